From an optimization exercise on the open Yosys and OpenROAD flow, aimed at small area, a short achievable clock period and few clock cycles per item; shortcuts taken in it are not production practice.
At most, simulation tests tie the RTL to the original design; equivalence was not proved.
Order is by start time. A run may have started before the one above it ended, and the first run may already hold edits.
Some runs may be left out. An edit can pass the tests and still lose a function that they never use.
Only the layout flow was run in runs 10, 14, 17, 19 and 21 to 24; the RTL was not checked for function there.
In runs 9 to 24 the design's own scripts or RTL, not TritonCTS, make the clock network.
The clock input has no modelled driver; a real chip could not lean on it and would need a root buffer or a full tree.
Power figures rest on the tool's default switching activity, not on a simulated workload.

File: design/flow/run.sh
#!/bin/bash
# synth_recipe.tcl (not shown) runs the flow's synth.tcl, then flattens the netlist and writes it again
# the make line also repeats each setting of config.mk as NAME=value (left out here)
make -C /OpenROAD-flow-scripts/flow DESIGN_CONFIG=/design/flow/config.mk WORK_HOME=/design/flow/orfs CLKGATE_MAP_FILE= SYNTH_SCRIPT=/design/flow/synth_recipe.tcl finish
File: design/flow/config.mk
export PLATFORM = sky130hd
export DESIGN_NAME = qspi_memory_interface
export DESIGN_NICKNAME = qspi_memory_interface
export VERILOG_FILES = /design/flow/design.v
export SDC_FILE = /design/flow/constraint.sdc
export NUM_CORES = 4
export LEC_CHECK = 0
export CAP_MARGIN = 20
export CORE_MARGIN = 2
export CORE_UTILIZATION = 40
export SLEW_MARGIN = 20
File: design/flow/constraint.sdc
create_clock -name core_clock -period 10.0 [get_ports {clk}]
set_input_delay 2.0000 -clock core_clock [delete_from_list [all_inputs] [get_ports {clk}]]
set_output_delay 2.0000 -clock core_clock [all_outputs]
set_load 0.01 [all_outputs]
File: design/flow/design.v
module qspi_memory_interface (
    input  wire        clk,
    input  wire        spi_rst_n,
    input  wire        st,
    input  wire        ld,
    input  wire        spi_target,     
    input  wire [15:0] addr,
    input  wire [15:0] data_in,
    output reg  [15:0] data_out,
    output wire        spi_clk,
    output wire        spi_flash_cs,   
    output wire        spi_ram_cs,     
    input  wire [3:0]  spi_data_in,
    output wire [3:0]  spi_data_out,
    output wire [3:0]  spi_data_oe,
    output reg         busy
);
    wire init_done;
    reg        init_spi_clk;
    reg        init_flash_cs;
    reg        init_ram_cs;
    reg [3:0]  init_data_out;
    reg [3:0]  init_data_oe;
    reg        core_spi_clk;
    reg        core_flash_cs;
    reg        core_ram_cs;
    reg [3:0]  core_data_out;
    reg [3:0]  core_data_oe;
    assign spi_clk      = init_done ? core_spi_clk   : init_spi_clk;
    assign spi_flash_cs = init_done ? core_flash_cs  : init_flash_cs;
    assign spi_ram_cs   = init_done ? core_ram_cs    : init_ram_cs;
    assign spi_data_out = init_done ? core_data_out  : init_data_out;
    assign spi_data_oe  = init_done ? core_data_oe   : init_data_oe;
    localparam W_IDLE       = 2'd0;
    localparam W_START      = 2'd1;
    localparam W_WAIT_BUSY  = 2'd2;
    localparam W_WAIT_IDLE  = 2'd3;
    reg [1:0]  wstate;
    reg        op_is_read;
    reg [15:0] core_addr_cpu;
    reg [15:0] core_write_word;
    reg        core_start_read;
    reg        core_start_write;
    reg        core_target_ram;
    wire [15:0] core_read_word;
    wire        core_busy;
    always @(posedge clk or negedge spi_rst_n) begin
        if (!spi_rst_n) begin
            wstate           <= W_IDLE;
            busy             <= 1'b0;
            op_is_read       <= 1'b0;
            core_addr_cpu    <= 16'h0000;
            core_write_word  <= 16'h0000;
            core_start_read  <= 1'b0;
            core_start_write <= 1'b0;
            core_target_ram  <= 1'b0;
            data_out         <= 16'h0000;
        end else begin
            core_start_read  <= 1'b0;
            core_start_write <= 1'b0;
            case (wstate)
                W_IDLE: begin
                    busy <= !init_done;
                    if (!init_done) begin
                        wstate <= W_IDLE;
                    end else if (ld) begin
                        busy            <= 1'b1;
                        op_is_read      <= 1'b1;
                        core_target_ram <= spi_target;
                        core_addr_cpu   <= addr;
                        wstate          <= W_START;
                    end else if (st) begin
                        if (spi_target) begin
                            busy             <= 1'b1;
                            op_is_read       <= 1'b0;
                            core_target_ram  <= 1'b1;
                            core_addr_cpu    <= addr;
                            core_write_word  <= data_in;
                            wstate           <= W_START;
                        end else begin
                            busy   <= 1'b0;
                            wstate <= W_IDLE;
                        end
                    end
                end
                W_START: begin
                    busy <= 1'b1;
                    if (op_is_read)
                        core_start_read <= 1'b1;
                    else
                        core_start_write <= 1'b1;
                    wstate <= W_WAIT_BUSY;
                end
                W_WAIT_BUSY: begin
                    busy <= 1'b1;
                    if (core_busy)
                        wstate <= W_WAIT_IDLE;
                end
                W_WAIT_IDLE: begin
                    if (!core_busy) begin
                        if (op_is_read)
                            data_out <= core_read_word;
                        busy       <= 1'b0;
                        op_is_read <= 1'b0;
                        wstate     <= W_IDLE;
                    end else begin
                        busy <= 1'b1;
                    end
                end
            endcase
        end
    end
    localparam I_IDLE       = 3'd0;
    localparam I_WAIT_PWR   = 3'd1;
    localparam I_LOAD       = 3'd2;
    localparam I_SHIFT_LOW  = 3'd3;
    localparam I_SHIFT_HIGH = 3'd4;
    localparam I_CS_HIGH    = 3'd5;
    localparam I_GAP        = 3'd6;
    localparam I_DONE       = 3'd7;
    localparam INIT_STEP_FLASH_RST_EN = 4'd0;
    localparam INIT_STEP_FLASH_RST    = 4'd1;
    localparam INIT_STEP_FLASH_WREN   = 4'd2;
    localparam INIT_STEP_FLASH_SR2    = 4'd3;
    localparam INIT_STEP_FLASH_EB     = 4'd4;
    localparam INIT_STEP_FLASH_CONT   = 4'd5;
    localparam INIT_STEP_END          = 4'd6;
    localparam integer INIT_CLK_HZ      = 50000000;
    localparam integer INIT_WAIT_BITS   = 22;
    localparam [INIT_WAIT_BITS-1:0] INIT_POWER_WAIT_CYCLES      = (INIT_CLK_HZ / 1000) * 10;
    localparam [INIT_WAIT_BITS-1:0] INIT_RESET_WAIT_CYCLES      = (INIT_CLK_HZ / 1000) * 2;
    localparam [INIT_WAIT_BITS-1:0] INIT_FLASH_SR2_WAIT_CYCLES  = (INIT_CLK_HZ / 1000) * 40;
    localparam [INIT_WAIT_BITS-1:0] INIT_FLASH_CONT_WAIT_CYCLES = (INIT_CLK_HZ / 1000) * 1;
    localparam [INIT_WAIT_BITS-1:0] INIT_CMD_GAP_CYCLES         = (INIT_CLK_HZ / 1000000) * 5 + 4;
    function [INIT_WAIT_BITS-1:0] init_gap_cycles;
        input [3:0] stp;
        begin
            case (stp)
                INIT_STEP_FLASH_RST:  init_gap_cycles = INIT_RESET_WAIT_CYCLES;
                INIT_STEP_FLASH_SR2:  init_gap_cycles = INIT_FLASH_SR2_WAIT_CYCLES;
                INIT_STEP_FLASH_CONT: init_gap_cycles = INIT_FLASH_CONT_WAIT_CYCLES;
                default:              init_gap_cycles = INIT_CMD_GAP_CYCLES;
            endcase
        end
    endfunction
    function [2:0] init_bytes_left;
        input [3:0] stp;
        begin
            case (stp)
                INIT_STEP_FLASH_SR2:  init_bytes_left = 3'd2;
                INIT_STEP_FLASH_CONT: init_bytes_left = 3'd6;
                INIT_STEP_END:        init_bytes_left = 3'd0;
                default:              init_bytes_left = 3'd1;
            endcase
        end
    endfunction
    function [7:0] init_byte;
        input [3:0] stp;
        input [2:0] idx;
        begin
            case (stp)
                INIT_STEP_FLASH_RST_EN: init_byte = 8'h66;
                INIT_STEP_FLASH_RST:    init_byte = 8'h99;
                INIT_STEP_FLASH_WREN:   init_byte = 8'h06;
                INIT_STEP_FLASH_SR2:    init_byte = (idx == 3'd0) ? 8'h31 : 8'h02;
                INIT_STEP_FLASH_EB:     init_byte = 8'hEB;
                INIT_STEP_FLASH_CONT: begin
                    case (idx)
                        3'd0: init_byte = 8'h00;  
                        3'd1: init_byte = 8'h00;  
                        3'd2: init_byte = 8'h00;  
                        3'd3: init_byte = 8'hA0;  
                        default: init_byte = 8'h00;  
                    endcase
                end
                default: init_byte = 8'h00;
            endcase
        end
    endfunction
    reg [2:0]  init_state;
    reg [3:0]  init_step;
    reg [7:0]  init_shift;
    reg [2:0]  init_bit_cnt;
    reg [INIT_WAIT_BITS-1:0] init_wait_cnt;
    reg [2:0]  init_byte_idx;
    reg        init_done_r;
    wire       init_use_quad_w   = (init_step == INIT_STEP_FLASH_CONT);
    wire [2:0] init_bytes_left_w = init_bytes_left(init_step);
    assign init_done = init_done_r;
    always @(posedge clk or negedge spi_rst_n) begin
        if (!spi_rst_n) begin
            init_state    <= I_IDLE;
            init_step     <= INIT_STEP_FLASH_RST_EN;
            init_done_r   <= 1'b0;
            init_spi_clk  <= 1'b0;
            init_flash_cs <= 1'b1;
            init_ram_cs   <= 1'b1;
            init_data_out <= 4'b0000;
            init_data_oe  <= 4'b0000;
            init_shift    <= 8'h00;
            init_bit_cnt  <= 3'd0;
            init_wait_cnt <= {INIT_WAIT_BITS{1'b0}};
            init_byte_idx <= 3'd0;
        end else begin
            case (init_state)
                I_IDLE: begin
                    init_done_r   <= 1'b0;
                    init_spi_clk  <= 1'b0;
                    init_flash_cs <= 1'b1;
                    init_ram_cs   <= 1'b1;
                    init_data_oe  <= 4'b0000;
                    init_wait_cnt <= INIT_POWER_WAIT_CYCLES;
                    init_state    <= I_WAIT_PWR;
                end
                I_WAIT_PWR: begin
                    if (init_wait_cnt != {INIT_WAIT_BITS{1'b0}})
                        init_wait_cnt <= init_wait_cnt - {{(INIT_WAIT_BITS-1){1'b0}}, 1'b1};
                    else
                        init_state <= I_LOAD;
                end
                I_LOAD: begin
                    if (init_step >= INIT_STEP_END) begin
                        init_state <= I_DONE;
                    end else begin
                        init_spi_clk  <= 1'b0;
                        init_flash_cs <= 1'b0;
                        init_ram_cs   <= 1'b1;
                        init_byte_idx <= 3'd0;
                        init_shift    <= init_byte(init_step, 3'd0);
                        init_bit_cnt  <= init_use_quad_w ? 3'd1 : 3'd7;
                        init_state    <= I_SHIFT_LOW;
                    end
                end
                I_SHIFT_LOW: begin
                    init_spi_clk <= 1'b0;
                    if (init_use_quad_w) begin
                        init_data_oe  <= 4'b1111;
                        init_data_out <= init_shift[7:4];
                    end else begin
                        init_data_oe  <= 4'b0001;
                        init_data_out <= {3'b000, init_shift[7]};
                    end
                    init_state <= I_SHIFT_HIGH;
                end
                I_SHIFT_HIGH: begin
                    init_spi_clk <= 1'b1;
                    if (init_bit_cnt == 3'd0) begin
                        if (init_byte_idx + 3'd1 >= init_bytes_left_w) begin
                            init_state <= I_CS_HIGH;
                        end else begin
                            init_byte_idx <= init_byte_idx + 3'd1;
                            init_shift    <= init_byte(init_step, init_byte_idx + 3'd1);
                            init_bit_cnt  <= init_use_quad_w ? 3'd1 : 3'd7;
                            init_state    <= I_SHIFT_LOW;
                        end
                    end else begin
                        if (init_use_quad_w)
                            init_shift <= {init_shift[3:0], 4'h0};
                        else
                            init_shift <= {init_shift[6:0], 1'b0};
                        init_bit_cnt <= init_bit_cnt - 3'd1;
                        init_state   <= I_SHIFT_LOW;
                    end
                end
                I_CS_HIGH: begin
                    init_spi_clk <= 1'b0;
                    init_data_oe <= 4'b0000;
                    if (init_step == INIT_STEP_FLASH_EB) begin
                        init_flash_cs <= 1'b0;
                        init_ram_cs   <= 1'b1;
                        init_step     <= INIT_STEP_FLASH_CONT;
                        init_state    <= I_LOAD;
                    end else begin
                        init_flash_cs <= 1'b1;
                        init_ram_cs   <= 1'b1;
                        init_wait_cnt <= init_gap_cycles(init_step);
                        init_state    <= I_GAP;
                    end
                end
                I_GAP: begin
                    if (init_wait_cnt != {INIT_WAIT_BITS{1'b0}})
                        init_wait_cnt <= init_wait_cnt - {{(INIT_WAIT_BITS-1){1'b0}}, 1'b1};
                    else begin
                        init_step  <= init_step + 4'd1;
                        init_state <= I_LOAD;
                    end
                end
                I_DONE: begin
                    init_done_r   <= 1'b1;
                    init_spi_clk  <= 1'b0;
                    init_flash_cs <= 1'b1;
                    init_ram_cs   <= 1'b1;
                    init_data_oe  <= 4'b0000;
                end
            endcase
        end
    end
    localparam C_IDLE        = 4'd0;
    localparam C_FLASH_ADDR  = 4'd1;
    localparam C_FLASH_MODE  = 4'd2;
    localparam C_FLASH_DUMMY = 4'd3;
    localparam C_FLASH_DATA  = 4'd4;
    localparam C_RAM_CMD     = 4'd5;
    localparam C_RAM_ADDR    = 4'd6;
    localparam C_RAM_DATA    = 4'd7;
    localparam C_FINISH      = 4'd8;
    reg [3:0]  core_state;
    reg        core_is_writing;
    reg [15:0] core_read_shift;
    reg [4:0]  core_count;
    reg [15:0] core_read_word_r;
    assign core_busy      = (core_state != C_IDLE);
    assign core_read_word = core_read_word_r;
    wire [23:0] flash_byte_addr = {7'b0000000, core_addr_cpu, 1'b0};
    wire [23:0] ram_byte_addr   = {1'b0, 6'b000000, core_addr_cpu, 1'b0};
    wire ram_cmd_mosi = (core_count == 5'd1) ||
                        ((core_count == 5'd0) && !core_is_writing);  
    always @(posedge clk or negedge spi_rst_n) begin
        if (!spi_rst_n) begin
            core_state       <= C_IDLE;
            core_spi_clk     <= 1'b0;
            core_flash_cs    <= 1'b1;
            core_ram_cs      <= 1'b1;
            core_data_oe     <= 4'b0000;
            core_is_writing  <= 1'b0;
            core_read_shift  <= 16'h0000;
            core_count       <= 5'd0;
            core_read_word_r <= 16'h0000;
        end else if (!init_done) begin
            core_state     <= C_IDLE;
            core_spi_clk   <= 1'b0;
            core_flash_cs  <= 1'b1;
            core_ram_cs    <= 1'b1;
            core_data_oe   <= 4'b0000;
        end else begin
            if (core_state == C_IDLE) begin
                core_spi_clk  <= 1'b0;
                core_data_oe  <= 4'b0000;
                core_flash_cs <= 1'b1;
                core_ram_cs   <= 1'b1;
                if (core_start_read || core_start_write) begin
                    core_is_writing <= core_start_write;
                    core_read_shift <= 16'h0000;
                    if (core_target_ram) begin
                        core_flash_cs <= 1'b1;
                        core_ram_cs   <= 1'b0;
                        core_data_oe  <= 4'b0001;  
                        core_count    <= 5'd7;     
                        core_state    <= C_RAM_CMD;
                    end else begin
                        core_flash_cs <= 1'b0;
                        core_ram_cs   <= 1'b1;
                        core_data_oe  <= 4'b1111;
                        core_count    <= 5'd5;  
                        core_state    <= C_FLASH_ADDR;
                    end
                end
            end else if (core_state == C_FINISH) begin
                core_spi_clk    <= 1'b0;
                core_data_oe    <= 4'b0000;
                core_flash_cs   <= 1'b1;
                core_ram_cs     <= 1'b1;
                core_is_writing <= 1'b0;
                core_state      <= C_IDLE;
            end else begin
                core_spi_clk <= !core_spi_clk;
                if (core_spi_clk) begin
                    case (core_state)
                        C_FLASH_ADDR: begin
                            if (core_count == 5'd0) begin
                                core_count <= 5'd1;  
                                core_state <= C_FLASH_MODE;
                            end else begin
                                core_count <= core_count - 5'd1;
                            end
                        end
                        C_FLASH_MODE: begin
                            if (core_count == 5'd0) begin
                                core_data_oe <= 4'b0000;
                                core_count   <= 5'd3;  
                                core_state   <= C_FLASH_DUMMY;
                            end else begin
                                core_count <= core_count - 5'd1;
                            end
                        end
                        C_FLASH_DUMMY: begin
                            if (core_count == 5'd0) begin
                                core_count <= 5'd3;  
                                core_state <= C_FLASH_DATA;
                            end else begin
                                core_count <= core_count - 5'd1;
                            end
                        end
                        C_FLASH_DATA: begin
                            core_read_shift <= {core_read_shift[11:0], spi_data_in};
                            if (core_count == 5'd0) begin
                                core_read_word_r <= {core_read_shift[11:0], spi_data_in};
                                core_state       <= C_FINISH;
                            end else begin
                                core_count <= core_count - 5'd1;
                            end
                        end
                        C_RAM_CMD: begin
                            if (core_count == 5'd0) begin
                                core_count <= 5'd23;  
                                core_state <= C_RAM_ADDR;
                            end else begin
                                core_count <= core_count - 5'd1;
                            end
                        end
                        C_RAM_ADDR: begin
                            if (core_count == 5'd0) begin
                                core_count <= 5'd15;  
                                core_state <= C_RAM_DATA;
                                if (core_is_writing)
                                    core_data_oe <= 4'b0001;  
                                else
                                    core_data_oe <= 4'b0000;  
                            end else begin
                                core_count <= core_count - 5'd1;
                            end
                        end
                        C_RAM_DATA: begin
                            if (core_is_writing) begin
                                if (core_count == 5'd0) begin
                                    core_state <= C_FINISH;
                                end else begin
                                    core_count <= core_count - 5'd1;
                                end
                            end else begin
                                core_read_shift <= {core_read_shift[14:0], spi_data_in[1]};
                                if (core_count == 5'd0) begin
                                    core_read_word_r <= {core_read_shift[14:0], spi_data_in[1]};
                                    core_state       <= C_FINISH;
                                end else begin
                                    core_count <= core_count - 5'd1;
                                end
                            end
                        end
                        default: begin
                            core_state <= C_FINISH;
                        end
                    endcase
                end
            end
        end
    end
    always @(*) begin
        core_data_out = 4'b1111;
        case (core_state)
            C_FLASH_ADDR: begin
                case (core_count)
                    5'd5: core_data_out = flash_byte_addr[23:20];
                    5'd4: core_data_out = flash_byte_addr[19:16];
                    5'd3: core_data_out = flash_byte_addr[15:12];
                    5'd2: core_data_out = flash_byte_addr[11:8];
                    5'd1: core_data_out = flash_byte_addr[7:4];
                    default: core_data_out = flash_byte_addr[3:0];
                endcase
            end
            C_FLASH_MODE: begin
                core_data_out = (core_count == 5'd1) ? 4'hA : 4'h0;
            end
            C_FLASH_DUMMY: begin
                core_data_out = 4'b1111;
            end
            C_FLASH_DATA: begin
                core_data_out = 4'b1111;
            end
            C_RAM_CMD: begin
                core_data_out = {3'b111, ram_cmd_mosi};
            end
            C_RAM_ADDR: begin
                core_data_out = {3'b111, ram_byte_addr[core_count]};
            end
            C_RAM_DATA: begin
                if (core_is_writing)
                    core_data_out = {3'b111, core_write_word[core_count]};
                else
                    core_data_out = 4'b1111;
            end
            default: begin
                core_data_out = 4'b1111;
            end
        endcase
    end
endmodule
==> results of run 1 <==
where the power goes:
| part | total (W) | internal (W) | switching (W) |
|---|---|---|---|
| Combinational | 0.0000386 | 0.0000209 | 0.0000178 |
| Sequential | 0.000630 | 0.000625 | 0.00000552 |
| Clock | 0.000646 | 0.000338 | 0.000307 |
cells in the mapped netlist, types with 4 or more instances:
cell      instances
buf_1             5
mux2_2           75
a32o_1            7
mux4_2            8
a22oi_1           4
or3_1             5
or2_2             6
mux2i_1          25
and2_1            7
o32ai_1           5
inv_1            26
xnor2_1           7
o21ai_0          78
nor2b_1          11
ha_1             25
o22a_1            6
nor3_1           28
nand4_1           5
a31oi_1          18
nand2b_1         13
o211ai_1          4
nor4_1            5
and3_1            5
nand2_1          83
a22o_1            6
nor2_1           76
a21oi_1          49
o22ai_1           6
dfrtp_1         150
a211oi_1          5
clkbuf_1         46
or4_1             5
o31ai_1           6
nand3_1          13
routing by layer:
metal / track usage [%] / share of wire [%]
met5: 0 / 0
met4: 4.11 / 1.1
met3: 3.82 / 4.3
met2: 29.1 / 47
met1: 25.7 / 48
layout make-up:
| cell class | instances | area [um^2] | area share (%) |
|---|---|---|---|
| clock buffers | 17 | 425 | 4.21 |
| flip-flops and latches | 153 | 3830 | 37.9 |
| repair buffers | 78 | 764 | 7.56 |
| multi-input cells | 650 | 4480 | 44.3 |
| inverters | 26 | 97.6 | 0.966 |
| clock inverters | 15 | 166 | 1.65 |
| well taps | 275 | 344 | 3.40 |
cells in the final DEF, fill, tap and decap left out, types with 5 or more instances in the layout:
cell	count
nor2_1	76
o22a_1	6
a22o_1	6
o21ai_0	77
ha_1	25
or3_1	5
inv_8	8
inv_1	26
nand4_1	5
mux2_2	75
clkdlybuf4s50_1	67
nand2_1	83
a31oi_1	18
a21oi_1	49
or4_1	5
and3_1	5
a211oi_1	5
clkbuf_16	17
a32o_1	7
o32ai_1	5
nor2b_1	11
o31ai_1	6
o22ai_1	6
mux4_2	8
nand3_1	13
and2_1	7
nand2b_1	13
nor3_1	26
dfrtp_1	150
buf_4	8
or2_2	6
xnor2_1	7
mux2i_1	25
nor4_1	5
logic make-up (layout without fill, tap and decap cells):
kind of cell,after synthesis,after routing,synth area share [%]
adder cells (fa/ha/maj),25,25,3.64
AO/OA/AOI/OAI,232,232,17.1
flip-flops,153,153,44.6
AND/OR/NAND/NOR,277,277,15.5
multiplexers,108,108,14.8
XOR/XNOR,8,8,0.815
buffers and inverters,80,136,3.59
state kept, by name, indices dropped and copies added (netlist names), 2 cells and up:
name,count
core_count,5
wstate,2
core_write_word,16
init_step,4
init_bit_cnt,3
core_read_word_r,16
core_state,4
core_addr_cpu,16
init_state,3
init_data_out,4
core_data_oe,2
init_wait_cnt,22
init_shift,8
init_byte_idx,3
data_out,16
core_read_shift,15
init_data_oe,2
worst max-delay path by stage:
stage                       to  cells after the start  slack (ns)
2_1_floorplan  spi_data_out[0]                      5        5.99
3_3_place_gp   spi_data_out[0]                      6        5.16
3_5_place_dp   spi_data_out[0]                      8        5.16
5_1_grt        spi_data_out[0]                      8        4.38
6_report       spi_data_out[0]                      8        4.60
4_1_cts        spi_data_out[0]                      6        4.69
critical path, stage by stage (launching register included):
cell and delay [ns]:
dfrtp_1 0.53, inv_1 0.24, ha_1 0.19, nor4b_1 0.75, a22oi_1 0.16, a21oi_1 0.20
o22ai_1 0.10, o311ai_0 0.17, clkdlybuf4s50_1 0.63
stage by stage:
stage | setup slack (ns) | instance area, um^2 | utilization, %
floorplan | 5.99 | 8600 | -
detailed placement | 5.16 | 9500 | 45.0
global route | 4.38 | 10100 | 47.9
CTS | 4.69 | 10100 | 47.9
global placement | 5.16 | 9500 | 45.0
finish | 4.60 | 10100 | 47.9
==> qor.yml, run 1 <==
io_buffers: 68
vias: 6746
cts_buffers: 17
yosys_warnings: 1
path_class: "register to output pin"
netlist_top_cells_area: "dfrtp_1 44%, mux2_2 9.8%, o21ai_0 4.5%"
grt_pass1_wl_um: 33500
synth_cell_type_count: 68
hold_depth: 2
fin_crit_ns: 5.40
synth_nets: 949
r2r-start: "init_step[0]"
clk_pin_slew_ns: 0.07
startpoint: "core_count[0]"
worst-endpoint-required_ns: 8.00
cts_hold_buf: 0
synth-seq-cells: 153
whs_ns: 0.477
ff2ff_setup_slack_ns: 6.54
ff2ff_path_depth: 11
drive_gt1_share_pct: 16.0
rows: 53
critical_path.max_fanout: 10
yosysTopAreaCell: "dfrtp_1"
stdcell_count: 1214
synthCells: 883
die_h_um: 151
die_area_um2: 22700
power_leakage_nw: 4.34
finalHoldViolCount: 0
power.total_w: 0.00131
hp-start: "core_read_word_r[4]"
wl_per_cell_um: 16.3
die_w_um: 151
tns_ns: 0
async_reset_ff_share_pct: 100
vdd_drop_max_mv: 0.0851
r2r_end: "init_shift[6]"
first_pass_iters: 5
clockBufferDepth: 2
coreArea_um2: 21100
num-fill-cells: 1956
num_antenna_cells: 0
grt_setup_unrepaired: "false"
cts_sinks: 153
viasPerCell: 5.56
post-route-drc-count: 0
clockRootBuffer: "clkbuf_16"
timing.final.crit_share_pct: 54.0
area_growth_pct: 17.5
cts.repair.resized: 0
worstMarginPinSlew_ns: 1.00
drv_slew: 0
relSlewSlack_pct: 33.1
synth_area_um2: 8600
nets: 992
antenna_found_initial: 0
dp_hpwl_um: 13700
drt-total-wl_um: 19800
final_antenna_net_count: 0
power.density_nw_per_um2: 130
dr.first_iter.drc_count: 593
endpoint_kind: "output pin"
grt_max_degree: 78
ios: 69
finalClockSkew_ns: 0.0125
seq_area_frac_synth_pct: 44.6
start_util_pct: 40.8
worstHoldPathType: "register to register"
worstSkewPairLatency_ns: 0.43
avgSynthCellArea_um2: 9.74
yosys.area.top_type_share_pct: 43.6
grtUsageTotal_pct: 18.3
cts_tree: "done"
arrival_ns: 3.40
place_congestion: 0.872
grt_overflow: 0
status: "timing/DRC/antenna clean"
fmax_mhz: 185
cap_viol_max_count: 0
holdPathEnd: "core_read_word_r[4]"
h-tree-depth: 4
finalSetupViolCount: 0
post_cts_buffers: 0
synth_edf_count: 0
cp-start-kind: "register"
dp_cells: 1181
grt_pass1_vias: 6552
ys.flop_type: "dfrtp_1"
Testbench counts, summed over its fixed seeds: cycles 88,960, ops 1,280.
==> inputs of run 2 (changes only) <==
==> design/flow/design.v (replaced) <==
module qspi_memory_interface (
    input  wire        clk,
    input  wire        spi_rst_n,
    input  wire        st,
    input  wire        ld,
    input  wire        spi_target,     
    input  wire [15:0] addr,
    input  wire [15:0] data_in,
    output reg  [15:0] data_out,
    output wire        spi_clk,
    output reg         spi_flash_cs,   
    output reg         spi_ram_cs,     
    input  wire [3:0]  spi_data_in,
    output wire [3:0]  spi_data_out,
    output wire [3:0]  spi_data_oe,
    output reg         busy
);
    localparam integer LFSR_N = 28;
    localparam integer LFSR_M = 25;
    localparam integer PAT_K  = 15;
    localparam [PAT_K-1:0] PAT = 15'd31999;
    reg  [6:0]  cnt;
    reg         init_done;
    reg  [3:0]  istep;
    reg         wr;
    reg  [31:0] sr;
    reg  [3:0]  dq;
    reg         oeq;
    reg         oe0;
    assign spi_clk      = cnt[0];
    assign spi_data_out = dq;
    assign spi_data_oe  = {oeq, oeq, oeq, oe0};
    wire [5:0] b   = cnt[6:1];
    wire       ev  = !cnt[0];
    wire       fl  = !spi_flash_cs;
    wire       rm  = !spi_ram_cs;
    reg        i_wait;
    reg        i_cmd_bit;
    reg [6:0]  i_last;
    always @(*) begin
        i_wait    = 1'b0;
        i_cmd_bit = 1'b0;
        i_last    = 7'd15;
        case (istep)
            4'd1: i_cmd_bit = (b == 6'd1) || (b == 6'd2) || (b == 6'd5) || (b == 6'd6);    
            4'd2: i_cmd_bit = (b == 6'd0) || (b == 6'd3) || (b == 6'd4) || (b == 6'd7);    
            4'd4: i_cmd_bit = (b == 6'd5) || (b == 6'd6);                                  
            4'd5: begin                                                                    
                i_cmd_bit = (b == 6'd2) || (b == 6'd3) || (b == 6'd7) || (b == 6'd14);
                i_last    = 7'd31;
            end
            4'd10: begin                                                                   
                i_cmd_bit = (b == 6'd0) || (b == 6'd1) || (b == 6'd2) || (b == 6'd4) ||
                            (b == 6'd6) || (b == 6'd7);
                i_last    = 7'd39;
            end
            default: i_wait = 1'b1;
        endcase
    end
    wire i_eb   = (istep == 4'd10);
    wire hit    = (sr[PAT_K-1:0] == PAT);
    wire lfsr_fb = !(sr[LFSR_N-1] ^ sr[LFSR_M-1]);
    wire go_f   = ld & !spi_target;
    wire go_r   = spi_target & (ld | st);
    wire f_end  = (cnt == 7'd30);
    wire r_end  = (b == 6'd47) & (cnt[0] | !wr);
    reg [3:0] f_nib;
    always @(*) begin
        case (b)
            6'd1:    f_nib = {3'b000, sr[31]};
            6'd2:    f_nib = {sr[31], sr[29], sr[27], sr[25]};
            6'd3:    f_nib = {sr[25], sr[23], sr[21], sr[19]};
            6'd4:    f_nib = {sr[19], sr[17], sr[15], sr[13]};
            6'd5:    f_nib = {sr[13], sr[11], sr[9], 1'b0};
            6'd6:    f_nib = 4'b1010;
            default: f_nib = 4'b0000;
        endcase
    end
    wire r_bit = (b == 6'd6) | ((b == 6'd7) & !wr) |
                 ((b >= 6'd15) & (b <= 6'd30) & sr[27]) |
                 ((b >= 6'd32) & sr[28]);
    always @(posedge clk or negedge spi_rst_n) begin
        if (!spi_rst_n) begin
            busy         <= 1'b0;
            spi_flash_cs <= 1'b1;
            spi_ram_cs   <= 1'b1;
            cnt          <= 7'd0;
            init_done    <= 1'b0;
            istep        <= 4'd0;
            oeq          <= 1'b0;
            oe0          <= 1'b0;
            data_out     <= 16'h0000;
        end else if (!init_done) begin
            busy <= 1'b1;
            oeq  <= 1'b0;
            oe0  <= 1'b0;
            if (busy && !i_wait) begin
                if (spi_flash_cs) begin
                    spi_flash_cs <= 1'b0;
                end else begin
                    cnt <= cnt + 7'd1;
                    oe0 <= 1'b1;
                    oeq <= i_eb & (b >= 6'd8);
                    if (cnt == i_last) begin
                        cnt          <= 7'd0;
                        spi_flash_cs <= 1'b1;
                        oe0          <= 1'b0;
                        oeq          <= 1'b0;
                        istep        <= istep + 4'd1;
                        if (i_eb) begin
                            init_done <= 1'b1;
                            busy      <= 1'b0;
                        end
                    end
                end
            end else if (busy && hit) begin
                istep <= istep + 4'd1;
            end
        end else if (!busy) begin
            busy         <= go_f | go_r;
            spi_flash_cs <= !go_f;
            spi_ram_cs   <= !go_r;
            oeq          <= 1'b0;
            oe0          <= 1'b0;
        end else begin
            cnt <= cnt + 7'd1;
            if (fl) begin
                oeq <= (cnt < 7'd15);
                oe0 <= (cnt < 7'd15);
                if (ev && cnt >= 7'd24)
                    data_out <= {data_out[11:0], spi_data_in};
                if (f_end) begin
                    busy         <= 1'b0;
                    spi_flash_cs <= 1'b1;
                    cnt          <= 7'd0;
                    oeq          <= 1'b0;
                    oe0          <= 1'b0;
                end
            end else begin
                oeq <= 1'b0;
                oe0 <= 1'b1;
                if (!wr && ev && cnt >= 7'd64)
                    data_out <= {data_out[14:0], spi_data_in[1]};
                if (r_end) begin
                    busy       <= 1'b0;
                    spi_ram_cs <= 1'b1;
                    cnt        <= 7'd0;
                    oe0        <= 1'b0;
                end
            end
        end
    end
    wire [31:0] ring_in;
    genvar gi;
    generate
        for (gi = 0; gi < 16; gi = gi + 1) begin : g_map
            assign ring_in[(2*gi + 31) % 32] = addr[gi];
            assign ring_in[(2*gi + 30) % 32] = data_in[gi];
        end
    endgenerate
    wire sr_load = init_done & !busy;
    wire sr_rot  = busy & (init_done | (i_wait & !hit));
    wire sr_in0  = init_done ? sr[31] : lfsr_fb;
    always @(posedge clk) begin
        sr <= ({32{sr_load}} & ring_in) | ({32{sr_rot}} & {sr[30:0], sr_in0});
        if (sr_load)
            wr <= !ld;
    end
    always @(posedge clk) begin
        if (!init_done)
            dq <= {i_eb & (b == 6'd14), 1'b0, i_eb & (b == 6'd14), i_cmd_bit};
        else if (fl)
            dq <= f_nib;
        else
            dq <= {3'b000, r_bit};
    end
endmodule
==> qor.yml, run 2 <==
area_growth_pct: 24.3
num-fill-cells: 844
synth_nets: 406
grt_overflow: 0
finalHoldViolCount: 0
status: "timing/DRC/antenna clean"
largest_reg_flops: 32
synth_most_common_cell: "dfxtp_1"
start_util_pct: 40.6
mostFrequentLayoutCell: "clkdlybuf4s50_1"
synthTopCellsByCount: "36 x dfxtp_1, 34 x a22o_1, 31 x dfrtp_1, 27 x o21ai_0, 25 x nand2_1"
path_class: "register to output pin"
clk_pin_slew_ns: 0.08
arrival_ns: 2.01
dr.first_iter.drc_count: 149
crit_buf_inv: 1
antenna_found_initial: 0
io_buffers: 68
cp_top_family: "flip-flops"
worst-endpoint-required_ns: 8.00
ys.flop_type: "dfxtp_1"
synth_cell_type_count: 70
seq_area_frac_synth_pct: 42.9
async_reset_ff_share_pct: 47.1
finalSetupViolCount: 0
grt_setup_unrepaired: "false"
relSlewSlack_pct: 50.7
h-tree-depth: 3
fmax_mhz: 249
netlist_top_cells_area: "dfrtp_1 21%, dfxtp_1 20%, a22o_1 8.1%"
cts_tree: "done"
first_pass_iters: 4
fin_crit_ns: 4.01
regMostFlops: "sr"
die_area_um2: 9990
largest_registers: "sr (32), data_out (16), cnt (7)"
timing.final.crit_share_pct: 40.1
synthCells: 359
mostFrequentLayoutCells: "68 x clkdlybuf4s50_1, 36 x dfxtp_1, 34 x a22o_1"
critical_path.max_fanout: 26
yosys.area.top_type_share_pct: 21.1
design_area_um2: 4580
clockBufferDepth: 2
num_antenna_cells: 0
cts_buffers: 9
clockRootBuffer: "clkbuf_8"
yosysTopAreaCell: "dfrtp_1"
avgSynthCellArea_um2: 10.3
coreArea_um2: 9060
worstHoldPathType: "register to register"
endpoint_kind: "output pin"
yosys_warnings: 1
wl_per_cell_um: 16.2
rows: 35
synth-seq-cells: 70
synth_area_um2: 3680
grt_max_degree: 34
worstSkewPairLatency_ns: 0.36
cts.repair.resized: 0
grt_pass1_vias: 2790
finalClockSkew_ns: 0.0140
place_area_um2: 4330
synth_edf_count: 1
final_antenna_net_count: 0
cp-start-kind: "register"
grt_pass1_wl_um: 13800
ios: 69
cap_viol_max_count: 0
vias: 2889
cp_slowest_cell: "dfstp_2"
nets: 459
drv_slew: 0
drt-total-wl_um: 8550
drive_gt1_share_pct: 11.3
post_cts_buffers: 0
post-route-drc-count: 0
die_w_um: 99.9
worstMarginPinSlew_ns: 0.739
die_h_um: 99.9
tns_ns: 0
cpPeakStageDelay_ns: 1.00
cts_hold_buf: 0
cts_sinks: 70
cp_cell_sequence: "clkdlybuf4s50_1"
dp_hpwl_um: 6040
grtUsageTotal_pct: 17.6
place_congestion: 0.870
viasPerCell: 5.47
==> run 2: changes by cell type after synthesis, sizes merged, moves of 12 or more <==
cell    delta
dfrtp    -119
a21oi     -38
mux2      -72
inv       -12
clkbuf    -37
dfxtp     +36
nor3      -17
buf       +13
a22o      +28
ha        -19
o21ai     -51
nor2      -66
a31oi     -12
nand2     -58
==> run 2: through the flow <==
stage	cells	utilization [%]	hold slack (ns)	setup WS, ns
after floorplan	359	-	0.420	7.44
after global placement	510	47.7	0.427	6.37
after detailed placement	510	47.7	0.432	6.37
after CTS	526	50.2	0.447	5.97
after global routing	528	50.5	0.464	5.94
final	528	50.5	0.451	5.99
==> run 2: cells by family after synthesis <==
family | synth area share (%)
compound gates | 21.6
mux | 6.80
flops | 42.9
buf+inv | 6.80
simple gates | 17.7
fa+ha+maj | 2.04
xor+xnor | 2.18
==> run 2: worst paths after layout <==
kind | depth (start not counted) | start | endpoint | slack [ns]
max | 1 | spi_flash_cs | spi_flash_cs | 5.99
min | 1 | sr[20] | sr[21] | 0.45
max reg2reg | 6 | cnt[1] | istep[1] | 7.76
min reg2reg | 1 | sr[20] | sr[21] | 0.45
max in group asynchronous | 2 | spi_rst_n | spi_ram_cs | 7.61
min in group asynchronous | 2 | spi_rst_n | data_out[12] | 2.04
==> run 2: worst reg2reg max path: stages, from the launching register on <==
cell      delay [ns]
dfrtp_1         0.76
ha_1            0.33
nand3b_1        0.17
nor2_1          0.22
a31oi_4         0.14
nor3_4          0.19
mux2_4          0.32
==> run 2: layout make-up <==
cell class                 count  area [um^2]  share of cell area (%)
sequential                    70         1580                    34.5
multi-input combinational    245         1860                    40.7
tap                          111          139                    3.03
clock inverter                 6         92.6                    2.02
clock buffer                  10          128                    2.79
inverter                      14         52.6                    1.15
timing repair buffer          72          726                    15.9
==> run 2: layer usage <==
metal / GRT usage [%] / routed length [um]
met4: 6.74 / 163
met1: 23.9 / 4080
met5: 0 / 0
met3: 4.11 / 364
met2: 27.6 / 3940
Testbench counts for the RTL of run 2, summed over its fixed seeds: cycles 82,887, ops 1,280.
Power of run 2 is not shown: the default activity estimate is doubtful for this run.
==> inputs of run 3 (changes only) <==
--- a/design/flow/design.v
+++ b/design/flow/design.v
@@ -22,5 +22,4 @@
     reg  [6:0]  cnt;
     reg         init_done;
-    reg  [3:0]  istep;
     reg         wr;
     reg  [31:0] sr;
@@ -35,28 +34,19 @@
     wire       fl  = !spi_flash_cs;
     wire       rm  = !spi_ram_cs;
-    reg        i_wait;
-    reg        i_cmd_bit;
-    reg [6:0]  i_last;
-    always @(*) begin
-        i_wait    = 1'b0;
-        i_cmd_bit = 1'b0;
-        i_last    = 7'd15;
-        case (istep)
-            4'd1: i_cmd_bit = (b == 6'd1) || (b == 6'd2) || (b == 6'd5) || (b == 6'd6);    
-            4'd2: i_cmd_bit = (b == 6'd0) || (b == 6'd3) || (b == 6'd4) || (b == 6'd7);    
-            4'd4: i_cmd_bit = (b == 6'd5) || (b == 6'd6);                                  
-            4'd5: begin                                                                    
-                i_cmd_bit = (b == 6'd2) || (b == 6'd3) || (b == 6'd7) || (b == 6'd14);
-                i_last    = 7'd31;
-            end
-            4'd10: begin                                                                   
-                i_cmd_bit = (b == 6'd0) || (b == 6'd1) || (b == 6'd2) || (b == 6'd4) ||
-                            (b == 6'd6) || (b == 6'd7);
-                i_last    = 7'd39;
-            end
-            default: i_wait = 1'b1;
-        endcase
-    end
-    wire i_eb   = (istep == 4'd10);
+    wire [15:0] t = data_out;
+    wire s66  = t[0] & !t[1];
+    wire s99  = t[1] & !t[2];
+    wire s06  = t[3] & !t[4];
+    wire s31  = t[4] & !t[5];
+    wire i_eb = t[9];
+    wire i_wait = !t[0] | (t[2] & !t[3]) | (t[5] & !t[9]);
+    wire i_cmd_bit =
+        (s66 & ((b == 6'd1) || (b == 6'd2) || (b == 6'd5) || (b == 6'd6))) |
+        (s99 & ((b == 6'd0) || (b == 6'd3) || (b == 6'd4) || (b == 6'd7))) |
+        (s06 & ((b == 6'd5) || (b == 6'd6))) |
+        (s31 & ((b == 6'd2) || (b == 6'd3) || (b == 6'd7) || (b == 6'd14))) |
+        (i_eb & ((b == 6'd0) || (b == 6'd1) || (b == 6'd2) || (b == 6'd4) ||
+                 (b == 6'd6) || (b == 6'd7)));
+    wire [6:0] i_last = i_eb ? 7'd39 : (s31 ? 7'd31 : 7'd15);
     wire hit    = (sr[PAT_K-1:0] == PAT);
     wire lfsr_fb = !(sr[LFSR_N-1] ^ sr[LFSR_M-1]);
@@ -80,4 +70,18 @@
                  ((b >= 6'd15) & (b <= 6'd30) & sr[27]) |
                  ((b >= 6'd32) & sr[28]);
+    wire i_step  = busy & ((i_wait & hit) | (!i_wait & fl & (cnt == i_last)));
+    wire i_end   = i_step & i_eb;
+    wire d_sh4   = init_done & busy & fl & ev & (cnt >= 7'd24);
+    wire d_sh1   = init_done ? (busy & rm & !wr & ev & (cnt >= 7'd64)) : (i_step & !i_eb);
+    wire d_hold  = !(d_sh4 | d_sh1 | i_end);
+    wire d_in1   = spi_data_in[1] | !init_done;
+    always @(posedge clk or negedge spi_rst_n) begin
+        if (!spi_rst_n)
+            data_out <= 16'h0000;
+        else
+            data_out <= ({16{d_hold}} & data_out) |
+                        ({16{d_sh4}}  & {data_out[11:0], spi_data_in}) |
+                        ({16{d_sh1}}  & {data_out[14:0], d_in1});
+    end
     always @(posedge clk or negedge spi_rst_n) begin
         if (!spi_rst_n) begin
@@ -87,8 +91,6 @@
             cnt          <= 7'd0;
             init_done    <= 1'b0;
-            istep        <= 4'd0;
             oeq          <= 1'b0;
             oe0          <= 1'b0;
-            data_out     <= 16'h0000;
         end else if (!init_done) begin
             busy <= 1'b1;
@@ -107,5 +109,4 @@
                         oe0          <= 1'b0;
                         oeq          <= 1'b0;
-                        istep        <= istep + 4'd1;
                         if (i_eb) begin
                             init_done <= 1'b1;
@@ -114,6 +115,4 @@
                     end
                 end
-            end else if (busy && hit) begin
-                istep <= istep + 4'd1;
             end
         end else if (!busy) begin
@@ -128,6 +127,4 @@
                 oeq <= (cnt < 7'd15);
                 oe0 <= (cnt < 7'd15);
-                if (ev && cnt >= 7'd24)
-                    data_out <= {data_out[11:0], spi_data_in};
                 if (f_end) begin
                     busy         <= 1'b0;
@@ -140,6 +137,4 @@
                 oeq <= 1'b0;
                 oe0 <= 1'b1;
-                if (!wr && ev && cnt >= 7'd64)
-                    data_out <= {data_out[14:0], spi_data_in[1]};
                 if (r_end) begin
                     busy       <= 1'b0;
==> design/flow/flow/run.sh (new file) <==
#!/bin/bash
set -euo pipefail
bash standard.sh finish SETUP_SLACK_MARGIN=7 > make_finish.log 2>&1
==> design/flow/standard.sh (new file) <==
#!/bin/bash
# synth_recipe.tcl (not shown) runs the flow's synth.tcl, then flattens the netlist and writes it again
# the make line also repeats each setting of config.mk as NAME=value (left out here)
make -C /OpenROAD-flow-scripts/flow DESIGN_CONFIG=/design/flow/config.mk WORK_HOME=/design/flow/orfs CLKGATE_MAP_FILE= SYNTH_SCRIPT=/design/flow/synth_recipe.tcl "${@:-finish}"
removed: design/flow/run.sh
==> qor.yml, run 3 <==
crit_buf_inv: 1
synthCells: 333
cap_viol_max_count: 0
grt_overflow: 0
fmax_mhz: 333
synthAdderAreaFrac_pct: 0.778
grt_pass1_vias: 2743
cts_sinks: 66
largest_reg_flops: 32
yosys_warnings: 1
cpPeakStageDelay_ns: 0.56
seq_area_frac_synth_pct: 46.0
cts_hold_buf: 0
regMostFlops: "sr"
clockBufferDepth: 2
synth-seq-cells: 66
endpoint_kind: "output pin"
ff2ff_setup_slack_ns: 7.22
r2r-start: "cnt[3]"
dr.first_iter.drc_count: 223
synthTopCellsByCount: "36 x dfxtp_1, 34 x a22o_1, 27 x dfrtp_1, 27 x nand2_1, 20 x o21ai_0"
area_growth_pct: 30.4
largest_registers: "sr (32), data_out (16), cnt (7)"
grt_setup_unrepaired: "true"
synth_area_um2: 3220
grtUsageTotal_pct: 19.2
io_buffers: 68
worstHoldPathType: "register to register"
avgSynthCellArea_um2: 9.66
relSlewSlack_pct: 42.9
die_w_um: 93.7
cts_buffers: 9
clockRootBuffer: "clkbuf_8"
mostFrequentLayoutCell: "clkdlybuf4s50_1"
clk_pin_slew_ns: 0.07
drive_gt1_share_pct: 17.9
finalHoldViolCount: 0
drv_slew: 0
die_h_um: 93.7
synthSimpleGateAreaFrac_pct: 18.1
wl_per_cell_um: 16.1
dp_hpwl_um: 5440
cp-endpoint: "spi_ram_cs"
post-route-drc-count: 0
synthMuxAreaShare_pct: 0.933
timing.final.crit_share_pct: 30.1
yosysTopAreaCell: "dfxtp_1"
async_reset_ff_share_pct: 43.9
worst-path-stages: 1
grt_pass1_wl_um: 13300
arrival_ns: 1.01
ys.flop_type: "dfxtp_1"
start_util_pct: 41.4
worstMarginPinSlew_ns: 0.857
first_pass_iters: 4
ios: 69
r2r_end: "data_out[2]"
status: "timing/DRC/antenna clean"
ff2ff_path_depth: 6
cp_slowest_cell: "dfstp_2"
mostFrequentLayoutCells: "40 x clkdlybuf4s50_1, 36 x dfxtp_1, 34 x a22o_1"
synth_cell_type_count: 54
drt-total-wl_um: 8170
netlist_top_cells_area: "dfxtp_1 22%, dfrtp_1 21%, a22o_1 9.3%"
nets: 445
cts_tree: "done"
yosys.area.top_type_share_pct: 22.4
startpoint: "spi_ram_cs"
coreArea_um2: 7770
fin_crit_ns: 3.01
finalClockSkew_ns: 0.0109
rows: 32
final_antenna_net_count: 0
tns_ns: 0
synth_top_family_by_area: "compound AO/OA/AOI/OAI gates"
synth_most_common_cell: "dfxtp_1"
synth_nets: 376
synth_xor_area_share_pct: 1.36
worst-endpoint-required_ns: 8.00
cp_cell_sequence: "buf_6"
antenna_found_initial: 0
critical_path.max_fanout: 3
vias: 2833
die_area_um2: 8780
viasPerCell: 5.57
synth_compound_area_share_pct: 27.0
path_class: "register to output pin"
synth_edf_count: 1
place_congestion: 0.806
cp-start-kind: "register"
grt_max_degree: 35
cp_top_family: "flip-flops"
h-tree-depth: 3
worstSkewPairLatency_ns: 0.35
num_antenna_cells: 0
finalSetupViolCount: 0
## run 3: changes by cell type in the layout (fill, tap and decap cells not counted), moves of 12 or more
cell / change
clkdlybuf4s50_1: -28
buf_4: +19
mux2i_1: -16
a221o_1: +15
clkbuf_2: +14
and2_1: +12
dfrtp_1: -12
## run 3: routing by layer
metal  share of wire, %  up-vias  GRT usage (%)
li1                   -     1381              -
met1                 46     1347           25.8
met2                 47       91           30.9
met3                5.7       14           3.53
met4                1.5        0           6.76
met5                  0        -              0
## run 3: cell families after synthesis
| kind of cell | Yosys count |
|---|---|
| buffers and inverters | 40 |
| AO/OA/AOI/OAI | 112 |
| flip-flops | 66 |
| adder cells (fa/ha/maj) | 2 |
| XOR/XNOR | 5 |
| multiplexers | 3 |
| AND/OR/NAND/NOR | 105 |
## run 3: how the worst min path moves through the flow
stage               cells past startpoint  slack (ns)     end  startpoint
floorplan                               1        0.42  sr[17]      sr[16]
global placement                        1        0.43  sr[17]      sr[16]
detailed placement                      1        0.43  sr[19]      sr[18]
CTS                                     1        0.45  sr[17]      sr[16]
global route                            1        0.47  sr[21]      sr[20]
finish                                  1        0.45  sr[17]      sr[16]
## run 3: worst register-to-register path: stages (launching register included)
cell and delay [ns]:
dfrtp_1 0.81, nand2_1 0.20, a2111oi_4 0.80, nor2_1 0.14, nand2_1 0.11, o21ai_2 0.18, a221o_1 0.41
## run 3: layout make-up
class | count | area (um^2)
inverter | 9 | 33.8
clock inverter | 5 | 83.8
tap | 102 | 128
timing repair buffer | 89 | 754
sequential | 66 | 1490
fill | 739 | 3570
clock buffer | 11 | 151
multi-input combinational | 227 | 1550
## run 3: metrics by stage
| stage | hold slack [ns] | cell area [um^2] | setup WS, ns | cells | util (%) |
|---|---|---|---|---|---|
| after global placement | 0.427 | 3890 | 6.74 | 474 | 50.1 |
| after floorplan | 0.420 | 3220 | 7.45 | 333 | - |
| after CTS | 0.452 | 4260 | 6.95 | 508 | 54.8 |
| after detailed placement | 0.433 | 3890 | 6.73 | 474 | 50.1 |
| final | 0.448 | 4190 | 6.99 | 509 | 54.0 |
| after global routing | 0.472 | 4190 | 6.98 | 509 | 54.0 |
## run 3: timing repair
action                     4_1_cts  5_1_grt
resized for setup               67       17
setup endpoints to repair       28       32
buffers inserted                18        1
Testbench counts for the RTL of run 3, summed over its fixed seeds: cycles 82,887, ops 1,280.
Power of run 3 is not shown: the default activity estimate is doubtful for this run.
==> inputs of run 4 (changes only) <==
==> design/flow/flow/run.sh (replaced) <==
#!/bin/bash
set -euo pipefail
bash standard.sh finish SETUP_SLACK_MARGIN=7.5 > make_finish.log 2>&1
==> qor.yml, run 4 <==
status: "timing/DRC/antenna clean"
synthCells: 333
place_congestion: 0.813
grt_max_degree: 35
wl_per_cell_um: 15.8
fin_crit_ns: 3.00
grt_overflow: 0
endpoint_kind: "output pin"
cpPeakStageDelay_ns: 0.55
worstMarginPinSlew_ns: 0.858
yosysTopAreaCell: "dfxtp_1"
coreArea_um2: 7770
synth_cell_type_count: 54
synth-seq-cells: 66
h-tree-depth: 3
path_class: "register to output pin"
worstSkewPairLatency_ns: 0.35
critical_path.max_fanout: 2
vias: 2885
clockRootBuffer: "clkbuf_8"
dr.first_iter.drc_count: 147
start_util_pct: 41.4
largest_reg_flops: 32
grt_setup_unrepaired: "true"
antenna_found_initial: 1
cp-start-kind: "register"
avgSynthCellArea_um2: 9.66
regMostFlops: "sr"
synth_area_um2: 3220
largest_registers: "sr (32), data_out (16), cnt (7)"
synth_most_common_cell: "dfxtp_1"
grt_pass1_wl_um: 13300
fmax_mhz: 334
first_pass_iters: 4
mostFrequentLayoutCells: "34 x a22o_1, 34 x dfxtp_1, 33 x clkdlybuf4s50_1"
num-fill-cells: 711
drt-total-wl_um: 8210
finalClockSkew_ns: 0.00793
viasPerCell: 5.56
relSlewSlack_pct: 42.3
yosys.area.top_type_share_pct: 22.4
grt_pass1_vias: 2786
ys.flop_type: "dfxtp_1"
io_buffers: 68
grtUsageTotal_pct: 19.3
cts_sinks: 66
place_ws_ns: 6.73
async_reset_ff_share_pct: 43.9
finalSetupViolCount: 0
finalHoldViolCount: 0
whs_ns: 0.443
post-route-drc-count: 0
cp_top_family: "flip-flops"
layout_setup_ws_ns: 7.00
final_antenna_net_count: 0
cts_buffers: 9
cp_slowest_cell: "dfstp_2"
die_area_um2: 8780
netlist_top_cells_area: "dfxtp_1 22%, dfrtp_1 21%, a22o_1 9.3%"
cts_tree: "done"
die_w_um: 93.7
die_h_um: 93.7
synth_nets: 376
ff2ff_setup_slack_ns: 7.71
nets: 454
drv_slew: 0
area_growth_pct: 33.3
crit_buf_inv: 1
yosys_warnings: 1
synth_edf_count: 1
seq_area_frac_synth_pct: 46.0
synthTopCellsByCount: "36 x dfxtp_1, 34 x a22o_1, 27 x dfrtp_1, 27 x nand2_1, 20 x o21ai_0"
timing.final.crit_share_pct: 30.0
ios: 69
drive_gt1_share_pct: 23.3
clk_pin_slew_ns: 0.07
tns_ns: 0
dp_hpwl_um: 5380
rows: 32
worstHoldPathType: "register to register"
clockBufferDepth: 2
cap_viol_max_count: 0
cp_cell_sequence: "buf_6"
arrival_ns: 1.00
worst-endpoint-required_ns: 8.00
## run 4: final timing paths
check / cells past startpoint / end / startpoint
max reg2reg: 6 / data_out[7] / cnt[1]
min reg2reg: 1 / sr[31] / sr[30]
min in group asynchronous: 2 / data_out[14] / spi_rst_n
min: 1 / sr[31] / sr[30]
max: 1 / spi_ram_cs / spi_ram_cs
max in group asynchronous: 2 / spi_ram_cs / spi_rst_n
## run 4: cell type report
cell class / instances / area [um^2] / share of cell area [%]
multi-input cells: 227 / 1570 / 36.7
inverters: 9 / 33.8 / 0.788
repair buffers: 98 / 838 / 19.6
well taps: 102 / 128 / 2.98
diodes: 1 / 2.50 / 0.0584
flip-flops and latches: 66 / 1500 / 35.0
clock buffers: 11 / 153 / 3.56
clock inverters: 5 / 60.1 / 1.40
## run 4: timing repair
action                                  CTS  global route
buffers inserted                         22             5
endpoints found under the hold margin     0             0
pin swaps                                 3             2
hold buffers                              0             0
gates resized for setup                 142            10
endpoints found under the setup margin   46            43
## run 4: metrics by stage
| stage | utilization (%) | cells | instance area (um^2) |
|---|---|---|---|
| floorplan | - | 333 | 3230 |
| global placement | 50.1 | 474 | 3890 |
| detailed placement | 50.1 | 474 | 3890 |
| CTS | 54.1 | 512 | 4200 |
| global route | 55.2 | 519 | 4290 |
| finish | 55.2 | 519 | 4290 |
## run 4: kinds of logic after synthesis
logic type | count (synthesis) | synth area share [%]
muxes | 3 | 0.934
adders and majority gates | 2 | 0.778
buffers and inverters | 40 | 5.83
DFF | 66 | 46.0
AOI/OAI and AO/OA | 112 | 27.0
xor gates and xnor gates | 5 | 1.36
and+or+nand+nor | 105 | 18.1
## run 4: layer usage
layer	vias up	track usage, %	share of wire (%)
li1	1409	-	-
met1	1395	25.5	46
met2	71	30.3	48
met3	10	5.30	4.9
met4	0	7.25	1.3
met5	-	0	0
Power of run 4 is not shown: the default activity estimate is doubtful for this run.
==> inputs of run 5 (changes only) <==
==> design/flow/flow/run.sh (replaced) <==
#!/bin/bash
set -euo pipefail
bash standard.sh finish SETUP_SLACK_MARGIN=7 "BUFFER_PORTS_ARGS=-buffer_cell sky130_fd_sc_hd__buf_1" > make_finish.log 2>&1
--- a/design/flow/config.mk
+++ b/design/flow/config.mk
@@ -8,4 +8,4 @@
 export CAP_MARGIN = 20
 export CORE_MARGIN = 2
-export CORE_UTILIZATION = 40
+export CORE_UTILIZATION = 65
 export SLEW_MARGIN = 20
==> qor.yml, run 5 <==
regMostFlops: "sr"
cts_tree: "done"
grt_setup_unrepaired: "true"
drt-total-wl_um: 7780
finalSetupViolCount: 0
drive_gt1_share_pct: 10.2
synth_most_common_cell: "dfxtp_1"
dp_hpwl_um: 5130
cp_slowest_cell: "dfstp_2"
ff2ff_path_depth: 6
antenna_found_initial: 0
yosys.area.top_type_share_pct: 22.4
rows: 25
place_congestion: 0.896
cpPeakStageDelay_ns: 0.53
cp_top_family: "flip-flops"
synth_nets: 376
post-route-drc-count: 0
area_growth_pct: 13.7
cts_buffers: 9
netlist_top_cells_area: "dfxtp_1 22%, dfrtp_1 21%, a22o_1 9.3%"
cp_cell_sequence: "clkbuf_2"
coreArea_um2: 4750
worstHoldPathType: "register to register"
relSlewSlack_pct: 31.2
crit_buf_inv: 1
num_antenna_cells: 0
synth_cell_type_count: 54
r2r_end: "data_out[1]"
grt_pass1_vias: 2621
worstMarginPinSlew_ns: 1.03
multi_input_area_um2: 1550
async_reset_ff_share_pct: 43.9
drv_slew: 0
status: "timing/DRC/antenna clean"
startpoint: "spi_flash_cs"
yosys_warnings: 1
h-tree-depth: 3
worstSkewPairLatency_ns: 0.35
synth_area_um2: 3220
vias: 2874
fmax_mhz: 333
synthCells: 333
clockRootBuffer: "clkbuf_8"
cp-start-kind: "register"
dr.first_iter.drc_count: 339
nets: 431
wl_per_cell_um: 16.9
die_area_um2: 5530
clockBufferDepth: 2
final_antenna_net_count: 0
largest_registers: "sr (32), data_out (16), cnt (7)"
tns_ns: 0
worst-endpoint-required_ns: 8.00
fin_crit_ns: 3.00
ios: 69
place_ws_ns: 7.17
synthTopCellsByCount: "36 x dfxtp_1, 34 x a22o_1, 27 x dfrtp_1, 27 x nand2_1, 20 x o21ai_0"
ff2ff_setup_slack_ns: 7.14
die_w_um: 74.4
final_util_pct: 76.9
seq_area_frac_synth_pct: 46.0
grt_pass1_wl_um: 12400
timing.final.crit_share_pct: 30.0
critical_path.max_fanout: 2
first_pass_iters: 5
grt_overflow: 0
finalHoldViolCount: 0
viasPerCell: 6.25
start_util_pct: 67.7
holdPathEnd: "sr[17]"
io_buffers: 68
ys.flop_type: "dfxtp_1"
grt_max_degree: 35
path_class: "register to output pin"
synth-seq-cells: 66
clk_pin_slew_ns: 0.07
avgSynthCellArea_um2: 9.66
grtUsageTotal_pct: 29.5
seq_area_um2: 1490
dp_cells: 439
r2r-start: "cnt[1]"
synth_edf_count: 1
largest_reg_flops: 32
finalClockSkew_ns: 0.0115
cts_hold_buf: 0
die_h_um: 74.4
yosysTopAreaCell: "dfxtp_1"
num-fill-cells: 363
mostFrequentLayoutCells: "66 x buf_1, 36 x dfxtp_1, 34 x a22o_1"
arrival_ns: 1.00
endpoint_kind: "output pin"
cts_sinks: 66
stdcell_count: 460
cap_viol_max_count: 0
hp-start: "sr[16]"
hold_depth: 1
mostFrequentLayoutCell: "buf_1"
layout_setup_ws_ns: 7.00
-- run 5: cell counts after synthesis --
No cell type changed its count.
-- run 5: cell type report --
| cell class | count | area share, % |
|---|---|---|
| multi-input cells | 227 | 42.5 |
| repair buffers | 75 | 8.66 |
| well taps | 67 | 2.29 |
| clock buffers | 12 | 4.28 |
| inverters | 9 | 0.924 |
| flip-flops and latches | 66 | 40.7 |
| clock inverters | 4 | 0.684 |
-- run 5: worst max path at each step --
stage | end | slack, ns | depth (start not counted)
after floorplan | data_out[0] | 7.45 | 3
after detailed placement | spi_flash_cs | 7.17 | 1
after CTS | spi_flash_cs | 6.96 | 1
after global placement | spi_flash_cs | 7.17 | 1
after global routing | spi_flash_cs | 6.97 | 1
final | spi_flash_cs | 7.00 | 1
-- run 5: per-layer routing --
layer / wire length (um) / vias up / GRT usage [%] / share of wire (%)
li1: - / 1351 / - / -
met1: 3390 / 1377 / 40.4 / 44
met2: 3760 / 137 / 47.8 / 48
met3: 553 / 9 / 6.50 / 7.1
met4: 79 / 0 / 7.54 / 1.0
met5: 0 / - / 0 / 0
-- run 5: timing repair --
| item | CTS | global route |
|---|---|---|
| buffers inserted | 5 | 0 |
| endpoints found under the hold margin | 0 | 0 |
| endpoints found under the setup margin | 6 | 6 |
| gates resized for setup | 5 | 6 |
| cloned | 0 | 0 |
-- run 5: metrics by stage --
| stage | cell area, um^2 | hold slack, ns |
|---|---|---|
| finish | 3660 | 0.451 |
| CTS | 3640 | 0.450 |
| detailed placement | 3420 | 0.433 |
| floorplan | 3220 | 0.420 |
| global route | 3660 | 0.463 |
| global placement | 3420 | 0.423 |
-- run 5: cell families after synthesis --
family	Yosys count	synth area share, %
AOI/OAI and AO/OA	112	27.0
xor gates and xnor gates	5	1.36
adders and majority gates	2	0.778
buffers and inverters	40	5.83
DFF	66	46.0
muxes	3	0.934
and+or+nand+nor	105	18.1
Power of run 5 is not shown: the default activity estimate is doubtful for this run.
==> inputs of run 6 (changes only) <==
--- a/design/flow/config.mk
+++ b/design/flow/config.mk
@@ -8,4 +8,4 @@
 export CAP_MARGIN = 20
 export CORE_MARGIN = 2
-export CORE_UTILIZATION = 65
+export CORE_UTILIZATION = 40
 export SLEW_MARGIN = 20
==> qor.yml, run 6 <==
path_class: "register to output pin"
synthCells: 333
die_h_um: 93.7
cts_sinks: 66
fmax_mhz: 335
tns_ns: 0
synth_cell_type_count: 54
die_area_um2: 8780
largest_reg_flops: 32
ys.flop_type: "dfxtp_1"
ios: 69
synth_nets: 376
cts_hold_buf: 0
whs_ns: 0.442
first_pass_iters: 4
timing.final.crit_share_pct: 29.8
largest_registers: "sr (32), data_out (16), cnt (7)"
finalHoldViolCount: 0
async_reset_ff_share_pct: 43.9
critical_path.max_fanout: 3
cp_cell_sequence: "buf_6"
drv_slew: 0
synthTopCellsByCount: "36 x dfxtp_1, 34 x a22o_1, 27 x dfrtp_1, 27 x nand2_1, 20 x o21ai_0"
cp-start-kind: "register"
grt_pass1_vias: 2533
worstMarginPinSlew_ns: 0.872
grtUsageTotal_pct: 18.2
post-route-drc-count: 0
final_util_pct: 47.7
synth-seq-cells: 66
netlist_top_cells_area: "dfxtp_1 22%, dfrtp_1 21%, a22o_1 9.3%"
cpPeakStageDelay_ns: 0.55
mostFrequentLayoutCell: "buf_1"
worst-endpoint-required_ns: 8.00
grt_overflow: 0
h-tree-depth: 3
rows: 32
grt_max_degree: 35
yosys.area.top_type_share_pct: 22.4
io_buffers: 68
cp_top_family: "flip-flops"
worstHoldPathType: "register to register"
vias: 2774
synth_edf_count: 1
antenna_found_initial: 0
cap_viol_max_count: 0
clockBufferDepth: 2
endpoint_kind: "output pin"
crit_buf_inv: 1
regMostFlops: "sr"
start_util_pct: 41.4
place_congestion: 0.839
num_antenna_cells: 0
drt-total-wl_um: 7670
yosys_warnings: 1
yosysTopAreaCell: "dfxtp_1"
cp_slowest_cell: "dfstp_2"
die_w_um: 93.7
seq_area_um2: 1490
finalClockSkew_ns: 0.0122
seq_area_frac_synth_pct: 46.0
place_area_um2: 3460
design_area_um2: 3700
status: "timing/DRC/antenna clean"
dp_hpwl_um: 5230
finalSetupViolCount: 0
avgSynthCellArea_um2: 9.66
grt_setup_unrepaired: "true"
fin_crit_ns: 2.98
worstSkewPairLatency_ns: 0.34
mostFrequentLayoutCells: "66 x buf_1, 36 x dfxtp_1, 34 x a22o_1"
arrival_ns: 0.98
area_growth_pct: 15.2
final_antenna_net_count: 0
clockRootBuffer: "clkbuf_8"
grt_pass1_wl_um: 12600
synth_area_um2: 3220
multi_input_area_um2: 1550
drive_gt1_share_pct: 10.5
coreArea_um2: 7770
dr.first_iter.drc_count: 218
relSlewSlack_pct: 41.9
nets: 430
viasPerCell: 5.62
synth_most_common_cell: "dfxtp_1"
clk_pin_slew_ns: 0.07
cts_tree: "done"
cts_buffers: 9
num-fill-cells: 754
wl_per_cell_um: 15.5
-- run 6: cells by family (layout without fill, tap and decap cells) --
kind of cell    after synthesis  in the layout  share of synthesized area [%]
buf+inv                      40             99                           5.83
simple gates                105            105                           18.1
flops                        66             66                           46.0
fa+ha+maj                     2              2                          0.778
mux                           3              3                          0.934
compound gates              112            112                           27.0
xor+xnor                      5              5                           1.36
-- run 6: per-layer routing --
| layer | wire length [um] | global-route usage [%] |
|---|---|---|
| met5 | 0 | 0 |
| met4 | 90 | 5.07 |
| met3 | 441 | 4.82 |
| met2 | 3520 | 28.0 |
| met1 | 3610 | 25.4 |
-- run 6: through the flow --
step                cells  setup slack (ns)
floorplan             333              7.45
global placement      474              7.17
detailed placement    474              7.16
CTS                   494              7.00
global route          494              6.97
finish                494              7.02
-- run 6: path summary, 6_finish.rpt --
path | start | cells past startpoint | slack (ns) | to
worst max-delay path | spi_ram_cs | 1 | 7.02 | spi_ram_cs
worst min-delay path | sr[20] | 1 | 0.44 | sr[21]
worst max register to register | cnt[1] | 6 | 7.26 | data_out[6]
worst min register to register | sr[20] | 1 | 0.44 | sr[21]
max in group asynchronous | spi_rst_n | 2 | 8.02 | spi_flash_cs
min in group asynchronous | spi_rst_n | 2 | 1.65 | data_out[14]
-- run 6: repair_timing --
action	4_1_cts	5_1_grt
setup buffers	4	0
gates resized for setup	11	3
setup endpoints to repair	8	5
endpoints found under the hold margin	0	0
-- run 6: worst reg2reg max path: cells and delay by family (launching register included) --
| family | cells | cell delay [ns] |
|---|---|---|
| AOI/OAI and AO/OA | 3 | 0.94 |
| DFF | 1 | 0.91 |
| adders and majority gates | 1 | 0.39 |
| and+or+nand+nor | 2 | 0.39 |
-- run 6: layout make-up --
cell class / count / share of cell area, %
Timing Repair Buffer: 74 / 8.51
Clock inverter: 2 / 0.304
Clock buffer: 14 / 4.66
Multi-Input combinational cell: 227 / 41.9
Tap cell: 102 / 3.44
Sequential cell: 66 / 40.2
Inverter: 9 / 0.912
Power of run 6 is not shown: the default activity estimate is doubtful for this run.
==> inputs of run 7 (changes only) <==
--- a/design/flow/config.mk
+++ b/design/flow/config.mk
@@ -9,3 +9,5 @@
 export CORE_MARGIN = 2
 export CORE_UTILIZATION = 40
+export CTS_BUF_LIST = sky130_fd_sc_hd__clkbuf_4
+export CTS_CLUSTER_SIZE = 40
 export SLEW_MARGIN = 20
==> qor.yml, run 7 <==
status: "timing/DRC/antenna clean"
h-tree-depth: 3
cap_viol_max_count: 0
num-fill-cells: 769
worstSkewPairLatency_ns: 0.42
grt_max_degree: 35
hold_depth: 1
synthTopCellsByCount: "36 x dfxtp_1, 34 x a22o_1, 27 x dfrtp_1, 27 x nand2_1, 20 x o21ai_0"
post-route-drc-count: 0
synthCells: 333
synth_cell_type_count: 54
viasPerCell: 5.50
cts_buffers: 9
dr.first_iter.drc_count: 188
crit_buf_inv: 1
first_pass_iters: 5
relSlewSlack_pct: 41.1
cts_hold_buf: 0
largest_reg_flops: 32
worstMarginPinSlew_ns: 0.883
worstHoldPathType: "register to register"
die_w_um: 93.7
async_reset_ff_share_pct: 43.9
yosysTopAreaCell: "dfxtp_1"
drive_gt1_share_pct: 16.2
coreArea_um2: 7770
finalHoldViolCount: 0
seq_area_frac_synth_pct: 46.0
die_area_um2: 8780
worst-endpoint-required_ns: 8.00
fin_crit_ns: 3.06
die_h_um: 93.7
finalClockSkew_ns: 0.0238
clockRootBuffer: "clkbuf_4"
arrival_ns: 1.06
regMostFlops: "sr"
cts_tree: "done"
cp_cell_sequence: "buf_6"
cp_top_family: "flip-flops"
clockBufferDepth: 2
io_buffers: 68
ys.flop_type: "dfxtp_1"
place_congestion: 0.839
tns_ns: 0
wl_per_cell_um: 15.4
critical_path.max_fanout: 3
cp-start-kind: "register"
grt_pass1_vias: 2612
yosys.area.top_type_share_pct: 22.4
yosys_warnings: 1
rows: 32
ios: 69
dp_hpwl_um: 5230
grt_setup_unrepaired: "true"
drt-total-wl_um: 7870
timing.final.crit_share_pct: 30.6
clk_pin_slew_ns: 0.10
netlist_top_cells_area: "dfxtp_1 22%, dfrtp_1 21%, a22o_1 9.3%"
grt_overflow: 0
nets: 446
finalSetupViolCount: 0
cp_slowest_cell: "dfstp_2"
fmax_mhz: 327
ff2ff_path_depth: 6
ff2ff_setup_slack_ns: 7.22
avgSynthCellArea_um2: 9.66
worst-path-stages: 1
num_antenna_cells: 0
endpoint_kind: "output pin"
antenna_found_initial: 0
grt_pass1_wl_um: 12800
cts_sinks: 66
largest_registers: "sr (32), data_out (16), cnt (7)"
mostFrequentLayoutCells: "55 x buf_1, 36 x dfxtp_1, 34 x a22o_1"
area_growth_pct: 17.2
synth_area_um2: 3220
synth-seq-cells: 66
cpPeakStageDelay_ns: 0.56
final_antenna_net_count: 0
synth_nets: 376
vias: 2804
start_util_pct: 41.4
synth_most_common_cell: "dfxtp_1"
grtUsageTotal_pct: 18.6
drv_slew: 0
mostFrequentLayoutCell: "buf_1"
path_class: "register to output pin"
synth_edf_count: 1
==> run 7: cell types whose count changed in the layout (fill, tap and decap cells not counted) <==
cell,previous run,this run
buf_4,6,22
clkbuf_8,12,0
buf_1,66,55
clkbuf_4,0,11
clkbuf_2,0,9
clkinv_1,1,4
buf_6,2,4
clkbuf_1,2,0
dfrtp_1,18,19
dfrtp_2,9,8
==> run 7: repair_timing <==
item / in CTS / in global routing
setup buffers: 16 / 4
hold endpoints to repair: 0 / 0
gates resized for setup: 15 / 12
endpoints found under the setup margin: 17 / 14
==> run 7: routing by layer <==
layer	wire, um	GRT usage [%]
met2	3690	29.4
met4	73	4.35
met5	0	0
met3	440	5.70
met1	3660	25.2
==> run 7: kinds of logic (layout without fill, tap and decap cells) <==
group	after synthesis	after routing	synth area share (%)
AO/OA/AOI/OAI	112	112	27.0
AND/OR/NAND/NOR	105	105	18.1
buffers and inverters	40	115	5.83
multiplexers	3	3	0.934
flip-flops	66	66	46.0
XOR/XNOR	5	5	1.36
adder cells (fa/ha/maj)	2	2	0.778
==> run 7: through the flow <==
| stage | util, % | cells | setup slack (ns) | hold WS, ns | instance area (um^2) |
|---|---|---|---|---|---|
| 2_1_floorplan | - | 333 | 7.45 | 0.420 | 3220 |
| 3_3_place_gp | 44.6 | 474 | 7.17 | 0.426 | 3460 |
| 3_5_place_dp | 44.6 | 474 | 7.16 | 0.429 | 3460 |
| 4_1_cts | 47.9 | 506 | 6.91 | 0.451 | 3720 |
| 5_1_grt | 48.6 | 510 | 6.87 | 0.461 | 3770 |
| 6_report | 48.6 | 510 | 6.94 | 0.445 | 3770 |
==> run 7: path summary, 6_finish.rpt <==
kind,start,endpoint
max in group asynchronous,spi_rst_n,spi_ram_cs
min reg2reg,sr[20],sr[21]
max reg2reg,cnt[3],data_out[3]
min,sr[20],sr[21]
min in group asynchronous,spi_rst_n,data_out[14]
max,spi_ram_cs,spi_ram_cs
==> run 7: area by class of cell <==
type	instances	area [um^2]	area share, %
clock inverter	5	22.5	0.597
tap	102	128	3.38
inverter	9	33.8	0.896
sequential	66	1490	39.5
timing repair buffer	90	462	12.2
clock buffer	11	82.6	2.19
multi-input combinational	227	1550	41.2
Power of run 7 is not shown: the default activity estimate is doubtful for this run.
==> inputs of run 8 (changes only) <==
--- a/design/flow/config.mk
+++ b/design/flow/config.mk
@@ -9,5 +9,5 @@
 export CORE_MARGIN = 2
 export CORE_UTILIZATION = 40
-export CTS_BUF_LIST = sky130_fd_sc_hd__clkbuf_4
-export CTS_CLUSTER_SIZE = 40
+export CTS_CLUSTER_DIAMETER = 500
+export CTS_CLUSTER_SIZE = 100
 export SLEW_MARGIN = 20
==> qor.yml, run 8 <==
status: "timing/DRC/antenna clean"
path_class: "register to output pin"
io_buffers: 68
regMostFlops: "sr"
rows: 32
timing.final.crit_share_pct: 29.8
cpPeakStageDelay_ns: 0.55
finalClockSkew_ns: 0.0122
dp_hpwl_um: 5230
synth_area_um2: 3220
ff2ff_path_depth: 6
dr.first_iter.drc_count: 218
ios: 69
vias: 2774
clk_pin_slew_ns: 0.07
synth_nets: 376
synth_edf_count: 1
cp_top_family: "flip-flops"
viasPerCell: 5.62
arrival_ns: 0.98
worstSkewPairLatency_ns: 0.34
worstMarginPinSlew_ns: 0.872
synthCells: 333
hold_depth: 1
clockBufferDepth: 2
cap_viol_max_count: 0
drv_slew: 0
grt_max_degree: 35
cts_tree: "done"
grtUsageTotal_pct: 18.2
tns_ns: 0
cts_hold_buf: 0
crit_buf_inv: 1
first_pass_iters: 4
avgSynthCellArea_um2: 9.66
critical_path.max_fanout: 3
post-route-drc-count: 0
netlist_top_cells_area: "dfxtp_1 22%, dfrtp_1 21%, a22o_1 9.3%"
area_growth_pct: 15.2
synth_cell_type_count: 54
final_antenna_net_count: 0
yosys_warnings: 1
cp-start-kind: "register"
cp_slowest_cell: "dfstp_2"
die_area_um2: 8780
grt_pass1_wl_um: 12600
start_util_pct: 41.4
num-fill-cells: 754
die_w_um: 93.7
synth_most_common_cell: "dfxtp_1"
grt_setup_unrepaired: "true"
endpoint_kind: "output pin"
fmax_mhz: 335
clockRootBuffer: "clkbuf_8"
grt_overflow: 0
yosysTopAreaCell: "dfxtp_1"
die_h_um: 93.7
finalSetupViolCount: 0
num_antenna_cells: 0
ys.flop_type: "dfxtp_1"
coreArea_um2: 7770
worst-endpoint-required_ns: 8.00
largest_reg_flops: 32
drt-total-wl_um: 7670
largest_registers: "sr (32), data_out (16), cnt (7)"
mostFrequentLayoutCell: "buf_1"
yosys.area.top_type_share_pct: 22.4
synth-seq-cells: 66
finalHoldViolCount: 0
cp_cell_sequence: "buf_6"
place_congestion: 0.839
relSlewSlack_pct: 41.9
seq_area_frac_synth_pct: 46.0
cts_sinks: 66
cts_buffers: 9
async_reset_ff_share_pct: 43.9
synthTopCellsByCount: "36 x dfxtp_1, 34 x a22o_1, 27 x dfrtp_1, 27 x nand2_1, 20 x o21ai_0"
fin_crit_ns: 2.98
drive_gt1_share_pct: 10.5
worstHoldPathType: "register to register"
grt_pass1_vias: 2533
h-tree-depth: 3
nets: 430
wl_per_cell_um: 15.5
mostFrequentLayoutCells: "66 x buf_1, 36 x dfxtp_1, 34 x a22o_1"
worst-path-stages: 1
antenna_found_initial: 0
==> run 8: path summary, 6_finish.rpt <==
check | from | endpoint | slack [ns]
min in group asynchronous | spi_rst_n | data_out[14] | 1.65
worst min-delay path | sr[20] | sr[21] | 0.44
worst min register to register | sr[20] | sr[21] | 0.44
worst max-delay path | spi_ram_cs | spi_ram_cs | 7.02
max in group asynchronous | spi_rst_n | spi_flash_cs | 8.02
worst max register to register | cnt[1] | data_out[6] | 7.26
==> run 8: area by class of cell <==
| type | instances | area [um^2] | area share, % |
|---|---|---|---|
| Timing Repair Buffer | 74 | 315 | 8.51 |
| Clock buffer | 14 | 173 | 4.66 |
| Tap cell | 102 | 128 | 3.44 |
| Sequential cell | 66 | 1490 | 40.2 |
| Multi-Input combinational cell | 227 | 1550 | 41.9 |
| Inverter | 9 | 33.8 | 0.912 |
| Clock inverter | 2 | 11.3 | 0.304 |
==> run 8: timing repair <==
action | CTS | global route
cloned | 0 | 0
setup endpoints to repair | 8 | 5
buffers inserted | 4 | 0
endpoints found under the hold margin | 0 | 0
resized for setup | 11 | 3
==> run 8: routing by layer <==
metal	part of all wire (%)	global-route usage, %	vias up	wire [um]
met3	5.8	4.82	9	441
met5	0	0	-	0
met2	46	28.0	84	3520
met4	1.2	5.07	0	90
met1	47	25.4	1329	3610
li1	-	-	1352	-
==> run 8: stage by stage <==
step           instances  hold WS [ns]  cell area (um^2)  setup slack, ns  util [%]
2_1_floorplan        333         0.420              3220             7.45         -
3_3_place_gp         474         0.426              3460             7.17      44.6
3_5_place_dp         474         0.429              3460             7.16      44.6
4_1_cts              494         0.445              3700             7.00      47.6
5_1_grt              494         0.452              3700             6.97      47.7
6_report             494         0.442              3700             7.02      47.7
==> run 8: kinds of logic after synthesis <==
logic type,count (synthesis),synth area share [%]
DFF,66,46.0
adders and majority gates,2,0.778
and+or+nand+nor,105,18.1
AOI/OAI and AO/OA,112,27.0
buffers and inverters,40,5.83
xor gates and xnor gates,5,1.36
muxes,3,0.934
Power of run 8 is not shown: the default activity estimate is doubtful for this run.
==> inputs of run 9 (changes only) <==
--- a/design/flow/design.v
+++ b/design/flow/design.v
@@ -22,5 +22,4 @@
     reg  [6:0]  cnt;
     reg         init_done;
-    reg         wr;
     reg  [31:0] sr;
     reg  [3:0]  dq;
@@ -34,4 +33,5 @@
     wire       fl  = !spi_flash_cs;
     wire       rm  = !spi_ram_cs;
+    wire       wr  = oeq;
     wire [15:0] t = data_out;
     wire s66  = t[0] & !t[1];
@@ -89,5 +89,4 @@
             spi_flash_cs <= 1'b1;
             spi_ram_cs   <= 1'b1;
-            cnt          <= 7'd0;
             init_done    <= 1'b0;
             oeq          <= 1'b0;
@@ -101,9 +100,7 @@
                     spi_flash_cs <= 1'b0;
                 end else begin
-                    cnt <= cnt + 7'd1;
                     oe0 <= 1'b1;
                     oeq <= i_eb & (b >= 6'd8);
                     if (cnt == i_last) begin
-                        cnt          <= 7'd0;
                         spi_flash_cs <= 1'b1;
                         oe0          <= 1'b0;
@@ -120,8 +117,7 @@
             spi_flash_cs <= !go_f;
             spi_ram_cs   <= !go_r;
-            oeq          <= 1'b0;
+            oeq          <= go_r & !ld;
             oe0          <= 1'b0;
         end else begin
-            cnt <= cnt + 7'd1;
             if (fl) begin
                 oeq <= (cnt < 7'd15);
@@ -130,20 +126,29 @@
                     busy         <= 1'b0;
                     spi_flash_cs <= 1'b1;
-                    cnt          <= 7'd0;
                     oeq          <= 1'b0;
                     oe0          <= 1'b0;
                 end
             end else begin
-                oeq <= 1'b0;
                 oe0 <= 1'b1;
                 if (r_end) begin
                     busy       <= 1'b0;
                     spi_ram_cs <= 1'b1;
-                    cnt        <= 7'd0;
                     oe0        <= 1'b0;
+                    oeq        <= 1'b0;
                 end
             end
         end
     end
+    wire c_run = busy & (init_done ? !(fl ? f_end : r_end)
+                                   : (!i_wait & fl & (cnt != i_last)));
+    wire [6:0] cnt_nx = c_run ? cnt + 7'd1 : 7'd0;
+    always @(posedge clk or negedge spi_rst_n) begin
+        if (!spi_rst_n)
+            cnt[0] <= 1'b0;
+        else
+            cnt[0] <= cnt_nx[0];
+    end
+    always @(posedge clk)
+        cnt[6:1] <= cnt_nx[6:1];
     wire [31:0] ring_in;
     genvar gi;
@@ -157,9 +162,6 @@
     wire sr_rot  = busy & (init_done | (i_wait & !hit));
     wire sr_in0  = init_done ? sr[31] : lfsr_fb;
-    always @(posedge clk) begin
+    always @(posedge clk)
         sr <= ({32{sr_load}} & ring_in) | ({32{sr_rot}} & {sr[30:0], sr_in0});
-        if (sr_load)
-            wr <= !ld;
-    end
     always @(posedge clk) begin
         if (!init_done)
==> design/flow/flow/run.sh (replaced) <==
#!/bin/bash
set -euo pipefail
export POST_CTS_TCL="$PWD/flow/post_cts.tcl"
bash standard.sh finish SETUP_SLACK_MARGIN=7.5 "BUFFER_PORTS_ARGS=-buffer_cell sky130_fd_sc_hd__buf_1" > make_finish.log 2>&1
==> design/flow/flow/clocktree.tcl (new file) <==
# Replace the clock tree that CTS built with one level of clkbuf_16 buffers,
# each driving a group of flip-flops (split by x position).  The clock port
# then drives only these few buffers.
proc my_flat_clock_tree { ngroups } {
  set block [ord::get_db_block]
  set db [ord::get_db]
  set clknet [$block findNet clk]
  # all clock sinks reached through the existing tree
  set sinks {}
  set bufs {}
  set todo [list $clknet]
  while {[llength $todo]} {
    set net [lindex $todo 0]
    set todo [lrange $todo 1 end]
    foreach it [$net getITerms] {
      set inst [$it getInst]
      if {[[$it getMTerm] getName] eq "CLK"} {
        lappend sinks $it
      } elseif {[lsearch -exact $bufs $inst] < 0} {
        # a clock buffer, inverter or dummy load of the old tree
        lappend bufs $inst
        foreach ot [$inst getITerms] {
          if {[$ot isOutputSignal]} {
            set on [$ot getNet]
            if {$on ne "NULL" && $on ne ""} { lappend todo $on }
          }
        }
      }
    }
  }
  puts "flat clock tree: [llength $sinks] sinks, removing [llength $bufs] buffers"
  foreach it $sinks { $it disconnect }
  foreach inst $bufs {
    foreach it [$inst getITerms] {
      set n [$it getNet]
      $it disconnect
    }
  }
  foreach inst $bufs {
    set on ""
    odb::dbInst_destroy $inst
  }
  # remove now-empty clock nets except clk
  foreach net [$block getNets] {
    if {$net ne $clknet && [llength [$net getITerms]] == 0 && [llength [$net getBTerms]] == 0} {
      odb::dbNet_destroy $net
    }
  }
  # sort sinks by x and split into groups
  set keyed {}
  foreach it $sinks {
    set b [[$it getInst] getBBox]
    lappend keyed [list [$b xMin] [$b yMin] $it]
  }
  set keyed [lsort -integer -index 0 $keyed]
  set n [llength $keyed]
  set master [$db findMaster sky130_fd_sc_hd__clkbuf_16]
  for {set g 0} {$g < $ngroups} {incr g} {
    set lo [expr {$g * $n / $ngroups}]
    set hi [expr {($g + 1) * $n / $ngroups}]
    set inst [odb::dbInst_create $block $master "clkroot_$g"]
    set net [odb::dbNet_create $block "clknet_root_$g"]
    $net setSigType CLOCK
    set sx 0; set sy 0
    for {set i $lo} {$i < $hi} {incr i} {
      set e [lindex $keyed $i]
      [lindex $e 2] connect $net
      set sx [expr {$sx + [lindex $e 0]}]; set sy [expr {$sy + [lindex $e 1]}]
    }
    set k [expr {$hi - $lo}]
    [$inst findITerm A] connect $clknet
    [$inst findITerm X] connect $net
    $inst setLocation [expr {$sx / $k}] [expr {$sy / $k}]
    $inst setPlacementStatus PLACED
  }
}
==> design/flow/flow/post_cts.tcl (new file) <==
# POST_CTS hook: flatten the clock tree to one level of buffers, then
# legalise and repair timing again on the new tree.
source [file join [file dirname [info script]] clocktree.tcl]
my_flat_clock_tree 3
detailed_placement
estimate_parasitics -placement
repair_timing_helper
detailed_placement
check_placement -verbose
--- a/design/flow/config.mk
+++ b/design/flow/config.mk
@@ -9,5 +9,3 @@
 export CORE_MARGIN = 2
 export CORE_UTILIZATION = 40
-export CTS_CLUSTER_DIAMETER = 500
-export CTS_CLUSTER_SIZE = 100
 export SLEW_MARGIN = 20
==> qor.yml, run 9 <==
io_buffers: 68
synth_most_common_cell: "dfxtp_1"
grt_pass1_wl_um: 12300
clk_pin_slew_ns: 0.09
grt_max_degree: 33
die_h_um: 92.5
grt_pass1_vias: 2522
seq_area_um2: 1430
avgSynthCellArea_um2: 10.2
cp_cell_sequence: "buf_6"
cp-start-kind: "register"
multi_input_area_um2: 1550
start_util_pct: 41.0
layout_setup_ws_ns: 7.20
grt_overflow: 0
vias: 2603
fmax_mhz: 357
finalSetupViolCount: 0
cpPeakStageDelay_ns: 0.55
worstSkewPairLatency_ns: 0.15
grt_setup_unrepaired: "true"
die_w_um: 92.5
wl_per_cell_um: 15.4
synth_cell_type_count: 56
antenna_found_initial: 0
area_growth_pct: 20.2
drv_slew: 0
worstMarginPinSlew_ns: 0.623
path_class: "register to output pin"
place_congestion: 0.856
mostFrequentLayoutCells: "39 x dfxtp_1, 39 x buf_1, 34 x a22o_1"
place_ws_ns: 7.19
largest_reg_flops: 32
synth-seq-cells: 65
worst-endpoint-required_ns: 8.00
synth_area_um2: 3140
ios: 69
cp_top_family: "flip-flops"
drive_gt1_share_pct: 23.5
yosysTopAreaCell: "dfxtp_1"
finalHoldViolCount: 0
timing.final.crit_share_pct: 28.0
first_pass_iters: 6
largest_registers: "sr (32), data_out (16), cnt (7)"
cap_viol_max_count: 0
yosys.area.top_type_share_pct: 26.8
endpoint_kind: "output pin"
async_reset_ff_share_pct: 35.4
synthCells: 308
yosys_warnings: 1
dp_hpwl_um: 5130
fin_crit_ns: 2.80
dp_cells: 452
synth_edf_count: 0
dr.first_iter.drc_count: 134
grtUsageTotal_pct: 17.6
final_antenna_net_count: 0
ys.flop_type: "dfxtp_1"
num-fill-cells: 750
crit_buf_inv: 1
synth_nets: 351
synthTopCellsByCount: "42 x dfxtp_1, 34 x a22o_1, 21 x dfrtp_1"
worstHoldPathType: "register to register"
num_antenna_cells: 0
finalClockSkew_ns: 0.00912
relSlewSlack_pct: 58.4
post-route-drc-count: 0
regMostFlops: "sr"
nets: 423
netlist_top_cells_area: "dfxtp_1 27%, dfrtp_1 17%, a22o_1 9.5%"
viasPerCell: 5.42
status: "timing/DRC/antenna clean"
drt-total-wl_um: 7400
rows: 32
cp_slowest_cell: "dfstp_2"
die_area_um2: 8560
tns_ns: 0
seq_area_frac_synth_pct: 45.3
critical_path.max_fanout: 2
coreArea_um2: 7650
cts_sinks: 65
arrival_ns: 0.80
stdcell_count: 480
-- run 9: cell count changes after synthesis, sizes merged, moves of 3 or more --
cell	previous run	this run
xnor2	0	4
nand2	27	15
nand3b	0	3
nor3b	4	1
nor3	4	11
dfxtp	36	42
and3	5	1
a31oi	1	4
mux2i	3	6
dfrtp	27	21
nor2	13	8
a211oi	6	0
o21ai	23	11
clkbuf	16	11
-- run 9: per-layer routing --
layer  vias to the layer above  global-route usage [%]  wire length, um
met3                         3                    2.44              296
met1                      1242                    24.4             3470
met2                        65                    29.5             3580
met5                         -                       0                0
met4                         0                    3.48               51
li1                       1293                       -                -
-- run 9: cell type report --
class / count / share of cell area, %
multi-input combinational: 207 / 41.1
sequential: 65 / 38.0
timing repair buffer: 95 / 14.8
tap: 102 / 3.39
buffer: 3 / 1.99
inverter: 8 / 0.797
-- run 9: worst paths after layout --
check | startpoint | to | slack (ns) | cells after the start
hold reg to reg | sr[18] | sr[19] | 0.45 | 1
setup / recovery | spi_flash_cs | spi_flash_cs | 7.20 | 1
hold / removal | sr[18] | sr[19] | 0.45 | 1
min in group asynchronous | spi_rst_n | cnt[0] | 1.80 | 2
setup reg to reg | data_out[5] | data_out[9] | 7.73 | 6
max in group asynchronous | spi_rst_n | spi_flash_cs | 7.92 | 2
-- run 9: logic make-up (layout without fill, tap and decap cells) --
| logic type | Yosys count | in the layout | share of synthesized area, % |
|---|---|---|---|
| DFF | 65 | 65 | 45.3 |
| muxes | 6 | 6 | 1.92 |
| AOI/OAI and AO/OA | 100 | 100 | 26.6 |
| buffers and inverters | 36 | 106 | 5.79 |
| xor gates and xnor gates | 10 | 10 | 2.79 |
| and+or+nand+nor | 89 | 89 | 16.9 |
| adders and majority gates | 2 | 2 | 0.798 |
-- run 9: stage by stage --
stage | util, % | area [um^2] | hold slack, ns
global placement | 44.3 | 3390 | 0.432
global route | 49.3 | 3770 | 0.468
finish | 49.3 | 3770 | 0.453
detailed placement | 44.3 | 3390 | 0.435
floorplan | - | 3150 | 0.426
Testbench counts for the RTL of run 9, summed over its fixed seeds: cycles 82,887, ops 1,280.
Power of run 9 is not shown: the default activity estimate is doubtful for this run.
==> inputs of run 10 (changes only) <==
--- a/design/flow/design.v
+++ b/design/flow/design.v
@@ -9,6 +9,6 @@
     output reg  [15:0] data_out,
     output wire        spi_clk,
-    output reg         spi_flash_cs,   
-    output reg         spi_ram_cs,     
+    output wire        spi_flash_cs,   
+    output wire        spi_ram_cs,     
     input  wire [3:0]  spi_data_in,
     output wire [3:0]  spi_data_out,
@@ -31,6 +31,8 @@
     wire [5:0] b   = cnt[6:1];
     wire       ev  = !cnt[0];
-    wire       fl  = !spi_flash_cs;
-    wire       rm  = !spi_ram_cs;
+    reg        fl;
+    reg        rm;
+    assign spi_flash_cs = !fl;
+    assign spi_ram_cs   = !rm;
     wire       wr  = oeq;
     wire [15:0] t = data_out;
@@ -87,6 +89,6 @@
         if (!spi_rst_n) begin
             busy         <= 1'b0;
-            spi_flash_cs <= 1'b1;
-            spi_ram_cs   <= 1'b1;
+            fl <= 1'b0;
+            rm <= 1'b0;
             init_done    <= 1'b0;
             oeq          <= 1'b0;
@@ -97,11 +99,11 @@
             oe0  <= 1'b0;
             if (busy && !i_wait) begin
-                if (spi_flash_cs) begin
-                    spi_flash_cs <= 1'b0;
+                if (!fl) begin
+                    fl <= 1'b1;
                 end else begin
                     oe0 <= 1'b1;
                     oeq <= i_eb & (b >= 6'd8);
                     if (cnt == i_last) begin
-                        spi_flash_cs <= 1'b1;
+                        fl <= 1'b0;
                         oe0          <= 1'b0;
                         oeq          <= 1'b0;
@@ -115,6 +117,6 @@
         end else if (!busy) begin
             busy         <= go_f | go_r;
-            spi_flash_cs <= !go_f;
-            spi_ram_cs   <= !go_r;
+            fl <= go_f;
+            rm <= go_r;
             oeq          <= go_r & !ld;
             oe0          <= 1'b0;
@@ -125,5 +127,5 @@
                 if (f_end) begin
                     busy         <= 1'b0;
-                    spi_flash_cs <= 1'b1;
+                    fl <= 1'b0;
                     oeq          <= 1'b0;
                     oe0          <= 1'b0;
@@ -133,5 +135,5 @@
                 if (r_end) begin
                     busy       <= 1'b0;
-                    spi_ram_cs <= 1'b1;
+                    rm <= 1'b0;
                     oe0        <= 1'b0;
                     oeq        <= 1'b0;
==> design/flow/flow/run.sh (replaced) <==
#!/bin/bash
set -euo pipefail
export POST_CTS_TCL="$PWD/flow/post_cts.tcl"
bash standard.sh finish SETUP_SLACK_MARGIN=7 "BUFFER_PORTS_ARGS=-buffer_cell sky130_fd_sc_hd__buf_1" > make_finish.log 2>&1
==> qor.yml, run 10 <==
status: "timing/DRC/antenna clean"
synth_nets: 389
netlist_top_cells_area: "dfxtp_1 25%, dfrtp_1 17%, a22o_1 8.6%"
clk_pin_slew_ns: 0.09
synth_most_common_cell: "nand2_1"
fmax_mhz: 353
num-fill-cells: 825
grt_overflow: 0
critical_path.max_fanout: 13
largest_registers: "sr (32), data_out (16), cnt (7)"
synth_edf_count: 0
cp_top_family: "flip-flops"
largest_reg_flops: 32
cp_slowest_cell: "dfrtp_2"
grtUsageTotal_pct: 17.8
timing.final.crit_share_pct: 28.4
grt_setup_unrepaired: "false"
io_buffers: 68
fin_crit_ns: 2.84
dp_hpwl_um: 5620
r2r_end: "data_out[0]"
synth_area_um2: 3360
ff2ff_setup_slack_ns: 7.28
yosys.area.top_type_share_pct: 25.0
ff2ff_path_depth: 6
rows: 33
cpPeakStageDelay_ns: 0.50
drive_gt1_share_pct: 13.0
worstMarginPinSlew_ns: 1.09
area_growth_pct: 8.52
cap_viol_max_count: 0
grt_pass1_wl_um: 12700
relSlewSlack_pct: 27.1
synth_cell_type_count: 63
finalHoldViolCount: 0
synth-seq-cells: 65
r2r-start: "cnt[1]"
yosys_warnings: 1
finalSetupViolCount: 0
die_w_um: 95.7
seq_area_frac_synth_pct: 42.1
drv_slew: 0
die_area_um2: 9160
wl_per_cell_um: 16.0
holdPathEnd: "sr[23]"
start_util_pct: 41.2
antenna_found_initial: 0
cts_sinks: 65
die_h_um: 95.7
path_class: "register to output pin"
mostFrequentLayoutCell: "buf_1"
nets: 437
finalClockSkew_ns: 0.0110
grt_pass1_vias: 2611
first_pass_iters: 4
drt-total-wl_um: 7950
dr.first_iter.drc_count: 123
tns_ns: 0
post-route-drc-count: 0
worstSkewPairLatency_ns: 0.15
place_congestion: 0.856
vias: 2779
ys.flop_type: "dfxtp_1"
cp_cell_sequence: "buf_1"
viasPerCell: 5.59
final_antenna_net_count: 0
hold_depth: 1
grt_max_degree: 34
mostFrequentLayoutCells: "68 x buf_1, 46 x nand2_1, 42 x dfxtp_1"
regMostFlops: "sr"
synthTopCellsByCount: "46 x nand2_1, 42 x dfxtp_1, 33 x a22o_1, 23 x dfrtp_1, 20 x o21ai_0"
cp-start-kind: "register"
final_util_pct: 44.7
avgSynthCellArea_um2: 9.72
async_reset_ff_share_pct: 35.4
worst-endpoint-required_ns: 8.00
coreArea_um2: 8180
hp-start: "sr[22]"
endpoint_kind: "output pin"
synthCells: 346
arrival_ns: 0.84
crit_buf_inv: 1
ios: 69
num_antenna_cells: 0
worstHoldPathType: "register to register"
yosysTopAreaCell: "dfxtp_1"
==> run 10: changes by cell type after synthesis, moves of 5 or more <==
cell      before  now
nand2_1       15   46
a221o_1       15    0
and2_1        15    0
o21ai_0        7   20
o211ai_2       0    9
buf_6          1    9
mux2i_1        6    0
nor2_1         8   13
o211ai_1       1    6
==> run 10: worst max-delay path by stage <==
stage	startpoint	endpoint	slack, ns	cells past startpoint
after detailed placement	ld	oeq	7.22	5
after global placement	data_out[9]	data_out[9]	7.24	1
after floorplan	st	oeq	7.40	4
final	data_out[9]	data_out[9]	7.16	1
after global routing	data_out[9]	data_out[9]	7.12	1
==> run 10: routing by layer <==
metal  wire length, um  GRT usage, %  vias to the layer above
met2              3710          28.4                       72
met3               435          3.60                        6
li1                  -             -                     1351
met5                 0             0                        -
met1              3750          25.0                     1350
met4                65          3.69                        0
==> run 10: area by class of cell <==
cell class              count  area [um^2]  share of cell area, %
plain buffers               3         75.1                   2.06
inverters                   9         33.8                  0.925
multi-input cells         241         1690                   46.2
flip-flops and latches     65         1430                   39.0
well taps                 105          131                   3.60
repair buffers             74          300                   8.22
==> run 10: kinds of logic (layout without fill, tap and decap cells) <==
logic type	after synthesis	count (layout)	share of synthesized area [%]
compound gates	105	105	26.3
mux	3	3	1.00
simple gates	122	122	19.6
xor+xnor	9	9	2.34
buf+inv	40	86	7.88
fa+ha+maj	2	2	0.744
flops	65	65	42.1
==> run 10: stage by stage <==
step           area (um^2)  cells  hold WS [ns]  setup slack (ns)
3_5_place_dp          3530    489         0.435              7.22
2_1_floorplan         3360    346         0.426              7.40
6_report              3650    497         0.454              7.16
5_1_grt               3650    497         0.472              7.12
3_3_place_gp          3530    489         0.431              7.24
Power of run 10 is not shown: the default activity estimate is doubtful for this run.
==> inputs of run 11 (changes only) <==
--- a/design/flow/design.v
+++ b/design/flow/design.v
@@ -9,6 +9,6 @@
     output reg  [15:0] data_out,
     output wire        spi_clk,
-    output wire        spi_flash_cs,   
-    output wire        spi_ram_cs,     
+    output reg         spi_flash_cs,   
+    output reg         spi_ram_cs,     
     input  wire [3:0]  spi_data_in,
     output wire [3:0]  spi_data_out,
@@ -31,8 +31,6 @@
     wire [5:0] b   = cnt[6:1];
     wire       ev  = !cnt[0];
-    reg        fl;
-    reg        rm;
-    assign spi_flash_cs = !fl;
-    assign spi_ram_cs   = !rm;
+    wire       fl  = !spi_flash_cs;
+    wire       rm  = !spi_ram_cs;
     wire       wr  = oeq;
     wire [15:0] t = data_out;
@@ -89,6 +87,6 @@
         if (!spi_rst_n) begin
             busy         <= 1'b0;
-            fl <= 1'b0;
-            rm <= 1'b0;
+            spi_flash_cs <= 1'b1;
+            spi_ram_cs   <= 1'b1;
             init_done    <= 1'b0;
             oeq          <= 1'b0;
@@ -99,11 +97,11 @@
             oe0  <= 1'b0;
             if (busy && !i_wait) begin
-                if (!fl) begin
-                    fl <= 1'b1;
+                if (spi_flash_cs) begin
+                    spi_flash_cs <= 1'b0;
                 end else begin
                     oe0 <= 1'b1;
                     oeq <= i_eb & (b >= 6'd8);
                     if (cnt == i_last) begin
-                        fl <= 1'b0;
+                        spi_flash_cs <= 1'b1;
                         oe0          <= 1'b0;
                         oeq          <= 1'b0;
@@ -117,6 +115,6 @@
         end else if (!busy) begin
             busy         <= go_f | go_r;
-            fl <= go_f;
-            rm <= go_r;
+            spi_flash_cs <= !go_f;
+            spi_ram_cs   <= !go_r;
             oeq          <= go_r & !ld;
             oe0          <= 1'b0;
@@ -127,5 +125,5 @@
                 if (f_end) begin
                     busy         <= 1'b0;
-                    fl <= 1'b0;
+                    spi_flash_cs <= 1'b1;
                     oeq          <= 1'b0;
                     oe0          <= 1'b0;
@@ -135,5 +133,5 @@
                 if (r_end) begin
                     busy       <= 1'b0;
-                    rm <= 1'b0;
+                    spi_ram_cs <= 1'b1;
                     oe0        <= 1'b0;
                     oeq        <= 1'b0;
==> qor.yml, run 11 <==
seq_area_frac_synth_pct: 45.3
arrival_ns: 0.83
mostFrequentLayoutCell: "buf_1"
worstMarginPinSlew_ns: 0.924
drv_slew: 0
cp_cell_sequence: "buf_1"
crit_buf_inv: 1
ff2ff_path_depth: 6
synth_cell_type_count: 56
nets: 404
dp_hpwl_um: 5150
grtUsageTotal_pct: 17.2
io_buffers: 68
path_class: "register to output pin"
synthSimpleGateAreaFrac_pct: 16.9
final_antenna_net_count: 0
rows: 32
drt-total-wl_um: 7190
avgSynthCellArea_um2: 10.2
regMostFlops: "sr"
synth_top_family_by_area: "compound AO/OA/AOI/OAI gates"
wl_per_cell_um: 15.6
viasPerCell: 5.50
post-route-drc-count: 0
critical_path.max_fanout: 2
grt_pass1_vias: 2399
num_antenna_cells: 0
synth_compound_area_share_pct: 26.6
place_congestion: 0.811
worst-path-stages: 1
cp-start-kind: "register"
finalSetupViolCount: 0
synthTopCellsByCount: "42 x dfxtp_1, 34 x a22o_1, 21 x dfrtp_1"
die_area_um2: 8560
worstSkewPairLatency_ns: 0.15
tns_ns: 0
cp_top_family: "flip-flops"
relSlewSlack_pct: 38.3
grt_overflow: 0
yosys.area.top_type_share_pct: 26.8
dr.first_iter.drc_count: 103
worst-endpoint-required_ns: 8.00
start_util_pct: 41.0
die_w_um: 92.5
netlist_top_cells_area: "dfxtp_1 27%, dfrtp_1 17%, a22o_1 9.5%"
finalClockSkew_ns: 0.00697
largest_registers: "sr (32), data_out (16), cnt (7)"
finalHoldViolCount: 0
die_h_um: 92.5
ios: 69
drive_gt1_share_pct: 9.19
area_growth_pct: 12.0
synth_edf_count: 0
yosysTopAreaCell: "dfxtp_1"
synthAdderAreaFrac_pct: 0.798
grt_setup_unrepaired: "false"
synth_xor_area_share_pct: 2.79
hold_depth: 1
coreArea_um2: 7650
synth_most_common_cell: "dfxtp_1"
first_pass_iters: 4
vias: 2536
timing.final.crit_share_pct: 28.3
endpoint_kind: "output pin"
cpPeakStageDelay_ns: 0.53
antenna_found_initial: 0
grt_max_degree: 33
grt_pass1_wl_um: 12000
ys.flop_type: "dfxtp_1"
async_reset_ff_share_pct: 35.4
final_util_pct: 45.9
mostFrequentLayoutCells: "67 x buf_1, 42 x dfxtp_1, 34 x a22o_1"
cp_slowest_cell: "dfstp_2"
worstHoldPathType: "register to register"
cap_viol_max_count: 0
synthMuxAreaShare_pct: 1.92
fin_crit_ns: 2.83
synth-seq-cells: 65
clk_pin_slew_ns: 0.09
fmax_mhz: 353
num-fill-cells: 769
cts_sinks: 65
synth_nets: 351
synth_area_um2: 3140
status: "timing/DRC/antenna clean"
largest_reg_flops: 32
yosys_warnings: 1
synthCells: 308
[run 11: worst paths after layout]
check	start	end	slack, ns
hold reg to reg	sr[18]	sr[19]	0.45
setup reg to reg	cnt[1]	data_out[3]	7.39
setup / recovery	spi_flash_cs	spi_flash_cs	7.17
min in group asynchronous	spi_rst_n	cnt[0]	1.80
max in group asynchronous	spi_rst_n	spi_flash_cs	7.92
hold / removal	sr[18]	sr[19]	0.45
[run 11: final cells by class]
class	instances	area, um^2	area share [%]
flip-flops and latches	65	1420	40.5
plain buffers	3	75.1	2.14
inverters	8	30.0	0.855
well taps	102	128	3.64
multi-input cells	207	1540	43.8
repair buffers	76	317	9.02
[run 11: logic make-up after synthesis]
logic type      Yosys count
mux                       6
xor+xnor                 10
simple gates             89
fa+ha+maj                 2
flops                    65
buf+inv                  36
compound gates          100
[run 11: metrics by stage]
| stage | std cells | worst slack, ns | area, um^2 | hold WS [ns] |
|---|---|---|---|---|
| detailed placement | 453 | 7.20 | 3390 | 0.438 |
| global route | 461 | 7.13 | 3510 | 0.469 |
| global placement | 453 | 7.20 | 3390 | 0.432 |
| finish | 461 | 7.17 | 3510 | 0.450 |
| floorplan | 308 | 7.43 | 3140 | 0.426 |
[run 11: layer usage]
metal,vias up,routed length (um),global-route usage [%]
met5,-,0,0
li1,1257,-,-
met1,1221,3540,24.6
met3,6,253,2.44
met2,52,3350,28.0
met4,0,57,3.11
Testbench counts for the RTL of run 11, summed over its fixed seeds: cycles 82,887, ops 1,280.
Power of run 11 is not shown: the default activity estimate is doubtful for this run.
==> inputs of run 12 (changes only) <==
--- a/design/flow/config.mk
+++ b/design/flow/config.mk
@@ -8,4 +8,4 @@
 export CAP_MARGIN = 20
 export CORE_MARGIN = 2
-export CORE_UTILIZATION = 40
+export CORE_UTILIZATION = 65
 export SLEW_MARGIN = 20
==> qor.yml, run 12 <==
top_usage_layer: "met2"
finalSetupViolCount: 0
nets: 403
largest_reg_flops: 32
die_h_um: 73.5
coreArea_um2: 4690
worstHoldPathType: "register to register"
finalClockSkew_ns: 0.00837
fin_crit_ns: 2.83
start_util_pct: 66.8
hold_depth: 1
wl_per_cell_um: 16.2
mostFrequentLayoutCell: "buf_1"
whs_ns: 0.451
synth_most_common_cell: "dfxtp_1"
worstSkewPairLatency_ns: 0.15
synthCells: 308
grt_pass1_wl_um: 10800
regMostFlops: "sr"
rows: 25
drv_slew: 0
finalHoldViolCount: 0
antenna_found_initial: 0
clk_pin_slew_ns: 0.08
path_class: "register to output pin"
area_growth_pct: 10.0
largest_registers: "sr (32), data_out (16), cnt (7)"
die_w_um: 73.5
die_area_um2: 5400
dp_hpwl_um: 4680
ios: 69
yosys.area.top_type_share_pct: 26.8
synth-seq-cells: 65
grt_pass1_vias: 2279
post-route-drc-count: 0
grt_max_degree: 33
first_pass_iters: 4
ys.flop_type: "dfxtp_1"
io_buffers: 68
arrival_ns: 0.83
timing.final.crit_share_pct: 28.3
synth_cell_type_count: 56
drt-total-wl_um: 6660
met1_usage_pct: 34.1
endpoint_kind: "output pin"
r2r-start: "init_done"
crit_buf_inv: 1
viasPerCell: 6.23
avgSynthCellArea_um2: 10.2
status: "timing/DRC/antenna clean"
synth_area_um2: 3140
synth_edf_count: 0
place_congestion: 0.837
yosysTopAreaCell: "dfxtp_1"
cap_viol_max_count: 0
tns_ns: 0
worst-endpoint-required_ns: 8.00
worstMarginPinSlew_ns: 0.855
relSlewSlack_pct: 42.9
grt_util_met2_pct: 42.3
cp_cell_sequence: "buf_1"
num_antenna_cells: 0
ff2ff_setup_slack_ns: 7.33
seq_area_frac_synth_pct: 45.3
cp-start-kind: "register"
grt_overflow: 0
synthTopCellsByCount: "42 x dfxtp_1, 34 x a22o_1, 21 x dfrtp_1"
dr.first_iter.drc_count: 260
holdPathEnd: "sr[31]"
synth_nets: 351
critical_path.max_fanout: 2
final_antenna_net_count: 0
grtUsageTotal_pct: 25.4
cp_top_family: "flip-flops"
fmax_mhz: 353
cpPeakStageDelay_ns: 0.53
vias: 2566
hp-start: "sr[30]"
ff2ff_path_depth: 5
yosys_warnings: 1
r2r_end: "data_out[15]"
met3_usage_pct: 4.80
cp_slowest_cell: "dfstp_2"
async_reset_ff_share_pct: 35.4
drive_gt1_share_pct: 8.94
mostFrequentLayoutCells: "67 x buf_1, 42 x dfxtp_1, 34 x a22o_1"
cts_sinks: 65
grt_setup_unrepaired: "false"
netlist_top_cells_area: "dfxtp_1 27%, dfrtp_1 17%, a22o_1 9.5%"
run 12: logic make-up (layout without fill, tap and decap cells):
logic type	after synthesis	count (layout)	synth area share [%]
AOI/OAI and AO/OA	100	100	26.6
muxes	6	6	1.92
adders and majority gates	2	2	0.798
buffers and inverters	36	86	5.79
DFF	65	65	45.3
and+or+nand+nor	89	89	16.9
xor gates and xnor gates	10	10	2.79
run 12: routing by layer:
metal	up-vias	part of all wire (%)
met5	-	0
li1	1250	-
met3	8	5.2
met2	88	50
met4	0	1.4
met1	1220	44
run 12: how the worst max path moves through the flow:
stage,from,to,slack (ns),cells after the start
floorplan,oeq,spi_data_oe[1],7.43,1
global placement,spi_flash_cs,spi_flash_cs,7.21,1
detailed placement,spi_flash_cs,spi_flash_cs,7.19,1
global route,init_done,data_out[14],7.10,5
finish,spi_flash_cs,spi_flash_cs,7.17,1
run 12: final cells by class:
cell class | count | area [um^2]
Sequential cell | 65 | 1420
Tap cell | 54 | 67.6
Fill cell | 367 | 1240
Multi-Input combinational cell | 207 | 1540
Buffer | 3 | 75.1
Timing Repair Buffer | 75 | 315
Inverter | 8 | 30.0
run 12: through the flow:
step           setup slack, ns  area [um^2]  util (%)  instances
2_1_floorplan             7.43         3140         -        308
3_3_place_gp              7.21         3320      70.9        404
3_5_place_dp              7.19         3320      70.9        404
5_1_grt                   7.10         3450      73.5        412
6_report                  7.17         3450      73.5        412
Power of run 12 is not shown: the default activity estimate is doubtful for this run.
==> inputs of run 13 (changes only) <==
--- a/design/flow/flow/clocktree.tcl
+++ b/design/flow/flow/clocktree.tcl
@@ -1,6 +1,6 @@
-# Replace the clock tree that CTS built with one level of clkbuf_16 buffers,
+# Replace the clock tree that CTS built with one level of clock buffers,
 # each driving a group of flip-flops (split by x position).  The clock port
 # then drives only these few buffers.
-proc my_flat_clock_tree { ngroups } {
+proc my_flat_clock_tree { ngroups cell } {
   set block [ord::get_db_block]
   set db [ord::get_db]
@@ -55,5 +55,5 @@
   set keyed [lsort -integer -index 0 $keyed]
   set n [llength $keyed]
-  set master [$db findMaster sky130_fd_sc_hd__clkbuf_16]
+  set master [$db findMaster $cell]
   for {set g 0} {$g < $ngroups} {incr g} {
     set lo [expr {$g * $n / $ngroups}]
--- a/design/flow/flow/post_cts.tcl
+++ b/design/flow/flow/post_cts.tcl
@@ -2,5 +2,5 @@
 # legalise and repair timing again on the new tree.
 source [file join [file dirname [info script]] clocktree.tcl]
-my_flat_clock_tree 3
+my_flat_clock_tree 4 sky130_fd_sc_hd__clkbuf_8
 detailed_placement
 estimate_parasitics -placement
--- a/design/flow/config.mk
+++ b/design/flow/config.mk
@@ -8,4 +8,4 @@
 export CAP_MARGIN = 20
 export CORE_MARGIN = 2
-export CORE_UTILIZATION = 65
+export CORE_UTILIZATION = 40
 export SLEW_MARGIN = 20
==> qor.yml, run 13 <==
fmax_mhz: 352
design_area_um2: 3490
die_h_um: 92.5
worstHoldPathType: "register to register"
drive_gt1_share_pct: 9.44
viasPerCell: 5.54
synth_most_common_cell: "dfxtp_1"
netlist_top_cells_area: "dfxtp_1 27%, dfrtp_1 17%, a22o_1 9.5%"
crit_buf_inv: 1
regMostFlops: "sr"
mostFrequentLayoutCell: "buf_1"
clk_pin_slew_ns: 0.10
grt_setup_unrepaired: "false"
grt_max_degree: 33
grt_pass1_wl_um: 12200
multi_input_area_um2: 1540
start_util_pct: 41.0
worst-endpoint-required_ns: 8.00
tns_ns: 0
cp_top_family: "flip-flops"
worstMarginPinSlew_ns: 0.893
async_reset_ff_share_pct: 35.4
finalClockSkew_ns: 0.00772
die_area_um2: 8560
status: "timing/DRC/antenna clean"
worstSkewPairLatency_ns: 0.16
wl_per_cell_um: 15.7
layout_setup_ws_ns: 7.16
area_growth_pct: 11.3
drt-total-wl_um: 7250
synth_cell_type_count: 56
final_antenna_net_count: 0
post-route-drc-count: 0
place_ws_ns: 7.20
place_area_um2: 3390
yosys.area.top_type_share_pct: 26.8
yosys_warnings: 1
first_pass_iters: 4
synthCells: 308
seq_area_frac_synth_pct: 45.3
largest_reg_flops: 32
yosysTopAreaCell: "dfxtp_1"
drv_slew: 0
avgSynthCellArea_um2: 10.2
ios: 69
seq_area_um2: 1420
cts_sinks: 65
synth_area_um2: 3140
cp-start-kind: "register"
ys.flop_type: "dfxtp_1"
antenna_found_initial: 0
dp_hpwl_um: 5150
arrival_ns: 0.84
relSlewSlack_pct: 40.4
coreArea_um2: 7650
largest_registers: "sr (32), data_out (16), cnt (7)"
endpoint_kind: "output pin"
critical_path.max_fanout: 2
num-fill-cells: 766
finalSetupViolCount: 0
whs_ns: 0.458
nets: 405
cp_cell_sequence: "buf_1"
die_w_um: 92.5
vias: 2561
cpPeakStageDelay_ns: 0.54
cap_viol_max_count: 0
rows: 32
timing.final.crit_share_pct: 28.4
synth_edf_count: 0
place_congestion: 0.811
synth_nets: 351
dr.first_iter.drc_count: 136
grt_overflow: 0
synthTopCellsByCount: "42 x dfxtp_1, 34 x a22o_1, 21 x dfrtp_1"
finalHoldViolCount: 0
grtUsageTotal_pct: 17.5
io_buffers: 68
grt_pass1_vias: 2424
fin_crit_ns: 2.84
mostFrequentLayoutCells: "67 x buf_1, 42 x dfxtp_1, 34 x a22o_1"
num_antenna_cells: 0
path_class: "register to output pin"
synth-seq-cells: 65
cp_slowest_cell: "dfstp_2"
run 13: cells by family after synthesis:
| logic type | Yosys count | synth area share [%] |
|---|---|---|
| mux | 6 | 1.92 |
| compound gates | 100 | 26.6 |
| simple gates | 89 | 16.9 |
| xor+xnor | 10 | 2.79 |
| fa+ha+maj | 2 | 0.798 |
| buf+inv | 36 | 5.79 |
| flops | 65 | 45.3 |
run 13: area by class of cell:
cell class | instances | area share, %
buffer | 4 | 1.58
timing repair buffer | 76 | 9.07
tap | 102 | 3.66
multi-input combinational | 207 | 44.1
inverter | 8 | 0.860
sequential | 65 | 40.8
run 13: per-stage QoR:
stage,utilization (%),instances
2_1_floorplan,-,308
3_5_place_dp,44.4,453
5_1_grt,45.6,462
6_report,45.6,462
3_3_place_gp,44.4,453
run 13: routing by layer:
| metal | share of wire [%] | track usage, % | routed length, um |
|---|---|---|---|
| met1 | 47 | 24.8 | 3410 |
| met2 | 47 | 28.6 | 3390 |
| met3 | 5.1 | 2.69 | 372 |
| met4 | 1.0 | 3.48 | 74 |
| met5 | 0 | 0 | 0 |
run 13: path summary, 6_finish.rpt:
path | start | end | cells past startpoint | slack, ns
worst max-delay path | spi_flash_cs | spi_flash_cs | 1 | 7.16
worst min-delay path | sr[20] | sr[21] | 1 | 0.46
worst max register to register | cnt[1] | data_out[3] | 6 | 7.41
worst min register to register | sr[20] | sr[21] | 1 | 0.46
max in group asynchronous | spi_rst_n | spi_flash_cs | 2 | 7.93
min in group asynchronous | spi_rst_n | oe0 | 2 | 1.79
Power of run 13 is not shown: the default activity estimate is doubtful for this run.
==> inputs of run 14 (changes only) <==
--- a/design/flow/design.v
+++ b/design/flow/design.v
@@ -59,8 +59,5 @@
         case (b)
             6'd1:    f_nib = {3'b000, sr[31]};
-            6'd2:    f_nib = {sr[31], sr[29], sr[27], sr[25]};
-            6'd3:    f_nib = {sr[25], sr[23], sr[21], sr[19]};
-            6'd4:    f_nib = {sr[19], sr[17], sr[15], sr[13]};
-            6'd5:    f_nib = {sr[13], sr[11], sr[9], 1'b0};
+            6'd2, 6'd3, 6'd4, 6'd5: f_nib = data_out[15:12];
             6'd6:    f_nib = 4'b1010;
             default: f_nib = 4'b0000;
@@ -72,7 +69,15 @@
     wire i_step  = busy & ((i_wait & hit) | (!i_wait & fl & (cnt == i_last)));
     wire i_end   = i_step & i_eb;
-    wire d_sh4   = init_done & busy & fl & ev & (cnt >= 7'd24);
+    wire d_ld    = init_done & busy & fl & (cnt == 7'd0);
+    wire d_sh4   = init_done & busy & fl & ev & (cnt >= 7'd24 || (cnt >= 7'd4 && cnt <= 7'd8));
+    wire [15:0] a_ring;
+    genvar ai;
+    generate
+        for (ai = 0; ai < 16; ai = ai + 1) begin : g_aring
+            assign a_ring[ai] = sr[(2*ai + 31) % 32];
+        end
+    endgenerate
     wire d_sh1   = init_done ? (busy & rm & !wr & ev & (cnt >= 7'd64)) : (i_step & !i_eb);
-    wire d_hold  = !(d_sh4 | d_sh1 | i_end);
+    wire d_hold  = !(d_sh4 | d_sh1 | d_ld | i_end);
     wire d_in1   = spi_data_in[1] | !init_done;
     always @(posedge clk or negedge spi_rst_n) begin
@@ -82,5 +87,6 @@
             data_out <= ({16{d_hold}} & data_out) |
                         ({16{d_sh4}}  & {data_out[11:0], spi_data_in}) |
-                        ({16{d_sh1}}  & {data_out[14:0], d_in1});
+                        ({16{d_sh1}}  & {data_out[14:0], d_in1}) |
+                        ({16{d_ld}}   & {a_ring[14:0], 1'b0});
     end
     always @(posedge clk or negedge spi_rst_n) begin
--- a/design/flow/flow/clocktree.tcl
+++ b/design/flow/flow/clocktree.tcl
@@ -1,6 +1,6 @@
-# Replace the clock tree that CTS built with one level of clock buffers,
+# Replace the clock tree that CTS built with one level of clkbuf_16 buffers,
 # each driving a group of flip-flops (split by x position).  The clock port
 # then drives only these few buffers.
-proc my_flat_clock_tree { ngroups cell } {
+proc my_flat_clock_tree { ngroups } {
   set block [ord::get_db_block]
   set db [ord::get_db]
@@ -55,5 +55,5 @@
   set keyed [lsort -integer -index 0 $keyed]
   set n [llength $keyed]
-  set master [$db findMaster $cell]
+  set master [$db findMaster sky130_fd_sc_hd__clkbuf_16]
   for {set g 0} {$g < $ngroups} {incr g} {
     set lo [expr {$g * $n / $ngroups}]
==> design/flow/flow/post_cts.tcl (replaced) <==
# POST_CTS hook: flatten the clock tree to one level of buffers, then
# legalise and repair timing again on the new tree.
source [file join [file dirname [info script]] clocktree.tcl]
my_flat_clock_tree 3
detailed_placement
estimate_parasitics -placement
repair_timing_helper
detailed_placement
check_placement -verbose
==> qor.yml, run 14 <==
start_util_pct: 40.9
drv_slew: 0
largest_reg_flops: 32
hold_depth: 1
synthTopCellsByCount: "47 x a22o_1, 42 x dfxtp_1, 21 x dfrtp_1, 19 x nor2_1, 17 x nand2_1"
layout_setup_ws_ns: 7.15
num_antenna_cells: 0
cp-start-kind: "register"
avgSynthCellArea_um2: 10.1
cpPeakStageDelay_ns: 0.55
cts_sinks: 65
final_antenna_net_count: 0
coreArea_um2: 7690
fin_crit_ns: 2.85
synth_nets: 356
grt_setup_unrepaired: "false"
first_pass_iters: 4
nets: 408
tns_ns: 0
endpoint_kind: "output pin"
synth_cell_type_count: 57
grt_pass1_vias: 2513
mostFrequentLayoutCells: "67 x buf_1, 47 x a22o_1, 42 x dfxtp_1"
grt_pass1_wl_um: 12800
vdd_drop_max_mv: 0.135
fmax_mhz: 351
die_area_um2: 8580
holdPathEnd: "sr[31]"
largest_registers: "sr (32), data_out (16), cnt (7)"
wl_per_cell_um: 16.6
worst-endpoint-required_ns: 8.00
dr.first_iter.drc_count: 155
worstHoldPathType: "register to register"
ff2ff_path_depth: 6
dp_hpwl_um: 5560
synth_most_common_cell: "a22o_1"
worstMarginPinSlew_ns: 1.07
worstSkewPairLatency_ns: 0.15
critical_path.max_fanout: 2
status: "timing/DRC/antenna clean"
cp_top_family: "flip-flops"
r2r-start: "cnt[2]"
netlist_top_cells_area: "dfxtp_1 27%, dfrtp_1 17%, a22o_1 13%"
synth_edf_count: 0
cp_slowest_cell: "dfstp_2"
cp_cell_sequence: "buf_1"
post-route-drc-count: 0
vias: 2588
whs_ns: 0.451
power.density_nw_per_um2: 118
synth-seq-cells: 65
place_ws_ns: 7.19
arrival_ns: 0.85
num-fill-cells: 741
ios: 69
synth_area_um2: 3140
grtUsageTotal_pct: 18.3
finalSetupViolCount: 0
viasPerCell: 5.58
final_util_pct: 45.6
finalClockSkew_ns: 0.0112
power_leakage_nw: 1.35
drive_gt1_share_pct: 8.29
ys.flop_type: "dfxtp_1"
finalHoldViolCount: 0
regMostFlops: "sr"
mostFrequentLayoutCell: "buf_1"
yosys_warnings: 1
antenna_found_initial: 0
path_class: "register to output pin"
relSlewSlack_pct: 28.2
hp-start: "sr[30]"
place_congestion: 0.899
r2r_end: "data_out[0]"
async_reset_ff_share_pct: 35.4
synthCells: 312
die_h_um: 92.6
seq_area_frac_synth_pct: 45.2
cap_viol_max_count: 0
grt_max_degree: 34
die_w_um: 92.6
io_buffers: 68
drt-total-wl_um: 7720
timing.final.crit_share_pct: 28.5
clk_pin_slew_ns: 0.09
yosysTopAreaCell: "dfxtp_1"
area_growth_pct: 11.6
crit_buf_inv: 1
grt_overflow: 0
ff2ff_setup_slack_ns: 7.28
yosys.area.top_type_share_pct: 26.8
rows: 32
run 14: cell count changes in the layout (fill, tap and decap cells not counted), sizes merged, moves of 4 or more:
cell   change
and2      -14
a22o      +13
nor2      +11
nor3       -6
mux2i      -5
nor2b      +5
a31oi      -4
run 14: logic make-up after synthesis:
| family | Yosys count | synth area share [%] |
|---|---|---|
| AO/OA/AOI/OAI | 112 | 29.2 |
| XOR/XNOR | 10 | 2.79 |
| adder cells (fa/ha/maj) | 3 | 1.19 |
| buffers and inverters | 37 | 6.45 |
| flip-flops | 65 | 45.2 |
| multiplexers | 1 | 0.319 |
| AND/OR/NAND/NOR | 84 | 14.9 |
run 14: how the worst max path moves through the flow:
stage	from	endpoint	slack, ns	depth (start not counted)
after floorplan	data_out[9]	data_out[9]	7.41	1
after global placement	spi_flash_cs	spi_flash_cs	7.19	1
after detailed placement	spi_flash_cs	spi_flash_cs	7.19	1
after global routing	cnt[2]	data_out[0]	7.07	6
final	spi_flash_cs	spi_flash_cs	7.15	1
run 14: layout make-up:
type | count | area, um^2 | area share, %
inverter | 10 | 37.5 | 1.07
tap | 102 | 128 | 3.64
sequential | 65 | 1430 | 40.7
timing repair buffer | 74 | 308 | 8.78
multi-input combinational | 210 | 1530 | 43.6
buffer | 3 | 75.1 | 2.14
run 14: routing by layer:
layer  track usage (%)  up-vias  wire length, um
met5                 0        -                0
met1              27.6     1243             3870
met2              28.3       66             3480
met4              3.31        0               28
li1                  -     1277                -
met3              2.52        2              338
run 14: metrics by stage:
| step | total power, W | cells | instance area (um^2) |
|---|---|---|---|
| final | 0.000414 | 464 | 3510 |
| after global routing | 0.000429 | 464 | 3510 |
| after detailed placement | 0.000300 | 457 | 3380 |
| after global placement | 0.000299 | 457 | 3380 |
| after floorplan | 0.000287 | 312 | 3140 |
run 14: power by group:
| part | internal, W | leakage, nW | switching (W) |
|---|---|---|---|
| sequential | 0.000263 | 0.633 | 0.00000536 |
| clock | 0.0000548 | 0.0370 | 0.0000651 |
| combinational | 0.0000114 | 0.676 | 0.0000142 |
| total | 0.000329 | 1.35 | 0.0000846 |
run 14: worst reg2reg max path, delay by kind of cell (launching register included):
| kind | cells | cell delay, ns |
|---|---|---|
| AOI/OAI and AO/OA | 3 | 0.33 |
| DFF | 1 | 0.76 |
| and+or+nand+nor | 3 | 1.58 |
==> inputs of run 15 (changes only) <==
--- a/design/flow/design.v
+++ b/design/flow/design.v
@@ -59,5 +59,8 @@
         case (b)
             6'd1:    f_nib = {3'b000, sr[31]};
-            6'd2, 6'd3, 6'd4, 6'd5: f_nib = data_out[15:12];
+            6'd2:    f_nib = {sr[31], sr[29], sr[27], sr[25]};
+            6'd3:    f_nib = {sr[25], sr[23], sr[21], sr[19]};
+            6'd4:    f_nib = {sr[19], sr[17], sr[15], sr[13]};
+            6'd5:    f_nib = {sr[13], sr[11], sr[9], 1'b0};
             6'd6:    f_nib = 4'b1010;
             default: f_nib = 4'b0000;
@@ -69,15 +72,7 @@
     wire i_step  = busy & ((i_wait & hit) | (!i_wait & fl & (cnt == i_last)));
     wire i_end   = i_step & i_eb;
-    wire d_ld    = init_done & busy & fl & (cnt == 7'd0);
-    wire d_sh4   = init_done & busy & fl & ev & (cnt >= 7'd24 || (cnt >= 7'd4 && cnt <= 7'd8));
-    wire [15:0] a_ring;
-    genvar ai;
-    generate
-        for (ai = 0; ai < 16; ai = ai + 1) begin : g_aring
-            assign a_ring[ai] = sr[(2*ai + 31) % 32];
-        end
-    endgenerate
+    wire d_sh4   = init_done & busy & fl & ev & (cnt >= 7'd24);
     wire d_sh1   = init_done ? (busy & rm & !wr & ev & (cnt >= 7'd64)) : (i_step & !i_eb);
-    wire d_hold  = !(d_sh4 | d_sh1 | d_ld | i_end);
+    wire d_hold  = !(d_sh4 | d_sh1 | i_end);
     wire d_in1   = spi_data_in[1] | !init_done;
     always @(posedge clk or negedge spi_rst_n) begin
@@ -87,6 +82,5 @@
             data_out <= ({16{d_hold}} & data_out) |
                         ({16{d_sh4}}  & {data_out[11:0], spi_data_in}) |
-                        ({16{d_sh1}}  & {data_out[14:0], d_in1}) |
-                        ({16{d_ld}}   & {a_ring[14:0], 1'b0});
+                        ({16{d_sh1}}  & {data_out[14:0], d_in1});
     end
     always @(posedge clk or negedge spi_rst_n) begin
==> design/flow/flow/run.sh (replaced) <==
#!/bin/bash
set -euo pipefail
export POST_CTS_TCL="$PWD/flow/post_cts.tcl"
KNOBS=(SETUP_SLACK_MARGIN=7 "BUFFER_PORTS_ARGS=-buffer_cell sky130_fd_sc_hd__buf_1")
bash standard.sh synth "${KNOBS[@]}" > make_synth.log 2>&1

R="$PWD/orfs/results/$FLOW_PLATFORM/qspi_memory_interface/base"
PLAT="$FLOW_HOME/platforms/$FLOW_PLATFORM"
LIB="$PLAT/lib/sky130_fd_sc_hd__tt_025C_1v80.lib"
DU=$(sed -n '/DONT_USE_CELLS/,/^$/p' "$PLAT/config.mk" | grep -o 'sky130_fd_sc_hd__[a-z0-9_]*' | sed 's/^/-dont_use /' | tr '\n' ' ')
YOSYS=yosys
if [[ -x "$FLOW_HOME/../tools/install/yosys/bin/yosys" ]]; then YOSYS="$FLOW_HOME/../tools/install/yosys/bin/yosys"; fi
cp "$R/1_2_yosys.v" netlist_in.v
sed -e "s|LIBERTY|$LIB|g" -e "s|DONT_USE|$DU|" flow/remap.ys > remap.ys
"$YOSYS" -s remap.ys > yosys_remap.log 2>&1
cp netlist_out.v "$R/1_2_yosys.v"
rm -f "$R/1_synth.odb" "$R/1_synth.sdc"

bash standard.sh finish "${KNOBS[@]}" > make_finish.log 2>&1
==> design/flow/flow/remap.ys (new file) <==
# Re-map the combinational logic of the standard synthesis netlist for area.
# Flip-flops are kept as black boxes, so every register keeps its name and
# cell type; only the gates between them change.
read_verilog netlist_in.v
read_liberty -ignore_miss_func LIBERTY
hierarchy -top qspi_memory_interface
blackbox sky130_fd_sc_hd__df* sky130_fd_sc_hd__edf* sky130_fd_sc_hd__sdf*
flatten
hierarchy -top qspi_memory_interface
opt_clean -purge
techmap
opt -fast -purge
abc -liberty LIBERTY DONT_USE -script +strash;&get,-n;&st;&dch;&nf,-a;&put
opt_clean -purge
hilomap -singleton -hicell sky130_fd_sc_hd__conb_1 HI -locell sky130_fd_sc_hd__conb_1 LO
splitnets
opt_clean -purge
stat -liberty LIBERTY
write_verilog -noattr -noexpr -nohex -nodec netlist_out.v
==> qor.yml, run 15 <==
status: "timing/DRC/antenna clean"
grt_pass1_vias: 2265
nets: 396
grt_pass1_wl_um: 11400
worstMarginPinSlew_ns: 0.804
cp-start-kind: "register"
tns_ns: 0
antenna_found_initial: 0
critical_path.max_fanout: 7
cts_sinks: 65
drt-total-wl_um: 7010
synthCells: 273
place_congestion: 0.835
finalHoldViolCount: 0
clk_pin_slew_ns: 0.10
first_pass_iters: 5
ff2ff_setup_slack_ns: 7.28
num_antenna_cells: 0
rows: 30
endpoint_kind: "output pin"
wl_per_cell_um: 15.6
synth_area_um2: 2840
r2r_end: "data_out[8]"
relSlewSlack_pct: 45.9
startpoint: "data_out[4]"
drive_gt1_share_pct: 6.23
path_class: "register to output pin"
fmax_mhz: 354
fin_crit_ns: 2.82
final_antenna_net_count: 0
mostFrequentLayoutCell: "buf_1"
cp_cell_sequence: "buf_1"
cp_top_family: "flip-flops"
ff2ff_path_depth: 5
die_w_um: 88.2
worst-path-stages: 1
regMostFlops: "sr"
grtUsageTotal_pct: 18.3
cp-endpoint: "data_out[4]"
whs_ns: 0.448
yosys_warnings: 1
grt_max_degree: 36
dr.first_iter.drc_count: 164
grt_overflow: 0
arrival_ns: 0.82
worstSkewPairLatency_ns: 0.16
vias: 2500
die_h_um: 88.2
io_buffers: 68
timing.final.crit_share_pct: 28.2
viasPerCell: 5.57
coreArea_um2: 6830
ios: 69
drv_slew: 0
die_area_um2: 7780
r2r-start: "cnt[3]"
synth_nets: 314
area_growth_pct: 19.0
crit_buf_inv: 1
cap_viol_max_count: 0
largest_reg_flops: 32
final_util_pct: 49.4
finalSetupViolCount: 0
dp_hpwl_um: 4850
worst-endpoint-required_ns: 8.00
largest_registers: "sr (32), data_out (16), cnt (7)"
post-route-drc-count: 0
cp_slowest_cell: "dfrtp_1"
num-fill-cells: 688
start_util_pct: 41.5
cpPeakStageDelay_ns: 0.48
finalClockSkew_ns: 0.0185
mostFrequentLayoutCells: "67 x buf_1, 42 x dfxtp_1, 34 x a22o_1"
grt_setup_unrepaired: "false"
worstHoldPathType: "register to register"
avgSynthCellArea_um2: 10.4
-- run 15: how the worst min path moves through the flow --
stage / startpoint / endpoint / slack, ns / cells past startpoint
after floorplan: sr[16] / sr[17] / 0.42 / 1
after global placement: sr[26] / sr[27] / 0.42 / 1
after detailed placement: sr[30] / sr[31] / 0.44 / 1
after global routing: sr[16] / sr[17] / 0.47 / 1
final: sr[30] / sr[31] / 0.45 / 1
-- run 15: per-stage QoR --
stage                     setup slack (ns)  cells  instance area (um^2)
after floorplan                       7.27    273                  2840
after global placement                7.23    442                  3260
after detailed placement              7.21    442                  3260
after global routing                  7.06    449                  3380
final                                 7.18    449                  3380
-- run 15: routing by layer --
metal / share of wire [%] / global-route usage (%) / vias to the layer above
met1: 49 / 27.8 / 1202
li1: - / - / 1231
met4: 1.3 / 3.99 / 0
met5: 0 / 0 / -
met2: 45 / 27.2 / 60
met3: 4.8 / 3.36 / 7
-- run 15: layout make-up --
class                      count  area (um^2)  area share [%]
sequential                    65         1430            42.2
buffer                         3         75.1            2.22
tap                           96          120            3.56
inverter                       7         26.3           0.778
timing repair buffer          77          330            9.79
multi-input combinational    201         1400            41.4
Testbench counts for the RTL of run 15, summed over its fixed seeds: cycles 82,887, ops 1,280.
Power of run 15 is not shown: the default activity estimate is doubtful for this run.
==> inputs of run 16 (changes only) <==
--- a/design/flow/flow/remap.ys
+++ b/design/flow/flow/remap.ys
@@ -11,5 +11,5 @@
 techmap
 opt -fast -purge
-abc -liberty LIBERTY DONT_USE -script +strash;&get,-n;&st;&dch;&nf,-a;&put
+abc -liberty LIBERTY DONT_USE -script +strash;dc2;dc2;&get,-n;&st;&dch,-f;&nf,-a,-R,1000;&put
 opt_clean -purge
 hilomap -singleton -hicell sky130_fd_sc_hd__conb_1 HI -locell sky130_fd_sc_hd__conb_1 LO
==> qor.yml, run 16 <==
status: "timing/DRC/antenna clean"
place_congestion: 0.848
fmax_mhz: 355
drive_gt1_share_pct: 6.80
holdPathEnd: "sr[27]"
ios: 69
start_util_pct: 41.9
path_class: "register to output pin"
hp-start: "sr[26]"
grt_pass1_wl_um: 11600
relSlewSlack_pct: 56.0
cts_sinks: 65
layout_setup_ws_ns: 7.19
cp_cell_sequence: "buf_6"
r2r-start: "cnt[0]"
regMostFlops: "sr"
die_h_um: 86.3
timing.final.crit_share_pct: 28.1
rows: 29
nets: 396
ff2ff_setup_slack_ns: 7.47
wl_per_cell_um: 15.9
arrival_ns: 0.81
place_ws_ns: 7.11
die_w_um: 86.3
viasPerCell: 5.78
io_buffers: 68
first_pass_iters: 6
post-route-drc-count: 0
dr.first_iter.drc_count: 215
hold_depth: 1
synth_nets: 315
grt_max_degree: 35
clk_pin_slew_ns: 0.09
crit_buf_inv: 1
worstSkewPairLatency_ns: 0.16
yosys_warnings: 1
final_antenna_net_count: 0
finalClockSkew_ns: 0.0104
mostFrequentLayoutCells: "66 x buf_1, 41 x dfxtp_1, 31 x a22o_1"
largest_reg_flops: 32
worstHoldPathType: "register to register"
coreArea_um2: 6460
worst-endpoint-required_ns: 8.00
antenna_found_initial: 0
grt_setup_unrepaired: "false"
drt-total-wl_um: 6830
die_area_um2: 7440
cap_viol_max_count: 0
synthCells: 274
mostFrequentLayoutCell: "buf_1"
avgSynthCellArea_um2: 9.88
fin_crit_ns: 2.81
grt_pass1_vias: 2284
cp-start-kind: "register"
critical_path.max_fanout: 2
dp_hpwl_um: 4880
largest_registers: "sr (32), data_out (16), cnt (7)"
area_growth_pct: 19.3
num_antenna_cells: 0
cp_slowest_cell: "dfstp_2"
grt_overflow: 0
worstMarginPinSlew_ns: 0.654
finalSetupViolCount: 0
synth_area_um2: 2710
drv_slew: 0
finalHoldViolCount: 0
cpPeakStageDelay_ns: 0.56
r2r_end: "data_out[5]"
ff2ff_path_depth: 10
grtUsageTotal_pct: 19.3
vias: 2486
cp_top_family: "flip-flops"
endpoint_kind: "output pin"
tns_ns: 0
run 16: final cells by class:
type	instances	area (um^2)
buffer	3	75.1
fill	652	3230
inverter	21	78.8
multi-input combinational	188	1220
sequential	65	1430
tap	77	96.3
timing repair buffer	76	330
run 16: per-layer routing:
layer  GRT usage [%]  vias up  share of wire, %
li1                -     1216                 -
met4            3.98        0              0.62
met3            3.14        2               4.2
met5               0        -                 0
met1            28.5     1203                48
met2            30.2       65                47
run 16: per-stage QoR:
| stage | hold WS (ns) | instance area, um^2 | util (%) | std cells |
|---|---|---|---|---|
| 2_1_floorplan | 0.420 | 2710 | - | 274 |
| 3_3_place_gp | 0.427 | 3110 | 48.1 | 424 |
| 3_5_place_dp | 0.429 | 3110 | 48.1 | 424 |
| 5_1_grt | 0.462 | 3230 | 50.0 | 430 |
| 6_report | 0.442 | 3230 | 50.0 | 430 |
run 16: worst max-delay path by stage:
stage | from | endpoint | slack [ns] | cells past startpoint
3_5_place_dp | cnt[1] | data_out[15] | 7.11 | 9
2_1_floorplan | data_out[9] | sr[0] | 7.01 | 7
6_report | spi_flash_cs | spi_flash_cs | 7.19 | 1
3_3_place_gp | spi_flash_cs | spi_flash_cs | 7.20 | 1
5_1_grt | cnt[3] | data_out[13] | 7.13 | 10
Power of run 16 is not shown: the default activity estimate is doubtful for this run.
==> inputs of run 17 (changes only) <==
--- a/design/flow/design.v
+++ b/design/flow/design.v
@@ -59,8 +59,5 @@
         case (b)
             6'd1:    f_nib = {3'b000, sr[31]};
-            6'd2:    f_nib = {sr[31], sr[29], sr[27], sr[25]};
-            6'd3:    f_nib = {sr[25], sr[23], sr[21], sr[19]};
-            6'd4:    f_nib = {sr[19], sr[17], sr[15], sr[13]};
-            6'd5:    f_nib = {sr[13], sr[11], sr[9], 1'b0};
+            6'd2, 6'd3, 6'd4, 6'd5: f_nib = data_out[15:12];
             6'd6:    f_nib = 4'b1010;
             default: f_nib = 4'b0000;
@@ -72,7 +69,15 @@
     wire i_step  = busy & ((i_wait & hit) | (!i_wait & fl & (cnt == i_last)));
     wire i_end   = i_step & i_eb;
-    wire d_sh4   = init_done & busy & fl & ev & (cnt >= 7'd24);
+    wire d_ld    = init_done & busy & fl & (cnt == 7'd0);
+    wire d_sh4   = init_done & busy & fl & ev & (cnt >= 7'd24 || (cnt >= 7'd4 && cnt <= 7'd8));
+    wire [15:0] a_ring;
+    genvar ai;
+    generate
+        for (ai = 0; ai < 16; ai = ai + 1) begin : g_aring
+            assign a_ring[ai] = sr[(2*ai + 31) % 32];
+        end
+    endgenerate
     wire d_sh1   = init_done ? (busy & rm & !wr & ev & (cnt >= 7'd64)) : (i_step & !i_eb);
-    wire d_hold  = !(d_sh4 | d_sh1 | i_end);
+    wire d_hold  = !(d_sh4 | d_sh1 | d_ld | i_end);
     wire d_in1   = spi_data_in[1] | !init_done;
     always @(posedge clk or negedge spi_rst_n) begin
@@ -82,5 +87,6 @@
             data_out <= ({16{d_hold}} & data_out) |
                         ({16{d_sh4}}  & {data_out[11:0], spi_data_in}) |
-                        ({16{d_sh1}}  & {data_out[14:0], d_in1});
+                        ({16{d_sh1}}  & {data_out[14:0], d_in1}) |
+                        ({16{d_ld}}   & {a_ring[14:0], 1'b0});
     end
     always @(posedge clk or negedge spi_rst_n) begin
==> qor.yml, run 17 <==
num-fill-cells: 681
cts_sinks: 65
startpoint: "spi_flash_cs"
area_growth_pct: 18.6
grt_util_met2_pct: 31.0
ff2ff_setup_slack_ns: 7.34
synthCells: 288
worstSkewPairLatency_ns: 0.15
critical_path.max_fanout: 2
cap_viol_max_count: 0
start_util_pct: 41.0
finalHoldViolCount: 0
dr.first_iter.drc_count: 250
hold_depth: 1
drive_gt1_share_pct: 5.99
place_congestion: 0.838
drv_slew: 0
fin_crit_ns: 2.82
worstMarginPinSlew_ns: 1.02
rows: 30
grt_max_degree: 34
synth_area_um2: 2760
ff2ff_path_depth: 10
coreArea_um2: 6720
wl_per_cell_um: 16.0
finalSetupViolCount: 0
ios: 69
worst-endpoint-required_ns: 8.00
endpoint_kind: "output pin"
yosys_warnings: 1
clk_pin_slew_ns: 0.09
grt_overflow: 0
final_antenna_net_count: 0
viasPerCell: 5.83
drt-total-wl_um: 7170
mostFrequentLayoutCell: "buf_1"
first_pass_iters: 7
top_usage_layer: "met2"
tns_ns: 0
path_class: "register to output pin"
design_area_um2: 3270
relSlewSlack_pct: 31.5
nets: 410
cp_slowest_cell: "dfstp_2"
timing.final.crit_share_pct: 28.2
io_buffers: 68
regMostFlops: "sr"
avgSynthCellArea_um2: 9.57
mostFrequentLayoutCells: "66 x buf_1, 53 x nand2_1, 42 x dfxtp_1"
arrival_ns: 0.82
largest_registers: "sr (32), data_out (16), cnt (7)"
synth_nets: 329
met1_usage_pct: 27.9
grt_pass1_vias: 2331
die_area_um2: 7570
die_h_um: 87.0
crit_buf_inv: 1
worstHoldPathType: "register to register"
dp_hpwl_um: 5020
place_area_um2: 3150
fmax_mhz: 354
cp-start-kind: "register"
post-route-drc-count: 0
r2r_end: "data_out[10]"
largest_reg_flops: 32
num_antenna_cells: 0
status: "timing/DRC/antenna clean"
cpPeakStageDelay_ns: 0.54
cp-endpoint: "spi_flash_cs"
grt_pass1_wl_um: 11600
grtUsageTotal_pct: 19.3
antenna_found_initial: 0
finalClockSkew_ns: 0.0116
grt_setup_unrepaired: "false"
vias: 2604
die_w_um: 87.0
cp_cell_sequence: "buf_2"
met3_usage_pct: 3.32
cp_top_family: "flip-flops"
r2r-start: "cnt[2]"
worst-path-stages: 1
-- run 17: worst min path at each step --
stage,to,slack [ns],start
global route,sr[30],0.46,sr[29]
floorplan,data_out[10],0.41,sr[17]
global placement,sr[23],0.42,sr[22]
detailed placement,sr[17],0.43,sr[16]
finish,sr[30],0.45,sr[29]
-- run 17: metal layers --
metal  routed length [um]  share of wire, %
met3                  416               5.8
met5                    0                 0
met1                 3320                46
met4                   55              0.77
met2                 3380                47
-- run 17: through the flow --
step	util (%)	hold WS, ns	setup slack (ns)	cells
finish	48.6	0.449	7.18	447
global route	48.6	0.461	7.07	447
detailed placement	46.8	0.430	7.22	440
global placement	46.8	0.423	7.22	440
floorplan	-	0.413	7.39	288
-- run 17: layout make-up --
class | instances | area [um^2] | share of cell area (%)
tap | 80 | 100 | 3.06
multi-input combinational | 216 | 1320 | 40.4
inverter | 7 | 26.3 | 0.804
buffer | 3 | 75.1 | 2.30
sequential | 65 | 1420 | 43.6
timing repair buffer | 76 | 324 | 9.92
Power of run 17 is not shown: the default activity estimate is doubtful for this run.
==> inputs of run 18 (changes only) <==
--- a/design/flow/design.v
+++ b/design/flow/design.v
@@ -59,5 +59,8 @@
         case (b)
             6'd1:    f_nib = {3'b000, sr[31]};
-            6'd2, 6'd3, 6'd4, 6'd5: f_nib = data_out[15:12];
+            6'd2:    f_nib = {sr[31], sr[29], sr[27], sr[25]};
+            6'd3:    f_nib = {sr[25], sr[23], sr[21], sr[19]};
+            6'd4:    f_nib = {sr[19], sr[17], sr[15], sr[13]};
+            6'd5:    f_nib = {sr[13], sr[11], sr[9], 1'b0};
             6'd6:    f_nib = 4'b1010;
             default: f_nib = 4'b0000;
@@ -69,15 +72,7 @@
     wire i_step  = busy & ((i_wait & hit) | (!i_wait & fl & (cnt == i_last)));
     wire i_end   = i_step & i_eb;
-    wire d_ld    = init_done & busy & fl & (cnt == 7'd0);
-    wire d_sh4   = init_done & busy & fl & ev & (cnt >= 7'd24 || (cnt >= 7'd4 && cnt <= 7'd8));
-    wire [15:0] a_ring;
-    genvar ai;
-    generate
-        for (ai = 0; ai < 16; ai = ai + 1) begin : g_aring
-            assign a_ring[ai] = sr[(2*ai + 31) % 32];
-        end
-    endgenerate
+    wire d_sh4   = init_done & busy & fl & ev & (cnt >= 7'd24);
     wire d_sh1   = init_done ? (busy & rm & !wr & ev & (cnt >= 7'd64)) : (i_step & !i_eb);
-    wire d_hold  = !(d_sh4 | d_sh1 | d_ld | i_end);
+    wire d_hold  = !(d_sh4 | d_sh1 | i_end);
     wire d_in1   = spi_data_in[1] | !init_done;
     always @(posedge clk or negedge spi_rst_n) begin
@@ -87,6 +82,5 @@
             data_out <= ({16{d_hold}} & data_out) |
                         ({16{d_sh4}}  & {data_out[11:0], spi_data_in}) |
-                        ({16{d_sh1}}  & {data_out[14:0], d_in1}) |
-                        ({16{d_ld}}   & {a_ring[14:0], 1'b0});
+                        ({16{d_sh1}}  & {data_out[14:0], d_in1});
     end
     always @(posedge clk or negedge spi_rst_n) begin
--- a/design/flow/flow/run.sh
+++ b/design/flow/flow/run.sh
@@ -2,5 +2,5 @@
 set -euo pipefail
 export POST_CTS_TCL="$PWD/flow/post_cts.tcl"
-KNOBS=(SETUP_SLACK_MARGIN=7 "BUFFER_PORTS_ARGS=-buffer_cell sky130_fd_sc_hd__buf_1")
+KNOBS=(SETUP_SLACK_MARGIN=7.3 "BUFFER_PORTS_ARGS=-buffer_cell sky130_fd_sc_hd__buf_1")
 bash standard.sh synth "${KNOBS[@]}" > make_synth.log 2>&1
 
==> qor.yml, run 18 <==
crit_buf_inv: 1
finalClockSkew_ns: 0.00747
cp_top_family: "flip-flops"
avgSynthCellArea_um2: 9.88
place_congestion: 0.855
clk_pin_slew_ns: 0.09
yosys_warnings: 1
largest_reg_flops: 32
met1_usage_pct: 29.3
start_util_pct: 41.9
seq_area_um2: 1440
die_area_um2: 7440
grt_setup_unrepaired: "true"
final_antenna_net_count: 0
dp_hpwl_um: 4810
critical_path.max_fanout: 2
regMostFlops: "sr"
met3_usage_pct: 2.67
num-fill-cells: 619
cp-start-kind: "register"
timing.final.crit_share_pct: 28.1
cts_sinks: 65
vias: 2601
first_pass_iters: 6
relSlewSlack_pct: 53.2
cpPeakStageDelay_ns: 0.56
endpoint_kind: "output pin"
worstSkewPairLatency_ns: 0.15
wl_per_cell_um: 16.0
multi_input_area_um2: 1270
drt-total-wl_um: 7250
synthCells: 274
die_h_um: 86.3
rows: 29
drv_slew: 0
grt_pass1_wl_um: 11900
fin_crit_ns: 2.81
cp_slowest_cell: "dfstp_2"
ios: 69
tns_ns: 0
antenna_found_initial: 0
grt_util_met2_pct: 31.5
area_growth_pct: 30.1
cap_viol_max_count: 0
mostFrequentLayoutCell: "buf_1"
drive_gt1_share_pct: 21.3
mostFrequentLayoutCells: "46 x buf_1, 39 x dfxtp_1, 31 x a22o_1"
viasPerCell: 5.75
num_antenna_cells: 0
largest_registers: "sr (32), data_out (16), cnt (7)"
finalHoldViolCount: 0
status: "timing/DRC/antenna clean"
nets: 418
worstHoldPathType: "register to register"
arrival_ns: 0.81
post-route-drc-count: 0
cp_cell_sequence: "buf_6"
finalSetupViolCount: 0
synth_area_um2: 2710
worstMarginPinSlew_ns: 0.696
die_w_um: 86.3
dr.first_iter.drc_count: 193
top_usage_layer: "met2"
fmax_mhz: 355
coreArea_um2: 6460
synth_nets: 315
path_class: "register to output pin"
grt_max_degree: 35
grt_pass1_vias: 2381
worst-endpoint-required_ns: 8.00
io_buffers: 68
grt_overflow: 0
grtUsageTotal_pct: 19.9
-- run 18: metrics by stage --
step	utilization, %	hold slack [ns]	cells	worst slack [ns]	instance area [um^2]
after floorplan	-	0.420	274	7.38	2730
after global placement	48.2	0.424	423	7.19	3110
after detailed placement	48.2	0.425	423	7.14	3110
after global routing	54.5	0.466	452	7.17	3520
final	54.5	0.446	452	7.19	3520
-- run 18: layer usage --
layer	routed length, um	vias up
met5	0	-
li1	-	1260
met1	3390	1244
met2	3350	87
met3	418	10
met4	94	0
-- run 18: cell type report --
class | count | area share, %
sequential | 65 | 40.7
multi-input combinational | 188 | 36.0
timing repair buffer | 98 | 16.2
tap | 77 | 2.74
inverter | 21 | 2.24
buffer | 3 | 2.13
-- run 18: path summary, 6_finish.rpt --
kind	depth (start not counted)	endpoint	slack [ns]	startpoint
worst max register to register	14	data_out[10]	7.43	data_out[5]
max in group asynchronous	2	spi_ram_cs	7.91	spi_rst_n
worst min register to register	1	sr[31]	0.45	sr[30]
worst max-delay path	1	spi_flash_cs	7.19	spi_flash_cs
min in group asynchronous	2	data_out[10]	1.81	spi_rst_n
worst min-delay path	1	sr[31]	0.45	sr[30]
Testbench counts for the RTL of run 18, summed over its fixed seeds: cycles 82,887, ops 1,280.
Power of run 18 is not shown: the default activity estimate is doubtful for this run.
==> inputs of run 19 (changes only) <==
--- a/design/flow/design.v
+++ b/design/flow/design.v
@@ -9,6 +9,6 @@
     output reg  [15:0] data_out,
     output wire        spi_clk,
-    output reg         spi_flash_cs,   
-    output reg         spi_ram_cs,     
+    output wire        spi_flash_cs,   
+    output wire        spi_ram_cs,     
     input  wire [3:0]  spi_data_in,
     output wire [3:0]  spi_data_out,
@@ -31,6 +31,8 @@
     wire [5:0] b   = cnt[6:1];
     wire       ev  = !cnt[0];
-    wire       fl  = !spi_flash_cs;
-    wire       rm  = !spi_ram_cs;
+    reg        fl;
+    reg        rm;
+    assign spi_flash_cs = !fl;
+    assign spi_ram_cs   = !rm;
     wire       wr  = oeq;
     wire [15:0] t = data_out;
@@ -87,6 +89,6 @@
         if (!spi_rst_n) begin
             busy         <= 1'b0;
-            spi_flash_cs <= 1'b1;
-            spi_ram_cs   <= 1'b1;
+            fl <= 1'b0;
+            rm <= 1'b0;
             init_done    <= 1'b0;
             oeq          <= 1'b0;
@@ -97,11 +99,11 @@
             oe0  <= 1'b0;
             if (busy && !i_wait) begin
-                if (spi_flash_cs) begin
-                    spi_flash_cs <= 1'b0;
+                if (!fl) begin
+                    fl <= 1'b1;
                 end else begin
                     oe0 <= 1'b1;
                     oeq <= i_eb & (b >= 6'd8);
                     if (cnt == i_last) begin
-                        spi_flash_cs <= 1'b1;
+                        fl <= 1'b0;
                         oe0          <= 1'b0;
                         oeq          <= 1'b0;
@@ -115,6 +117,6 @@
         end else if (!busy) begin
             busy         <= go_f | go_r;
-            spi_flash_cs <= !go_f;
-            spi_ram_cs   <= !go_r;
+            fl <= go_f;
+            rm <= go_r;
             oeq          <= go_r & !ld;
             oe0          <= 1'b0;
@@ -125,5 +127,5 @@
                 if (f_end) begin
                     busy         <= 1'b0;
-                    spi_flash_cs <= 1'b1;
+                    fl <= 1'b0;
                     oeq          <= 1'b0;
                     oe0          <= 1'b0;
@@ -133,5 +135,5 @@
                 if (r_end) begin
                     busy       <= 1'b0;
-                    spi_ram_cs <= 1'b1;
+                    rm <= 1'b0;
                     oe0        <= 1'b0;
                     oeq        <= 1'b0;
--- a/design/flow/flow/run.sh
+++ b/design/flow/flow/run.sh
@@ -2,5 +2,5 @@
 set -euo pipefail
 export POST_CTS_TCL="$PWD/flow/post_cts.tcl"
-KNOBS=(SETUP_SLACK_MARGIN=7.3 "BUFFER_PORTS_ARGS=-buffer_cell sky130_fd_sc_hd__buf_1")
+KNOBS=(SETUP_SLACK_MARGIN=7 "BUFFER_PORTS_ARGS=-buffer_cell sky130_fd_sc_hd__buf_1")
 bash standard.sh synth "${KNOBS[@]}" > make_synth.log 2>&1
 
==> qor.yml, run 19 <==
status: "timing/DRC/antenna clean"
critical_path.max_fanout: 7
grtUsageTotal_pct: 18.8
viasPerCell: 5.67
num_antenna_cells: 0
ff2ff_setup_slack_ns: 7.31
arrival_ns: 0.85
regMostFlops: "sr"
dr.first_iter.drc_count: 197
worstSkewPairLatency_ns: 0.16
r2r_end: "data_out[13]"
met1_usage_pct: 26.5
drive_gt1_share_pct: 5.62
die_area_um2: 7480
place_congestion: 0.808
dp_hpwl_um: 4700
coreArea_um2: 6680
grt_setup_unrepaired: "false"
grt_util_met2_pct: 30.8
synth_area_um2: 2720
drt-total-wl_um: 6700
tns_ns: 0
r2r-start: "data_out[4]"
largest_reg_flops: 32
cts_sinks: 65
ff2ff_path_depth: 10
met3_usage_pct: 3.24
worstMarginPinSlew_ns: 0.673
final_util_pct: 48.4
cp-start-kind: "register"
worst-endpoint-required_ns: 8.00
hp-start: "sr[26]"
relSlewSlack_pct: 54.8
holdPathEnd: "sr[27]"
hold_depth: 1
grt_pass1_wl_um: 11400
synth_nets: 318
ios: 69
worstHoldPathType: "register to register"
vias: 2474
antenna_found_initial: 0
mostFrequentLayoutCells: "68 x buf_1, 42 x dfxtp_1, 31 x a22o_1"
clk_pin_slew_ns: 0.09
die_w_um: 86.5
finalSetupViolCount: 0
finalClockSkew_ns: 0.0112
avgSynthCellArea_um2: 9.82
first_pass_iters: 7
synthCells: 277
fmax_mhz: 351
path_class: "register to output pin"
final_antenna_net_count: 0
cap_viol_max_count: 0
timing.final.crit_share_pct: 28.5
rows: 30
finalHoldViolCount: 0
mostFrequentLayoutCell: "buf_1"
largest_registers: "sr (32), data_out (16), cnt (7)"
whs_ns: 0.455
grt_pass1_vias: 2361
fin_crit_ns: 2.85
yosys_warnings: 1
post-route-drc-count: 0
io_buffers: 68
drv_slew: 0
grt_overflow: 0
top_usage_layer: "met2"
grt_max_degree: 33
die_h_um: 86.5
nets: 399
start_util_pct: 40.7
area_growth_pct: 18.8
endpoint_kind: "output pin"
wl_per_cell_um: 15.4
run 19: metal layers:
metal  wire length [um]  up-vias
met5                  0        -
met4                 15        0
met3                285        3
met2               3200       63
met1               3200     1188
li1                   -     1220
run 19: worst max path at each step:
stage,startpoint,endpoint,cells past startpoint
6_report,fl,spi_flash_cs,2
5_1_grt,data_out[4],data_out[3],10
3_5_place_dp,data_out[9],data_out[3],10
3_3_place_gp,fl,spi_flash_cs,2
2_1_floorplan,data_out[9],sr[0],7
run 19: cell type report:
cell class / instances / area, um^2
Timing Repair Buffer: 76 / 315
Inverter: 20 / 76.3
Buffer: 3 / 75.1
Multi-Input combinational cell: 192 / 1240
Tap cell: 80 / 100
Fill cell: 650 / 3450
Sequential cell: 65 / 1420
run 19: stage by stage:
stage          setup slack, ns  area, um^2  cells
2_1_floorplan             7.00        2730    277
3_3_place_gp              7.19        3130    430
3_5_place_dp              7.15        3130    430
5_1_grt                   7.03        3230    436
6_report                  7.15        3230    436
run 19: worst max-delay path, stage by stage (launching register included):
cell and delay, ns:
dfrtp_1 0.41, clkinv_2 0.12, buf_1 0.16
Power of run 19 is not shown: the default activity estimate is doubtful for this run.
==> inputs of run 20 (changes only) <==
--- a/design/flow/design.v
+++ b/design/flow/design.v
@@ -9,6 +9,6 @@
     output reg  [15:0] data_out,
     output wire        spi_clk,
-    output wire        spi_flash_cs,   
-    output wire        spi_ram_cs,     
+    output reg         spi_flash_cs,   
+    output reg         spi_ram_cs,     
     input  wire [3:0]  spi_data_in,
     output wire [3:0]  spi_data_out,
@@ -31,8 +31,6 @@
     wire [5:0] b   = cnt[6:1];
     wire       ev  = !cnt[0];
-    reg        fl;
-    reg        rm;
-    assign spi_flash_cs = !fl;
-    assign spi_ram_cs   = !rm;
+    wire       fl  = !spi_flash_cs;
+    wire       rm  = !spi_ram_cs;
     wire       wr  = oeq;
     wire [15:0] t = data_out;
@@ -89,6 +87,6 @@
         if (!spi_rst_n) begin
             busy         <= 1'b0;
-            fl <= 1'b0;
-            rm <= 1'b0;
+            spi_flash_cs <= 1'b1;
+            spi_ram_cs   <= 1'b1;
             init_done    <= 1'b0;
             oeq          <= 1'b0;
@@ -99,11 +97,11 @@
             oe0  <= 1'b0;
             if (busy && !i_wait) begin
-                if (!fl) begin
-                    fl <= 1'b1;
+                if (spi_flash_cs) begin
+                    spi_flash_cs <= 1'b0;
                 end else begin
                     oe0 <= 1'b1;
                     oeq <= i_eb & (b >= 6'd8);
                     if (cnt == i_last) begin
-                        fl <= 1'b0;
+                        spi_flash_cs <= 1'b1;
                         oe0          <= 1'b0;
                         oeq          <= 1'b0;
@@ -117,6 +115,6 @@
         end else if (!busy) begin
             busy         <= go_f | go_r;
-            fl <= go_f;
-            rm <= go_r;
+            spi_flash_cs <= !go_f;
+            spi_ram_cs   <= !go_r;
             oeq          <= go_r & !ld;
             oe0          <= 1'b0;
@@ -127,5 +125,5 @@
                 if (f_end) begin
                     busy         <= 1'b0;
-                    fl <= 1'b0;
+                    spi_flash_cs <= 1'b1;
                     oeq          <= 1'b0;
                     oe0          <= 1'b0;
@@ -135,5 +133,5 @@
                 if (r_end) begin
                     busy       <= 1'b0;
-                    rm <= 1'b0;
+                    spi_ram_cs <= 1'b1;
                     oe0        <= 1'b0;
                     oeq        <= 1'b0;
==> design/flow/flow/isolate.tcl (new file) <==
# Give each output port's driving flip-flop a light load: the flip-flop
# keeps only the port buffer, and a new buffer drives its other loads.
proc my_isolate_outputs { cell } {
  set block [ord::get_db_block]
  set n 0
  set obufs {}
  foreach bt [$block getBTerms] {
    if {[$bt getIoType] ne "OUTPUT"} { continue }
    foreach it [[$bt getNet] getITerms] {
      if {[$it isOutputSignal]} { lappend obufs [$it getInst] }
    }
  }
  set done {}
  foreach bt [$block getBTerms] {
    if {[$bt getIoType] ne "OUTPUT"} { continue }
    set pnet [$bt getNet]
    set obuf ""
    foreach it [$pnet getITerms] {
      if {[$it isOutputSignal]} { set obuf [$it getInst] }
    }
    if {$obuf eq ""} { continue }
    set qnet [[$obuf findITerm A] getNet]
    if {$qnet eq "NULL" || $qnet eq ""} { continue }
    # step back through one inverter to the flip-flop
    set keep [list $obuf]
    foreach it [$qnet getITerms] {
      if {[$it isOutputSignal]} {
        set d [$it getInst]
        if {[string match "sky130_fd_sc_hd__*inv_*" [[$d getMaster] getName]]} {
          set qnet [[$d findITerm A] getNet]
          lappend keep $d
        }
      }
    }
    set drv ""
    set loads {}
    foreach it [$qnet getITerms] {
      if {[$it isOutputSignal]} {
        set drv $it
      } elseif {[lsearch -exact $obufs [$it getInst]] < 0 && [lsearch -exact $keep [$it getInst]] < 0} {
        lappend loads $it
      }
    }
    if {$drv eq "" || [llength $loads] == 0 || [lsearch -exact $done $qnet] >= 0} { continue }
    lappend done $qnet
    if {![string match "sky130_fd_sc_hd__df*" [[[$drv getInst] getMaster] getName]]} { continue }
    set pins {}
    foreach it $loads {
      lappend pins [sta::find_pin [$it getName]]
    }
    set loc [[$drv getInst] getLocation]
    insert_buffer -buffer_cell $cell -net [sta::find_net [$qnet getName]] -load_pins $pins \
      -location [list [ord::dbu_to_microns [lindex $loc 0]] [ord::dbu_to_microns [lindex $loc 1]]]
    incr n
  }
  puts "isolated $n output flip-flops"
}
==> design/flow/flow/post_cts.tcl (replaced) <==
# POST_CTS hook: flatten the clock tree to one level of buffers, give the
# output flip-flops a light load, then legalise and repair timing again.
source [file join [file dirname [info script]] clocktree.tcl]
source [file join [file dirname [info script]] isolate.tcl]
my_flat_clock_tree 3
my_isolate_outputs sky130_fd_sc_hd__buf_1
detailed_placement
estimate_parasitics -placement
repair_timing_helper
detailed_placement
check_placement -verbose
==> qor.yml, run 20 <==
grtUsageTotal_pct: 20.4
wl_per_cell_um: 16.0
m1WireLength_um: 3380
synthCells: 274
num_antenna_cells: 0
synth_area_um2: 2710
vias: 2587
path_class: "register to output pin"
cp-start-kind: "register"
cp_cell_sequence: "buf_6"
fmax_mhz: 354
arrival_ns: 0.83
critical_path.max_fanout: 2
stdcell_count: 451
area_growth_pct: 22.4
dp_cells: 424
die_area_um2: 7440
cpPeakStageDelay_ns: 0.57
dr.first_iter.drc_count: 242
cts_sinks: 65
cap_viol_max_count: 0
relSlewSlack_pct: 56.3
antenna_found_initial: 0
rows: 29
worstMarginPinSlew_ns: 0.650
coreArea_um2: 6460
worstSkewPairLatency_ns: 0.16
highest_layer: "met4"
finalClockSkew_ns: 0.0104
avgSynthCellArea_um2: 9.88
yosys_warnings: 1
ios: 69
mostFrequentLayoutCells: "87 x buf_1, 41 x dfxtp_1, 31 x a22o_1"
io_buffers: 68
cp_top_family: "flip-flops"
first_pass_iters: 10
dp_hpwl_um: 4880
drt-total-wl_um: 7240
tns_ns: 0
finalHoldViolCount: 0
largest_registers: "sr (32), data_out (16), cnt (7)"
finalSetupViolCount: 0
wl_met2_um: 3390
fin_crit_ns: 2.83
endpoint_kind: "output pin"
crit_buf_inv: 1
grt_setup_unrepaired: "false"
die_h_um: 86.3
wl_met3_um: 409
clk_pin_slew_ns: 0.09
post-route-drc-count: 0
start_util_pct: 41.9
viasPerCell: 5.74
drive_gt1_share_pct: 6.95
grt_pass1_vias: 2404
nets: 417
grt_pass1_wl_um: 12300
worstHoldPathType: "register to register"
grt_overflow: 0
grt_max_degree: 35
cp_slowest_cell: "dfstp_2"
regMostFlops: "sr"
die_w_um: 86.3
synth_nets: 315
place_congestion: 0.848
mostFrequentLayoutCell: "buf_1"
drv_slew: 0
worst-endpoint-required_ns: 8.00
timing.final.crit_share_pct: 28.3
final_antenna_net_count: 0
largest_reg_flops: 32
status: "timing/DRC/antenna clean"
-- run 20: cell types whose count changed in the layout (fill, tap and decap cells not counted), moves of 3 or more --
cell	before	now
a31oi_1	1	4
buf_1	68	87
nand3b_1	0	3
nand4_1	6	3
nor2_1	21	16
o21ai_0	14	18
xor2_1	3	0
-- run 20: final cells by class --
| class | count | area, um^2 |
|---|---|---|
| Buffer | 3 | 75.1 |
| Multi-Input combinational cell | 188 | 1230 |
| Tap cell | 77 | 96.3 |
| Sequential cell | 65 | 1430 |
| Inverter | 21 | 78.8 |
| Fill cell | 652 | 3150 |
| Timing Repair Buffer | 97 | 409 |
-- run 20: final timing paths --
check / startpoint / cells after the start / to / slack [ns]
max reg2reg: data_out[4] / 11 / data_out[8] / 7.33
min reg2reg: sr[26] / 1 / sr[27] / 0.44
max in group asynchronous: spi_rst_n / 2 / spi_ram_cs / 7.91
min in group asynchronous: spi_rst_n / 2 / busy / 1.80
min: sr[26] / 1 / sr[27] / 0.44
max: spi_flash_cs / 1 / spi_flash_cs / 7.17
-- run 20: routing by layer --
metal | vias up | track usage (%)
met5 | - | 0
met1 | 1254 | 30.1
met4 | 0 | 3.69
met2 | 82 | 32.3
li1 | 1247 | -
met3 | 4 | 3.05
-- run 20: through the flow --
stage               util, %  instance area, um^2  hold slack (ns)  worst slack, ns
floorplan                 -                 2710            0.420             7.01
global placement       48.1                 3110            0.427             7.20
detailed placement     48.1                 3110            0.429             7.11
global route           51.3                 3310            0.462             7.03
finish                 51.3                 3310            0.442             7.17
Testbench counts for the RTL of run 20, summed over its fixed seeds: cycles 82,887, ops 1,280.
Power of run 20 is not shown: the default activity estimate is doubtful for this run.
==> inputs of run 21 (changes only) <==
--- a/design/flow/design.v
+++ b/design/flow/design.v
@@ -9,6 +9,6 @@
     output reg  [15:0] data_out,
     output wire        spi_clk,
-    output reg         spi_flash_cs,   
-    output reg         spi_ram_cs,     
+    output wire        spi_flash_cs,   
+    output wire        spi_ram_cs,     
     input  wire [3:0]  spi_data_in,
     output wire [3:0]  spi_data_out,
@@ -31,6 +31,8 @@
     wire [5:0] b   = cnt[6:1];
     wire       ev  = !cnt[0];
-    wire       fl  = !spi_flash_cs;
-    wire       rm  = !spi_ram_cs;
+    reg        fl;
+    reg        rm;
+    assign spi_flash_cs = !fl;
+    assign spi_ram_cs   = !rm;
     wire       wr  = oeq;
     wire [15:0] t = data_out;
@@ -87,6 +89,6 @@
         if (!spi_rst_n) begin
             busy         <= 1'b0;
-            spi_flash_cs <= 1'b1;
-            spi_ram_cs   <= 1'b1;
+            fl <= 1'b0;
+            rm <= 1'b0;
             init_done    <= 1'b0;
             oeq          <= 1'b0;
@@ -97,11 +99,11 @@
             oe0  <= 1'b0;
             if (busy && !i_wait) begin
-                if (spi_flash_cs) begin
-                    spi_flash_cs <= 1'b0;
+                if (!fl) begin
+                    fl <= 1'b1;
                 end else begin
                     oe0 <= 1'b1;
                     oeq <= i_eb & (b >= 6'd8);
                     if (cnt == i_last) begin
-                        spi_flash_cs <= 1'b1;
+                        fl <= 1'b0;
                         oe0          <= 1'b0;
                         oeq          <= 1'b0;
@@ -115,6 +117,6 @@
         end else if (!busy) begin
             busy         <= go_f | go_r;
-            spi_flash_cs <= !go_f;
-            spi_ram_cs   <= !go_r;
+            fl <= go_f;
+            rm <= go_r;
             oeq          <= go_r & !ld;
             oe0          <= 1'b0;
@@ -125,5 +127,5 @@
                 if (f_end) begin
                     busy         <= 1'b0;
-                    spi_flash_cs <= 1'b1;
+                    fl <= 1'b0;
                     oeq          <= 1'b0;
                     oe0          <= 1'b0;
@@ -133,5 +135,5 @@
                 if (r_end) begin
                     busy       <= 1'b0;
-                    spi_ram_cs <= 1'b1;
+                    rm <= 1'b0;
                     oe0        <= 1'b0;
                     oeq        <= 1'b0;
==> qor.yml, run 21 <==
stdcell_count: 457
die_w_um: 86.5
num-fill-cells: 656
largest_reg_flops: 32
clk_pin_slew_ns: 0.09
timing.final.crit_share_pct: 28.6
rows: 30
path_class: "register to output pin"
synth_nets: 318
cp-start-kind: "register"
start_util_pct: 40.7
dp_hpwl_um: 4700
fin_crit_ns: 2.86
drv_slew: 0
die_h_um: 86.5
vias: 2585
grt_overflow: 0
arrival_ns: 0.86
drt-total-wl_um: 7160
place_congestion: 0.808
viasPerCell: 5.66
status: "timing/DRC/antenna clean"
ff2ff_setup_slack_ns: 7.23
post-route-drc-count: 0
yosys_warnings: 1
synth_area_um2: 2720
tns_ns: 0
wl_per_cell_um: 15.7
area_growth_pct: 22.3
regMostFlops: "sr"
cts_sinks: 65
endpoint_kind: "output pin"
antenna_found_initial: 0
dr.first_iter.drc_count: 224
startpoint: "fl"
io_buffers: 68
r2r_end: "data_out[14]"
grt_max_degree: 33
whs_ns: 0.454
finalClockSkew_ns: 0.0103
ios: 69
fmax_mhz: 349
worstMarginPinSlew_ns: 0.703
critical_path.max_fanout: 7
r2r-start: "data_out[4]"
grt_pass1_vias: 2440
place_ws_ns: 7.15
nets: 420
mostFrequentLayoutCells: "88 x buf_1, 42 x dfxtp_1, 31 x a22o_1"
mostFrequentLayoutCell: "buf_1"
coreArea_um2: 6680
largest_registers: "sr (32), data_out (16), cnt (7)"
grtUsageTotal_pct: 20.0
worstSkewPairLatency_ns: 0.16
finalSetupViolCount: 0
drive_gt1_share_pct: 6.63
holdPathEnd: "sr[17]"
final_antenna_net_count: 0
first_pass_iters: 6
ff2ff_path_depth: 11
finalHoldViolCount: 0
grt_pass1_wl_um: 12100
layout_setup_ws_ns: 7.14
relSlewSlack_pct: 52.8
worst-endpoint-required_ns: 8.00
hold_depth: 1
die_area_um2: 7480
cap_viol_max_count: 0
hp-start: "sr[16]"
grt_setup_unrepaired: "false"
worstHoldPathType: "register to register"
dp_cells: 430
synthCells: 277
num_antenna_cells: 0
avgSynthCellArea_um2: 9.82
## run 21: critical path: stages, from the launching register on
cell and delay (ns):
dfrtp_1 0.42, clkinv_2 0.13, buf_1 0.16
## run 21: worst max path at each step
stage | to | slack, ns | cells past startpoint
6_report | spi_flash_cs | 7.14 | 2
3_3_place_gp | spi_flash_cs | 7.19 | 2
2_1_floorplan | sr[0] | 7.00 | 7
5_1_grt | data_out[3] | 7.01 | 11
3_5_place_dp | data_out[3] | 7.15 | 10
## run 21: stage by stage
stage                     utilization (%)  area, um^2
after floorplan                         -        2730
after global placement               46.8        3130
after detailed placement             46.8        3130
after global routing                 49.8        3330
final                                49.8        3330
## run 21: per-layer routing
layer	GRT usage, %	vias up	wire, um
li1	-	1258	-
met1	28.8	1243	3530
met2	32.2	79	3320
met3	3.24	5	290
met4	3.41	0	21
met5	0	-	0
## run 21: area by class of cell
| cell class | count | area [um^2] | share of cell area [%] |
|---|---|---|---|
| flip-flops and latches | 65 | 1420 | 42.8 |
| multi-input cells | 192 | 1260 | 37.8 |
| repair buffers | 97 | 395 | 11.9 |
| well taps | 80 | 100 | 3.01 |
| inverters | 20 | 76.3 | 2.29 |
| plain buffers | 3 | 75.1 | 2.26 |
Power of run 21 is not shown: the default activity estimate is doubtful for this run.
==> inputs of run 22 (changes only) <==
--- a/design/flow/flow/run.sh
+++ b/design/flow/flow/run.sh
@@ -2,5 +2,5 @@
 set -euo pipefail
 export POST_CTS_TCL="$PWD/flow/post_cts.tcl"
-KNOBS=(SETUP_SLACK_MARGIN=7 "BUFFER_PORTS_ARGS=-buffer_cell sky130_fd_sc_hd__buf_1")
+KNOBS=(SETUP_SLACK_MARGIN=7.25 "BUFFER_PORTS_ARGS=-buffer_cell sky130_fd_sc_hd__buf_1")
 bash standard.sh synth "${KNOBS[@]}" > make_synth.log 2>&1
 
==> design/flow/flow/post_cts.tcl (replaced) <==
# POST_CTS hook: flatten the clock tree to one level of buffers, then
# legalise and repair timing again on the new tree.
source [file join [file dirname [info script]] clocktree.tcl]
my_flat_clock_tree 3
detailed_placement
estimate_parasitics -placement
repair_timing_helper
detailed_placement
check_placement -verbose
removed: design/flow/flow/isolate.tcl
==> qor.yml, run 22 <==
tns_ns: 0
path_class: "register to output pin"
num_antenna_cells: 0
rows: 30
mostFrequentLayoutCells: "58 x buf_1, 42 x dfxtp_1, 31 x a22o_1"
timing.final.crit_share_pct: 27.2
place_area_um2: 3130
largest_registers: "sr (32), data_out (16), cnt (7)"
r2r_end: "data_out[5]"
ff2ff_setup_slack_ns: 7.46
die_h_um: 86.5
drv_slew: 0
num-fill-cells: 635
avgSynthCellArea_um2: 9.82
viasPerCell: 5.66
worstHoldPathType: "register to register"
grtUsageTotal_pct: 19.1
worst-endpoint-required_ns: 8.00
design_area_um2: 3420
r2r-start: "data_out[5]"
final_antenna_net_count: 0
finalSetupViolCount: 0
cap_viol_max_count: 0
fin_crit_ns: 2.72
finalClockSkew_ns: 0.00782
worstSkewPairLatency_ns: 0.15
yosys_warnings: 1
mostFrequentLayoutCell: "buf_1"
worstMarginPinSlew_ns: 0.683
synthCells: 277
arrival_ns: 0.72
dp_hpwl_um: 4700
grt_setup_unrepaired: "true"
holdPathEnd: "sr[21]"
grt_max_degree: 36
status: "timing/DRC/antenna clean"
ios: 69
io_buffers: 68
critical_path.max_fanout: 2
clk_pin_slew_ns: 0.09
regMostFlops: "sr"
finalHoldViolCount: 0
synth_nets: 318
cts_sinks: 65
cp-start-kind: "register"
grt_pass1_vias: 2317
vias: 2563
post-route-drc-count: 0
relSlewSlack_pct: 54.1
whs_ns: 0.445
drt-total-wl_um: 7020
nets: 416
drive_gt1_share_pct: 15.3
ff2ff_path_depth: 11
endpoint_kind: "output pin"
final_util_pct: 51.2
fmax_mhz: 367
first_pass_iters: 5
die_w_um: 86.5
grt_overflow: 0
antenna_found_initial: 0
place_congestion: 0.850
hp-start: "sr[20]"
start_util_pct: 40.7
synth_area_um2: 2720
hold_depth: 1
die_area_um2: 7480
dr.first_iter.drc_count: 223
grt_pass1_wl_um: 11600
largest_reg_flops: 32
area_growth_pct: 25.6
wl_per_cell_um: 15.5
coreArea_um2: 6680
[run 22: per-stage QoR]
stage          setup WS [ns]  std cells
2_1_floorplan           7.28        277
6_report                7.28        453
3_3_place_gp            7.16        430
3_5_place_dp            7.15        430
5_1_grt                 7.24        453
[run 22: critical path: stages, from the launching register on]
cell      delay (ns)
dfrtp_1         0.38
clkinv_2        0.07
buf_6           0.12
[run 22: how the worst max path moves through the flow]
stage	startpoint	to	cells past startpoint
floorplan	cnt[3]	data_out[11]	5
global placement	fl	spi_flash_cs	2
detailed placement	data_out[9]	data_out[8]	10
global route	fl	spi_flash_cs	2
finish	fl	spi_flash_cs	2
[run 22: layout make-up]
class	instances	area, um^2	share of cell area [%]
repair buffers	93	468	13.7
flip-flops and latches	65	1430	41.8
inverters	20	76.3	2.23
well taps	80	100	2.93
plain buffers	3	75.1	2.20
multi-input cells	192	1270	37.2
[run 22: per-layer routing]
| layer | track usage (%) | routed length, um |
|---|---|---|
| met1 | 28.1 | 3290 |
| met2 | 30.2 | 3220 |
| met3 | 2.76 | 410 |
| met4 | 3.98 | 91 |
| met5 | 0 | 0 |
Power of run 22 is not shown: the default activity estimate is doubtful for this run.
==> inputs of run 23 (changes only) <==
==> design/flow/flow/isolate.tcl (new file) <==
# Give each output port's driving flip-flop a light load: the flip-flop (and
# an inverter between it and the port buffer, if there is one) keeps only
# the path to the port buffer, and a new buffer drives its other loads.
proc my_net_driver { net } {
  foreach it [$net getITerms] {
    if {[$it isOutputSignal]} { return [$it getInst] }
  }
  return ""
}

proc my_move_loads { net keep cell } {
  set loads {}
  foreach it [$net getITerms] {
    if {[$it isOutputSignal]} { continue }
    if {[lsearch -exact $keep [$it getInst]] >= 0} { continue }
    lappend loads $it
  }
  if {[llength $loads] == 0} { return 0 }
  set pins {}
  foreach it $loads { lappend pins [sta::find_pin [$it getName]] }
  set loc [[my_net_driver $net] getLocation]
  insert_buffer -buffer_cell $cell -net [sta::find_net [$net getName]] -load_pins $pins \
    -location [list [ord::dbu_to_microns [lindex $loc 0]] [ord::dbu_to_microns [lindex $loc 1]]]
  return 1
}

proc my_isolate_outputs { cell } {
  set block [ord::get_db_block]
  set obufs {}
  foreach bt [$block getBTerms] {
    if {[$bt getIoType] ne "OUTPUT"} { continue }
    set d [my_net_driver [$bt getNet]]
    if {$d ne ""} { lappend obufs $d }
  }
  set done {}
  set n 0
  foreach obuf $obufs {
    set net1 [[$obuf findITerm A] getNet]
    if {$net1 eq "NULL" || $net1 eq ""} { continue }
    if {[lsearch -exact $done $net1] >= 0} { continue }
    lappend done $net1
    set d1 [my_net_driver $net1]
    if {$d1 eq ""} { continue }
    set m1 [[$d1 getMaster] getName]
    if {[string match "sky130_fd_sc_hd__df*" $m1]} {
      incr n [my_move_loads $net1 $obufs $cell]
    } elseif {[string match "sky130_fd_sc_hd__*inv_*" $m1]} {
      set net0 [[$d1 findITerm A] getNet]
      set d0 [my_net_driver $net0]
      if {$d0 eq "" || ![string match "sky130_fd_sc_hd__df*" [[$d0 getMaster] getName]]} { continue }
      incr n [my_move_loads $net1 $obufs $cell]
      incr n [my_move_loads $net0 [list $d1] $cell]
    }
  }
  puts "isolated output paths: $n buffers inserted"
}
==> design/flow/flow/post_cts.tcl (replaced) <==
# POST_CTS hook: flatten the clock tree to one level of buffers, give the
# output flip-flops a light load, then legalise and repair timing again.
source [file join [file dirname [info script]] clocktree.tcl]
source [file join [file dirname [info script]] isolate.tcl]
my_flat_clock_tree 3
my_isolate_outputs sky130_fd_sc_hd__buf_1
detailed_placement
estimate_parasitics -placement
repair_timing_helper
detailed_placement
check_placement -verbose
==> qor.yml, run 23 <==
status: "timing/DRC/antenna clean"
worstHoldPathType: "register to register"
mostFrequentLayoutCells: "80 x buf_1, 42 x dfxtp_1, 31 x a22o_1"
endpoint_kind: "output pin"
arrival_ns: 0.76
synth_nets: 318
antenna_found_initial: 0
synthCells: 277
m1WireLength_um: 3570
viasPerCell: 5.63
grt_pass1_wl_um: 12200
grt_overflow: 0
synth_area_um2: 2720
clk_pin_slew_ns: 0.09
grt_setup_unrepaired: "true"
timing.final.crit_share_pct: 27.6
die_w_um: 86.5
regMostFlops: "sr"
dp_hpwl_um: 4700
wl_met2_um: 3430
num_antenna_cells: 0
dr.first_iter.drc_count: 251
nets: 442
avgSynthCellArea_um2: 9.82
cp_top_family: "flip-flops"
cts_sinks: 65
mostFrequentLayoutCell: "buf_1"
worstSkewPairLatency_ns: 0.15
grt_pass1_vias: 2453
cap_viol_max_count: 0
fin_crit_ns: 2.76
finalHoldViolCount: 0
stdcell_count: 479
crit_buf_inv: 2
rows: 30
finalSetupViolCount: 0
relSlewSlack_pct: 46.9
worstMarginPinSlew_ns: 0.790
grtUsageTotal_pct: 20.2
vias: 2696
cp_cell_sequence: "clkinv_2 -> buf_6"
critical_path.max_fanout: 2
fmax_mhz: 363
coreArea_um2: 6680
drt-total-wl_um: 7540
drive_gt1_share_pct: 16.3
io_buffers: 68
grt_max_degree: 36
drv_slew: 0
cp-start-kind: "register"
wl_per_cell_um: 15.7
tns_ns: 0
start_util_pct: 40.7
path_class: "register to output pin"
largest_reg_flops: 32
area_growth_pct: 31.0
first_pass_iters: 5
final_antenna_net_count: 0
place_congestion: 0.850
post-route-drc-count: 0
cp_slowest_cell: "dfrtp_1"
wl_met3_um: 453
highest_layer: "met4"
die_area_um2: 7480
yosys_warnings: 1
ios: 69
largest_registers: "sr (32), data_out (16), cnt (7)"
cpPeakStageDelay_ns: 0.39
whs_ns: 0.445
worst-endpoint-required_ns: 8.00
die_h_um: 86.5
finalClockSkew_ns: 0.00868
dp_cells: 430
## run 23: cell type report
type | count | area, um^2
fill | 634 | 3120
tap | 80 | 100
sequential | 65 | 1430
inverter | 20 | 76.3
multi-input combinational | 193 | 1310
buffer | 3 | 75.1
timing repair buffer | 118 | 577
## run 23: metrics by stage
stage / setup slack [ns] / area (um^2) / utilization (%)
final: 7.24 / 3570 / 53.4
after global routing: 7.21 / 3570 / 53.4
after detailed placement: 7.15 / 3130 / 46.8
after global placement: 7.16 / 3130 / 46.8
after floorplan: 7.28 / 2730 / -
## run 23: worst paths after layout
path | startpoint | endpoint | slack (ns) | depth (start not counted)
worst min-delay path | sr[20] | sr[21] | 0.45 | 1
worst min register to register | sr[20] | sr[21] | 0.45 | 1
worst max register to register | data_out[4] | data_out[5] | 7.42 | 13
max in group asynchronous | spi_rst_n | data_out[4] | 7.94 | 2
worst max-delay path | fl | spi_flash_cs | 7.24 | 2
min in group asynchronous | spi_rst_n | rm | 1.80 | 2
## run 23: metal layers
metal | GRT usage [%] | vias to the layer above
met4 | 4.26 | 0
met2 | 32.0 | 115
met3 | 2.76 | 10
li1 | - | 1313
met5 | 0 | -
met1 | 29.6 | 1258
## run 23: worst register-to-register path, cell delays in order, from the launching register on
cell and delay (ns):
dfrtp_2 0.44, buf_6 0.12, buf_4 0.12, nor2b_4 0.12
and2_4 0.15, xor2_2 0.14, nor4_2 0.21, nor2b_4 0.24
a31oi_4 0.06, a21oi_2 0.15, nor3_2 0.07, buf_4 0.21
a222oi_1 0.29, clkinv_1 0.13
Power of run 23 is not shown: the default activity estimate is doubtful for this run.
==> inputs of run 24 (changes only) <==
--- a/design/flow/design.v
+++ b/design/flow/design.v
@@ -9,6 +9,6 @@
     output reg  [15:0] data_out,
     output wire        spi_clk,
-    output wire        spi_flash_cs,   
-    output wire        spi_ram_cs,     
+    output reg         spi_flash_cs,   
+    output reg         spi_ram_cs,     
     input  wire [3:0]  spi_data_in,
     output wire [3:0]  spi_data_out,
@@ -31,8 +31,6 @@
     wire [5:0] b   = cnt[6:1];
     wire       ev  = !cnt[0];
-    reg        fl;
-    reg        rm;
-    assign spi_flash_cs = !fl;
-    assign spi_ram_cs   = !rm;
+    wire       fl  = !spi_flash_cs;
+    wire       rm  = !spi_ram_cs;
     wire       wr  = oeq;
     wire [15:0] t = data_out;
@@ -50,11 +48,12 @@
         (i_eb & ((b == 6'd0) || (b == 6'd1) || (b == 6'd2) || (b == 6'd4) ||
                  (b == 6'd6) || (b == 6'd7)));
-    wire [6:0] i_last = i_eb ? 7'd39 : (s31 ? 7'd31 : 7'd15);
+    wire i_last = (cnt[2:0] == 3'b111) &
+                  (i_eb ? cnt[5] : (s31 ? (cnt[4] & cnt[3]) : cnt[3]));
     wire hit    = (sr[PAT_K-1:0] == PAT);
     wire lfsr_fb = !(sr[LFSR_N-1] ^ sr[LFSR_M-1]);
     wire go_f   = ld & !spi_target;
     wire go_r   = spi_target & (ld | st);
-    wire f_end  = (cnt == 7'd30);
-    wire r_end  = (b == 6'd47) & (cnt[0] | !wr);
+    wire f_end  = (cnt[4:1] == 4'b1111);
+    wire r_end  = cnt[6] & (cnt[4:1] == 4'b1111) & (cnt[0] | !wr);
     reg [3:0] f_nib;
     always @(*) begin
@@ -71,9 +70,9 @@
     wire r_bit = (b == 6'd6) | ((b == 6'd7) & !wr) |
                  ((b >= 6'd15) & (b <= 6'd30) & sr[27]) |
-                 ((b >= 6'd32) & sr[28]);
-    wire i_step  = busy & ((i_wait & hit) | (!i_wait & fl & (cnt == i_last)));
+                 (cnt[6] & sr[28]);
+    wire i_step  = busy & ((i_wait & hit) | (!i_wait & fl & i_last));
     wire i_end   = i_step & i_eb;
-    wire d_sh4   = init_done & busy & fl & ev & (cnt >= 7'd24);
-    wire d_sh1   = init_done ? (busy & rm & !wr & ev & (cnt >= 7'd64)) : (i_step & !i_eb);
+    wire d_sh4   = init_done & busy & fl & ev & (cnt[4] & cnt[3]);
+    wire d_sh1   = init_done ? (busy & rm & !wr & ev & cnt[6]) : (i_step & !i_eb);
     wire d_hold  = !(d_sh4 | d_sh1 | i_end);
     wire d_in1   = spi_data_in[1] | !init_done;
@@ -89,6 +88,6 @@
         if (!spi_rst_n) begin
             busy         <= 1'b0;
-            fl <= 1'b0;
-            rm <= 1'b0;
+            spi_flash_cs <= 1'b1;
+            spi_ram_cs   <= 1'b1;
             init_done    <= 1'b0;
             oeq          <= 1'b0;
@@ -99,11 +98,11 @@
             oe0  <= 1'b0;
             if (busy && !i_wait) begin
-                if (!fl) begin
-                    fl <= 1'b1;
+                if (spi_flash_cs) begin
+                    spi_flash_cs <= 1'b0;
                 end else begin
                     oe0 <= 1'b1;
                     oeq <= i_eb & (b >= 6'd8);
-                    if (cnt == i_last) begin
-                        fl <= 1'b0;
+                    if (i_last) begin
+                        spi_flash_cs <= 1'b1;
                         oe0          <= 1'b0;
                         oeq          <= 1'b0;
@@ -117,15 +116,15 @@
         end else if (!busy) begin
             busy         <= go_f | go_r;
-            fl <= go_f;
-            rm <= go_r;
+            spi_flash_cs <= !go_f;
+            spi_ram_cs   <= !go_r;
             oeq          <= go_r & !ld;
             oe0          <= 1'b0;
         end else begin
             if (fl) begin
-                oeq <= (cnt < 7'd15);
-                oe0 <= (cnt < 7'd15);
+                oeq <= (cnt[6:4] == 3'd0);
+                oe0 <= (cnt[6:4] == 3'd0);
                 if (f_end) begin
                     busy         <= 1'b0;
-                    fl <= 1'b0;
+                    spi_flash_cs <= 1'b1;
                     oeq          <= 1'b0;
                     oe0          <= 1'b0;
@@ -135,5 +134,5 @@
                 if (r_end) begin
                     busy       <= 1'b0;
-                    rm <= 1'b0;
+                    spi_ram_cs <= 1'b1;
                     oe0        <= 1'b0;
                     oeq        <= 1'b0;
@@ -143,5 +142,5 @@
     end
     wire c_run = busy & (init_done ? !(fl ? f_end : r_end)
-                                   : (!i_wait & fl & (cnt != i_last)));
+                                   : (!i_wait & fl & !i_last));
     wire [6:0] cnt_nx = c_run ? cnt + 7'd1 : 7'd0;
     always @(posedge clk or negedge spi_rst_n) begin
--- a/design/flow/flow/run.sh
+++ b/design/flow/flow/run.sh
@@ -2,5 +2,5 @@
 set -euo pipefail
 export POST_CTS_TCL="$PWD/flow/post_cts.tcl"
-KNOBS=(SETUP_SLACK_MARGIN=7.25 "BUFFER_PORTS_ARGS=-buffer_cell sky130_fd_sc_hd__buf_1")
+KNOBS=(SETUP_SLACK_MARGIN=7 "BUFFER_PORTS_ARGS=-buffer_cell sky130_fd_sc_hd__buf_1")
 bash standard.sh synth "${KNOBS[@]}" > make_synth.log 2>&1
 
==> design/flow/flow/post_cts.tcl (replaced) <==
# POST_CTS hook: flatten the clock tree to one level of buffers, then
# legalise and repair timing again on the new tree.
source [file join [file dirname [info script]] clocktree.tcl]
my_flat_clock_tree 3
detailed_placement
estimate_parasitics -placement
repair_timing_helper
detailed_placement
check_placement -verbose
removed: design/flow/flow/isolate.tcl
==> qor.yml, run 24 <==
synthCells: 264
finalClockSkew_ns: 0.00471
viasPerCell: 5.72
nets: 384
cp-start-kind: "register"
mostFrequentLayoutCells: "67 x buf_1, 40 x dfxtp_1, 32 x a22o_1"
status: "timing/DRC/antenna clean"
r2r_end: "data_out[3]"
yosys_warnings: 1
endpoint_kind: "output pin"
grt_overflow: 0
num-fill-cells: 666
grt_max_degree: 37
drv_slew: 0
timing.final.crit_share_pct: 28.6
path_class: "register to output pin"
worstSkewPairLatency_ns: 0.15
start_util_pct: 41.5
ff2ff_path_depth: 12
cp-endpoint: "spi_flash_cs"
synth_area_um2: 2650
largest_registers: "sr (32), data_out (16), cnt (7)"
mostFrequentLayoutCell: "buf_1"
grt_setup_unrepaired: "true"
regMostFlops: "sr"
seq_area_um2: 1430
cp_slowest_cell: "dfstp_2"
io_buffers: 68
cp_cell_sequence: "buf_1"
place_area_um2: 3050
avgSynthCellArea_um2: 10.0
coreArea_um2: 6390
grt_pass1_vias: 2213
cpPeakStageDelay_ns: 0.54
drive_gt1_share_pct: 8.21
antenna_found_initial: 0
tns_ns: 0
cap_viol_max_count: 0
post-route-drc-count: 0
design_area_um2: 3170
synth_nets: 305
die_area_um2: 7300
crit_buf_inv: 1
area_growth_pct: 19.6
die_h_um: 85.4
vias: 2389
fmax_mhz: 349
finalSetupViolCount: 0
critical_path.max_fanout: 2
ff2ff_setup_slack_ns: 7.26
place_congestion: 0.879
worstMarginPinSlew_ns: 0.868
wl_per_cell_um: 15.9
worstHoldPathType: "register to register"
fin_crit_ns: 2.86
cp_top_family: "flip-flops"
r2r-start: "cnt[1]"
cts_sinks: 65
multi_input_area_um2: 1190
arrival_ns: 0.86
grt_pass1_wl_um: 11200
num_antenna_cells: 0
dr.first_iter.drc_count: 141
die_w_um: 85.4
drt-total-wl_um: 6640
largest_reg_flops: 32
dp_hpwl_um: 4760
final_antenna_net_count: 0
ios: 69
worst-endpoint-required_ns: 8.00
rows: 29
grtUsageTotal_pct: 18.8
first_pass_iters: 6
clk_pin_slew_ns: 0.09
relSlewSlack_pct: 41.6
startpoint: "spi_flash_cs"
worst-path-stages: 1
finalHoldViolCount: 0
## run 24: area by class of cell
cell class | instances | area share (%)
Sequential cell | 65 | 45.1
Multi-Input combinational cell | 179 | 37.4
Timing Repair Buffer | 74 | 9.70
Tap cell | 77 | 3.04
Buffer | 3 | 2.37
Inverter | 20 | 2.37
## run 24: how the worst min path moves through the flow
| stage | cells past startpoint | slack [ns] | to | from |
|---|---|---|---|---|
| after floorplan | 1 | 0.42 | sr[17] | sr[16] |
| after global placement | 1 | 0.42 | sr[19] | sr[18] |
| after detailed placement | 1 | 0.43 | sr[21] | sr[20] |
| after global routing | 1 | 0.47 | sr[19] | sr[18] |
| final | 1 | 0.45 | sr[19] | sr[18] |
## run 24: per-layer routing
layer / track usage [%] / share of wire, %
met4: 3.03 / 0.65
met1: 27.4 / 47
met5: 0 / 0
met3: 2.82 / 5.4
met2: 30.0 / 47
## run 24: metrics by stage
stage | hold slack (ns) | utilization [%] | setup WS [ns] | std cells
floorplan | 0.420 | - | 7.01 | 264
global route | 0.465 | 49.7 | 6.97 | 418
detailed placement | 0.433 | 47.7 | 6.86 | 413
global placement | 0.424 | 47.7 | 6.92 | 413
finish | 0.449 | 49.7 | 7.14 | 418
Power of run 24 is not shown: the default activity estimate is doubtful for this run.

-- port drivers added, routing unchanged --
In the flow no input, the clock included, has a driving cell. The finished layouts below were timed again as built, in two steps. Step 1, drivers: a clkbuf_16 drives clk and a buf_2 each remaining input, both assumed. Step 2 adds t to the input delays and takes it off the output delays; t is the mean of the earliest and latest rising clock arrival at the registers after step 1. Input paths then give back, and output paths get back, about the clock's delay inside the block. a / b / c = ideal ports / drivers / drivers and shift; a / b = the first two.
| run | shift t [ns] | setup slack, ns | worst hold slack (ns) |
|---|---|---|---|
| run 1 | 0.470 | 4.596 / 4.553 / 5.023 | 0.476 / 0.477 / 0.477 |
| run 2 | 0.389 | 5.990 / 5.955 / 6.344 | 0.451 / 0.451 / 0.451 |
| run 3 | 0.373 | 6.993 / 6.964 / 6.873 | 0.448 / 0.448 / 0.448 |
| run 4 | 0.374 | 7.004 / 6.975 / 7.210 | 0.443 / 0.443 / 0.443 |
| run 5 | 0.369 | 6.998 / 6.970 / 7.140 | 0.451 / 0.451 / 0.451 |
| run 6 | 0.365 | 7.018 / 6.988 / 7.229 | 0.442 / 0.442 / 0.442 |
| run 7 | 0.430 | 6.942 / 6.916 / 7.218 | 0.445 / 0.445 / 0.445 |
| run 8 | 0.365 | 7.018 / 6.988 / 7.229 | 0.442 / 0.442 / 0.442 |
| run 9 | 0.208 | 7.202 / 7.143 / 7.332 | 0.453 / 0.453 / 0.453 |
| run 10 | 0.211 | 7.165 / 7.101 / 7.213 | 0.454 / 0.454 / 0.454 |
| run 11 | 0.207 | 7.170 / 7.110 / 7.317 | 0.450 / 0.450 / 0.450 |
| run 12 | 0.203 | 7.171 / 7.114 / 7.317 | 0.451 / 0.451 / 0.451 |
| run 13 | 0.208 | 7.157 / 7.103 / 7.311 | 0.458 / 0.458 / 0.458 |
| run 14 | 0.208 | 7.155 / 7.096 / 7.279 | 0.451 / 0.451 / 0.451 |
| run 15 | 0.214 | 7.178 / 7.115 / 7.275 | 0.448 / 0.448 / 0.448 |
| run 16 | 0.209 | 7.186 / 7.127 / 7.336 | 0.442 / 0.442 / 0.442 |
| run 17 | 0.207 | 7.176 / 7.117 / 7.324 | 0.449 / 0.449 / 0.449 |
| run 18 | 0.211 | 7.186 / 7.124 / 7.311 | 0.446 / 0.446 / 0.446 |
| run 19 | 0.208 | 7.152 / 7.094 / 7.222 | 0.455 / 0.455 / 0.455 |
| run 20 | 0.210 | 7.174 / 7.115 / 7.312 | 0.442 / 0.442 / 0.442 |
| run 21 | 0.209 | 7.136 / 7.077 / 7.229 | 0.454 / 0.454 / 0.454 |
| run 22 | 0.209 | 7.276 / 7.216 / 7.255 | 0.445 / 0.445 / 0.445 |
| run 23 | 0.210 | 7.244 / 7.182 / 7.246 | 0.445 / 0.445 / 0.445 |
| run 24 | 0.206 | 7.137 / 7.077 / 7.251 | 0.449 / 0.449 / 0.449 |
After both steps every run listed still meets setup and hold. The setup slack of run 3, which loses most, moves by -0.029 ns with the drivers and by -0.120 ns with both steps.
